Source: an optimization exercise on an open RTL-to-GDS flow (aim: small area and a short achievable clock period). Production flows keep margins and buffers that such runs may drop. The RTL was checked by simulation tests, not by an equivalence proof against the original design. The runs stand in the order in which they began. Some may have run side by side, so a run need not build on the results above it, and the first need not be the original design. The series may have gaps, and a smaller design here may also do less where the tests do not look. Power and IR drop assume default switching activity.

**design/flow/design.v**
```verilog
`timescale 1ns / 1ps
module mux_2_to_1 #(
    DATA_WIDTH = 32
    )(
        input [DATA_WIDTH - 1 : 0] data0,
        input [DATA_WIDTH - 1 : 0] data1,
        input sel,
        output reg [DATA_WIDTH - 1 : 0] out
    );
    always @(*) begin
        case (sel)
            1'b0: out = data0;
            1'b1: out = data1;
        endcase
    end
endmodule
`timescale 1ns / 1ps
module mux_3_to_1 #(
    DATA_WIDTH = 32
    )(
        input [DATA_WIDTH - 1 : 0] data0,
        input [DATA_WIDTH - 1 : 0] data1,
        input [DATA_WIDTH - 1 : 0] data2,
        input [1:0]sel,
        output reg [DATA_WIDTH - 1 : 0] out
    );
    always @(*) begin
        case (sel)
            2'b00: out = data0;
            2'b01: out = data1;
            2'b10: out = data2;
            default: out = {DATA_WIDTH{1'b0}};
        endcase
    end
endmodule
`timescale 1ns / 1ps
module alu #(
    WORD_SIZE = 32
    )(
    input [3:0] alu_op,
    input [WORD_SIZE - 1 : 0] A,  
    input [WORD_SIZE - 1 : 0] B,  
    output reg [WORD_SIZE - 1 : 0] result,
    output zero
    );
    wire signed [WORD_SIZE - 1 : 0] signed_A = $signed(A);  
    wire signed [WORD_SIZE - 1 : 0] signed_B = $signed(B);
    always @(*) begin
        case (alu_op)
            4'b0000:    result = A + B;  
            4'b1000:    result = A - B;
            4'b0001:    result = A << B[4:0];
            4'b0010:    result = (signed_A < signed_B) ? {{(WORD_SIZE - 1){1'b0}}, 1'b1} : {WORD_SIZE{1'b0}};
            4'b0011:   result = (A < B) ? {{(WORD_SIZE - 1){1'b0}}, 1'b1} : {WORD_SIZE{1'b0}};
            4'b0100:    result = A ^ B;
            4'b0101:    result = A >> B[4:0];             
            4'b1101:    result = signed_A >>> B[4:0];     
            4'b0110:     result = A | B;
            4'b0111:    result = A & B;
            4'b1111:   result = B;
            default:        result = {WORD_SIZE{1'b0}};  
        endcase
    end
    assign zero = (result == {WORD_SIZE{1'b0}}) ? 1 : 0; 
endmodule
`timescale 1ns / 1ps
module ex_stage #(
    WORD_SIZE = 32,
    NUM_REGS = 32,
    NUM_WORDS = 1024,
    REG_SEL = $clog2(NUM_REGS),
    ADDR_SIZE = $clog2(NUM_WORDS)
    )(
    input [ADDR_SIZE - 1 : 0] pc,    
    input [WORD_SIZE - 1 : 0] data1,
    input [WORD_SIZE - 1 : 0] mem_forward1,
    input [WORD_SIZE - 1 : 0] wb_forward1,
    input [WORD_SIZE - 1 : 0] data2,
    input [WORD_SIZE - 1 : 0] mem_forward2,
    input [WORD_SIZE - 1 : 0] wb_forward2,
    input [WORD_SIZE - 1 : 0] immd,
    input [1 : 0] sel_forward1,
    input [1 : 0] sel_forward2,
    input [3:0] alu_op,
    input alu_src,
    input branch, 
    input jump,
    output zero,     
    output [ADDR_SIZE - 1 : 0] branch_target,    
    output [WORD_SIZE - 1 : 0] result,           
    output [WORD_SIZE - 1 : 0] write_data        
    );
    wire [WORD_SIZE - 1 : 0] alu1, alu2, alu_src2, alu_res;
    wire alu_zero;
    assign write_data = alu_src2;
    assign result = alu_res;
    assign branch_target = (branch || jump) ? (pc - 4) + immd : (pc - 4);
    assign zero = (alu_op == 4'b0010 || alu_op == 4'b0011) ? alu_res : alu_zero;
    mux_3_to_1 #(
        .DATA_WIDTH(WORD_SIZE)
    ) data1_mux (
        .data0(data1),
        .data1(mem_forward1),
        .data2(wb_forward1),
        .sel(sel_forward1),
        .out(alu1)
    );
    mux_3_to_1 #(
        .DATA_WIDTH(WORD_SIZE)
    ) data2_mux (
        .data0(data2),
        .data1(mem_forward2),
        .data2(wb_forward2),
        .sel(sel_forward2),
        .out(alu_src2)
    );
    mux_2_to_1 #(
        .DATA_WIDTH(WORD_SIZE)
    ) alu_src_mux (
        .data0(alu_src2),
        .data1(immd),
        .sel(alu_src),
        .out(alu2)
    );
    alu alu(
        .alu_op(alu_op),
        .A(alu1),
        .B(alu2),
        .result(alu_res),
        .zero(alu_zero)
    );
endmodule
`timescale 1ns / 1ps
module forwarding_unit #(
    NUM_REGS = 32,
    REG_SEL = $clog2(NUM_REGS)
    )(
    input [REG_SEL - 1 : 0] ex_rs1,
    input [REG_SEL - 1 : 0] ex_rs2,
    input [REG_SEL - 1 : 0] mem_rd,
    input [REG_SEL - 1 : 0] wb_rd,
    input mem_reg_write,
    input wb_reg_write,
    output reg [1 : 0] forward1,  
    output reg [1 : 0] forward2   
    );
    always @(*) begin
        forward1 = 2'b00;
        forward2 = 2'b00;
        if(mem_reg_write && (mem_rd != 0) && (mem_rd == ex_rs1)) forward1 = 2'b10;
        if(mem_reg_write && (mem_rd != 0) && (mem_rd == ex_rs2)) forward2 = 2'b10;
        if(wb_reg_write && (wb_rd != 0) && !(mem_reg_write && (mem_rd == ex_rs1)) && (wb_rd == ex_rs1)) forward1 = 2'b01;
        if(wb_reg_write && (wb_rd != 0) && !(mem_reg_write && (mem_rd == ex_rs2)) && (wb_rd == ex_rs2)) forward2 = 2'b01;
    end
endmodule
`timescale 1ns / 1ps
module id_ex_reg #(
    WORD_SIZE = 32,
    NUM_REGS = 32,
    NUM_WORDS = 1024,
    REG_SEL = $clog2(NUM_REGS),
    ADDR_SIZE = $clog2(NUM_WORDS)
    )(
    input clk,
    input rst,
    input flush,
    input stall,
    input [ADDR_SIZE - 1 : 0] pc,
    input [WORD_SIZE - 1 : 0] immd,
    input [WORD_SIZE - 1 : 0] data1,
    input [WORD_SIZE - 1 : 0] data2,
    input [3:0] alu_op,
    input [REG_SEL - 1 : 0] rd,  
    input [REG_SEL - 1 : 0] rs1, 
    input [REG_SEL - 1 : 0] rs2,  
    input mem_read,     
    input mem_write,    
    input mem_to_reg,   
    input reg_write,
    input alu_src,      
    input branch,       
    input jump,         
    input [1:0] data_size,
    input data_sign,
    output reg [WORD_SIZE - 1:0] pc_out,
    output reg [WORD_SIZE - 1:0] data1_out,
    output reg [WORD_SIZE - 1:0] data2_out,
    output reg [WORD_SIZE - 1:0] immd_out,
    output reg [3:0] alu_op_out,
    output reg [REG_SEL - 1:0] rs1_out,
    output reg [REG_SEL - 1:0] rs2_out,
    output reg [REG_SEL - 1:0] rd_out,
    output reg mem_read_out,
    output reg mem_write_out,
    output reg mem_to_reg_out,
    output reg reg_write_out,
    output reg alu_src_out,
    output reg branch_out,
    output reg jump_out,
    output reg [1:0] data_size_out,
    output reg data_sign_out
    );
    always @(posedge clk or posedge rst) begin
        if (rst) begin
            pc_out <= {WORD_SIZE{1'b0}};
            data1_out <= {WORD_SIZE{1'b0}};
            data2_out <= {WORD_SIZE{1'b0}};
            immd_out <= {WORD_SIZE{1'b0}};
            rd_out <= {REG_SEL{1'b0}};
            rs1_out <= {REG_SEL{1'b0}};
            rs2_out <= {REG_SEL{1'b0}};
            alu_op_out <= 4'b0000;  
            mem_read_out <= 1'b0;
            mem_write_out <= 1'b0;
            mem_to_reg_out <= 1'b0;
            reg_write_out <= 1'b0;
            alu_src_out <= 1'b1;  
            branch_out <= 1'b0;
            jump_out <= 1'b0;
            data_size_out <= 2'd0;
            data_sign_out <= 1'b0;
        end else if (flush) begin
            pc_out <= {WORD_SIZE{1'b0}};
            data1_out <= {WORD_SIZE{1'b0}};
            data2_out <= {WORD_SIZE{1'b0}};
            immd_out <= {WORD_SIZE{1'b0}};
            rd_out <= {REG_SEL{1'b0}};
            rs1_out <= {REG_SEL{1'b0}};
            rs2_out <= {REG_SEL{1'b0}};
            alu_op_out <= 4'b0000;  
            mem_read_out <= 1'b0;
            mem_write_out <= 1'b0;
            mem_to_reg_out <= 1'b0;
            reg_write_out <= 1'b0;
            alu_src_out <= 1'b1;  
            branch_out <= 1'b0;
            jump_out <= 1'b0;
            data_size_out <= 2'd0;
            data_sign_out <= 1'b0;
        end else if (!stall) begin
            pc_out <= pc;
            data1_out <= data1;
            data2_out <= data2;
            immd_out <= immd;
            rd_out <= rd;
            rs1_out <= rs1;
            rs2_out <= rs2;
            alu_op_out <= alu_op;
            mem_read_out <= mem_read;
            mem_write_out <= mem_write;
            mem_to_reg_out <= mem_to_reg;
            reg_write_out <= reg_write;
            alu_src_out <= alu_src;
            branch_out <= branch;
            jump_out <= jump;
            data_size_out <= data_size;
            data_sign_out <= data_sign;
        end
    end
endmodule
`timescale 1ns / 1ps
module ex_mem_reg #(
    WORD_SIZE = 32,
    NUM_REGS = 32,
    NUM_WORDS = 1024,
    REG_SEL = $clog2(NUM_REGS),
    ADDR_SIZE = $clog2(NUM_WORDS)
    )(
    input clk,
    input rst,
    input flush,
    input stall,
    input [ADDR_SIZE - 1 : 0] pc,
    input [ADDR_SIZE - 1 : 0] branch_target,     
    input [WORD_SIZE - 1 : 0] alu_result,        
    input [REG_SEL - 1 : 0] rd,                  
    input mem_read,              
    input mem_write,             
    input mem_to_reg,            
    input reg_write,             
    input alu_zero,              
    input branch,                
    input jump,                  
    input [WORD_SIZE - 1 : 0] write_data,    
    input [1:0] data_size,                   
    input data_sign,                         
    output reg [ADDR_SIZE - 1 : 0] pc_out,
    output reg [ADDR_SIZE - 1 : 0] branch_target_out,    
    output reg [WORD_SIZE - 1 : 0] alu_result_out,       
    output reg [REG_SEL - 1 : 0] rd_out,  
    output reg mem_read_out,             
    output reg mem_write_out,            
    output reg mem_to_reg_out,
    output reg reg_write_out,
    output reg alu_zero_out,             
    output reg branch_out,   
    output reg jump_out, 
    output reg [WORD_SIZE - 1 : 0] write_data_out,       
    output reg [1:0] data_size_out,
    output reg data_sign_out
    );
    always @(posedge clk or posedge rst) begin
        if (rst) begin
            pc_out <= {ADDR_SIZE{1'b0}};
            branch_target_out <= {ADDR_SIZE{1'b0}};
            alu_result_out <= {WORD_SIZE{1'b0}};
            write_data_out <= {WORD_SIZE{1'b0}};
            rd_out <= {REG_SEL{1'b0}};
            alu_zero_out <= 1'b0; 
            branch_out <= 1'b0;
            jump_out <= 1'b0;
            mem_read_out <= 1'b0;
            mem_to_reg_out <= 1'b0;
            mem_write_out <= 1'b0;
            reg_write_out <= 1'b0;
            data_sign_out <= 1'b0;
            data_size_out <= 2'b00;
        end else if (flush) begin
            pc_out <= {ADDR_SIZE{1'b0}};
            branch_target_out <= {ADDR_SIZE{1'b0}};
            alu_result_out <= {WORD_SIZE{1'b0}};
            write_data_out <= {WORD_SIZE{1'b0}};
            rd_out <= {REG_SEL{1'b0}};
            alu_zero_out <= 1'b0; 
            branch_out <= 1'b0;
            jump_out <= 1'b0;
            mem_read_out <= 1'b0;
            mem_to_reg_out <= 1'b0;
            mem_write_out <= 1'b0;
            reg_write_out <= 1'b0;
            data_sign_out <= 1'b0;
            data_size_out <= 2'b00;
        end else if(!stall) begin
            pc_out <= pc;
            branch_target_out <= branch_target;
            alu_result_out <= alu_result;
            write_data_out <= write_data;
            rd_out <= rd;
            alu_zero_out <= alu_zero; 
            branch_out <= branch;
            jump_out <= jump;
            mem_read_out <= mem_read;
            mem_to_reg_out <= mem_to_reg;
            mem_write_out <= mem_write;
            reg_write_out <= reg_write;
            data_sign_out <= data_sign;
            data_size_out <= data_size;
        end
    end
endmodule
`timescale 1ns / 1ps
module ex_unit #(
    WORD_SIZE = 32,
    NUM_REGS = 32,
    REG_SEL = $clog2(NUM_REGS),
    NUM_WORDS = 1024,
    ADDR_SIZE = $clog2(NUM_WORDS)
    )(
    input clk,
    input rst,
    input flush_idex,
    input stall_idex,
    input flush_exmem,
    input stall_exmem,
    input [ADDR_SIZE - 1 : 0] pc,
    input [WORD_SIZE - 1 : 0] immd,
    input [WORD_SIZE - 1 : 0] data1,
    input [WORD_SIZE - 1 : 0] data2,
    input [3:0] alu_op,
    input [REG_SEL - 1 : 0] rd,
    input [REG_SEL - 1 : 0] rs1,
    input [REG_SEL - 1 : 0] rs2,
    input mem_read,
    input mem_write,
    input mem_to_reg,
    input reg_write,
    input alu_src,
    input branch,
    input jump,
    input [1:0] data_size,
    input data_sign,
    input [WORD_SIZE - 1 : 0] wb_data,
    input [REG_SEL - 1 : 0] wb_rd,
    input wb_reg_write,
    output [ADDR_SIZE - 1 : 0] pc_mem,
    output [ADDR_SIZE - 1 : 0] branch_target_mem,
    output [WORD_SIZE - 1 : 0] alu_result_mem,
    output [REG_SEL - 1 : 0] rd_mem,
    output mem_read_mem,
    output mem_write_mem,
    output mem_to_reg_mem,
    output reg_write_mem,
    output alu_zero_mem,
    output branch_mem,
    output jump_mem,
    output [WORD_SIZE - 1 : 0] write_data_mem,
    output [1:0] data_size_mem,
    output data_sign_mem
    );
    wire [WORD_SIZE - 1 : 0] pc_ex;
    wire [WORD_SIZE - 1 : 0] immd_ex, data1_ex, data2_ex;
    wire [3:0] alu_op_ex;
    wire [REG_SEL - 1 : 0] rd_ex, rs1_ex, rs2_ex;
    wire mem_read_ex, mem_write_ex, mem_to_reg_ex, reg_write_ex;
    wire alu_src_ex, branch_ex, jump_ex;
    wire [1:0] data_size_ex;
    wire data_sign_ex;
    wire [1:0] forward_select1, forward_select2;
    wire alu_zero_ex;
    wire [ADDR_SIZE - 1 : 0] branch_target_ex;
    wire [WORD_SIZE - 1 : 0] alu_result_ex, write_data_ex;
    id_ex_reg #(
        .WORD_SIZE(WORD_SIZE),
        .NUM_REGS(NUM_REGS),
        .NUM_WORDS(NUM_WORDS),
        .REG_SEL(REG_SEL),
        .ADDR_SIZE(ADDR_SIZE)
    ) IDEX_register (
        .clk(clk),
        .rst(rst),
        .flush(flush_idex),
        .stall(stall_idex),
        .pc(pc),
        .immd(immd),
        .data1(data1),
        .data2(data2),
        .alu_op(alu_op),
        .rd(rd),
        .rs1(rs1),
        .rs2(rs2),
        .mem_read(mem_read),
        .mem_write(mem_write),
        .mem_to_reg(mem_to_reg),
        .reg_write(reg_write),
        .alu_src(alu_src),
        .branch(branch),
        .jump(jump),
        .data_size(data_size),
        .data_sign(data_sign),
        .pc_out(pc_ex),
        .immd_out(immd_ex),
        .data1_out(data1_ex),
        .data2_out(data2_ex),
        .alu_op_out(alu_op_ex),
        .rs1_out(rs1_ex),
        .rs2_out(rs2_ex),
        .rd_out(rd_ex),
        .mem_read_out(mem_read_ex),
        .mem_write_out(mem_write_ex),
        .mem_to_reg_out(mem_to_reg_ex),
        .reg_write_out(reg_write_ex),
        .alu_src_out(alu_src_ex),
        .branch_out(branch_ex),
        .jump_out(jump_ex),
        .data_size_out(data_size_ex),
        .data_sign_out(data_sign_ex)
    );
    forwarding_unit #(
        .NUM_REGS(NUM_REGS),
        .REG_SEL(REG_SEL)
    ) forwarding_unit (
        .ex_rs1(rs1_ex),
        .ex_rs2(rs2_ex),
        .mem_rd(rd_mem),
        .wb_rd(wb_rd),
        .mem_reg_write(reg_write_mem),
        .wb_reg_write(wb_reg_write),
        .forward1(forward_select1),
        .forward2(forward_select2)
    );
    ex_stage #(
        .WORD_SIZE(WORD_SIZE),
        .NUM_REGS(NUM_REGS),
        .NUM_WORDS(NUM_WORDS),
        .REG_SEL(REG_SEL),
        .ADDR_SIZE(ADDR_SIZE)
    ) execution (
        .pc(pc_ex[ADDR_SIZE - 1 : 0]),
        .data1(data1_ex),
        .mem_forward1(alu_result_mem),
        .wb_forward1(wb_data),
        .sel_forward1({forward_select1[0], forward_select1[1]}),
        .data2(data2_ex),
        .mem_forward2(alu_result_mem),
        .wb_forward2(wb_data),
        .sel_forward2({forward_select2[0], forward_select2[1]}),
        .alu_src(alu_src_ex),
        .immd(immd_ex),
        .alu_op(alu_op_ex),
        .zero(alu_zero_ex),
        .branch(branch_ex),
        .jump(jump_ex),
        .branch_target(branch_target_ex),
        .result(alu_result_ex),
        .write_data(write_data_ex)
    );
    ex_mem_reg #(
        .WORD_SIZE(WORD_SIZE),
        .NUM_REGS(NUM_REGS),
        .NUM_WORDS(NUM_WORDS),
        .REG_SEL(REG_SEL),
        .ADDR_SIZE(ADDR_SIZE)
    ) EXMEM_register (
        .clk(clk),
        .rst(rst),
        .flush(flush_exmem),
        .stall(stall_exmem),
        .pc(pc_ex[ADDR_SIZE - 1 : 0]),
        .branch_target(branch_target_ex),
        .alu_result(alu_result_ex),
        .rd(rd_ex),
        .mem_read(mem_read_ex),
        .mem_write(mem_write_ex),
        .mem_to_reg(mem_to_reg_ex),
        .reg_write(reg_write_ex),
        .alu_zero(alu_zero_ex),
        .branch(branch_ex),
        .jump(jump_ex),
        .write_data(write_data_ex),
        .data_size(data_size_ex),
        .data_sign(data_sign_ex),
        .pc_out(pc_mem),
        .branch_target_out(branch_target_mem),
        .alu_result_out(alu_result_mem),
        .rd_out(rd_mem),
        .mem_read_out(mem_read_mem),
        .mem_write_out(mem_write_mem),
        .mem_to_reg_out(mem_to_reg_mem),
        .reg_write_out(reg_write_mem),
        .alu_zero_out(alu_zero_mem),
        .branch_out(branch_mem),
        .jump_out(jump_mem),
        .write_data_out(write_data_mem),
        .data_size_out(data_size_mem),
        .data_sign_out(data_sign_mem)
    );
endmodule
```
**design/flow/run.sh**
```bash
#!/bin/bash
# synth_recipe.tcl (not shown) runs the flow's synth.tcl, then flattens the netlist and writes it again
# the make line also repeats each setting of config.mk as NAME=value (left out here)
make -C /OpenROAD-flow-scripts/flow DESIGN_CONFIG=/design/flow/config.mk WORK_HOME=/design/flow/orfs CLKGATE_MAP_FILE= SYNTH_SCRIPT=/design/flow/synth_recipe.tcl finish
```
**design/flow/config.mk**
```make
export PLATFORM = sky130hd
export DESIGN_NAME = ex_unit
export DESIGN_NICKNAME = ex_unit
export VERILOG_FILES = /design/flow/design.v
export SDC_FILE = /design/flow/constraint.sdc
export NUM_CORES = 4
export LEC_CHECK = 0
export CAP_MARGIN = 20
export CORE_MARGIN = 2
export CORE_UTILIZATION = 40
export SETUP_SLACK_MARGIN = 0.25
export SLEW_MARGIN = 20
```
**design/flow/constraint.sdc**
```tcl
create_clock -name core_clock -period 7.5 [get_ports {clk}]
set_input_delay 1.5000 -clock core_clock [delete_from_list [all_inputs] [get_ports {clk}]]
set_output_delay 1.5000 -clock core_clock [all_outputs]
set_load 0.01 [all_outputs]
```
==> qor.txt, run 1 <==
RUN STATUS
----------------------------------------------------------------------------------------------------
Run status                                                          no timing/DRC/antenna violations

DIE
----------------------------------------------------------------------------------------------------
Die area                                                                                  54600 um^2
Height of the die                                                                             234 um
Core Box Area                                                                             52300 um^2
Initial Util                                                                                   40.3%
Count of standard-cell rows                                                                       84
X dimension of the die                                                                        234 um
I/O Pins                                                                                         278

LOGIC SYNTHESIS
----------------------------------------------------------------------------------------------------
FF+latch count, synth                                                                            234
Number of distinct library cells after synthesis                                                  92
EDFF count, synth                                                                                  0
Async S/R FF share, synth                                                                       100%
Cells after Synth                                                                               2561
Post-synth top flop                                                                     sky130_fd_sc_hd__dfrtp_1
Post-synthesis instance area                                                              21100 um^2
Count of yosys warnings during synthesis                                                           6
Post-synthesis net count                                                                        2853
Average size of a mapped cell                                                              8.24 um^2
Share of the yosys chip area belonging to registers                                            27.7%

CRITICAL PATH
----------------------------------------------------------------------------------------------------
Startpoint of the worst register-to-register path                                       EXMEM_register.rd_out[1]
Critical path class                                                                     input pin to flip-flop
Worst R2R Setup Slack                                                                        0.91 ns
Critical Path Source Type                                                                  input pin
End of the worst register-to-register path                                              EXMEM_register.alu_zero_out
Critical path data arrival time                                                              7.64 ns
Setup crit end kind                                                                        flip-flop
Worst endpoint required time                                                                 7.97 ns
Largest fanout of any net on the critical path                                                     7
Depth of the most critical reg-to-reg path                                                        29

STA
----------------------------------------------------------------------------------------------------
Final cycle utilization of the critical path                                                   95.6%
RSZ-0062 raised after global routing                                                           false
Worst-case clock skew                                                                      0.0278 ns
Worst-Margin Slew                                                                            1.30 ns
Number of max-slew violations in the final report                                                  0
Fmax                                                                                         139 MHz
Number of hold-slack violations in the final timing report                                         0
Final setup violation count                                                                        0
Post-layout minimum cycle time                                                               7.17 ns
Max-Slew Margin vs Limit                                                                       13.3%

DRT
----------------------------------------------------------------------------------------------------
Count of nets left with antenna violations after detail routing                                    0
Per-cell routed wire length                                                                  29.4 um
DRC violations left                                                                                0
Drt first-iter violations                                                                       2673
Count of TritonRoute iterations in the first routing pass                                          7
Vias per inst                                                                                   6.28
Via count                                                                                      23.2k
Post-Route WL                                                                              108000 um

LAYOUT
----------------------------------------------------------------------------------------------------
Fin nets                                                                                        3279
Post-Layout Cell Count                                                                          3692
Area overhead of the layout relative to synthesis                                              30.7%
Share of cells above drive strength 1                                                          17.0%
Commonest non-fill, non-tap cells in the layout                                         sky130_fd_sc_hd__nor2_1 (392), sky130_fd_sc_hd__buf_4 (316), sky130_fd_sc_hd__mux2i_1 (315)
Post-layout util                                                                               52.7%
Most common cell after layout, fill and taps aside                                      sky130_fd_sc_hd__nor2_1

PWR
----------------------------------------------------------------------------------------------------
Worst IR drop on VDD                                                                        0.177 mV
Total net switching power                                                                    1920 uW
Total leakage power                                                                        0.0127 uW
Internal power                                                                               3000 uW
Share of total power consumed by net switching                                                 39.0%
Clock share of power                                                                           26.4%
Pwr Density                                                                              178 nW/um^2
Logic pwr share                                                                                44.7%
Sequential group share of total power                                                          28.9%

CTS
----------------------------------------------------------------------------------------------------
CTS tree                                                                                       built
Clk buf depth                                                                                      3
Num Clock Sinks                                                                                  234
Root Buffer Master                                                                      sky130_fd_sc_hd__clkbuf_16
Insertion delay of the later-clocked pin in the worst-skew pair                              0.55 ns
Inserted Clock Buffers                                                                            25
Clock-pin slew reported for the worst setup and hold paths after clock tree synthesis        0.08 ns
Number of H-tree levels                                                                            1
Number of hold buffers added after cts                                                             0

PLACED DESIGN
----------------------------------------------------------------------------------------------------
Gpl congestion                                                                                  1.04
Placed Cells incl. Taps                                                                         3633
Post-DP HPWL                                                                                83600 um
Number of buffers added on ports                                                                 277

GRT
----------------------------------------------------------------------------------------------------
Number of global-route vias before repair                                                      22.3k
All-Layer GR Usage                                                                             38.8%
Antenna violations before repair                                                                   6
Remaining global-route overflow                                                                    0
Maximum number of pins on one net before global-route repair                                     145
Wire length of the first global-routing pass                                               156000 um

MIN PATH
----------------------------------------------------------------------------------------------------
Beginning of the worst hold path                                                        IDEX_register.reg_write_out
End point of the most critical hold path                                                EXMEM_register.reg_write_out
Hold Path Depth                                                                                    2
HP Class                                                                                flip-flop to flip-flop

RUN
----------------------------------------------------------------------------------------------------
# Max-Cap Violations                                                                               0

[layout make-up]
cell class,count,area (um^2)
fill,5031,24800
sequential,234,5860
timing repair buffer,597,5260
clock buffer,32,692
inverter,106,412
clock inverter,11,136
tap,688,861
multi-input combinational,2023,14400
antenna,1,2.50
[layer usage]
metal  up-vias  part of all wire, %  global-route usage (%)
met2      1309                   45                    61.4
met1     11500                   40                    51.3
met5         -                0.045                       0
li1      10200                    -                       -
met4         8                  5.3                    17.1
met3       268                  9.4                    7.79
[critical path: stages]
cell	delay (ns)
sky130_fd_sc_hd__clkdlybuf4s50_1	0.42
sky130_fd_sc_hd__or4_4	0.57
sky130_fd_sc_hd__o211a_4	0.27
sky130_fd_sc_hd__o211a_4	0.21
sky130_fd_sc_hd__a221o_1	0.32
sky130_fd_sc_hd__o21a_2	0.24
sky130_fd_sc_hd__ha_2	0.21
sky130_fd_sc_hd__fa_1	0.45
sky130_fd_sc_hd__a211o_1	0.35
sky130_fd_sc_hd__a21oi_2	0.15
sky130_fd_sc_hd__buf_4	0.15
sky130_fd_sc_hd__o21bai_1	0.09
sky130_fd_sc_hd__a31oi_1	0.21
sky130_fd_sc_hd__buf_4	0.19
sky130_fd_sc_hd__nand2b_1	0.09
sky130_fd_sc_hd__xnor2_1	0.22
sky130_fd_sc_hd__nor2_1	0.10
sky130_fd_sc_hd__a2111oi_2	0.41
sky130_fd_sc_hd__o211ai_1	0.20
sky130_fd_sc_hd__nor4_1	0.22
sky130_fd_sc_hd__nand4_1	0.24
sky130_fd_sc_hd__nor4_2	0.31
sky130_fd_sc_hd__buf_4	0.15
sky130_fd_sc_hd__nand4_1	0.10
sky130_fd_sc_hd__o32ai_2	0.26
[cell usage after synthesis, types with 10 or more instances]
cell type	count	share of area (%)
sky130_fd_sc_hd__nor2_1	394	7.0
sky130_fd_sc_hd__mux2i_1	319	15
sky130_fd_sc_hd__dfrtp_1	233	28
sky130_fd_sc_hd__nand2_1	178	3.2
sky130_fd_sc_hd__a21oi_1	172	4.1
sky130_fd_sc_hd__clkbuf_1	127	2.3
sky130_fd_sc_hd__ha_1	110	6.5
sky130_fd_sc_hd__inv_1	100	1.8
sky130_fd_sc_hd__o21ai_0	100	2.4
sky130_fd_sc_hd__nor3_1	63	1.5
sky130_fd_sc_hd__a211oi_1	49	1.7
sky130_fd_sc_hd__nand2b_1	46	1.4
sky130_fd_sc_hd__o22ai_1	44	1.3
sky130_fd_sc_hd__xnor2_1	41	1.7
sky130_fd_sc_hd__nand3_1	36	0.85
sky130_fd_sc_hd__buf_1	35	0.62
sky130_fd_sc_hd__o211ai_1	33	1.2
sky130_fd_sc_hd__a22oi_1	31	1.1
sky130_fd_sc_hd__o221ai_1	24	1.0
sky130_fd_sc_hd__a221oi_1	20	0.83
sky130_fd_sc_hd__buf_2	19	0.45
sky130_fd_sc_hd__mux2_2	19	1.0
sky130_fd_sc_hd__a31oi_1	17	0.50
sky130_fd_sc_hd__o221a_2	17	0.91
sky130_fd_sc_hd__a21o_1	16	0.57
sky130_fd_sc_hd__nor4_1	16	0.47
sky130_fd_sc_hd__o21bai_1	14	0.50
sky130_fd_sc_hd__o21a_1	13	0.46
sky130_fd_sc_hd__o31ai_1	13	0.46
sky130_fd_sc_hd__xor2_1	13	0.54
sky130_fd_sc_hd__nand4_1	12	0.36
sky130_fd_sc_hd__nor2b_1	12	0.36
sky130_fd_sc_hd__or3_1	12	0.36
sky130_fd_sc_hd__a221o_1	10	0.47
sky130_fd_sc_hd__o211a_1	10	0.47
[flip-flops by register name (all words and copies together) (netlist names), 5 cells and up]
| name | cells |
|---|---|
| EXMEM_register.alu_result_out | 32 |
| EXMEM_register.branch_target_out | 10 |
| EXMEM_register.pc_out | 10 |
| EXMEM_register.rd_out | 5 |
| EXMEM_register.write_data_out | 32 |
| IDEX_register.data1_out | 32 |
| IDEX_register.data2_out | 32 |
| IDEX_register.immd_out | 32 |
| IDEX_register.pc_out | 10 |
| IDEX_register.rd_out | 5 |
| IDEX_register.rs1_out | 5 |
| IDEX_register.rs2_out | 5 |
[worst max path at each step]
stage / startpoint / end / slack (ns) / cells past startpoint
floorplan: wb_rd[1] / EXMEM_register.alu_zero_out / 0.40 / 26
global placement: wb_rd[1] / EXMEM_register.alu_zero_out / -0.51 / 25
detailed placement: wb_rd[1] / EXMEM_register.alu_zero_out / -0.46 / 25
CTS: wb_rd[1] / EXMEM_register.alu_zero_out / 0.22 / 28
global route: wb_rd[1] / EXMEM_register.alu_zero_out / 0.19 / 28
finish: wb_rd[1] / EXMEM_register.alu_zero_out / 0.33 / 25
[per-stage QoR]
step / TNS (ns) / instance area, um^2 / power (uW) / setup WS, ns / hold slack, ns
after floorplan: 0 / 21100 / 2520 / 0.401 / 0.480
after global placement: -1.99 / 26300 / 3480 / -0.506 / 0.496
after detailed placement: -1.95 / 26300 / 3490 / -0.456 / 0.507
after CTS: 0 / 27100 / 4790 / 0.215 / 0.525
after global routing: 0 / 27600 / 5100 / 0.188 / 0.550
final: 0 / 27600 / 4920 / 0.328 / 0.521
[timing repair]
action                                  CTS  global route
endpoints found under the hold margin     0             0
pin swaps                                 2            30
endpoints found under the setup margin    3             7
cloned                                    0             1
resized for setup                         9            67
setup buffers                             1            12
[power groups by stage]
stage	clock network, uW	registers, uW	logic, uW
after detailed placement	0	1440	2050
after global placement	0	1440	2040
after global routing	1360	1430	2310
after CTS	1300	1420	2070
final	1300	1420	2200
after floorplan	0	1420	1100
[kinds of logic after synthesis]
kind of cell               synth area share, %
buffers and inverters                     6.16
and+or+nand+nor                           17.0
muxes                                     17.3
xor gates and xnor gates                  2.24
AOI/OAI and AO/OA                         22.8
DFF                                       27.7
adders and majority gates                 6.80
==> run 2: changes to the inputs <==
==> design/flow/design.v (replaced) <==
`timescale 1ns / 1ps
module ex_unit #(
    parameter WORD_SIZE = 32,
    NUM_REGS = 32,
    REG_SEL = $clog2(NUM_REGS),
    NUM_WORDS = 1024,
    ADDR_SIZE = $clog2(NUM_WORDS)
    )(
    input clk,
    input rst,
    input flush_idex,
    input stall_idex,
    input flush_exmem,
    input stall_exmem,
    input [ADDR_SIZE - 1 : 0] pc,
    input [WORD_SIZE - 1 : 0] immd,
    input [WORD_SIZE - 1 : 0] data1,
    input [WORD_SIZE - 1 : 0] data2,
    input [3:0] alu_op,
    input [REG_SEL - 1 : 0] rd,
    input [REG_SEL - 1 : 0] rs1,
    input [REG_SEL - 1 : 0] rs2,
    input mem_read,
    input mem_write,
    input mem_to_reg,
    input reg_write,
    input alu_src,
    input branch,
    input jump,
    input [1:0] data_size,
    input data_sign,
    input [WORD_SIZE - 1 : 0] wb_data,
    input [REG_SEL - 1 : 0] wb_rd,
    input wb_reg_write,
    output reg [ADDR_SIZE - 1 : 0] pc_mem,
    output reg [ADDR_SIZE - 1 : 0] branch_target_mem,
    output reg [WORD_SIZE - 1 : 0] alu_result_mem,
    output reg [REG_SEL - 1 : 0] rd_mem,
    output reg mem_read_mem,
    output reg mem_write_mem,
    output reg mem_to_reg_mem,
    output reg reg_write_mem,
    output reg alu_zero_mem,
    output reg branch_mem,
    output reg jump_mem,
    output reg [WORD_SIZE - 1 : 0] write_data_mem,
    output reg [1:0] data_size_mem,
    output reg data_sign_mem
    );
    reg bubble_ex;
    always @(posedge clk or posedge rst) begin
        if (rst)              bubble_ex <= 1'b1;
        else if (flush_idex)  bubble_ex <= 1'b1;
        else if (!stall_idex) bubble_ex <= 1'b0;
    end
    reg [ADDR_SIZE - 1 : 0] pc_ex;
    reg [WORD_SIZE - 1 : 0] immd_ex, data1_ex, data2_ex;
    reg [3:0] alu_op_ex;
    reg [REG_SEL - 1 : 0] rd_ex, rs1_ex, rs2_ex;
    reg mem_read_ex, mem_write_ex, mem_to_reg_ex, reg_write_ex;
    reg alu_src_ex, branch_ex, jump_ex;
    reg [1:0] data_size_ex;
    reg data_sign_ex;
    always @(posedge clk) begin
        if (!stall_idex) begin
            pc_ex <= pc;
            immd_ex <= immd;
            data1_ex <= data1;
            data2_ex <= data2;
            alu_op_ex <= alu_op;
            rd_ex <= rd;
            rs1_ex <= rs1;
            rs2_ex <= rs2;
            mem_read_ex <= mem_read;
            mem_write_ex <= mem_write;
            mem_to_reg_ex <= mem_to_reg;
            reg_write_ex <= reg_write;
            alu_src_ex <= alu_src;
            branch_ex <= branch;
            jump_ex <= jump;
            data_size_ex <= data_size;
            data_sign_ex <= data_sign;
        end
    end
    wire mem_hit1 = reg_write_mem && (rd_mem != 0) && (rd_mem == rs1_ex);
    wire mem_hit2 = reg_write_mem && (rd_mem != 0) && (rd_mem == rs2_ex);
    wire wb_hit1 = wb_reg_write && (wb_rd != 0) && (wb_rd == rs1_ex) && !mem_hit1;
    wire wb_hit2 = wb_reg_write && (wb_rd != 0) && (wb_rd == rs2_ex) && !mem_hit2;
    wire [WORD_SIZE - 1 : 0] a_early = mem_hit1 ? alu_result_mem : data1_ex;
    wire [WORD_SIZE - 1 : 0] s2_early = mem_hit2 ? alu_result_mem : data2_ex;
    wire [WORD_SIZE - 1 : 0] op_a = wb_hit1 ? wb_data : a_early;
    wire [WORD_SIZE - 1 : 0] src2 = wb_hit2 ? wb_data : s2_early;
    wire [WORD_SIZE - 1 : 0] op_b = alu_src_ex ? immd_ex : src2;
    wire [3:0] op = alu_op_ex;
    wire is_add  = (op == 4'b0000);
    wire is_sub  = (op == 4'b1000);
    wire is_sll  = (op == 4'b0001);
    wire is_slt  = (op == 4'b0010);
    wire is_sltu = (op == 4'b0011);
    wire is_xor  = (op == 4'b0100);
    wire is_srl  = (op == 4'b0101);
    wire is_sra  = (op == 4'b1101);
    wire is_or   = (op == 4'b0110);
    wire is_and  = (op == 4'b0111);
    wire is_pass = (op == 4'b1111);
    wire subtract = is_sub | is_slt | is_sltu;
    wire [WORD_SIZE - 1 : 0] b_inv = op_b ^ {WORD_SIZE{subtract}};
    wire [WORD_SIZE : 0] sum = {1'b0, op_a} + {1'b0, b_inv} + {{WORD_SIZE{1'b0}}, subtract};
    wire ltu = ~sum[WORD_SIZE];
    wire lts = (op_a[WORD_SIZE - 1] ^ op_b[WORD_SIZE - 1]) ? op_a[WORD_SIZE - 1] : sum[WORD_SIZE - 1];
    function [WORD_SIZE - 1 : 0] reverse(input [WORD_SIZE - 1 : 0] v);
        integer i;
        for (i = 0; i < WORD_SIZE; i = i + 1) reverse[i] = v[WORD_SIZE - 1 - i];
    endfunction
    wire [WORD_SIZE - 1 : 0] sh_in = is_sll ? reverse(op_a) : op_a;
    wire sh_fill = is_sra & op_a[WORD_SIZE - 1];
    wire [2 * WORD_SIZE - 1 : 0] sh_wide = {{WORD_SIZE{sh_fill}}, sh_in} >> op_b[4:0];
    wire [WORD_SIZE - 1 : 0] sh_out = sh_wide[WORD_SIZE - 1 : 0];
    wire [WORD_SIZE - 1 : 0] alu_res =
          ({WORD_SIZE{is_add | is_sub}} & sum[WORD_SIZE - 1 : 0])
        | ({WORD_SIZE{is_srl | is_sra}} & sh_out)
        | ({WORD_SIZE{is_sll}} & reverse(sh_out))
        | ({WORD_SIZE{is_xor}} & (op_a ^ op_b))
        | ({WORD_SIZE{is_or}} & (op_a | op_b))
        | ({WORD_SIZE{is_and}} & (op_a & op_b))
        | ({WORD_SIZE{is_pass}} & op_b)
        | {{(WORD_SIZE - 1){1'b0}}, (is_slt & lts) | (is_sltu & ltu)};
    wire alu_zero = (is_slt | is_sltu) ? alu_res[0] : ~|alu_res;
    wire [ADDR_SIZE - 1 : 0] pc_m4 = pc_ex - 4;
    wire [ADDR_SIZE - 1 : 0] branch_target = (branch_ex | jump_ex) ? pc_m4 + immd_ex[ADDR_SIZE - 1 : 0] : pc_m4;
    wire live = !bubble_ex;
    always @(posedge clk or posedge rst) begin
        if (rst) begin
            pc_mem <= 0;
            branch_target_mem <= 0;
            alu_result_mem <= 0;
            write_data_mem <= 0;
            rd_mem <= 0;
            alu_zero_mem <= 1'b0;
            branch_mem <= 1'b0;
            jump_mem <= 1'b0;
            mem_read_mem <= 1'b0;
            mem_to_reg_mem <= 1'b0;
            mem_write_mem <= 1'b0;
            reg_write_mem <= 1'b0;
            data_sign_mem <= 1'b0;
            data_size_mem <= 2'b00;
        end else if (flush_exmem) begin
            pc_mem <= 0;
            branch_target_mem <= 0;
            alu_result_mem <= 0;
            write_data_mem <= 0;
            rd_mem <= 0;
            alu_zero_mem <= 1'b0;
            branch_mem <= 1'b0;
            jump_mem <= 1'b0;
            mem_read_mem <= 1'b0;
            mem_to_reg_mem <= 1'b0;
            mem_write_mem <= 1'b0;
            reg_write_mem <= 1'b0;
            data_sign_mem <= 1'b0;
            data_size_mem <= 2'b00;
        end else if (!stall_exmem) begin
            pc_mem <= live ? pc_ex : {ADDR_SIZE{1'b0}};
            branch_target_mem <= live ? branch_target : {{(ADDR_SIZE - 2){1'b1}}, 2'b00};
            alu_result_mem <= live ? alu_res : {WORD_SIZE{1'b0}};
            write_data_mem <= live ? src2 : {WORD_SIZE{1'b0}};
            rd_mem <= live ? rd_ex : {REG_SEL{1'b0}};
            alu_zero_mem <= live ? alu_zero : 1'b1;
            branch_mem <= live & branch_ex;
            jump_mem <= live & jump_ex;
            mem_read_mem <= live & mem_read_ex;
            mem_to_reg_mem <= live & mem_to_reg_ex;
            mem_write_mem <= live & mem_write_ex;
            reg_write_mem <= live & reg_write_ex;
            data_sign_mem <= live & data_sign_ex;
            data_size_mem <= live ? data_size_ex : 2'b00;
        end
    end
endmodule
==> run 2 against run 1 <==
Critical path depth is 1 higher. Sequential share of layout area is 4.8 points higher. Routed wire length is 11% lower. Critical endpoint is now alu_zero_mem.
==> qor.txt, run 2 <==
LAYOUT
----------------------------------------------------------------------------------------------------
Area overhead of the layout relative to synthesis                                              32.8%   was 30.7%
Post-Layout Cell Count                                                                          3206   was 3692
Commonest non-fill, non-tap cells in the layout                                         sky130_fd_sc_hd__clkdlybuf4s50_1 (275), sky130_fd_sc_hd__buf_4 (275), sky130_fd_sc_hd__nand2_1 (249)   was sky130_fd_sc_hd__nor2_1 (392), sky130_fd_sc_hd__buf_4 (316), sky130_fd_sc_hd__mux2i_1 (315)
Antenna fix cells                                                                                  0   was 1
Share of cells above drive strength 1                                                          15.4%   was 17.0%
Fin nets                                                                                        2869   was 3279

STA
----------------------------------------------------------------------------------------------------
Post-layout minimum cycle time                                                               7.02 ns   was 7.17 ns
Final setup violation count                                                                        0   unchanged
Worst-case clock skew                                                                      0.0399 ns   was 0.0278 ns
Final worst slack                                                                           0.480 ns   was 0.328 ns
Final cycle utilization of the critical path                                                   93.6%   was 95.6%
Post-Route Setup TNS                                                                            0 ns   unchanged
Number of hold-slack violations in the final timing report                                         0   unchanged
RSZ-0062 raised after global routing                                                           false   unchanged
Worst-Margin Slew                                                                            1.24 ns   was 1.30 ns
Max-Slew Margin vs Limit                                                                       16.3%   was 13.3%
Fmax                                                                                         142 MHz   was 139 MHz
Minimum hold slack                                                                          0.465 ns   was 0.521 ns
Number of max-slew violations in the final report                                                  0   unchanged

CRITICAL PATH
----------------------------------------------------------------------------------------------------
Setup crit end kind                                                                        flip-flop   unchanged
Critical Path Slowest Stage Cell                                                        sky130_fd_sc_hd__or4_4   unchanged
Depth of the most critical reg-to-reg path                                                        23   was 29
Bufs and invs on worst path                                                                        5   was 4
Crit path largest cell delay                                                                 0.55 ns   was 0.57 ns
Worst endpoint required time                                                                 8.00 ns   was 7.97 ns
Critical path data arrival time                                                              7.52 ns   was 7.64 ns
Largest fanout of any net on the critical path                                                     7   unchanged
Logic depth of the worst path, buffers included                                                   26   was 25
Critical Path Source Type                                                                  input pin   unchanged
Critical path class                                                                     input pin to flip-flop   unchanged
Dominant delay contributor by cell family on the critical path                          simple AND/OR/NAND/NOR gates   was compound AO/OA/AOI/OAI gates

LOGIC SYNTHESIS
----------------------------------------------------------------------------------------------------
Count of yosys warnings during synthesis                                                           1   was 6
Post-synth top flop                                                                     sky130_fd_sc_hd__edfxtp_1   was sky130_fd_sc_hd__dfrtp_1
Share of synthesized area spent on multiplexers                                                9.31%   was 17.3%
Most frequent cells after synthesis                                                     sky130_fd_sc_hd__nand2_1 (249), sky130_fd_sc_hd__o21ai_0 (176), sky130_fd_sc_hd__mux2i_1 (165), sky130_fd_sc_hd__edfxtp_1 (135), sky130_fd_sc_hd__nor2_1 (134)   was sky130_fd_sc_hd__nor2_1 (394), sky130_fd_sc_hd__mux2i_1 (319), sky130_fd_sc_hd__dfrtp_1 (233), sky130_fd_sc_hd__nand2_1 (178), sky130_fd_sc_hd__a21oi_1 (172)
Leading cell type by number of instances after synthesis                                sky130_fd_sc_hd__nand2_1   was sky130_fd_sc_hd__nor2_1
Post-synthesis net count                                                                        2446   was 2853
Cells after Synth                                                                               2155   was 2561
Compound-gate portion of the synthesized area                                                  24.3%   was 22.8%
Fraction of synthesized cell area in xor and xnor cells                                        4.02%   was 2.24%
Number of distinct library cells after synthesis                                                  90   was 92
Share of the yosys chip area belonging to registers                                            34.6%   was 27.7%
Cell taking the most area after synthesis                                               sky130_fd_sc_hd__edfxtp_1   was sky130_fd_sc_hd__dfrtp_1
Most area-consuming cells after synthesis                                               sky130_fd_sc_hd__edfxtp_1 (21%), sky130_fd_sc_hd__dfrtp_1 (13%), sky130_fd_sc_hd__mux2i_1 (8.7%), sky130_fd_sc_hd__ha_1 (7.3%), sky130_fd_sc_hd__nand2_1 (4.9%)   was sky130_fd_sc_hd__dfrtp_1 (28%), sky130_fd_sc_hd__mux2i_1 (15%), sky130_fd_sc_hd__nor2_1 (7.0%), sky130_fd_sc_hd__ha_1 (6.5%), sky130_fd_sc_hd__a21oi_1 (4.1%)
FF+latch count, synth                                                                            235   was 234
Average size of a mapped cell                                                              8.80 um^2   was 8.24 um^2
Portion of synthesized cell area occupied by the leading cell type                             21.4%   was 27.6%
Async S/R FF share, synth                                                                      42.6%   was 100%
Adder-Cell Fraction of Synth Area                                                              7.47%   was 6.80%
Post-synthesis instance area                                                              19000 um^2   was 21100 um^2
EDFF count, synth                                                                                135   was 0
Area share of and/or/nand/nor cells after synthesis                                            14.9%   was 17.0%
Dominant combinational cell family by area after synthesis                              compound AO/OA/AOI/OAI gates   unchanged

MIN PATH
----------------------------------------------------------------------------------------------------
Hold Path Depth                                                                                    1   was 2
HP Class                                                                                flip-flop to flip-flop   unchanged

GRT
----------------------------------------------------------------------------------------------------
Number of global-route vias before repair                                                      19.9k   was 22.3k
Antenna violations before repair                                                                   5   was 6
Remaining global-route overflow                                                                    0   unchanged
Wire length of the first global-routing pass                                               139000 um   was 156000 um
All-Layer GR Usage                                                                             38.1%   was 38.8%
Maximum number of pins on one net before global-route repair                                      89   was 145

DIE
----------------------------------------------------------------------------------------------------
Die area                                                                                  49100 um^2   was 54600 um^2
Count of standard-cell rows                                                                       79   was 84
Height of the die                                                                             222 um   was 234 um
Core Box Area                                                                             46700 um^2   was 52300 um^2
Initial Util                                                                                   40.6%   was 40.3%
X dimension of the die                                                                        222 um   was 234 um
I/O Pins                                                                                         278   unchanged

DRT
----------------------------------------------------------------------------------------------------
DRC violations left                                                                                0   unchanged
Post-Route WL                                                                               96600 um   was 108000 um
Vias per inst                                                                                   6.30   was 6.28
Via count                                                                                      20.2k   was 23.2k
Per-cell routed wire length                                                                  30.1 um   was 29.4 um
Drt first-iter violations                                                                       2294   was 2673
Count of nets left with antenna violations after detail routing                                    0   unchanged
Count of TritonRoute iterations in the first routing pass                                          8   was 7

CTS
----------------------------------------------------------------------------------------------------
Insertion delay of the later-clocked pin in the worst-skew pair                              0.60 ns   was 0.55 ns
Inserted Clock Buffers                                                                            27   was 25
Number of H-tree levels                                                                            1   unchanged
CTS tree                                                                                       built   unchanged
Num Clock Sinks                                                                                  235   was 234
Clk buf depth                                                                                      3   unchanged
Clock-pin slew reported for the worst setup and hold paths after clock tree synthesis        0.08 ns   about the same
Number of hold buffers added after cts                                                             0   unchanged
Root Buffer Master                                                                      sky130_fd_sc_hd__clkbuf_16   unchanged

RUN STATUS
----------------------------------------------------------------------------------------------------
Run status                                                          no timing/DRC/antenna violations   unchanged

PWR
----------------------------------------------------------------------------------------------------
Pwr Density                                                                              205 nW/um^2   was 178 nW/um^2
Total leakage power                                                                        0.0104 uW   was 0.0127 uW
Worst IR drop on VDD                                                                        0.210 mV   was 0.177 mV

PLACED DESIGN
----------------------------------------------------------------------------------------------------
Post-placement worst setup slack                                                           -0.425 ns   was -0.456 ns
Placed Cells incl. Taps                                                                         3148   was 3633
Post-DP HPWL                                                                                74000 um   was 83600 um
Number of buffers added on ports                                                                 277   unchanged
Gpl congestion                                                                                  1.02   was 1.04

RUN
----------------------------------------------------------------------------------------------------
# Max-Cap Violations                                                                               0   unchanged

## run 2: final timing paths
| check | start | end | slack (ns) |
|---|---|---|---|
| min in group asynchronous | rst | branch_mem | 1.31 |
| worst max-delay path | wb_rd[2] | alu_zero_mem | 0.48 |
| worst min-delay path | mem_write_ex | mem_write_mem | 0.47 |
| max in group asynchronous | rst | alu_result_mem[4] | 4.86 |
| worst max register to register | rd_mem[1] | alu_zero_mem | 1.04 |
| worst min register to register | mem_write_ex | mem_write_mem | 0.47 |
## run 2: layer usage
metal	GRT usage [%]	vias to the layer above	part of all wire, %
met1	48.7	9902	39
met2	60.8	1096	45
met3	7.50	261	9.3
li1	-	8942	-
met4	20.3	4	6.3
met5	0	-	0.029
## run 2: per-stage QoR
| step | util (%) | total power (uW) | cell area [um^2] |
|---|---|---|---|
| 2_1_floorplan | - | 2640 | 19000 |
| 3_3_place_gp | 51.5 | 3660 | 24000 |
| 3_5_place_dp | 51.5 | 3670 | 24000 |
| 4_1_cts | 53.5 | 5070 | 25000 |
| 5_1_grt | 54.0 | 5360 | 25200 |
| 6_report | 54.0 | 5160 | 25200 |
## run 2: what timing repair did
action | in CTS | in global routing
pin swaps | 0 | 17
gates resized for setup | 2 | 32
setup endpoints to repair | 1 | 1
cloned | 0 | 0
setup buffers | 0 | 8
## run 2: cell type report
| class | count | area, um^2 |
|---|---|---|
| fillers | 4343 | 21500 |
| multi-input cells | 1663 | 11600 |
| flip-flops and latches | 235 | 6560 |
| repair buffers | 558 | 4960 |
| well taps | 607 | 759 |
| clock buffers | 33 | 728 |
| inverters | 93 | 357 |
| clock inverters | 17 | 194 |
## run 2: where the power goes
group	switching, uW	leakage, uW	internal [uW]
Clock	595	0.000458	803
Combinational	1290	0.00726	917
Sequential	90.0	0.00269	1460
## run 2: cells by family (layout without fill, tap and decap cells)
kind of cell             count (synthesis)  count (layout)
XOR/XNOR                                87              87
AO/OA/AOI/OAI                          671             671
AND/OR/NAND/NOR                        618             618
flip-flops                             235             235
adder cells (fa/ha/maj)                112             112
multiplexers                           175             175
buffers and inverters                  257             701
==> run 3: changes to the inputs <==
--- a/design/flow/design.v
+++ b/design/flow/design.v
@@ -84,11 +84,15 @@
     end
-    wire mem_hit1 = reg_write_mem && (rd_mem != 0) && (rd_mem == rs1_ex);
-    wire mem_hit2 = reg_write_mem && (rd_mem != 0) && (rd_mem == rs2_ex);
-    wire wb_hit1 = wb_reg_write && (wb_rd != 0) && (wb_rd == rs1_ex) && !mem_hit1;
-    wire wb_hit2 = wb_reg_write && (wb_rd != 0) && (wb_rd == rs2_ex) && !mem_hit2;
+    wire mem_ok = reg_write_mem && (rd_mem != 0);
+    wire mem_hit1 = mem_ok && (rd_mem == rs1_ex);
+    wire mem_hit2 = mem_ok && (rd_mem == rs2_ex);
+    wire wb_may1 = (rs1_ex != 0) && !mem_hit1;
+    wire wb_may2 = (rs2_ex != 0) && !mem_hit2;
+    wire wb_hit1 = wb_reg_write && (wb_rd == rs1_ex) && wb_may1;
+    wire wb_hit2 = wb_reg_write && (wb_rd == rs2_ex) && wb_may2;
+    wire wb_hitb = wb_reg_write && (wb_rd == rs2_ex) && wb_may2 && !alu_src_ex;
     wire [WORD_SIZE - 1 : 0] a_early = mem_hit1 ? alu_result_mem : data1_ex;
     wire [WORD_SIZE - 1 : 0] s2_early = mem_hit2 ? alu_result_mem : data2_ex;
+    wire [WORD_SIZE - 1 : 0] b_early = alu_src_ex ? immd_ex : s2_early;
     wire [WORD_SIZE - 1 : 0] op_a = wb_hit1 ? wb_data : a_early;
     wire [WORD_SIZE - 1 : 0] src2 = wb_hit2 ? wb_data : s2_early;
-    wire [WORD_SIZE - 1 : 0] op_b = alu_src_ex ? immd_ex : src2;
     wire [3:0] op = alu_op_ex;
@@ -106,6 +110,11 @@
     wire subtract = is_sub | is_slt | is_sltu;
-    wire [WORD_SIZE - 1 : 0] b_inv = op_b ^ {WORD_SIZE{subtract}};
-    wire [WORD_SIZE : 0] sum = {1'b0, op_a} + {1'b0, b_inv} + {{WORD_SIZE{1'b0}}, subtract};
+    wire [WORD_SIZE - 1 : 0] b_inv = wb_hitb ? (wb_data ^ {WORD_SIZE{subtract}})
+                                             : (b_early ^ {WORD_SIZE{subtract}});
+    wire [WORD_SIZE - 1 : 0] op_b = b_inv;   
+    wire [WORD_SIZE - 1 : 0] prop = op_a ^ b_inv;
+    wire [WORD_SIZE - 1 : 0] gen = op_a & b_inv;
+    wire [WORD_SIZE + 1 : 0] sum_x = {1'b0, op_a, 1'b1} + {1'b0, b_inv, subtract};
+    wire [WORD_SIZE : 0] sum = sum_x[WORD_SIZE + 1 : 1];
     wire ltu = ~sum[WORD_SIZE];
-    wire lts = (op_a[WORD_SIZE - 1] ^ op_b[WORD_SIZE - 1]) ? op_a[WORD_SIZE - 1] : sum[WORD_SIZE - 1];
+    wire lts = (op_a[WORD_SIZE - 1] ^ ~b_inv[WORD_SIZE - 1]) ? op_a[WORD_SIZE - 1] : sum[WORD_SIZE - 1];
     function [WORD_SIZE - 1 : 0] reverse(input [WORD_SIZE - 1 : 0] v);
@@ -118,12 +127,18 @@
     wire [WORD_SIZE - 1 : 0] sh_out = sh_wide[WORD_SIZE - 1 : 0];
+    wire [WORD_SIZE - 1 : 0] res_other =
+          ({WORD_SIZE{is_srl | is_sra}} & sh_out)
+        | ({WORD_SIZE{is_sll}} & reverse(sh_out))
+        | ({WORD_SIZE{is_xor | is_or}} & prop)
+        | ({WORD_SIZE{is_and | is_or}} & gen)
+        | ({WORD_SIZE{is_pass}} & op_b);
+    wire is_cmp = is_slt | is_sltu;
+    wire cmp = (is_slt & lts) | (is_sltu & ltu);
+    wire is_addsub = is_add | is_sub;
     wire [WORD_SIZE - 1 : 0] alu_res =
-          ({WORD_SIZE{is_add | is_sub}} & sum[WORD_SIZE - 1 : 0])
-        | ({WORD_SIZE{is_srl | is_sra}} & sh_out)
-        | ({WORD_SIZE{is_sll}} & reverse(sh_out))
-        | ({WORD_SIZE{is_xor}} & (op_a ^ op_b))
-        | ({WORD_SIZE{is_or}} & (op_a | op_b))
-        | ({WORD_SIZE{is_and}} & (op_a & op_b))
-        | ({WORD_SIZE{is_pass}} & op_b)
-        | {{(WORD_SIZE - 1){1'b0}}, (is_slt & lts) | (is_sltu & ltu)};
-    wire alu_zero = (is_slt | is_sltu) ? alu_res[0] : ~|alu_res;
+          ({WORD_SIZE{is_addsub}} & sum[WORD_SIZE - 1 : 0])
+        | res_other
+        | {{(WORD_SIZE - 1){1'b0}}, cmp};
+    wire [WORD_SIZE - 1 : 0] zero_carry = {op_a[WORD_SIZE - 2 : 0] | b_inv[WORD_SIZE - 2 : 0], subtract};
+    wire [WORD_SIZE - 1 : 0] zero_bit = is_addsub ? ~(prop ^ zero_carry) : ~res_other;
+    wire alu_zero = is_cmp ? cmp : &zero_bit;
     wire [ADDR_SIZE - 1 : 0] pc_m4 = pc_ex - 4;
--- a/design/flow/config.mk
+++ b/design/flow/config.mk
@@ -7,2 +7,3 @@
 export LEC_CHECK = 0
+export ABC_AREA = 1
 export CAP_MARGIN = 20
@@ -10,3 +11,3 @@
 export CORE_UTILIZATION = 40
-export SETUP_SLACK_MARGIN = 0.25
+export SETUP_SLACK_MARGIN = 2.0
 export SLEW_MARGIN = 20
==> run 3 against run 2 <==
Combinational power up 3%. Design area down 5.9%. Critical path depth down 1. Fmax up 33%. Sequential cell count unchanged. Critical path type unchanged. Highest routed layer unchanged.
==> qor.txt, run 3 <==
STA
----------------------------------------------------------------------------------------------------
Final cycle utilization of the critical path                                                   70.3%   was 93.6%
Number of max-slew violations in the final report                                                  0   unchanged
Worst-case clock skew                                                                      0.0228 ns   was 0.0399 ns
Fmax                                                                                         190 MHz   was 142 MHz
Final worst slack                                                                            2.23 ns   was 0.480 ns
Max-Slew Margin vs Limit                                                                       28.4%   was 16.3%
Post-Route Setup TNS                                                                            0 ns   unchanged
RSZ-0062 raised after global routing                                                           false   unchanged
Post-layout minimum cycle time                                                               5.27 ns   was 7.02 ns
Final setup violation count                                                                        0   unchanged
Worst-Margin Slew                                                                            1.07 ns   was 1.24 ns
Number of hold-slack violations in the final timing report                                         0   unchanged

DIE
----------------------------------------------------------------------------------------------------
Core Box Area                                                                             44300 um^2   was 46700 um^2
Height of the die                                                                             216 um   was 222 um
Initial Util                                                                                   40.6%   about the same
Die area                                                                                  46700 um^2   was 49100 um^2
X dimension of the die                                                                        216 um   was 222 um
Count of standard-cell rows                                                                       77   was 79
I/O Pins                                                                                         278   unchanged

PLACED DESIGN
----------------------------------------------------------------------------------------------------
Post-placement worst setup slack                                                            0.713 ns   was -0.425 ns
Post-DP HPWL                                                                                67200 um   was 74000 um
Gpl congestion                                                                                 0.988   was 1.02
Number of buffers added on ports                                                                 277   unchanged
Placed Cells incl. Taps                                                                         3285   was 3148

LAYOUT
----------------------------------------------------------------------------------------------------
Fin nets                                                                                        3045   was 2869
Post-layout util                                                                               53.5%   was 54.0%
Area overhead of the layout relative to synthesis                                              31.6%   was 32.8%
Share of cells above drive strength 1                                                          12.6%   was 15.4%
Antenna fix cells                                                                                  0   unchanged
Post-Layout Cell Count                                                                          3407   was 3206
Most common cell after layout, fill and taps aside                                      sky130_fd_sc_hd__nand2_1
Commonest non-fill, non-tap cells in the layout                                         sky130_fd_sc_hd__nand2_1 (627), sky130_fd_sc_hd__nand3_1 (431), sky130_fd_sc_hd__clkdlybuf4s50_1 (272)   was sky130_fd_sc_hd__clkdlybuf4s50_1 (275), sky130_fd_sc_hd__buf_4 (275), sky130_fd_sc_hd__nand2_1 (249)

RUN STATUS
----------------------------------------------------------------------------------------------------
Run status                                                          no timing/DRC/antenna violations   unchanged

PWR
----------------------------------------------------------------------------------------------------
Total leakage power                                                                        0.0106 uW   was 0.0104 uW
Pwr Density                                                                              224 nW/um^2   was 205 nW/um^2
Worst IR drop on VDD                                                                        0.182 mV   was 0.210 mV

LOGIC SYNTHESIS
----------------------------------------------------------------------------------------------------
Count of yosys warnings during synthesis                                                           1   unchanged
Share of the yosys chip area belonging to registers                                            36.4%   was 34.6%
Most frequent cells after synthesis                                                     sky130_fd_sc_hd__nand2_1 (654), sky130_fd_sc_hd__nand3_1 (434), sky130_fd_sc_hd__inv_1 (274), sky130_fd_sc_hd__nor2_1 (179), sky130_fd_sc_hd__o21ai_0 (152)   was sky130_fd_sc_hd__nand2_1 (249), sky130_fd_sc_hd__o21ai_0 (176), sky130_fd_sc_hd__mux2i_1 (165), sky130_fd_sc_hd__edfxtp_1 (135), sky130_fd_sc_hd__nor2_1 (134)
FF+latch count, synth                                                                            235   unchanged
Cell taking the most area after synthesis                                               sky130_fd_sc_hd__edfxtp_1   unchanged
Most area-consuming cells after synthesis                                               sky130_fd_sc_hd__edfxtp_1 (23%), sky130_fd_sc_hd__dfrtp_1 (14%), sky130_fd_sc_hd__nand2_1 (14%), sky130_fd_sc_hd__nand3_1 (12%), sky130_fd_sc_hd__inv_1 (5.7%)   was sky130_fd_sc_hd__edfxtp_1 (21%), sky130_fd_sc_hd__dfrtp_1 (13%), sky130_fd_sc_hd__mux2i_1 (8.7%), sky130_fd_sc_hd__ha_1 (7.3%), sky130_fd_sc_hd__nand2_1 (4.9%)
EDFF count, synth                                                                                135   unchanged
Average size of a mapped cell                                                              7.16 um^2   was 8.80 um^2
Leading cell type by number of instances after synthesis                                sky130_fd_sc_hd__nand2_1   unchanged
Post-synth top flop                                                                     sky130_fd_sc_hd__edfxtp_1   unchanged
Post-synthesis net count                                                                        2769   was 2446
Number of distinct library cells after synthesis                                                  54   was 90
Post-synthesis instance area                                                              18000 um^2   was 19000 um^2
Cells after Synth                                                                               2516   was 2155
Portion of synthesized cell area occupied by the leading cell type                             22.5%   was 21.4%
Async S/R FF share, synth                                                                      42.6%   unchanged

RUN
----------------------------------------------------------------------------------------------------
# Max-Cap Violations                                                                               0   unchanged

CTS
----------------------------------------------------------------------------------------------------
Root Buffer Master                                                                      sky130_fd_sc_hd__clkbuf_16   unchanged
Number of H-tree levels                                                                            1   unchanged
CTS tree                                                                                       built   unchanged
Insertion delay of the later-clocked pin in the worst-skew pair                              0.58 ns   was 0.60 ns
Inserted Clock Buffers                                                                            29   was 27
Clk buf depth                                                                                      3   unchanged
Num Clock Sinks                                                                                  235   unchanged
Clock-pin slew reported for the worst setup and hold paths after clock tree synthesis        0.06 ns   was 0.08 ns

GRT
----------------------------------------------------------------------------------------------------
Number of global-route vias before repair                                                      18.6k   was 19.9k
Fraction of met3 tracks used by global routing                                                 7.17%   was 7.50%
Met1 usage                                                                                     50.3%   was 48.7%
Most used routing layer in global routing                                                       met2   unchanged
Antenna violations before repair                                                                   1   was 5
Wire length of the first global-routing pass                                               125000 um   was 139000 um
Remaining global-route overflow                                                                    0   unchanged
All-Layer GR Usage                                                                             35.9%   was 38.1%
Grt met2 use                                                                                   54.1%   was 60.8%
Maximum number of pins on one net before global-route repair                                      70   was 89

DRT
----------------------------------------------------------------------------------------------------
Count of TritonRoute iterations in the first routing pass                                          6   was 8
Drt first-iter violations                                                                       2517   was 2294
Post-Route WL                                                                               87200 um   was 96600 um
Via count                                                                                      19.8k   was 20.2k
Per-cell routed wire length                                                                  25.6 um   was 30.1 um
Vias per inst                                                                                   5.80   was 6.30
Count of nets left with antenna violations after detail routing                                    0   unchanged
DRC violations left                                                                                0   unchanged

CRITICAL PATH
----------------------------------------------------------------------------------------------------
Crit path largest cell delay                                                                 0.50 ns   was 0.55 ns
Critical path class                                                                     input pin to flip-flop   unchanged
Critical path data arrival time                                                              5.77 ns   was 7.52 ns
Critical Path Slowest Stage Cell                                                        sky130_fd_sc_hd__clkdlybuf4s50_1   was sky130_fd_sc_hd__or4_4
Largest fanout of any net on the critical path                                                     8   was 7
Cell seen most often among critical-path stages                                         sky130_fd_sc_hd__nand2_1
Worst endpoint required time                                                                 8.00 ns   about the same
Critical Path Source Type                                                                  input pin   unchanged
Setup crit end kind                                                                        flip-flop   unchanged

MIN PATH
----------------------------------------------------------------------------------------------------
HP Class                                                                                flip-flop to flip-flop   unchanged

## run 3: cell count changes in the layout (fill, tap and decap cells not counted), moves of 38 or more
| cell | delta |
|---|---|
| sky130_fd_sc_hd__a21oi_1 | -38 |
| sky130_fd_sc_hd__a31oi_1 | -46 |
| sky130_fd_sc_hd__buf_4 | -181 |
| sky130_fd_sc_hd__inv_1 | +181 |
| sky130_fd_sc_hd__a22o_1 | -38 |
| sky130_fd_sc_hd__o21ai_0 | -46 |
| sky130_fd_sc_hd__nand2_1 | +378 |
| sky130_fd_sc_hd__nor3_1 | -40 |
| sky130_fd_sc_hd__ha_1 | -66 |
| sky130_fd_sc_hd__nand3_1 | +375 |
| sky130_fd_sc_hd__mux2i_1 | -160 |
## run 3: kinds of logic after synthesis
group / count (synthesis) / share of synthesized area (%)
adder cells (fa/ha/maj): 74 / 5.22
flip-flops: 235 / 36.4
multiplexers: 5 / 0.278
buffers and inverters: 444 / 10.1
AO/OA/AOI/OAI: 339 / 11.7
XOR/XNOR: 82 / 4.03
AND/OR/NAND/NOR: 1337 / 32.3
## run 3: final timing paths
kind,from,end,slack [ns],cells after the start
hold / removal,rd_ex[4],rd_mem[4],0.46,2
min in group asynchronous,rst,data_sign_mem,1.47,2
setup reg to reg,rd_mem[1],alu_zero_mem,2.39,29
max in group asynchronous,rst,write_data_mem[0],4.77,3
setup / recovery,wb_reg_write,alu_result_mem[25],2.23,25
hold reg to reg,rd_ex[4],rd_mem[4],0.46,2
## run 3: worst max-delay path, delay by kind of cell
kind                       cells  cell delay, ns
buffers and inverters          5            0.96
xor gates and xnor gates       1            0.22
AOI/OAI and AO/OA              4            0.50
adders and majority gates      1            0.41
and+or+nand+nor               14            2.15
## run 3: stage by stage
stage / total power, uW / cell area [um^2] / hold slack, ns
floorplan: 2780 / 18000 / 0.430
global placement: 3490 / 21200 / 0.445
detailed placement: 3490 / 21200 / 0.445
CTS: 5080 / 22700 / 0.457
global route: 5550 / 23700 / 0.473
finish: 5300 / 23700 / 0.455
## run 3: area by class of cell
| cell class | count | area (um^2) |
|---|---|---|
| sequential | 235 | 6560 |
| fill | 4344 | 20600 |
| clock buffer | 38 | 840 |
| clock inverter | 16 | 184 |
| multi-input combinational | 1839 | 10500 |
| tap | 592 | 741 |
| inverter | 307 | 1170 |
| timing repair buffer | 380 | 3680 |
## run 3: per-layer routing
layer / vias to the layer above / part of all wire [%]
met2: 1246 / 43
li1: 8896 / -
met5: - / 0.017
met3: 208 / 11
met4: 2 / 5.2
met1: 9414 / 42
## run 3: power by group
part	leakage, uW	internal (uW)	switching [uW]
registers	0.00269	1460	56.2
clock network	0.000499	895	605
logic	0.00737	813	1470
## run 3: what timing repair did
action,in CTS,in global routing
resized for setup,78,133
endpoints found under the hold margin,0,0
setup buffers,8,55
gates cloned,2,3
hold buffers,0,0
setup endpoints to repair,11,13
pin swaps,3,38
==> run 4: changes to the inputs <==
==> design/flow/flow/run.sh (new file) <==
#!/bin/bash
# Standard layout, with plain buf_1 cells (not delay buffers) as the port buffers.
set -euo pipefail
export BUFFER_PORTS_ARGS="-buffer_cell sky130_fd_sc_hd__buf_1"
bash standard.sh > standard_flow.log 2>&1
==> design/flow/standard.sh (new file) <==
#!/bin/bash
# synth_recipe.tcl (not shown) runs the flow's synth.tcl, then flattens the netlist and writes it again
# the make line also repeats each setting of config.mk as NAME=value (left out here)
make -C /OpenROAD-flow-scripts/flow DESIGN_CONFIG=/design/flow/config.mk WORK_HOME=/design/flow/orfs CLKGATE_MAP_FILE= SYNTH_SCRIPT=/design/flow/synth_recipe.tcl "${@:-finish}"
removed: design/flow/run.sh
==> run 4 against run 3 <==
Cell count fell by 1.6%. Still clean. Highest routed layer unchanged. Global-route usage fell by 1.8 points. Via count fell by 3.4%. Routed wire length fell by 5.9%. Largest power group unchanged.
==> qor.txt, run 4 <==
RUN STATUS
----------------------------------------------------------------------------------------------------
Run status                                                          no timing/DRC/antenna violations   unchanged

CRITICAL PATH
----------------------------------------------------------------------------------------------------
Critical Path Slowest Stage Cell                                                        sky130_fd_sc_hd__fa_2   was sky130_fd_sc_hd__clkdlybuf4s50_1
Crit path largest cell delay                                                                 0.39 ns   was 0.50 ns
Bufs and invs on worst path                                                                        6   was 5
Worst endpoint required time                                                                 7.91 ns   was 8.00 ns
Depth of the most critical reg-to-reg path                                                        25   was 29
Worst R2R Setup Slack                                                                        2.28 ns   was 2.39 ns
Cell seen most often among critical-path stages                                         sky130_fd_sc_hd__nand2_1   unchanged
Critical path class                                                                     input pin to flip-flop   unchanged
Dominant delay contributor by cell family on the critical path                          simple AND/OR/NAND/NOR gates   unchanged
Critical path data arrival time                                                              5.69 ns   was 5.77 ns
Critical Path Source Type                                                                  input pin   unchanged
Startpoint of the worst register-to-register path                                       alu_op_ex[2]   was rd_mem[1]
End of the worst register-to-register path                                              alu_result_mem[0]   was alu_zero_mem
Largest fanout of any net on the critical path                                                     7   was 8
Setup crit end kind                                                                        flip-flop   unchanged

DRT
----------------------------------------------------------------------------------------------------
Drt first-iter violations                                                                       2518   was 2517
DRC violations left                                                                                0   unchanged
Per-cell routed wire length                                                                  24.5 um   was 25.6 um
Via count                                                                                      19.1k   was 19.8k
Count of nets left with antenna violations after detail routing                                    0   unchanged
Count of TritonRoute iterations in the first routing pass                                          6   unchanged
Post-Route WL                                                                               82000 um   was 87200 um
Vias per inst                                                                                   5.70   was 5.80

LOGIC SYNTHESIS
----------------------------------------------------------------------------------------------------
Share of the yosys chip area belonging to registers                                            36.4%   unchanged
Post-synth top flop                                                                     sky130_fd_sc_hd__edfxtp_1   unchanged
Async S/R FF share, synth                                                                      42.6%   unchanged
Count of yosys warnings during synthesis                                                           1   unchanged
Most area-consuming cells after synthesis                                               sky130_fd_sc_hd__edfxtp_1 (23%), sky130_fd_sc_hd__dfrtp_1 (14%), sky130_fd_sc_hd__nand2_1 (14%), sky130_fd_sc_hd__nand3_1 (12%), sky130_fd_sc_hd__inv_1 (5.7%)   unchanged
Cell taking the most area after synthesis                                               sky130_fd_sc_hd__edfxtp_1   unchanged
Leading cell type by number of instances after synthesis                                sky130_fd_sc_hd__nand2_1   unchanged
Number of distinct library cells after synthesis                                                  54   unchanged
Portion of synthesized cell area occupied by the leading cell type                             22.5%   unchanged
FF+latch count, synth                                                                            235   unchanged
Average size of a mapped cell                                                              7.16 um^2   unchanged
EDFF count, synth                                                                                135   unchanged
Most frequent cells after synthesis                                                     sky130_fd_sc_hd__nand2_1 (654), sky130_fd_sc_hd__nand3_1 (434), sky130_fd_sc_hd__inv_1 (274), sky130_fd_sc_hd__nor2_1 (179), sky130_fd_sc_hd__o21ai_0 (152)   unchanged
Post-synthesis instance area                                                              18000 um^2   unchanged
Cells after Synth                                                                               2516   unchanged
Post-synthesis net count                                                                        2769   unchanged

DIE
----------------------------------------------------------------------------------------------------
Core Box Area                                                                             44300 um^2   unchanged
Height of the die                                                                             216 um   unchanged
Count of standard-cell rows                                                                       77   unchanged
Initial Util                                                                                   40.6%   unchanged
I/O Pins                                                                                         278   unchanged
Die area                                                                                  46700 um^2   unchanged
X dimension of the die                                                                        216 um   unchanged

CTS
----------------------------------------------------------------------------------------------------
Num Clock Sinks                                                                                  235   unchanged
Inserted Clock Buffers                                                                            26   was 29
Clk buf depth                                                                                      3   unchanged
Clock-pin slew reported for the worst setup and hold paths after clock tree synthesis        0.06 ns   about the same
Number of H-tree levels                                                                            1   unchanged
Root Buffer Master                                                                      sky130_fd_sc_hd__clkbuf_16   unchanged
CTS tree                                                                                       built   unchanged
Insertion delay of the later-clocked pin in the worst-skew pair                              0.56 ns   was 0.58 ns
Number of hold buffers added after cts                                                             0   unchanged

LAYOUT
----------------------------------------------------------------------------------------------------
Antenna fix cells                                                                                  0   unchanged
Most common cell after layout, fill and taps aside                                      sky130_fd_sc_hd__nand2_1   unchanged
Share of cells above drive strength 1                                                          8.80%   was 12.6%
Commonest non-fill, non-tap cells in the layout                                         sky130_fd_sc_hd__nand2_1 (645), sky130_fd_sc_hd__nand3_1 (431), sky130_fd_sc_hd__buf_1 (273)   was sky130_fd_sc_hd__nand2_1 (627), sky130_fd_sc_hd__nand3_1 (431), sky130_fd_sc_hd__clkdlybuf4s50_1 (272)
Post-Layout Cell Count                                                                          3352   was 3407
Area overhead of the layout relative to synthesis                                              17.1%   was 31.6%
Fin nets                                                                                        2993   was 3045

PLACED DESIGN
----------------------------------------------------------------------------------------------------
Number of buffers added on ports                                                                 277   unchanged
Post-DP HPWL                                                                                64100 um   was 67200 um
Gpl congestion                                                                                  1.03   was 0.988
Placed Cells incl. Taps                                                                         3279   was 3285

GRT
----------------------------------------------------------------------------------------------------
Wire length of the first global-routing pass                                               119000 um   was 125000 um
Antenna violations before repair                                                                   1   unchanged
Remaining global-route overflow                                                                    0   unchanged
Maximum number of pins on one net before global-route repair                                      70   unchanged
All-Layer GR Usage                                                                             34.1%   was 35.9%
Number of global-route vias before repair                                                      18.3k   was 18.6k

MIN PATH
----------------------------------------------------------------------------------------------------
End point of the most critical hold path                                                   rd_mem[0]   was rd_mem[4]
Hold Path Depth                                                                                    2   unchanged
HP Class                                                                                flip-flop to flip-flop   unchanged
Beginning of the worst hold path                                                            rd_ex[0]   was rd_ex[4]

RUN
----------------------------------------------------------------------------------------------------
# Max-Cap Violations                                                                               0   unchanged

STA
----------------------------------------------------------------------------------------------------
Fmax                                                                                         189 MHz   was 190 MHz
Final cycle utilization of the critical path                                                   70.4%   was 70.3%
Number of max-slew violations in the final report                                                  0   unchanged
Max-Slew Margin vs Limit                                                                       23.1%   was 28.4%
Post-layout minimum cycle time                                                               5.28 ns   was 5.27 ns
Final setup violation count                                                                        0   unchanged
Worst-Margin Slew                                                                            1.15 ns   was 1.07 ns
RSZ-0062 raised after global routing                                                           false   unchanged
Post-Route Setup TNS                                                                            0 ns   unchanged
Worst-case clock skew                                                                      0.0158 ns   was 0.0228 ns
Number of hold-slack violations in the final timing report                                         0   unchanged

PWR
----------------------------------------------------------------------------------------------------
Worst IR drop on VDD                                                                        0.204 mV   was 0.182 mV
Pwr Density                                                                              228 nW/um^2   was 224 nW/um^2
Total leakage power                                                                       0.00943 uW   was 0.0106 uW

run 4: report_power, final:
part | total (uW) | internal, uW | leakage (uW) | switching (uW)
Clock | 1260 | 718 | 0.000401 | 547
Combinational | 2040 | 639 | 0.00634 | 1400
Sequential | 1520 | 1460 | 0.00269 | 52.9
run 4: stage by stage:
| step | worst slack (ns) | utilization, % | total power [uW] | cell area, um^2 | hold WS, ns |
|---|---|---|---|---|---|
| final | 2.22 | 47.6 | 4820 | 21100 | 0.465 |
| after global routing | 1.97 | 47.6 | 5070 | 21100 | 0.478 |
| after CTS | 2.01 | 45.8 | 4650 | 20300 | 0.466 |
| after detailed placement | 1.12 | 43.8 | 3370 | 19400 | 0.449 |
| after global placement | 1.21 | 43.8 | 3380 | 19400 | 0.446 |
| after floorplan | 2.06 | - | 2780 | 18000 | 0.430 |
run 4: timing repair:
item / 4_1_cts / 5_1_grt
cloned: 0 / 4
pin swaps: 1 / 19
gates resized for setup: 14 / 118
endpoints found under the setup margin: 3 / 12
setup buffers: 1 / 20
run 4: layer usage:
layer  global-route usage, %  vias to the layer above  part of all wire (%)
li1                        -                     8791                     -
met5                       0                        -                 0.013
met1                    46.6                     9132                    42
met3                    8.03                      163                   9.9
met2                    52.2                     1011                    44
met4                    13.3                        2                   4.5
run 4: how the worst max path moves through the flow:
| stage | startpoint | to | slack, ns | depth (start not counted) |
|---|---|---|---|---|
| after floorplan | wb_rd[0] | alu_result_mem[0] | 2.06 | 30 |
| after global routing | wb_rd[0] | alu_result_mem[0] | 1.97 | 29 |
| after detailed placement | wb_rd[0] | alu_result_mem[0] | 1.12 | 29 |
| final | wb_rd[0] | alu_result_mem[0] | 2.22 | 29 |
| after global placement | wb_rd[0] | alu_result_mem[0] | 1.21 | 29 |
| after CTS | wb_rd[0] | alu_result_mem[0] | 2.01 | 30 |
run 4: cell families (layout without fill, tap and decap cells):
family          count (synthesis)  after routing  share of synthesized area [%]
simple gates                 1337           1338                           32.3
flops                         235            235                           36.4
buf+inv                       444            687                           10.1
mux                             5              5                          0.278
xor+xnor                       82             82                           4.03
compound gates                339            339                           11.7
fa+ha+maj                      74             74                           5.22
run 4: final cells by class:
type / instances / area [um^2]
Fill cell: 4661 / 23200
Multi-Input combinational cell: 1838 / 10200
Sequential cell: 235 / 6560
Timing Repair Buffer: 332 / 1560
Inverter: 307 / 1170
Tap cell: 592 / 741
Clock buffer: 37 / 733
Clock inverter: 11 / 97.6
run 4: tightest hold or removal path, stage by stage (launching register included):
cell	delay [ns]
sky130_fd_sc_hd__edfxtp_1	0.32
sky130_fd_sc_hd__nand2_1	0.05
sky130_fd_sc_hd__o21ai_0	0.06
==> run 5: changes to the inputs <==
--- a/design/flow/design.v
+++ b/design/flow/design.v
@@ -115,6 +115,26 @@
     wire [WORD_SIZE - 1 : 0] gen = op_a & b_inv;
-    wire [WORD_SIZE + 1 : 0] sum_x = {1'b0, op_a, 1'b1} + {1'b0, b_inv, subtract};
-    wire [WORD_SIZE : 0] sum = sum_x[WORD_SIZE + 1 : 1];
+    localparam NPOS = WORD_SIZE + 1;
+    wire [NPOS - 1 : 0] pg_g [0 : 6];
+    wire [NPOS - 1 : 0] pg_p [0 : 6];
+    assign pg_g[0] = {gen, subtract};
+    assign pg_p[0] = {prop, 1'b0};
+    genvar lv, j;
+    generate
+        for (lv = 0; lv < 6; lv = lv + 1) begin : prefix
+            for (j = 0; j < NPOS; j = j + 1) begin : node
+                if ((j >> lv) & 1) begin : combine
+                    localparam integer K = ((j >> lv) << lv) - 1;
+                    assign pg_g[lv + 1][j] = pg_g[lv][j] | (pg_p[lv][j] & pg_g[lv][K]);
+                    assign pg_p[lv + 1][j] = pg_p[lv][j] & pg_p[lv][K];
+                end else begin : pass
+                    assign pg_g[lv + 1][j] = pg_g[lv][j];
+                    assign pg_p[lv + 1][j] = pg_p[lv][j];
+                end
+            end
+        end
+    endgenerate
+    wire [WORD_SIZE : 0] carry = pg_g[6];
+    wire [WORD_SIZE : 0] sum = {carry[WORD_SIZE], prop ^ carry[WORD_SIZE - 1 : 0]};
     wire ltu = ~sum[WORD_SIZE];
-    wire lts = (op_a[WORD_SIZE - 1] ^ ~b_inv[WORD_SIZE - 1]) ? op_a[WORD_SIZE - 1] : sum[WORD_SIZE - 1];
+    wire lts = sum[WORD_SIZE] ^ prop[WORD_SIZE - 1];
     function [WORD_SIZE - 1 : 0] reverse(input [WORD_SIZE - 1 : 0] v);
@@ -136,6 +156,2 @@
     wire is_addsub = is_add | is_sub;
-    wire [WORD_SIZE - 1 : 0] alu_res =
-          ({WORD_SIZE{is_addsub}} & sum[WORD_SIZE - 1 : 0])
-        | res_other
-        | {{(WORD_SIZE - 1){1'b0}}, cmp};
     wire [WORD_SIZE - 1 : 0] zero_carry = {op_a[WORD_SIZE - 2 : 0] | b_inv[WORD_SIZE - 2 : 0], subtract};
@@ -145,3 +161,19 @@
     wire [ADDR_SIZE - 1 : 0] branch_target = (branch_ex | jump_ex) ? pc_m4 + immd_ex[ADDR_SIZE - 1 : 0] : pc_m4;
-    wire live = !bubble_ex;
+    wire hold = !flush_exmem && stall_exmem;
+    wire load = !flush_exmem && !stall_exmem;
+    wire load_live = load && !bubble_ex;
+    wire load_bubble = load && bubble_ex;
+    wire load_sum = load_live && is_addsub;
+    wire [WORD_SIZE - 1 : 0] res_next_other =
+          ({WORD_SIZE{hold}} & alu_result_mem)
+        | ({WORD_SIZE{load_live}} & (res_other | {{(WORD_SIZE - 1){1'b0}}, cmp}));
+    wire [WORD_SIZE - 1 : 0] res_next_c0 = ({WORD_SIZE{load_sum}} & prop) | res_next_other;
+    wire [WORD_SIZE - 1 : 0] res_next_c1 = ({WORD_SIZE{load_sum}} & ~prop) | res_next_other;
+    wire [WORD_SIZE - 1 : 0] res_next;
+    generate
+        for (j = 0; j < WORD_SIZE; j = j + 1) begin : res_sel
+            assign res_next[j] = carry[j] ? res_next_c1[j] : res_next_c0[j];
+        end
+    endgenerate
+    wire [ADDR_SIZE - 1 : 0] bubble_target = {{(ADDR_SIZE - 2){1'b1}}, 2'b00};   
     always @(posedge clk or posedge rst) begin
@@ -162,32 +194,19 @@
             data_size_mem <= 2'b00;
-        end else if (flush_exmem) begin
-            pc_mem <= 0;
-            branch_target_mem <= 0;
-            alu_result_mem <= 0;
-            write_data_mem <= 0;
-            rd_mem <= 0;
-            alu_zero_mem <= 1'b0;
-            branch_mem <= 1'b0;
-            jump_mem <= 1'b0;
-            mem_read_mem <= 1'b0;
-            mem_to_reg_mem <= 1'b0;
-            mem_write_mem <= 1'b0;
-            reg_write_mem <= 1'b0;
-            data_sign_mem <= 1'b0;
-            data_size_mem <= 2'b00;
-        end else if (!stall_exmem) begin
-            pc_mem <= live ? pc_ex : {ADDR_SIZE{1'b0}};
-            branch_target_mem <= live ? branch_target : {{(ADDR_SIZE - 2){1'b1}}, 2'b00};
-            alu_result_mem <= live ? alu_res : {WORD_SIZE{1'b0}};
-            write_data_mem <= live ? src2 : {WORD_SIZE{1'b0}};
-            rd_mem <= live ? rd_ex : {REG_SEL{1'b0}};
-            alu_zero_mem <= live ? alu_zero : 1'b1;
-            branch_mem <= live & branch_ex;
-            jump_mem <= live & jump_ex;
-            mem_read_mem <= live & mem_read_ex;
-            mem_to_reg_mem <= live & mem_to_reg_ex;
-            mem_write_mem <= live & mem_write_ex;
-            reg_write_mem <= live & reg_write_ex;
-            data_sign_mem <= live & data_sign_ex;
-            data_size_mem <= live ? data_size_ex : 2'b00;
+        end else begin
+            pc_mem <= ({ADDR_SIZE{hold}} & pc_mem) | ({ADDR_SIZE{load_live}} & pc_ex);
+            branch_target_mem <= ({ADDR_SIZE{hold}} & branch_target_mem)
+                               | ({ADDR_SIZE{load_live}} & branch_target)
+                               | ({ADDR_SIZE{load_bubble}} & bubble_target);
+            alu_result_mem <= res_next;
+            write_data_mem <= ({WORD_SIZE{hold}} & write_data_mem) | ({WORD_SIZE{load_live}} & src2);
+            rd_mem <= ({REG_SEL{hold}} & rd_mem) | ({REG_SEL{load_live}} & rd_ex);
+            alu_zero_mem <= (hold & alu_zero_mem) | (load_live & alu_zero) | load_bubble;
+            branch_mem <= (hold & branch_mem) | (load_live & branch_ex);
+            jump_mem <= (hold & jump_mem) | (load_live & jump_ex);
+            mem_read_mem <= (hold & mem_read_mem) | (load_live & mem_read_ex);
+            mem_to_reg_mem <= (hold & mem_to_reg_mem) | (load_live & mem_to_reg_ex);
+            mem_write_mem <= (hold & mem_write_mem) | (load_live & mem_write_ex);
+            reg_write_mem <= (hold & reg_write_mem) | (load_live & reg_write_ex);
+            data_sign_mem <= (hold & data_sign_mem) | (load_live & data_sign_ex);
+            data_size_mem <= ({2{hold}} & data_size_mem) | ({2{load_live}} & data_size_ex);
         end
==> run 5 against run 4 <==
Register-to-register slack improved by 0.16 ns. Highest routed layer unchanged. Critical path type unchanged. Still clean on timing, DRC and antenna. Design area decreased by 4.0%. Fmax about the same. Via count decreased by 5.7%. Worst hold slack improved by 0.00086 ns. Sequential cell count unchanged. Non-clock buffer count decreased by 19.
==> qor.txt, run 5 <==
RUN STATUS
----------------------------------------------------------------------------------------------------
Run status                                                          no timing/DRC/antenna violations   unchanged

GRT
----------------------------------------------------------------------------------------------------
Wire length of the first global-routing pass                                               109000 um   was 119000 um
Met1 usage                                                                                     46.8%   was 46.6%
Maximum number of pins on one net before global-route repair                                      75   was 70
Fraction of met3 tracks used by global routing                                                 6.07%   was 8.03%
Remaining global-route overflow                                                                    0   unchanged
Number of global-route vias before repair                                                      16.9k   was 18.3k
Antenna violations before repair                                                                   2   was 1
All-Layer GR Usage                                                                             32.5%   was 34.1%
Grt met2 use                                                                                   48.6%   was 52.2%
Most used routing layer in global routing                                                       met2   unchanged

STA
----------------------------------------------------------------------------------------------------
Post-layout minimum cycle time                                                               5.28 ns   about the same
Fmax                                                                                         189 MHz   about the same
Worst-Margin Slew                                                                           0.995 ns   was 1.15 ns
Max-Slew Margin vs Limit                                                                       33.6%   was 23.1%
Worst-case clock skew                                                                      0.0437 ns   was 0.0158 ns
Final setup violation count                                                                        0   unchanged
Number of max-slew violations in the final report                                                  0   unchanged
Number of hold-slack violations in the final timing report                                         0   unchanged
Final cycle utilization of the critical path                                                   70.4%   about the same
RSZ-0062 raised after global routing                                                           false   unchanged
Post-Route Setup TNS                                                                            0 ns   unchanged

MIN PATH
----------------------------------------------------------------------------------------------------
HP Class                                                                                flip-flop to flip-flop   unchanged
Hold Path Depth                                                                                    1   was 2
End point of the most critical hold path                                                data_size_mem[0]   was rd_mem[0]
Beginning of the worst hold path                                                        data_size_ex[0]   was rd_ex[0]

LOGIC SYNTHESIS
----------------------------------------------------------------------------------------------------
Average size of a mapped cell                                                              7.36 um^2   was 7.16 um^2
EDFF count, synth                                                                                135   unchanged
Post-synthesis instance area                                                              17300 um^2   was 18000 um^2
Cells after Synth                                                                               2356   was 2516
Post-synth top flop                                                                     sky130_fd_sc_hd__edfxtp_1   unchanged
Most frequent cells after synthesis                                                     sky130_fd_sc_hd__nand2_1 (617), sky130_fd_sc_hd__nand3_1 (420), sky130_fd_sc_hd__inv_1 (288), sky130_fd_sc_hd__nor2_1 (140), sky130_fd_sc_hd__edfxtp_1 (135)   was sky130_fd_sc_hd__nand2_1 (654), sky130_fd_sc_hd__nand3_1 (434), sky130_fd_sc_hd__inv_1 (274), sky130_fd_sc_hd__nor2_1 (179), sky130_fd_sc_hd__o21ai_0 (152)
Portion of synthesized cell area occupied by the leading cell type                             23.4%   was 22.5%
Number of distinct library cells after synthesis                                                  56   was 54
Share of the yosys chip area belonging to registers                                            37.8%   was 36.4%
Most area-consuming cells after synthesis                                               sky130_fd_sc_hd__edfxtp_1 (23%), sky130_fd_sc_hd__dfrtp_1 (14%), sky130_fd_sc_hd__nand2_1 (13%), sky130_fd_sc_hd__nand3_1 (12%), sky130_fd_sc_hd__inv_1 (6.2%)   was sky130_fd_sc_hd__edfxtp_1 (23%), sky130_fd_sc_hd__dfrtp_1 (14%), sky130_fd_sc_hd__nand2_1 (14%), sky130_fd_sc_hd__nand3_1 (12%), sky130_fd_sc_hd__inv_1 (5.7%)
Post-synthesis net count                                                                        2607   was 2769
Leading cell type by number of instances after synthesis                                sky130_fd_sc_hd__nand2_1   unchanged
Async S/R FF share, synth                                                                      42.6%   unchanged
Count of yosys warnings during synthesis                                                           1   unchanged
Cell taking the most area after synthesis                                               sky130_fd_sc_hd__edfxtp_1   unchanged
FF+latch count, synth                                                                            235   unchanged

CTS
----------------------------------------------------------------------------------------------------
Clock-pin slew reported for the worst setup and hold paths after clock tree synthesis        0.07 ns   was 0.06 ns
Insertion delay of the later-clocked pin in the worst-skew pair                              0.59 ns   was 0.56 ns
CTS tree                                                                                       built   unchanged
Num Clock Sinks                                                                                  235   unchanged
Inserted Clock Buffers                                                                            27   was 26
Number of H-tree levels                                                                            1   unchanged
Clk buf depth                                                                                      3   unchanged
Root Buffer Master                                                                      sky130_fd_sc_hd__clkbuf_16   unchanged

DRT
----------------------------------------------------------------------------------------------------
Drt first-iter violations                                                                       2062   was 2518
DRC violations left                                                                                0   unchanged
Vias per inst                                                                                   5.65   was 5.70
Count of TritonRoute iterations in the first routing pass                                          7   was 6
Per-cell routed wire length                                                                  23.3 um   was 24.5 um
Count of nets left with antenna violations after detail routing                                    0   unchanged
Via count                                                                                      18.0k   was 19.1k
Post-Route WL                                                                               74400 um   was 82000 um

LAYOUT
----------------------------------------------------------------------------------------------------
Fin nets                                                                                        2835   was 2993
Fillcell total                                                                                  4452   was 4661
Most common cell after layout, fill and taps aside                                      sky130_fd_sc_hd__nand2_1   unchanged
Post-Layout Cell Count                                                                          3191   was 3352
Commonest non-fill, non-tap cells in the layout                                         sky130_fd_sc_hd__nand2_1 (613), sky130_fd_sc_hd__nand3_1 (417), sky130_fd_sc_hd__inv_1 (284)   was sky130_fd_sc_hd__nand2_1 (645), sky130_fd_sc_hd__nand3_1 (431), sky130_fd_sc_hd__buf_1 (273)
Share of cells above drive strength 1                                                          7.95%   was 8.80%
Area overhead of the layout relative to synthesis                                              16.8%   was 17.1%

PWR
----------------------------------------------------------------------------------------------------
Pwr Density                                                                              230 nW/um^2   was 228 nW/um^2
Worst IR drop on VDD                                                                        0.174 mV   was 0.204 mV
Total leakage power                                                                       0.00924 uW   was 0.00943 uW

CRITICAL PATH
----------------------------------------------------------------------------------------------------
Critical path data arrival time                                                              5.82 ns   was 5.69 ns
Setup crit end kind                                                                        flip-flop   unchanged
Startpoint of the worst register-to-register path                                          rs2_ex[0]   was alu_op_ex[2]
Worst R2R Setup Slack                                                                        2.44 ns   was 2.28 ns
Largest fanout of any net on the critical path                                                    16   was 7
Worst endpoint required time                                                                 8.03 ns   was 7.91 ns
End of the worst register-to-register path                                              alu_zero_mem   was alu_result_mem[0]
Critical path class                                                                     input pin to flip-flop   unchanged
Depth of the most critical reg-to-reg path                                                        27   was 25
Critical Path Source Type                                                                  input pin   unchanged

RUN
----------------------------------------------------------------------------------------------------
# Max-Cap Violations                                                                               0   unchanged

DIE
----------------------------------------------------------------------------------------------------
I/O Pins                                                                                         278   unchanged
Count of standard-cell rows                                                                       76   was 77
Height of the die                                                                             212 um   was 216 um
Initial Util                                                                                   40.4%   was 40.6%
Core Box Area                                                                             43000 um^2   was 44300 um^2
X dimension of the die                                                                        212 um   was 216 um
Die area                                                                                  45100 um^2   was 46700 um^2

PLACED DESIGN
----------------------------------------------------------------------------------------------------
Placed Cells incl. Taps                                                                         3127   was 3279
Gpl congestion                                                                                  1.00   was 1.03
Post-DP HPWL                                                                                56500 um   was 64100 um
Number of buffers added on ports                                                                 277   unchanged

run 5: cell types whose count changed after synthesis, moves of 9 or more:
| cell | before | now |
|---|---|---|
| sky130_fd_sc_hd__a21oi_1 | 60 | 35 |
| sky130_fd_sc_hd__a22o_1 | 22 | 10 |
| sky130_fd_sc_hd__a22oi_1 | 2 | 13 |
| sky130_fd_sc_hd__clkbuf_1 | 72 | 50 |
| sky130_fd_sc_hd__inv_1 | 274 | 288 |
| sky130_fd_sc_hd__nand2_1 | 654 | 617 |
| sky130_fd_sc_hd__nand3_1 | 434 | 420 |
| sky130_fd_sc_hd__nand3b_1 | 4 | 19 |
| sky130_fd_sc_hd__nand4_1 | 10 | 21 |
| sky130_fd_sc_hd__nor2_1 | 179 | 140 |
| sky130_fd_sc_hd__o21ai_0 | 152 | 100 |
| sky130_fd_sc_hd__o221ai_1 | 9 | 36 |
| sky130_fd_sc_hd__o31ai_1 | 2 | 11 |
| sky130_fd_sc_hd__xnor2_1 | 35 | 6 |
run 5: final cells by class:
class,count,area [um^2],area share (%)
Sequential cell,235,6560,32.4
Antenna cell,1,2.50,0.0124
Clock inverter,19,168,0.828
Tap cell,585,732,3.61
Multi-Input combinational cell,1692,9530,47.0
Inverter,314,1210,5.96
Timing Repair Buffer,313,1350,6.68
Timing Repair inverter,1,6.26,0.0309
Clock buffer,31,701,3.46
run 5: report_power, final:
part           leakage (uW)  switching [uW]  total [uW]  internal [uW]
clock              0.000412             598        1320            719
sequential          0.00269            53.1        1520           1460
combinational       0.00614            1280        1830            549
total               0.00924            1930        4660           2730
run 5: stage by stage:
| stage | utilization, % | setup WS [ns] | cell area [um^2] | power (uW) | hold slack (ns) |
|---|---|---|---|---|---|
| floorplan | - | 2.63 | 17300 | 2670 | 0.430 |
| global placement | 43.5 | 0.476 | 18700 | 3200 | 0.446 |
| detailed placement | 43.5 | 0.424 | 18700 | 3200 | 0.453 |
| CTS | 46.0 | 2.06 | 19800 | 4540 | 0.469 |
| global route | 47.1 | 1.96 | 20300 | 4890 | 0.480 |
| finish | 47.1 | 2.22 | 20300 | 4660 | 0.466 |
run 5: what timing repair did:
item / CTS / global route
gates resized for setup: 30 / 64
gates cloned: 2 / 1
buffers inserted: 2 / 8
setup endpoints to repair: 5 / 6
hold buffers: 0 / 0
pin swaps: 6 / 10
run 5: routing by layer:
layer,vias up,wire length (um)
met5,-,14
met4,2,2990
met3,144,7270
met2,981,32000
met1,8546,32100
li1,8341,-
run 5: worst max-delay path, stage by stage:
cell,delay (ns)
sky130_fd_sc_hd__buf_1,0.11
sky130_fd_sc_hd__inv_1,0.08
sky130_fd_sc_hd__nand2_1,0.06
sky130_fd_sc_hd__nand3_1,0.07
sky130_fd_sc_hd__nor2_1,0.13
sky130_fd_sc_hd__nand3_2,0.16
sky130_fd_sc_hd__clkinv_4,0.16
sky130_fd_sc_hd__clkbuf_16,0.21
sky130_fd_sc_hd__o21ai_0,0.08
sky130_fd_sc_hd__o21ai_0,0.16
sky130_fd_sc_hd__nand3_1,0.11
sky130_fd_sc_hd__nand2_1,0.10
sky130_fd_sc_hd__xor2_1,0.27
sky130_fd_sc_hd__inv_1,0.10
sky130_fd_sc_hd__ha_1,0.42
sky130_fd_sc_hd__a21oi_1,0.38
sky130_fd_sc_hd__o2111ai_2,0.22
sky130_fd_sc_hd__nor4b_4,0.42
sky130_fd_sc_hd__nand3_1,0.13
sky130_fd_sc_hd__a31oi_1,0.20
sky130_fd_sc_hd__o221ai_2,0.17
sky130_fd_sc_hd__a21oi_2,0.23
sky130_fd_sc_hd__nand3_1,0.13
sky130_fd_sc_hd__nand2_1,0.08
sky130_fd_sc_hd__nand2_1,0.05
sky130_fd_sc_hd__nand2_1,0.06
run 5: cell families after synthesis:
family                   share of synthesized area [%]
XOR/XNOR                                          3.17
AND/OR/NAND/NOR                                   31.9
AO/OA/AOI/OAI                                     11.5
adder cells (fa/ha/maj)                           5.24
flip-flops                                        37.8
buffers and inverters                             10.5
run 5: worst max-delay path by stage:
stage                     cells after the start                 end  startpoint  slack [ns]
final                                        26        alu_zero_mem    wb_rd[0]        2.22
after global routing                         26        alu_zero_mem    wb_rd[0]        1.96
after CTS                                    28        alu_zero_mem    wb_rd[1]        2.06
after detailed placement                     27        alu_zero_mem    wb_rd[1]        0.42
after global placement                       28        alu_zero_mem    wb_rd[1]        0.48
after floorplan                              26  alu_result_mem[28]    wb_rd[3]        2.63
==> run 6: changes to the inputs <==
--- a/design/flow/config.mk
+++ b/design/flow/config.mk
@@ -11,3 +11,3 @@
 export CORE_UTILIZATION = 40
-export SETUP_SLACK_MARGIN = 2.0
+export SETUP_SLACK_MARGIN = 3.0
 export SLEW_MARGIN = 20
==> run 6 against run 5 <==
Clock skew decreased by 0.028 ns. Still clean. Die area stayed put. Power is 5.2% higher. Largest power group unchanged.
==> qor.txt, run 6 <==
CTS
----------------------------------------------------------------------------------------------------
Insertion delay of the later-clocked pin in the worst-skew pair                              0.56 ns   was 0.59 ns
CTS tree                                                                                       built   unchanged
Num Clock Sinks                                                                                  235   unchanged
Number of H-tree levels                                                                            1   unchanged
Clk buf depth                                                                                      3   unchanged
Number of hold buffers added after cts                                                             0   unchanged
Clock-pin slew reported for the worst setup and hold paths after clock tree synthesis        0.07 ns   about the same
Root Buffer Master                                                                      sky130_fd_sc_hd__clkbuf_16   unchanged
Inserted Clock Buffers                                                                            26   was 27

STA
----------------------------------------------------------------------------------------------------
Worst-Margin Slew                                                                            1.06 ns   was 0.995 ns
Final worst slack                                                                            2.48 ns   was 2.22 ns
Number of max-slew violations in the final report                                                  0   unchanged
Final cycle utilization of the critical path                                                   66.9%   was 70.4%
Worst-case clock skew                                                                      0.0156 ns   was 0.0437 ns
Post-Route Setup TNS                                                                            0 ns   unchanged
Post-layout minimum cycle time                                                               5.02 ns   was 5.28 ns
Final setup violation count                                                                        0   unchanged
Fmax                                                                                         199 MHz   was 189 MHz
Number of hold-slack violations in the final timing report                                         0   unchanged
Max-Slew Margin vs Limit                                                                       28.6%   was 33.6%
RSZ-0062 raised after global routing                                                            true   was false

PWR
----------------------------------------------------------------------------------------------------
Total net switching power                                                                    2000 uW   was 1930 uW
Sequential group share of total power                                                          31.0%   was 32.5%
Worst IR drop on VDD                                                                        0.188 mV   was 0.174 mV
Share of total power consumed by net switching                                                 40.7%   was 41.4%
Total leakage power                                                                       0.00956 uW   was 0.00924 uW
Pwr Density                                                                              232 nW/um^2   was 230 nW/um^2
Internal power                                                                               2910 uW   was 2730 uW
Clock share of power                                                                           27.9%   was 28.2%
Logic pwr share                                                                                41.1%   was 39.2%
Overall power                                                                                4900 uW   was 4660 uW

LAYOUT
----------------------------------------------------------------------------------------------------
Most common cell after layout, fill and taps aside                                      sky130_fd_sc_hd__nand2_1   unchanged
Combined area of the multi-input logic cells                                              10000 um^2   was 9530 um^2
Area taken by flip-flops and latches                                                       6560 um^2   unchanged
Fin nets                                                                                        2868   was 2835
Share of cells above drive strength 1                                                          11.9%   was 7.95%
Area overhead of the layout relative to synthesis                                              22.0%   was 16.8%
Commonest non-fill, non-tap cells in the layout                                         sky130_fd_sc_hd__nand2_1 (598), sky130_fd_sc_hd__nand3_1 (403), sky130_fd_sc_hd__inv_1 (277)   was sky130_fd_sc_hd__nand2_1 (613), sky130_fd_sc_hd__nand3_1 (417), sky130_fd_sc_hd__inv_1 (284)
Fillcell total                                                                                  4384   was 4452

GRT
----------------------------------------------------------------------------------------------------
Fraction of met3 tracks used by global routing                                                 7.22%   was 6.07%
Grt met2 use                                                                                   50.9%   was 48.6%
Maximum number of pins on one net before global-route repair                                      75   unchanged
Remaining global-route overflow                                                                    0   unchanged
Antenna violations before repair                                                                   4   was 2
All-Layer GR Usage                                                                             34.2%   was 32.5%
Number of global-route vias before repair                                                      17.6k   was 16.9k
Most used routing layer in global routing                                                       met2   unchanged
Wire length of the first global-routing pass                                               114000 um   was 109000 um
Met1 usage                                                                                     48.1%   was 46.8%

LOGIC SYNTHESIS
----------------------------------------------------------------------------------------------------
Post-synthesis instance area                                                              17300 um^2   unchanged
Post-synth top flop                                                                     sky130_fd_sc_hd__edfxtp_1   unchanged
Count of yosys warnings during synthesis                                                           1   unchanged
FF+latch count, synth                                                                            235   unchanged
Average size of a mapped cell                                                              7.36 um^2   unchanged
Number of distinct library cells after synthesis                                                  56   unchanged
Portion of synthesized cell area occupied by the leading cell type                             23.4%   unchanged
Cell taking the most area after synthesis                                               sky130_fd_sc_hd__edfxtp_1   unchanged
Post-synthesis net count                                                                        2607   unchanged
Most area-consuming cells after synthesis                                               sky130_fd_sc_hd__edfxtp_1 (23%), sky130_fd_sc_hd__dfrtp_1 (14%), sky130_fd_sc_hd__nand2_1 (13%), sky130_fd_sc_hd__nand3_1 (12%), sky130_fd_sc_hd__inv_1 (6.2%)   unchanged
Leading cell type by number of instances after synthesis                                sky130_fd_sc_hd__nand2_1   unchanged
Share of the yosys chip area belonging to registers                                            37.8%   unchanged
Async S/R FF share, synth                                                                      42.6%   unchanged
EDFF count, synth                                                                                135   unchanged
Most frequent cells after synthesis                                                     sky130_fd_sc_hd__nand2_1 (617), sky130_fd_sc_hd__nand3_1 (420), sky130_fd_sc_hd__inv_1 (288), sky130_fd_sc_hd__nor2_1 (140), sky130_fd_sc_hd__edfxtp_1 (135)   unchanged
Cells after Synth                                                                               2356   unchanged

DIE
----------------------------------------------------------------------------------------------------
X dimension of the die                                                                        212 um   unchanged
Core Box Area                                                                             43000 um^2   unchanged
Die area                                                                                  45100 um^2   unchanged
I/O Pins                                                                                         278   unchanged
Count of standard-cell rows                                                                       76   unchanged
Initial Util                                                                                   40.4%   unchanged
Height of the die                                                                             212 um   unchanged

CRITICAL PATH
----------------------------------------------------------------------------------------------------
Largest fanout of any net on the critical path                                                     8   was 16
Worst R2R Setup Slack                                                                        2.53 ns   was 2.44 ns
Worst endpoint required time                                                                 8.00 ns   was 8.03 ns
Critical Path Source Type                                                                  input pin   unchanged
Critical path data arrival time                                                              5.52 ns   was 5.82 ns
Setup crit end kind                                                                        flip-flop   unchanged
Critical path class                                                                     input pin to flip-flop   unchanged

DRT
----------------------------------------------------------------------------------------------------
DRC violations left                                                                                0   unchanged
Drt first-iter violations                                                                       2273   was 2062
Per-cell routed wire length                                                                  24.0 um   was 23.3 um
Vias per inst                                                                                   5.77   was 5.65
Count of TritonRoute iterations in the first routing pass                                          7   unchanged
Count of nets left with antenna violations after detail routing                                    0   unchanged
Post-Route WL                                                                               77200 um   was 74400 um
Via count                                                                                      18.6k   was 18.0k

PLACED DESIGN
----------------------------------------------------------------------------------------------------
Gpl congestion                                                                                  1.03   was 1.00
Post-placement worst setup slack                                                             1.08 ns   was 0.424 ns
Number of buffers added on ports                                                                 277   unchanged
Post-DP HPWL                                                                                57200 um   was 56500 um

RUN STATUS
----------------------------------------------------------------------------------------------------
Run status                                                          no timing/DRC/antenna violations   unchanged

MIN PATH
----------------------------------------------------------------------------------------------------
HP Class                                                                                flip-flop to flip-flop   unchanged

RUN
----------------------------------------------------------------------------------------------------
# Max-Cap Violations                                                                               0   unchanged

-- run 6: cell count changes in the layout (fill, tap and decap cells not counted), sizes merged --
cell / before / now
clkdlybuf4s18: 0 / 1
buf: 311 / 342
inv: 317 / 313
clkinv: 10 / 12
nand2: 631 / 634
clkbuf: 33 / 29
diode: 1 / 3
bufinv: 1 / 4
-- run 6: worst paths after layout --
| kind | cells past startpoint | start | endpoint |
|---|---|---|---|
| setup / recovery | 28 | wb_rd[3] | alu_zero_mem |
| setup reg to reg | 23 | rd_mem[2] | alu_zero_mem |
| hold / removal | 2 | rd_ex[3] | rd_mem[3] |
| min in group asynchronous | 2 | rst | data_size_mem[0] |
| max in group asynchronous | 3 | rst | write_data_mem[23] |
| hold reg to reg | 2 | rd_ex[3] | rd_mem[3] |
-- run 6: cells by family after synthesis --
kind of cell	count (synthesis)	synth area share, %
AO/OA/AOI/OAI	298	11.5
adder cells (fa/ha/maj)	72	5.24
AND/OR/NAND/NOR	1260	31.9
flip-flops	235	37.8
XOR/XNOR	61	3.17
buffers and inverters	430	10.5
-- run 6: layer usage --
metal,vias to the layer above,wire length (um)
met5,-,13
met4,2,3680
met3,199,7950
met2,1092,33000
met1,8905,32600
li1,8426,-
-- run 6: stage by stage --
step	utilization [%]	cell area, um^2	hold slack [ns]	instances
4_1_cts	48.7	21000	0.463	3216
6_report	49.2	21200	0.461	3225
5_1_grt	49.2	21200	0.479	3222
3_3_place_gp	43.9	18900	0.445	3131
3_5_place_dp	44.0	18900	0.445	3132
2_1_floorplan	-	17500	0.430	2356
-- run 6: layout make-up --
cell class	count	share of cell area [%]
multi-input cells	1695	47.3
flip-flops and latches	235	31.0
repair buffers	343	8.14
inverters	314	5.80
well taps	585	3.46
clock buffers	29	3.23
clock inverters	19	0.993
repair inverters	2	0.0828
diodes	3	0.0355
-- run 6: timing repair --
action / CTS / global route
hold endpoints to repair: 0 / 0
gates cloned: 8 / 1
pin swaps: 19 / 10
setup buffers: 28 / 5
setup endpoints to repair: 33 / 31
resized for setup: 167 / 37
-- run 6: power groups by stage --
stage	combinational, uW	sequential (uW)	clock [uW]
6_report	2020	1520	1370
5_1_grt	2170	1520	1430
4_1_cts	1910	1520	1380
3_5_place_dp	1700	1540	0
3_3_place_gp	1700	1540	0
2_1_floorplan	1160	1530	0
-- run 6: critical path: stages --
cell,delay [ns]
sky130_fd_sc_hd__buf_8,0.08
sky130_fd_sc_hd__inv_4,0.03
sky130_fd_sc_hd__nand2_1,0.04
sky130_fd_sc_hd__o21ai_1,0.07
sky130_fd_sc_hd__nor2_1,0.14
sky130_fd_sc_hd__nand3_2,0.15
sky130_fd_sc_hd__clkinv_4,0.18
sky130_fd_sc_hd__buf_12,0.16
sky130_fd_sc_hd__o21ai_0,0.10
sky130_fd_sc_hd__o21ai_1,0.14
sky130_fd_sc_hd__nand3_1,0.10
sky130_fd_sc_hd__nand2_1,0.13
sky130_fd_sc_hd__xor2_2,0.18
sky130_fd_sc_hd__inv_2,0.08
sky130_fd_sc_hd__ha_4,0.32
sky130_fd_sc_hd__xor2_4,0.19
sky130_fd_sc_hd__o211ai_1,0.14
sky130_fd_sc_hd__a2111oi_2,0.27
sky130_fd_sc_hd__nand3_1,0.22
sky130_fd_sc_hd__nor4b_4,0.32
sky130_fd_sc_hd__nand3_1,0.09
sky130_fd_sc_hd__a31oi_1,0.15
sky130_fd_sc_hd__o221ai_1,0.16
sky130_fd_sc_hd__a21oi_1,0.21
sky130_fd_sc_hd__nand3_1,0.12
sky130_fd_sc_hd__nand2_1,0.08
sky130_fd_sc_hd__nand2_1,0.06
sky130_fd_sc_hd__nand2_1,0.09
==> run 7: changes to the inputs <==
--- a/design/flow/config.mk
+++ b/design/flow/config.mk
@@ -11,3 +11,3 @@
 export CORE_UTILIZATION = 40
-export SETUP_SLACK_MARGIN = 3.0
+export SETUP_SLACK_MARGIN = 4.0
 export SLEW_MARGIN = 20
==> run 7 against run 6 <==
Largest power group unchanged. Worst setup slack better by 0.26 ns. Critical path depth is 4 lower. Register-to-register slack gained 0.21 ns. Largest cell class unchanged. Still clean. Sequential cell count unchanged. Clock skew about the same.
==> qor.txt, run 7 <==
RUN STATUS
----------------------------------------------------------------------------------------------------
Run status                                                          no timing/DRC/antenna violations   unchanged

STA
----------------------------------------------------------------------------------------------------
Number of max-slew violations in the final report                                                  0   unchanged
Post-Route Setup TNS                                                                            0 ns   unchanged
Minimum hold slack                                                                          0.459 ns   was 0.461 ns
RSZ-0062 raised after global routing                                                            true   unchanged
Final setup violation count                                                                        0   unchanged
Post-layout minimum cycle time                                                               4.76 ns   was 5.02 ns
Fmax                                                                                         210 MHz   was 199 MHz
Worst-Margin Slew                                                                            1.16 ns   was 1.06 ns
Worst-case clock skew                                                                      0.0157 ns   was 0.0156 ns
Final cycle utilization of the critical path                                                   63.4%   was 66.9%
Max-Slew Margin vs Limit                                                                       22.8%   was 28.6%
Number of hold-slack violations in the final timing report                                         0   unchanged

CRITICAL PATH
----------------------------------------------------------------------------------------------------
Depth of the most critical reg-to-reg path                                                        24   was 23
End of the worst register-to-register path                                              alu_zero_mem   unchanged
Critical Path Slowest Stage Cell                                                        sky130_fd_sc_hd__dfrtp_1   was sky130_fd_sc_hd__ha_4
Crit path largest cell delay                                                                 0.47 ns   was 0.32 ns
Critical Path Source Type                                                                  flip-flop   was input pin
Dominant delay contributor by cell family on the critical path                          simple AND/OR/NAND/NOR gates   unchanged
Startpoint of the worst register-to-register path                                          rd_mem[2]   unchanged
Worst R2R Setup Slack                                                                        2.74 ns   was 2.53 ns
Worst endpoint required time                                                                 8.00 ns   about the same
Largest fanout of any net on the critical path                                                    10   was 8
Critical path class                                                                     flip-flop to flip-flop   was input pin to flip-flop
Critical path data arrival time                                                              5.26 ns   was 5.52 ns
Worst path cell trace                                                                   nor2_1 > nand3_1 > nand2_1 > clkinvlp_4 > nand3_2 > o21ai_0 > o21ai_0 > inv_1 > o31ai_4 > xor2_4 > inv_1 > ha_1 > xor2_4 > nand3_1 > nor4_2 > nor4b_4 > nand3_1 > a31oi_1 > o221ai_1 > a21oi_1 > nand3_1 > nand2_1 > nand2_1 > nand2_1
Bufs and invs on worst path                                                                        3   was 5
Setup crit end kind                                                                        flip-flop   unchanged

LOGIC SYNTHESIS
----------------------------------------------------------------------------------------------------
Cells after Synth                                                                               2356   unchanged
Average size of a mapped cell                                                              7.36 um^2   unchanged
FF+latch count, synth                                                                            235   unchanged
Leading cell type by number of instances after synthesis                                sky130_fd_sc_hd__nand2_1   unchanged
Share of the yosys chip area belonging to registers                                            37.8%   unchanged
Portion of synthesized cell area occupied by the leading cell type                             23.4%   unchanged
Post-synthesis net count                                                                        2607   unchanged
Most area-consuming cells after synthesis                                               sky130_fd_sc_hd__edfxtp_1 (23%), sky130_fd_sc_hd__dfrtp_1 (14%), sky130_fd_sc_hd__nand2_1 (13%), sky130_fd_sc_hd__nand3_1 (12%), sky130_fd_sc_hd__inv_1 (6.2%)   unchanged
Post-synthesis instance area                                                              17300 um^2   unchanged
Number of distinct library cells after synthesis                                                  56   unchanged
Async S/R FF share, synth                                                                      42.6%   unchanged
EDFF count, synth                                                                                135   unchanged
Cell taking the most area after synthesis                                               sky130_fd_sc_hd__edfxtp_1   unchanged
Post-synth top flop                                                                     sky130_fd_sc_hd__edfxtp_1   unchanged
Count of yosys warnings during synthesis                                                           1   unchanged
Most frequent cells after synthesis                                                     sky130_fd_sc_hd__nand2_1 (617), sky130_fd_sc_hd__nand3_1 (420), sky130_fd_sc_hd__inv_1 (288), sky130_fd_sc_hd__nor2_1 (140), sky130_fd_sc_hd__edfxtp_1 (135)   unchanged

LAYOUT
----------------------------------------------------------------------------------------------------
Commonest non-fill, non-tap cells in the layout                                         sky130_fd_sc_hd__nand2_1 (552), sky130_fd_sc_hd__nand3_1 (373), sky130_fd_sc_hd__buf_1 (272)   was sky130_fd_sc_hd__nand2_1 (598), sky130_fd_sc_hd__nand3_1 (403), sky130_fd_sc_hd__inv_1 (277)
Final standard cell area without fillers                                                  23200 um^2   was 21200 um^2
Fin nets                                                                                        2975   was 2868
Post-layout util                                                                               53.9%   was 49.2%
Area overhead of the layout relative to synthesis                                              33.5%   was 22.0%
Share of cells above drive strength 1                                                          20.2%   was 11.9%
Most common cell after layout, fill and taps aside                                      sky130_fd_sc_hd__nand2_1   unchanged

DRT
----------------------------------------------------------------------------------------------------
DRC violations left                                                                                0   unchanged
Count of TritonRoute iterations in the first routing pass                                          6   was 7
Via count                                                                                      19.4k   was 18.6k
Drt first-iter violations                                                                       2779   was 2273
Per-cell routed wire length                                                                  24.3 um   was 24.0 um
Count of nets left with antenna violations after detail routing                                    0   unchanged
Vias per inst                                                                                   5.81   was 5.77
Post-Route WL                                                                               80900 um   was 77200 um

CTS
----------------------------------------------------------------------------------------------------
CTS tree                                                                                       built   unchanged
Root Buffer Master                                                                      sky130_fd_sc_hd__clkbuf_16   unchanged
Inserted Clock Buffers                                                                            27   was 26
Num Clock Sinks                                                                                  235   unchanged
Number of hold buffers added after cts                                                             0   unchanged
Clk buf depth                                                                                      3   unchanged
Number of H-tree levels                                                                            1   unchanged
Insertion delay of the later-clocked pin in the worst-skew pair                              0.56 ns   about the same
Clock-pin slew reported for the worst setup and hold paths after clock tree synthesis        0.07 ns   about the same

PWR
----------------------------------------------------------------------------------------------------
Share of total power consumed by net switching                                                 41.1%   was 40.7%
Total net switching power                                                                    2130 uW   was 2000 uW
Pwr Density                                                                              224 nW/um^2   was 232 nW/um^2
Total leakage power                                                                        0.0103 uW   was 0.00956 uW
Worst IR drop on VDD                                                                        0.185 mV   was 0.188 mV
Clock share of power                                                                           25.7%   was 27.9%
Logic pwr share                                                                                45.1%   was 41.1%
Sequential group share of total power                                                          29.2%   was 31.0%
Internal power                                                                               3060 uW   was 2910 uW
Overall power                                                                                5200 uW   was 4900 uW

DIE
----------------------------------------------------------------------------------------------------
I/O Pins                                                                                         278   unchanged
X dimension of the die                                                                        212 um   unchanged
Height of the die                                                                             212 um   unchanged
Initial Util                                                                                   40.4%   unchanged
Core Box Area                                                                             43000 um^2   unchanged
Die area                                                                                  45100 um^2   unchanged
Count of standard-cell rows                                                                       76   unchanged

PLACED DESIGN
----------------------------------------------------------------------------------------------------
Area post-placement                                                                       19100 um^2   was 18900 um^2
Post-DP HPWL                                                                                56500 um   was 57200 um
Gpl congestion                                                                                  1.01   was 1.03
Number of buffers added on ports                                                                 277   unchanged

GRT
----------------------------------------------------------------------------------------------------
Antenna violations before repair                                                                   2   was 4
Remaining global-route overflow                                                                    0   unchanged
Number of global-route vias before repair                                                      17.8k   was 17.6k
Maximum number of pins on one net before global-route repair                                      70   was 75
All-Layer GR Usage                                                                             34.3%   was 34.2%
Wire length of the first global-routing pass                                               114000 um   about the same

RUN
----------------------------------------------------------------------------------------------------
# Max-Cap Violations                                                                               0   unchanged

MIN PATH
----------------------------------------------------------------------------------------------------
Hold Path Depth                                                                                    1   was 2
End point of the most critical hold path                                                reg_write_mem   was rd_mem[3]
Beginning of the worst hold path                                                        reg_write_ex   was rd_ex[3]
HP Class                                                                                flip-flop to flip-flop   unchanged

-- run 7: cell counts after synthesis --
Identical to the previous run, type by type.
-- run 7: worst register-to-register path, cell delays in order, from the launching register on --
cell and delay [ns]:
sky130_fd_sc_hd__dfrtp_1 0.47, sky130_fd_sc_hd__nor2_1 0.12, sky130_fd_sc_hd__nand3_1 0.08, sky130_fd_sc_hd__nand2_1 0.14, sky130_fd_sc_hd__clkinvlp_4 0.30, sky130_fd_sc_hd__nand3_2 0.46, sky130_fd_sc_hd__o21ai_0 0.21, sky130_fd_sc_hd__o21ai_0 0.16
sky130_fd_sc_hd__inv_1 0.13, sky130_fd_sc_hd__o31ai_4 0.30, sky130_fd_sc_hd__xor2_4 0.27, sky130_fd_sc_hd__inv_1 0.08, sky130_fd_sc_hd__ha_1 0.27, sky130_fd_sc_hd__xor2_4 0.22, sky130_fd_sc_hd__nand3_1 0.10, sky130_fd_sc_hd__nor4_2 0.28
sky130_fd_sc_hd__nor4b_4 0.25, sky130_fd_sc_hd__nand3_1 0.10, sky130_fd_sc_hd__a31oi_1 0.15, sky130_fd_sc_hd__o221ai_1 0.15, sky130_fd_sc_hd__a21oi_1 0.16, sky130_fd_sc_hd__nand3_1 0.10, sky130_fd_sc_hd__nand2_1 0.08, sky130_fd_sc_hd__nand2_1 0.06
sky130_fd_sc_hd__nand2_1 0.05
-- run 7: power groups by stage --
| stage | logic (uW) | registers, uW | clock network [uW] |
|---|---|---|---|
| 4_1_cts | 1990 | 1520 | 1350 |
| 5_1_grt | 2500 | 1520 | 1400 |
| 2_1_floorplan | 1230 | 1530 | 0 |
| 3_5_place_dp | 1750 | 1540 | 0 |
| 6_report | 2340 | 1520 | 1330 |
| 3_3_place_gp | 1740 | 1540 | 0 |
-- run 7: worst max-delay path by stage --
stage / start / to / depth (start not counted)
after floorplan: wb_rd[0] / alu_zero_mem / 27
after global placement: wb_rd[0] / alu_result_mem[0] / 36
after detailed placement: wb_rd[0] / alu_zero_mem / 36
after CTS: wb_rd[4] / alu_zero_mem / 26
after global routing: rd_mem[2] / alu_zero_mem / 24
final: rd_mem[2] / alu_zero_mem / 24
-- run 7: area by class of cell --
class | instances | area, um^2
Timing Repair inverter | 4 | 42.5
Tap cell | 585 | 732
Fill cell | 4119 | 19800
Sequential cell | 235 | 6560
Inverter | 314 | 1260
Antenna cell | 2 | 5.00
Multi-Input combinational cell | 1702 | 11000
Timing Repair Buffer | 440 | 2680
Clock buffer | 31 | 691
Clock inverter | 18 | 179
-- run 7: metrics by stage --
step           setup slack, ns  std cells
5_1_grt                   2.53       3329
3_5_place_dp             0.997       3131
2_1_floorplan             2.89       2356
6_report                  2.74       3331
4_1_cts                   2.75       3251
3_3_place_gp              1.06       3131
-- run 7: cell families after synthesis --
| kind of cell | Yosys count | synth area share [%] |
|---|---|---|
| flip-flops | 235 | 37.8 |
| XOR/XNOR | 61 | 3.17 |
| AO/OA/AOI/OAI | 298 | 11.5 |
| buffers and inverters | 430 | 10.5 |
| adder cells (fa/ha/maj) | 72 | 5.24 |
| AND/OR/NAND/NOR | 1260 | 31.9 |
-- run 7: per-layer routing --
metal	vias to the layer above	wire length (um)	share of wire, %	GRT usage (%)
met1	9123	32400	40	47.8
li1	8662	-	-	-
met4	4	4040	5.0	15.0
met5	-	24	0.030	0
met3	261	8960	11	7.08
met2	1313	35400	44	51.4
-- run 7: what timing repair did --
| action | in CTS | in global routing |
|---|---|---|
| setup buffers | 59 | 73 |
| pin swaps | 41 | 75 |
| setup endpoints to repair | 33 | 34 |
| gates resized for setup | 168 | 239 |
| cloned | 12 | 5 |
| hold endpoints to repair | 0 | 0 |
==> run 8: changes to the inputs <==
--- a/design/flow/design.v
+++ b/design/flow/design.v
@@ -91,8 +91,14 @@
     wire wb_hit2 = wb_reg_write && (wb_rd == rs2_ex) && wb_may2;
-    wire wb_hitb = wb_reg_write && (wb_rd == rs2_ex) && wb_may2 && !alu_src_ex;
-    wire [WORD_SIZE - 1 : 0] a_early = mem_hit1 ? alu_result_mem : data1_ex;
-    wire [WORD_SIZE - 1 : 0] s2_early = mem_hit2 ? alu_result_mem : data2_ex;
-    wire [WORD_SIZE - 1 : 0] b_early = alu_src_ex ? immd_ex : s2_early;
-    wire [WORD_SIZE - 1 : 0] op_a = wb_hit1 ? wb_data : a_early;
-    wire [WORD_SIZE - 1 : 0] src2 = wb_hit2 ? wb_data : s2_early;
+    wire sel1_mem = mem_hit1;
+    wire sel1_wb  = wb_hit1;
+    wire sel1_reg = !mem_hit1 && !wb_hit1;
+    wire sel2_mem = mem_hit2;
+    wire sel2_wb  = wb_hit2;
+    wire sel2_reg = !mem_hit2 && !wb_hit2;
+    wire [WORD_SIZE - 1 : 0] op_a = ({WORD_SIZE{sel1_mem}} & alu_result_mem)
+                                  | ({WORD_SIZE{sel1_wb}} & wb_data)
+                                  | ({WORD_SIZE{sel1_reg}} & data1_ex);
+    wire [WORD_SIZE - 1 : 0] src2 = ({WORD_SIZE{sel2_mem}} & alu_result_mem)
+                                  | ({WORD_SIZE{sel2_wb}} & wb_data)
+                                  | ({WORD_SIZE{sel2_reg}} & data2_ex);
     wire [3:0] op = alu_op_ex;
@@ -110,4 +116,4 @@
     wire subtract = is_sub | is_slt | is_sltu;
-    wire [WORD_SIZE - 1 : 0] b_inv = wb_hitb ? (wb_data ^ {WORD_SIZE{subtract}})
-                                             : (b_early ^ {WORD_SIZE{subtract}});
+    wire [WORD_SIZE - 1 : 0] b_inv = (({WORD_SIZE{alu_src_ex}} & immd_ex)
+                                    | ({WORD_SIZE{!alu_src_ex}} & src2)) ^ {WORD_SIZE{subtract}};
     wire [WORD_SIZE - 1 : 0] op_b = b_inv;   
@@ -157,4 +163,5 @@
     wire [WORD_SIZE - 1 : 0] zero_carry = {op_a[WORD_SIZE - 2 : 0] | b_inv[WORD_SIZE - 2 : 0], subtract};
-    wire [WORD_SIZE - 1 : 0] zero_bit = is_addsub ? ~(prop ^ zero_carry) : ~res_other;
-    wire alu_zero = is_cmp ? cmp : &zero_bit;
+    wire zero_sum = &(~(prop ^ zero_carry));
+    wire zero_other = ~|res_other;
+    wire alu_zero = is_cmp ? cmp : is_addsub ? zero_sum : zero_other;
     wire [ADDR_SIZE - 1 : 0] pc_m4 = pc_ex - 4;
--- a/design/flow/config.mk
+++ b/design/flow/config.mk
@@ -11,3 +11,3 @@
 export CORE_UTILIZATION = 40
-export SETUP_SLACK_MARGIN = 4.0
+export SETUP_SLACK_MARGIN = 1.0
 export SLEW_MARGIN = 20
==> run 8 against run 7 <==
Synthesized area decreased by 2.9%. Via count decreased by 11%. Register-to-register slack got worse by 0.91 ns. Fmax decreased by 16%. Sequential power about the same. Clock power increased by 12%. Non-clock buffer count decreased by 139. Design area decreased by 17%. Global-route usage decreased by 3.5 points. Largest cell class unchanged. Highest routed layer unchanged.
==> qor.txt, run 8 <==
PWR
----------------------------------------------------------------------------------------------------
Logic pwr share                                                                                34.2%   was 45.1%
Pwr Density                                                                              239 nW/um^2   was 224 nW/um^2
Clock share of power                                                                           32.5%   was 25.7%
Share of total power consumed by net switching                                                 38.2%   was 41.1%
Sequential group share of total power                                                          33.3%   was 29.2%
Internal power                                                                               2830 uW   was 3060 uW
Worst IR drop on VDD                                                                        0.170 mV   was 0.185 mV
Overall power                                                                                4580 uW   was 5200 uW
Total net switching power                                                                    1750 uW   was 2130 uW
Total leakage power                                                                       0.00849 uW   was 0.0103 uW

CRITICAL PATH
----------------------------------------------------------------------------------------------------
Critical Path Slowest Stage Cell                                                        sky130_fd_sc_hd__ha_1   was sky130_fd_sc_hd__dfrtp_1
Critical path class                                                                     flip-flop to flip-flop   unchanged
Critical path data arrival time                                                              6.10 ns   was 5.26 ns
Setup crit end kind                                                                        flip-flop   unchanged
Largest fanout of any net on the critical path                                                    32   was 10
Critical Path Source Type                                                                  flip-flop   unchanged
Cell seen most often among critical-path stages                                         sky130_fd_sc_hd__nand2_1
Worst endpoint required time                                                                 7.94 ns   was 8.00 ns
Crit path largest cell delay                                                                 0.60 ns   was 0.47 ns

LAYOUT
----------------------------------------------------------------------------------------------------
Commonest non-fill, non-tap cells in the layout                                         sky130_fd_sc_hd__nand2_1 (570), sky130_fd_sc_hd__nand3_1 (520), sky130_fd_sc_hd__buf_1 (277)   was sky130_fd_sc_hd__nand2_1 (552), sky130_fd_sc_hd__nand3_1 (373), sky130_fd_sc_hd__buf_1 (272)
Fin nets                                                                                        2680   was 2975
Area overhead of the layout relative to synthesis                                              13.8%   was 33.5%
Share of cells above drive strength 1                                                          5.23%   was 20.2%
Combined area of the multi-input logic cells                                               8940 um^2   was 11000 um^2
Fillcell total                                                                                  4232   was 4119
Area taken by flip-flops and latches                                                       6560 um^2   unchanged
Most common cell after layout, fill and taps aside                                      sky130_fd_sc_hd__nand2_1   unchanged
Antenna fix cells                                                                                  0   was 2

LOGIC SYNTHESIS
----------------------------------------------------------------------------------------------------
FF+latch count, synth                                                                            235   unchanged
Leading cell type by number of instances after synthesis                                sky130_fd_sc_hd__nand2_1   unchanged
Average size of a mapped cell                                                              7.61 um^2   was 7.36 um^2
Cells after Synth                                                                               2215   was 2356
Post-synth top flop                                                                     sky130_fd_sc_hd__edfxtp_1   unchanged
Cell taking the most area after synthesis                                               sky130_fd_sc_hd__edfxtp_1   unchanged
Most frequent cells after synthesis                                                     sky130_fd_sc_hd__nand2_1 (570), sky130_fd_sc_hd__nand3_1 (520), sky130_fd_sc_hd__inv_1 (190), sky130_fd_sc_hd__edfxtp_1 (135), sky130_fd_sc_hd__dfrtp_1 (99)   was sky130_fd_sc_hd__nand2_1 (617), sky130_fd_sc_hd__nand3_1 (420), sky130_fd_sc_hd__inv_1 (288), sky130_fd_sc_hd__nor2_1 (140), sky130_fd_sc_hd__edfxtp_1 (135)
Share of the yosys chip area belonging to registers                                            38.9%   was 37.8%
Most area-consuming cells after synthesis                                               sky130_fd_sc_hd__edfxtp_1 (24%), sky130_fd_sc_hd__nand3_1 (15%), sky130_fd_sc_hd__dfrtp_1 (15%), sky130_fd_sc_hd__nand2_1 (13%), sky130_fd_sc_hd__ha_1 (5.4%)   was sky130_fd_sc_hd__edfxtp_1 (23%), sky130_fd_sc_hd__dfrtp_1 (14%), sky130_fd_sc_hd__nand2_1 (13%), sky130_fd_sc_hd__nand3_1 (12%), sky130_fd_sc_hd__inv_1 (6.2%)
Post-synthesis instance area                                                              16900 um^2   was 17300 um^2
Count of yosys warnings during synthesis                                                           1   unchanged
Post-synthesis net count                                                                        2468   was 2607
Portion of synthesized cell area occupied by the leading cell type                             24.1%   was 23.4%
Number of distinct library cells after synthesis                                                  50   was 56
EDFF count, synth                                                                                135   unchanged
Async S/R FF share, synth                                                                      42.6%   unchanged

STA
----------------------------------------------------------------------------------------------------
Post-layout minimum cycle time                                                               5.66 ns   was 4.76 ns
Final setup violation count                                                                        0   unchanged
RSZ-0062 raised after global routing                                                           false   was true
Number of max-slew violations in the final report                                                  0   unchanged
Final worst slack                                                                            1.84 ns   was 2.74 ns
Worst-Margin Slew                                                                            1.12 ns   was 1.16 ns
Number of hold-slack violations in the final timing report                                         0   unchanged
Max-Slew Margin vs Limit                                                                       25.3%   was 22.8%
Worst-case clock skew                                                                      0.0205 ns   was 0.0157 ns
Final cycle utilization of the critical path                                                   75.5%   was 63.4%
Post-Route Setup TNS                                                                            0 ns   unchanged
Fmax                                                                                         177 MHz   was 210 MHz
Minimum hold slack                                                                          0.465 ns   was 0.459 ns

DIE
----------------------------------------------------------------------------------------------------
Height of the die                                                                             209 um   was 212 um
Count of standard-cell rows                                                                       75   was 76
Initial Util                                                                                   40.4%   about the same
Core Box Area                                                                             41800 um^2   was 43000 um^2
X dimension of the die                                                                        209 um   was 212 um
I/O Pins                                                                                         278   unchanged
Die area                                                                                  43800 um^2   was 45100 um^2

CTS
----------------------------------------------------------------------------------------------------
Num Clock Sinks                                                                                  235   unchanged
Number of H-tree levels                                                                            1   unchanged
Clk buf depth                                                                                      3   unchanged
Number of hold buffers added after cts                                                             0   unchanged
Root Buffer Master                                                                      sky130_fd_sc_hd__clkbuf_16   unchanged
Clock-pin slew reported for the worst setup and hold paths after clock tree synthesis        0.06 ns   was 0.07 ns
Cells resized by post-CTS repair                                                                   0   was 168
CTS tree                                                                                       built   unchanged
Insertion delay of the later-clocked pin in the worst-skew pair                              0.57 ns   was 0.56 ns
Number of setup buffers added after CTS                                                            0   was 59
Inserted Clock Buffers                                                                            28   was 27

MIN PATH
----------------------------------------------------------------------------------------------------
HP Class                                                                                flip-flop to flip-flop   unchanged

DRT
----------------------------------------------------------------------------------------------------
Post-Route WL                                                                               69100 um   was 80900 um
Drt first-iter violations                                                                       1982   was 2779
DRC violations left                                                                                0   unchanged
Via count                                                                                      17.2k   was 19.4k
Count of nets left with antenna violations after detail routing                                    0   unchanged
Count of TritonRoute iterations in the first routing pass                                          6   unchanged
Per-cell routed wire length                                                                  23.1 um   was 24.3 um
Vias per inst                                                                                   5.75   was 5.81

GRT
----------------------------------------------------------------------------------------------------
Antenna violations before repair                                                                   1   was 2
All-Layer GR Usage                                                                             30.8%   was 34.3%
Wire length of the first global-routing pass                                               102000 um   was 114000 um
Remaining global-route overflow                                                                    0   unchanged
Number of global-route vias before repair                                                      16.2k   was 17.8k
Maximum number of pins on one net before global-route repair                                      81   was 70

PLACED DESIGN
----------------------------------------------------------------------------------------------------
Post-DP HPWL                                                                                52500 um   was 56500 um
Number of buffers added on ports                                                                 277   unchanged
Gpl congestion                                                                                 0.982   was 1.01
Post-placement worst setup slack                                                             1.60 ns   was 0.997 ns

RUN STATUS
----------------------------------------------------------------------------------------------------
Run status                                                          no timing/DRC/antenna violations   unchanged

RUN
----------------------------------------------------------------------------------------------------
# Max-Cap Violations                                                                               0   unchanged

## run 8: area by class of cell
type	count	area share [%]
tap	539	3.52
timing repair buffer	301	6.38
sequential	235	34.2
multi-input combinational	1654	46.6
clock buffer	35	3.95
clock inverter	17	1.23
inverter	207	4.10
## run 8: power groups by stage
stage	clock network, uW	registers (uW)	logic [uW]
5_1_grt	1550	1530	1720
6_report	1490	1520	1570
3_5_place_dp	0	1550	1540
2_1_floorplan	0	1540	1070
3_3_place_gp	0	1550	1540
4_1_cts	1500	1520	1540
## run 8: layer usage
layer | up-vias | share of wire (%) | track usage, %
met1 | 8279 | 45 | 45.1
li1 | 7974 | - | -
met4 | 2 | 2.3 | 7.34
met2 | 830 | 44 | 46.7
met3 | 95 | 9.1 | 6.02
met5 | - | 0.019 | 0
## run 8: stage by stage
stage	area, um^2	utilization (%)	instances
2_1_floorplan	16900	-	2215
3_3_place_gp	18200	43.5	2935
3_5_place_dp	18200	43.5	2935
4_1_cts	19200	45.9	2987
5_1_grt	19200	45.9	2988
6_report	19200	45.9	2988
## run 8: cell families (layout without fill, tap and decap cells)
group,Yosys count,after routing,synth area share [%]
DFF,235,235,38.9
buffers and inverters,326,560,8.26
AOI/OAI and AO/OA,221,221,8.67
muxes,6,6,0.356
and+or+nand+nor,1276,1276,34.2
xor gates and xnor gates,77,77,4.05
adders and majority gates,74,74,5.54
## run 8: worst paths after layout
kind,start,to,slack (ns),depth (start not counted)
setup / recovery,rd_mem[0],alu_result_mem[21],1.84,28
hold / removal,rd_ex[0],rd_mem[0],0.46,1
setup reg to reg,rd_mem[0],alu_result_mem[21],1.84,28
hold reg to reg,rd_ex[0],rd_mem[0],0.46,1
max in group asynchronous,rst,rd_mem[4],5.18,3
min in group asynchronous,rst,data_sign_mem,1.13,2
## run 8: worst max-delay path: cells and delay by family (launching register included)
kind	cells	cell delay [ns]
buffers and inverters	4	1.19
and+or+nand+nor	20	2.64
DFF	1	0.50
AOI/OAI and AO/OA	3	0.54
adders and majority gates	1	0.60
==> run 9: changes to the inputs <==
--- a/design/flow/config.mk
+++ b/design/flow/config.mk
@@ -11,3 +11,3 @@
 export CORE_UTILIZATION = 40
-export SETUP_SLACK_MARGIN = 1.0
+export SETUP_SLACK_MARGIN = 2.0
 export SLEW_MARGIN = 20
==> run 9 against run 8 <==
Largest power group unchanged. Worst hold slack improved by 0.0011 ns. Critical endpoint is now alu_zero_mem. Die area unchanged. Synthesized area unchanged. Still clean. Combinational power about the same. Non-clock buffer count unchanged.
==> qor.txt, run 9 <==
CRITICAL PATH
----------------------------------------------------------------------------------------------------
Cell seen most often among critical-path stages                                         sky130_fd_sc_hd__nand3_1   was sky130_fd_sc_hd__nand2_1
Critical path data arrival time                                                              5.68 ns   was 6.10 ns
End of the worst register-to-register path                                              alu_zero_mem   was alu_result_mem[21]
Setup crit end kind                                                                        flip-flop   unchanged
Crit. Startpoint                                                                            wb_rd[3]   was rd_mem[0]
Critical Path Slowest Stage Cell                                                        sky130_fd_sc_hd__nand2_4   was sky130_fd_sc_hd__ha_1
Depth of the most critical reg-to-reg path                                                        31   was 28
Critical path class                                                                     input pin to flip-flop   was flip-flop to flip-flop
Critical Path Source Type                                                                  input pin   was flip-flop
Largest fanout of any net on the critical path                                                    35   was 32
Worst endpoint required time                                                                 8.02 ns   was 7.94 ns
Worst setup path endpoint                                                               alu_zero_mem   was alu_result_mem[21]
Worst R2R Setup Slack                                                                        2.42 ns   was 1.84 ns
Startpoint of the worst register-to-register path                                          rd_mem[0]   unchanged
Crit path largest cell delay                                                                 0.66 ns   was 0.60 ns

PWR
----------------------------------------------------------------------------------------------------
Sequential group share of total power                                                          33.2%   was 33.3%
Logic pwr share                                                                                34.3%   was 34.2%
Clock share of power                                                                           32.4%   was 32.5%
Internal power                                                                               2830 uW   about the same
Worst IR drop on VDD                                                                        0.169 mV   was 0.170 mV
Total leakage power                                                                       0.00850 uW   was 0.00849 uW
Share of total power consumed by net switching                                                 38.2%   about the same
Total net switching power                                                                    1750 uW   about the same
Pwr Density                                                                              239 nW/um^2   about the same

DIE
----------------------------------------------------------------------------------------------------
X dimension of the die                                                                        209 um   unchanged
Initial Util                                                                                   40.4%   unchanged
I/O Pins                                                                                         278   unchanged
Height of the die                                                                             209 um   unchanged
Die area                                                                                  43800 um^2   unchanged
Count of standard-cell rows                                                                       75   unchanged
Core Box Area                                                                             41800 um^2   unchanged

DRT
----------------------------------------------------------------------------------------------------
Count of TritonRoute iterations in the first routing pass                                          6   unchanged
Count of nets left with antenna violations after detail routing                                    0   unchanged
DRC violations left                                                                                0   unchanged
Per-cell routed wire length                                                                  23.2 um   was 23.1 um
Via count                                                                                      17.1k   was 17.2k
Drt first-iter violations                                                                       1935   was 1982
Post-Route WL                                                                               69200 um   was 69100 um
Vias per inst                                                                                   5.74   was 5.75

STA
----------------------------------------------------------------------------------------------------
Post-layout minimum cycle time                                                               5.16 ns   was 5.66 ns
Number of hold-slack violations in the final timing report                                         0   unchanged
Max-Slew Margin vs Limit                                                                       24.5%   was 25.3%
Final worst slack                                                                            2.34 ns   was 1.84 ns
Worst-case clock skew                                                                      0.0269 ns   was 0.0205 ns
Post-Route Setup TNS                                                                            0 ns   unchanged
RSZ-0062 raised after global routing                                                            true   was false
Worst-Margin Slew                                                                            1.13 ns   was 1.12 ns
Number of max-slew violations in the final report                                                  0   unchanged
Final setup violation count                                                                        0   unchanged
Fmax                                                                                         194 MHz   was 177 MHz
Minimum hold slack                                                                          0.466 ns   was 0.465 ns
Final cycle utilization of the critical path                                                   68.8%   was 75.5%

LOGIC SYNTHESIS
----------------------------------------------------------------------------------------------------
Most area-consuming cells after synthesis                                               sky130_fd_sc_hd__edfxtp_1 (24%), sky130_fd_sc_hd__nand3_1 (15%), sky130_fd_sc_hd__dfrtp_1 (15%), sky130_fd_sc_hd__nand2_1 (13%), sky130_fd_sc_hd__ha_1 (5.4%)   unchanged
Portion of synthesized cell area occupied by the leading cell type                             24.1%   unchanged
Post-synthesis instance area                                                              16900 um^2   unchanged
Async S/R FF share, synth                                                                      42.6%   unchanged
Share of the yosys chip area belonging to registers                                            38.9%   unchanged
Leading cell type by number of instances after synthesis                                sky130_fd_sc_hd__nand2_1   unchanged
Post-synth top flop                                                                     sky130_fd_sc_hd__edfxtp_1   unchanged
Cell taking the most area after synthesis                                               sky130_fd_sc_hd__edfxtp_1   unchanged
EDFF count, synth                                                                                135   unchanged
Number of distinct library cells after synthesis                                                  50   unchanged
Post-synthesis net count                                                                        2468   unchanged
Average size of a mapped cell                                                              7.61 um^2   unchanged
Most frequent cells after synthesis                                                     sky130_fd_sc_hd__nand2_1 (570), sky130_fd_sc_hd__nand3_1 (520), sky130_fd_sc_hd__inv_1 (190), sky130_fd_sc_hd__edfxtp_1 (135), sky130_fd_sc_hd__dfrtp_1 (99)   unchanged
Count of yosys warnings during synthesis                                                           1   unchanged
FF+latch count, synth                                                                            235   unchanged
Cells after Synth                                                                               2215   unchanged

CTS
----------------------------------------------------------------------------------------------------
Root Buffer Master                                                                      sky130_fd_sc_hd__clkbuf_16   unchanged
Number of hold buffers added after cts                                                             0   unchanged
CTS tree                                                                                       built   unchanged
Num Clock Sinks                                                                                  235   unchanged
Clk buf depth                                                                                      3   unchanged
Insertion delay of the later-clocked pin in the worst-skew pair                              0.58 ns   was 0.57 ns
Clock-pin slew reported for the worst setup and hold paths after clock tree synthesis        0.07 ns   was 0.06 ns
Inserted Clock Buffers                                                                            28   unchanged
Number of H-tree levels                                                                            1   unchanged

PLACED DESIGN
----------------------------------------------------------------------------------------------------
Post-placement worst setup slack                                                             1.60 ns   unchanged
Number of buffers added on ports                                                                 277   unchanged
Gpl congestion                                                                                 0.982   unchanged
Placed Cells incl. Taps                                                                         2935   unchanged
Post-DP HPWL                                                                                52500 um   unchanged

RUN
----------------------------------------------------------------------------------------------------
# Max-Cap Violations                                                                               0   unchanged

RUN STATUS
----------------------------------------------------------------------------------------------------
Run status                                                          no timing/DRC/antenna violations   unchanged

LAYOUT
----------------------------------------------------------------------------------------------------
Combined area of the multi-input logic cells                                               8960 um^2   was 8940 um^2
Area taken by flip-flops and latches                                                       6560 um^2   unchanged
Post-Layout Cell Count                                                                          2988   unchanged
Area overhead of the layout relative to synthesis                                              14.0%   was 13.8%
Fillcell total                                                                                  4232   unchanged
Most common cell after layout, fill and taps aside                                      sky130_fd_sc_hd__nand2_1   unchanged
Commonest non-fill, non-tap cells in the layout                                         sky130_fd_sc_hd__nand2_1 (570), sky130_fd_sc_hd__nand3_1 (520), sky130_fd_sc_hd__buf_1 (277)   unchanged
Antenna fix cells                                                                                  0   unchanged
Fin nets                                                                                        2680   unchanged
Share of cells above drive strength 1                                                          5.35%   was 5.23%

GRT
----------------------------------------------------------------------------------------------------
Remaining global-route overflow                                                                    0   unchanged
Most used routing layer in global routing                                                       met2   unchanged
Antenna violations before repair                                                                   1   unchanged
Wire length of the first global-routing pass                                               102000 um   about the same
Maximum number of pins on one net before global-route repair                                      81   unchanged
Grt met2 use                                                                                   46.7%   about the same
Met1 usage                                                                                     45.1%   about the same
Number of global-route vias before repair                                                      16.2k   about the same
All-Layer GR Usage                                                                             30.8%   about the same
Fraction of met3 tracks used by global routing                                                 6.03%   was 6.02%

MIN PATH
----------------------------------------------------------------------------------------------------
HP Class                                                                                flip-flop to flip-flop   unchanged

## run 9: cell counts after synthesis
Identical to the previous run, type by type.
## run 9: layout make-up
cell class                 count  share of cell area (%)
multi-input combinational   1654                    46.6
sequential                   235                    34.1
timing repair buffer         301                    6.43
inverter                     207                    4.12
clock buffer                  35                    3.94
tap                          539                    3.51
clock inverter                17                    1.23
## run 9: stage by stage
stage / total power (uW) / util (%) / instance area (um^2)
after floorplan: 2610 / - / 16900
after global placement: 3080 / 43.5 / 18200
after detailed placement: 3080 / 43.5 / 18200
after CTS: 4570 / 45.9 / 19200
after global routing: 4810 / 46.0 / 19200
final: 4580 / 46.0 / 19200
## run 9: how the worst min path moves through the flow
stage	end	slack [ns]	depth (start not counted)	startpoint
2_1_floorplan	rd_mem[1]	0.43	2	rd_ex[1]
3_3_place_gp	rd_mem[0]	0.45	1	rd_ex[0]
3_5_place_dp	rd_mem[0]	0.45	1	rd_ex[0]
4_1_cts	rd_mem[0]	0.47	1	rd_ex[0]
5_1_grt	rd_mem[0]	0.48	1	rd_ex[0]
6_report	rd_mem[0]	0.47	1	rd_ex[0]
## run 9: routing by layer
metal / share of wire (%) / vias to the layer above
met5: 0.019 / -
met4: 2.2 / 2
met3: 8.8 / 98
met2: 44 / 825
met1: 45 / 8251
li1: - / 7964
## run 9: repair_timing
item | in CTS | in global routing
setup endpoints to repair | 4 | 24
gates resized for setup | 1 | 11
gates cloned | 0 | 0
setup buffers | 0 | 0
## run 9: power by group through the flow
stage	Combinational (uW)	Clock, uW	Sequential (uW)
after global placement	1540	0	1550
after global routing	1730	1550	1530
after CTS	1540	1500	1520
after floorplan	1070	0	1540
final	1570	1490	1520
after detailed placement	1540	0	1550
## run 9: worst max-delay path, delay by kind of cell
family	cells	cell delay, ns
AND/OR/NAND/NOR	23	3.97
buffers and inverters	2	0.19
## run 9: cell families (layout without fill, tap and decap cells)
logic type	after synthesis	in the layout	synth area share, %
fa+ha+maj	74	74	5.54
xor+xnor	77	77	4.05
buf+inv	326	560	8.26
compound gates	221	221	8.67
flops	235	235	38.9
mux	6	6	0.356
simple gates	1276	1276	34.2
==> run 10: changes to the inputs <==
--- a/design/flow/config.mk
+++ b/design/flow/config.mk
@@ -11,2 +11,4 @@
 export CORE_UTILIZATION = 40
+export CTS_CLUSTER_DIAMETER = 120
+export CTS_CLUSTER_SIZE = 20
 export SETUP_SLACK_MARGIN = 2.0
==> run 10 against run 9 <==
Routed wire length down 0.48%. Synthesized cell count unchanged. Clock-buffer cell count shrank 10. Largest power group unchanged. Highest routed layer unchanged.
==> qor.txt, run 10 <==
RUN STATUS
----------------------------------------------------------------------------------------------------
Run status                                                          no timing/DRC/antenna violations   unchanged

MIN PATH
----------------------------------------------------------------------------------------------------
HP Class                                                                                flip-flop to flip-flop   unchanged
End point of the most critical hold path                                                data_size_mem[0]   was rd_mem[0]
Beginning of the worst hold path                                                        data_size_ex[0]   was rd_ex[0]
Hold Path Depth                                                                                    1   unchanged

LOGIC SYNTHESIS
----------------------------------------------------------------------------------------------------
Average size of a mapped cell                                                              7.61 um^2   unchanged
Count of yosys warnings during synthesis                                                           1   unchanged
Cells after Synth                                                                               2215   unchanged
Leading cell type by number of instances after synthesis                                sky130_fd_sc_hd__nand2_1   unchanged
Number of distinct library cells after synthesis                                                  50   unchanged
Most frequent cells after synthesis                                                     sky130_fd_sc_hd__nand2_1 (570), sky130_fd_sc_hd__nand3_1 (520), sky130_fd_sc_hd__inv_1 (190), sky130_fd_sc_hd__edfxtp_1 (135), sky130_fd_sc_hd__dfrtp_1 (99)   unchanged
Compound-gate portion of the synthesized area                                                  8.67%   unchanged
Fraction of synthesized cell area in xor and xnor cells                                        4.05%   unchanged
Most area-consuming cells after synthesis                                               sky130_fd_sc_hd__edfxtp_1 (24%), sky130_fd_sc_hd__nand3_1 (15%), sky130_fd_sc_hd__dfrtp_1 (15%), sky130_fd_sc_hd__nand2_1 (13%), sky130_fd_sc_hd__ha_1 (5.4%)   unchanged
Post-synth top flop                                                                     sky130_fd_sc_hd__edfxtp_1   unchanged
FF+latch count, synth                                                                            235   unchanged
Adder-Cell Fraction of Synth Area                                                              5.54%   unchanged
Cell taking the most area after synthesis                                               sky130_fd_sc_hd__edfxtp_1   unchanged
EDFF count, synth                                                                                135   unchanged
Async S/R FF share, synth                                                                      42.6%   unchanged
Share of the yosys chip area belonging to registers                                            38.9%   unchanged
Portion of synthesized cell area occupied by the leading cell type                             24.1%   unchanged
Area share of and/or/nand/nor cells after synthesis                                            34.2%   unchanged
Share of synthesized area spent on multiplexers                                               0.356%   unchanged
Dominant combinational cell family by area after synthesis                              simple AND/OR/NAND/NOR gates   unchanged
Post-synthesis instance area                                                              16900 um^2   unchanged
Post-synthesis net count                                                                        2468   unchanged

CRITICAL PATH
----------------------------------------------------------------------------------------------------
Crit path largest cell delay                                                                 0.43 ns   was 0.66 ns
Depth of the most critical reg-to-reg path                                                        31   unchanged
Critical Path Slowest Stage Cell                                                        sky130_fd_sc_hd__xor2_1   was sky130_fd_sc_hd__nand2_4
Bufs and invs on worst path                                                                        8   was 2
Critical path data arrival time                                                              5.58 ns   was 5.68 ns
Worst R2R Setup Slack                                                                        2.36 ns   was 2.42 ns
Cell seen most often among critical-path stages                                         sky130_fd_sc_hd__nand2_1   was sky130_fd_sc_hd__nand3_1
Startpoint of the worst register-to-register path                                          rd_mem[0]   unchanged
End of the worst register-to-register path                                              alu_zero_mem   unchanged
Critical path class                                                                     input pin to flip-flop   unchanged
Largest fanout of any net on the critical path                                                    30   was 35
Worst endpoint required time                                                                 7.92 ns   was 8.02 ns
Setup crit end kind                                                                        flip-flop   unchanged
Dominant delay contributor by cell family on the critical path                          simple AND/OR/NAND/NOR gates   unchanged
Critical Path Source Type                                                                  input pin   unchanged

DRT
----------------------------------------------------------------------------------------------------
Count of nets left with antenna violations after detail routing                                    0   unchanged
Via count                                                                                      17.1k   about the same
DRC violations left                                                                                0   unchanged
Per-cell routed wire length                                                                  23.2 um   about the same
Vias per inst                                                                                   5.75   was 5.74
Count of TritonRoute iterations in the first routing pass                                          6   unchanged
Post-Route WL                                                                               68900 um   was 69200 um
Drt first-iter violations                                                                       1895   was 1935

CTS
----------------------------------------------------------------------------------------------------
Inserted Clock Buffers                                                                            16   was 28
CTS tree                                                                                       built   unchanged
Clock-pin slew reported for the worst setup and hold paths after clock tree synthesis        0.08 ns   was 0.07 ns
Clk buf depth                                                                                      3   unchanged
Number of H-tree levels                                                                            1   unchanged
Insertion delay of the later-clocked pin in the worst-skew pair                              0.55 ns   was 0.58 ns
Root Buffer Master                                                                      sky130_fd_sc_hd__clkbuf_16   unchanged
Num Clock Sinks                                                                                  235   unchanged
Number of setup buffers added after CTS                                                            0   unchanged

STA
----------------------------------------------------------------------------------------------------
Fmax                                                                                         194 MHz   about the same
Max-Slew Margin vs Limit                                                                       28.7%   was 24.5%
Worst-case clock skew                                                                      0.0454 ns   was 0.0269 ns
Post-layout minimum cycle time                                                               5.16 ns   about the same
Post-Route Setup TNS                                                                            0 ns   unchanged
Number of max-slew violations in the final report                                                  0   unchanged
Final cycle utilization of the critical path                                                   68.9%   was 68.8%
Worst-Margin Slew                                                                            1.07 ns   was 1.13 ns
Final setup violation count                                                                        0   unchanged
Number of hold-slack violations in the final timing report                                         0   unchanged
RSZ-0062 raised after global routing                                                            true   unchanged
Minimum hold slack                                                                          0.471 ns   was 0.466 ns

DIE
----------------------------------------------------------------------------------------------------
Die area                                                                                  43800 um^2   unchanged
I/O Pins                                                                                         278   unchanged
Height of the die                                                                             209 um   unchanged
Count of standard-cell rows                                                                       75   unchanged
Core Box Area                                                                             41800 um^2   unchanged
X dimension of the die                                                                        209 um   unchanged
Initial Util                                                                                   40.4%   unchanged

PWR
----------------------------------------------------------------------------------------------------
Logic pwr share                                                                                39.2%   was 34.3%
Total net switching power                                                                    1670 uW   was 1750 uW
Overall power                                                                                4030 uW   was 4580 uW
Internal power                                                                               2370 uW   was 2830 uW
Share of total power consumed by net switching                                                 41.3%   was 38.2%
Worst IR drop on VDD                                                                        0.168 mV   was 0.169 mV
Total leakage power                                                                       0.00828 uW   was 0.00850 uW
Clock share of power                                                                           23.1%   was 32.4%
Sequential group share of total power                                                          37.7%   was 33.2%
Pwr Density                                                                              215 nW/um^2   was 239 nW/um^2

GRT
----------------------------------------------------------------------------------------------------
Wire length of the first global-routing pass                                               102000 um   about the same
All-Layer GR Usage                                                                             30.6%   was 30.8%
Number of global-route vias before repair                                                      16.0k   was 16.2k
Antenna violations before repair                                                                   1   unchanged
Maximum number of pins on one net before global-route repair                                      81   unchanged
Remaining global-route overflow                                                                    0   unchanged

RUN
----------------------------------------------------------------------------------------------------
# Max-Cap Violations                                                                               0   unchanged

LAYOUT
----------------------------------------------------------------------------------------------------
Fillcell total                                                                                  4270   was 4232
Share of cells above drive strength 1                                                          4.49%   was 5.35%
Final standard cell area without fillers                                                  18800 um^2   was 19200 um^2
Most common cell after layout, fill and taps aside                                      sky130_fd_sc_hd__nand2_1   unchanged
Area overhead of the layout relative to synthesis                                              11.3%   was 14.0%
Commonest non-fill, non-tap cells in the layout                                         sky130_fd_sc_hd__nand2_1 (570), sky130_fd_sc_hd__nand3_1 (520), sky130_fd_sc_hd__buf_1 (277)   unchanged
Antenna fix cells                                                                                  0   unchanged
Fin nets                                                                                        2669   was 2680

PLACED DESIGN
----------------------------------------------------------------------------------------------------
Gpl congestion                                                                                 0.982   unchanged
Area post-placement                                                                       18200 um^2   unchanged
Number of buffers added on ports                                                                 277   unchanged
Post-DP HPWL                                                                                52500 um   unchanged

[run 10: worst max path at each step]
stage          cells past startpoint      start            endpoint  slack (ns)
2_1_floorplan                     29   wb_rd[0]  alu_result_mem[28]        2.63
3_3_place_gp                      27   wb_rd[0]  alu_result_mem[21]        1.69
3_5_place_dp                      31   wb_rd[3]        alu_zero_mem        1.60
4_1_cts                           18  rs1_ex[2]  alu_result_mem[21]        2.02
5_1_grt                           31   wb_rd[3]        alu_zero_mem        1.96
6_report                          30   wb_rd[3]        alu_zero_mem        2.34
[run 10: per-layer routing]
layer	vias up	share of wire [%]	GRT usage, %	wire length (um)
li1	7935	-	-	-
met1	8213	45	45.7	31200
met2	828	44	46.7	30300
met3	84	8.6	4.74	5920
met4	2	2.2	6.92	1500
met5	-	0.019	0	13
[run 10: repair_timing]
| action | in CTS | in global routing |
|---|---|---|
| endpoints found under the setup margin | 4 | 24 |
| hold buffers | 0 | 0 |
| resized for setup | 1 | 14 |
[run 10: power by group through the flow]
stage | registers (uW) | clock network (uW) | logic (uW)
2_1_floorplan | 1540 | 0 | 1070
3_3_place_gp | 1550 | 0 | 1540
3_5_place_dp | 1550 | 0 | 1540
4_1_cts | 1520 | 936 | 1540
5_1_grt | 1530 | 980 | 1730
6_report | 1520 | 930 | 1580
[run 10: cells by family (layout without fill, tap and decap cells)]
kind of cell,count (synthesis),after routing
XOR/XNOR,77,77
adder cells (fa/ha/maj),74,74
multiplexers,6,6
flip-flops,235,235
AND/OR/NAND/NOR,1276,1276
buffers and inverters,326,537
AO/OA/AOI/OAI,221,221
[run 10: metrics by stage]
stage / std cells / util (%) / worst slack (ns)
floorplan: 2215 / - / 2.63
global placement: 2935 / 43.5 / 1.69
detailed placement: 2935 / 43.5 / 1.60
CTS: 2963 / 44.7 / 2.02
global route: 2965 / 44.9 / 1.96
finish: 2965 / 44.9 / 2.34
[run 10: area by class of cell]
cell class                 instances  area (um^2)  area share, %
sequential                       235         6560           35.0
multi-input combinational       1654         8980           47.9
tap                              539          674           3.60
timing repair buffer             302         1250           6.69
clock buffer                      25          444           2.37
inverter                         207          792           4.22
clock inverter                     3         45.0          0.240
==> run 11: changes to the inputs <==
--- a/design/flow/config.mk
+++ b/design/flow/config.mk
@@ -13,3 +13,4 @@
 export CTS_CLUSTER_SIZE = 20
-export SETUP_SLACK_MARGIN = 2.0
+export SETUP_SLACK_MARGIN = 3.0
 export SLEW_MARGIN = 20
+export TNS_END_PERCENT = 0
==> run 11 against run 10 <==
Still clean on timing, DRC and antenna. Routed wire length grew 6.6%. Register-to-register slack better by 0.60 ns. Non-clock buffer count increased by 105. Largest power group unchanged.
==> qor.txt, run 11 <==
GRT
----------------------------------------------------------------------------------------------------
Maximum number of pins on one net before global-route repair                                      81   unchanged
Remaining global-route overflow                                                                    0   unchanged
Antenna violations before repair                                                                   1   unchanged
Number of global-route vias before repair                                                      16.9k   was 16.0k
Wire length of the first global-routing pass                                               106000 um   was 102000 um
All-Layer GR Usage                                                                             32.0%   was 30.6%

CRITICAL PATH
----------------------------------------------------------------------------------------------------
Critical Path Source Type                                                                  input pin   unchanged
Critical path data arrival time                                                              5.01 ns   was 5.58 ns
Crit path largest cell delay                                                                 0.17 ns   was 0.43 ns
Cell seen most often among critical-path stages                                         sky130_fd_sc_hd__buf_4   was sky130_fd_sc_hd__nand2_1
Worst R2R Setup Slack                                                                        2.96 ns   was 2.36 ns
Critical Path Slowest Stage Cell                                                        sky130_fd_sc_hd__buf_4   was sky130_fd_sc_hd__xor2_1
Worst endpoint required time                                                                 7.91 ns   was 7.92 ns
Setup crit end kind                                                                        flip-flop   unchanged
Critical path class                                                                     input pin to flip-flop   unchanged
Largest fanout of any net on the critical path                                                    11   was 30

STA
----------------------------------------------------------------------------------------------------
Worst-Margin Slew                                                                            1.07 ns   about the same
Number of hold-slack violations in the final timing report                                         0   unchanged
Final setup violation count                                                                        0   unchanged
Fmax                                                                                         218 MHz   was 194 MHz
Worst-case clock skew                                                                      0.0430 ns   was 0.0454 ns
Final cycle utilization of the critical path                                                   61.3%   was 68.9%
Number of max-slew violations in the final report                                                  0   unchanged
Max-Slew Margin vs Limit                                                                       28.3%   was 28.7%
Post-Route Setup TNS                                                                            0 ns   unchanged
Post-layout minimum cycle time                                                               4.60 ns   was 5.16 ns
RSZ-0062 raised after global routing                                                            true   unchanged

LOGIC SYNTHESIS
----------------------------------------------------------------------------------------------------
Cell taking the most area after synthesis                                               sky130_fd_sc_hd__edfxtp_1   unchanged
Most frequent cells after synthesis                                                     sky130_fd_sc_hd__nand2_1 (570), sky130_fd_sc_hd__nand3_1 (520), sky130_fd_sc_hd__inv_1 (190), sky130_fd_sc_hd__edfxtp_1 (135), sky130_fd_sc_hd__dfrtp_1 (99)   unchanged
Post-synth top flop                                                                     sky130_fd_sc_hd__edfxtp_1   unchanged
Async S/R FF share, synth                                                                      42.6%   unchanged
Compound-gate portion of the synthesized area                                                  8.67%   unchanged
Count of yosys warnings during synthesis                                                           1   unchanged
Share of synthesized area spent on multiplexers                                               0.356%   unchanged
Leading cell type by number of instances after synthesis                                sky130_fd_sc_hd__nand2_1   unchanged
EDFF count, synth                                                                                135   unchanged
Average size of a mapped cell                                                              7.61 um^2   unchanged
Adder-Cell Fraction of Synth Area                                                              5.54%   unchanged
Share of the yosys chip area belonging to registers                                            38.9%   unchanged
Post-synthesis net count                                                                        2468   unchanged
Area share of and/or/nand/nor cells after synthesis                                            34.2%   unchanged
FF+latch count, synth                                                                            235   unchanged
Cells after Synth                                                                               2215   unchanged
Number of distinct library cells after synthesis                                                  50   unchanged
Post-synthesis instance area                                                              16900 um^2   unchanged
Dominant combinational cell family by area after synthesis                              simple AND/OR/NAND/NOR gates   unchanged
Fraction of synthesized cell area in xor and xnor cells                                        4.05%   unchanged
Portion of synthesized cell area occupied by the leading cell type                             24.1%   unchanged
Most area-consuming cells after synthesis                                               sky130_fd_sc_hd__edfxtp_1 (24%), sky130_fd_sc_hd__nand3_1 (15%), sky130_fd_sc_hd__dfrtp_1 (15%), sky130_fd_sc_hd__nand2_1 (13%), sky130_fd_sc_hd__ha_1 (5.4%)   unchanged

RUN
----------------------------------------------------------------------------------------------------
# Max-Cap Violations                                                                               0   unchanged

CTS
----------------------------------------------------------------------------------------------------
CTS tree                                                                                       built   unchanged
Num Clock Sinks                                                                                  235   unchanged
Insertion delay of the later-clocked pin in the worst-skew pair                              0.55 ns   about the same
Root Buffer Master                                                                      sky130_fd_sc_hd__clkbuf_16   unchanged
Number of hold buffers added after cts                                                             0   unchanged
Number of H-tree levels                                                                            1   unchanged
Clk buf depth                                                                                      3   unchanged
Inserted Clock Buffers                                                                            16   unchanged
Clock-pin slew reported for the worst setup and hold paths after clock tree synthesis        0.09 ns   was 0.08 ns

DIE
----------------------------------------------------------------------------------------------------
Core Box Area                                                                             41800 um^2   unchanged
Height of the die                                                                             209 um   unchanged
I/O Pins                                                                                         278   unchanged
Die area                                                                                  43800 um^2   unchanged
Count of standard-cell rows                                                                       75   unchanged
Initial Util                                                                                   40.4%   unchanged
X dimension of the die                                                                        209 um   unchanged

DRT
----------------------------------------------------------------------------------------------------
Per-cell routed wire length                                                                  23.9 um   was 23.2 um
Via count                                                                                      18.1k   was 17.1k
Count of nets left with antenna violations after detail routing                                    0   unchanged
Count of TritonRoute iterations in the first routing pass                                          6   unchanged
Uppermost layer routed                                                                          met5   unchanged
Routed wl met2                                                                              32300 um   was 30300 um
Post-Route M1 WL                                                                            31300 um   was 31200 um
Vias per inst                                                                                   5.87   was 5.75
DRC violations left                                                                                0   unchanged
Drt first-iter violations                                                                       2217   was 1895
Total length of routed met3 wires                                                            7310 um   was 5920 um
Post-Route WL                                                                               73400 um   was 68900 um

LAYOUT
----------------------------------------------------------------------------------------------------
Fin nets                                                                                        2783   was 2669
Final standard cell area without fillers                                                  20600 um^2   was 18800 um^2
Most common cell after layout, fill and taps aside                                      sky130_fd_sc_hd__nand2_1   unchanged
Commonest non-fill, non-tap cells in the layout                                         sky130_fd_sc_hd__nand2_1 (540), sky130_fd_sc_hd__nand3_1 (514), sky130_fd_sc_hd__buf_1 (272)   was sky130_fd_sc_hd__nand2_1 (570), sky130_fd_sc_hd__nand3_1 (520), sky130_fd_sc_hd__buf_1 (277)
Combined area of the multi-input logic cells                                               9850 um^2   was 8980 um^2
Fillcell total                                                                                  4119   was 4270
Area taken by flip-flops and latches                                                       6560 um^2   about the same
Antenna fix cells                                                                                  0   unchanged
Share of cells above drive strength 1                                                          13.8%   was 4.49%
Area overhead of the layout relative to synthesis                                              22.5%   was 11.3%

PWR
----------------------------------------------------------------------------------------------------
Pwr Density                                                                              211 nW/um^2   was 215 nW/um^2
Total leakage power                                                                       0.00898 uW   was 0.00828 uW
Worst IR drop on VDD                                                                        0.170 mV   was 0.168 mV

PLACED DESIGN
----------------------------------------------------------------------------------------------------
Post-DP HPWL                                                                                51600 um   was 52500 um
Number of buffers added on ports                                                                 277   unchanged
Area post-placement                                                                       18200 um^2   about the same
Gpl congestion                                                                                 0.987   was 0.982

RUN STATUS
----------------------------------------------------------------------------------------------------
Run status                                                          no timing/DRC/antenna violations   unchanged

MIN PATH
----------------------------------------------------------------------------------------------------
HP Class                                                                                flip-flop to flip-flop   unchanged

## run 11: cell counts after synthesis
Identical to the previous run, type by type.
## run 11: repair_timing
item | CTS | global route
setup buffers | 81 | 21
endpoints found under the setup margin | 33 | 26
resized for setup | 151 | 72
gates cloned | 6 | 7
pin swaps | 52 | 47
hold endpoints to repair | 0 | 0
## run 11: path summary, 6_finish.rpt
kind / from / depth (start not counted) / end
setup / recovery: wb_rd[4] / 29 / write_data_mem[20]
min in group asynchronous: rst / 2 / data_sign_mem
max in group asynchronous: rst / 3 / rd_mem[4]
hold / removal: data_sign_ex / 1 / data_sign_mem
setup reg to reg: rs2_ex[1] / 32 / write_data_mem[13]
hold reg to reg: data_sign_ex / 1 / data_sign_mem
## run 11: cell families after synthesis
family,after synthesis
multiplexers,6
XOR/XNOR,77
buffers and inverters,326
adder cells (fa/ha/maj),74
AO/OA/AOI/OAI,221
AND/OR/NAND/NOR,1276
flip-flops,235
## run 11: layer usage
layer | global-route usage [%] | vias up
met5 | 0 | -
met4 | 9.09 | 2
met3 | 5.61 | 167
met2 | 49.0 | 1061
met1 | 46.3 | 8633
li1 | - | 8187
## run 11: per-stage QoR
step / hold slack, ns / utilization, % / std cells / power [uW] / setup WS, ns
6_report: 0.443 / 49.4 / 3077 / 4350 / 2.90
5_1_grt: 0.449 / 49.4 / 3077 / 4570 / 2.69
4_1_cts: 0.447 / 48.1 / 3049 / 4220 / 2.99
3_5_place_dp: 0.445 / 43.6 / 2936 / 3080 / 1.76
3_3_place_gp: 0.440 / 43.6 / 2936 / 3080 / 1.82
2_1_floorplan: 0.430 / - / 2215 / 2620 / 2.73
## run 11: cell type report
cell class	instances	area share (%)
clock buffers	23	2.07
clock inverters	3	0.218
inverters	207	4.01
multi-input cells	1661	47.7
flip-flops and latches	235	31.8
well taps	539	3.27
repair buffers	407	10.8
repair inverters	2	0.0970
## run 11: worst max-delay path: cells and delay by family
| kind | cells | cell delay [ns] |
|---|---|---|
| compound gates | 2 | 0.31 |
| buf+inv | 21 | 2.59 |
| simple gates | 6 | 0.58 |
## run 11: report_power, final
| group | internal, uW | switching (uW) | total [uW] |
|---|---|---|---|
| Sequential | 1460 | 63.1 | 1520 |
| Combinational | 685 | 1240 | 1920 |
| Clock | 411 | 498 | 909 |
==> run 12: changes to the inputs <==
--- a/design/flow/design.v
+++ b/design/flow/design.v
@@ -91,5 +91,6 @@
     wire wb_hit2 = wb_reg_write && (wb_rd == rs2_ex) && wb_may2;
-    wire sel1_mem = mem_hit1;
-    wire sel1_wb  = wb_hit1;
-    wire sel1_reg = !mem_hit1 && !wb_hit1;
+    wire pass_op = (alu_op_ex == 4'b1111);
+    wire sel1_mem = mem_hit1 && !pass_op;
+    wire sel1_wb  = wb_hit1 && !pass_op;
+    wire sel1_reg = !mem_hit1 && !wb_hit1 && !pass_op;
     wire sel2_mem = mem_hit2;
@@ -157,7 +158,6 @@
         | ({WORD_SIZE{is_xor | is_or}} & prop)
-        | ({WORD_SIZE{is_and | is_or}} & gen)
-        | ({WORD_SIZE{is_pass}} & op_b);
+        | ({WORD_SIZE{is_and | is_or}} & gen);
     wire is_cmp = is_slt | is_sltu;
     wire cmp = (is_slt & lts) | (is_sltu & ltu);
-    wire is_addsub = is_add | is_sub;
+    wire is_addsub = is_add | is_sub | is_pass;
     wire [WORD_SIZE - 1 : 0] zero_carry = {op_a[WORD_SIZE - 2 : 0] | b_inv[WORD_SIZE - 2 : 0], subtract};
==> run 12 against run 11 <==
Cell count down 2.3%. Sequential share of layout area up 0.43 points. Synthesized area down 1.7%. Critical path depth down 2. First-iteration DRC count down 22%. Sequential cell count unchanged. Worst setup slack better by 0.045 ns. Design area down 1.4%. Global-route usage down 1.6 points. Critical endpoint is now alu_result_mem[30]. Highest routed layer is now met4.
==> qor.txt, run 12 <==
PWR
----------------------------------------------------------------------------------------------------
Internal power                                                                               2580 uW   was 2560 uW
Share of total power consumed by net switching                                                 41.1%   was 41.3%
Total net switching power                                                                    1800 uW   about the same
Logic pwr share                                                                                44.5%   was 44.1%
Worst IR drop on VDD                                                                        0.166 mV   was 0.170 mV
Total leakage power                                                                       0.00885 uW   was 0.00898 uW
Pwr Density                                                                              215 nW/um^2   was 211 nW/um^2
Sequential group share of total power                                                          34.8%   was 35.0%
Clock share of power                                                                           20.7%   was 20.9%
Overall power                                                                                4380 uW   was 4350 uW

DIE
----------------------------------------------------------------------------------------------------
X dimension of the die                                                                        208 um   was 209 um
Initial Util                                                                                   40.6%   was 40.4%
Die area                                                                                  43100 um^2   was 43800 um^2
Count of standard-cell rows                                                                       74   was 75
Height of the die                                                                             208 um   was 209 um
Core Box Area                                                                             40800 um^2   was 41800 um^2
I/O Pins                                                                                         278   unchanged

LAYOUT
----------------------------------------------------------------------------------------------------
Combined area of the multi-input logic cells                                               9750 um^2   was 9850 um^2
Post-Layout Cell Count                                                                          3006   was 3077
Area taken by flip-flops and latches                                                       6560 um^2   about the same
Share of cells above drive strength 1                                                          13.6%   was 13.8%
Fin nets                                                                                        2715   was 2783
Commonest non-fill, non-tap cells in the layout                                         sky130_fd_sc_hd__nand2_1 (499), sky130_fd_sc_hd__nand3_1 (403), sky130_fd_sc_hd__buf_1 (273)   was sky130_fd_sc_hd__nand2_1 (540), sky130_fd_sc_hd__nand3_1 (514), sky130_fd_sc_hd__buf_1 (272)
Most common cell after layout, fill and taps aside                                      sky130_fd_sc_hd__nand2_1   unchanged
Area overhead of the layout relative to synthesis                                              22.8%   was 22.5%
Post-layout util                                                                               49.8%   was 49.4%
Fillcell total                                                                                  4052   was 4119

LOGIC SYNTHESIS
----------------------------------------------------------------------------------------------------
Fraction of synthesized cell area in xor and xnor cells                                        4.40%   was 4.05%
Number of distinct library cells after synthesis                                                  54   was 50
Post-synthesis instance area                                                              16600 um^2   was 16900 um^2
EDFF count, synth                                                                                135   unchanged
Cells after Synth                                                                               2164   was 2215
Cell taking the most area after synthesis                                               sky130_fd_sc_hd__edfxtp_1   unchanged
Post-synth top flop                                                                     sky130_fd_sc_hd__edfxtp_1   unchanged
Compound-gate portion of the synthesized area                                                  9.71%   was 8.67%
Portion of synthesized cell area occupied by the leading cell type                             24.5%   was 24.1%
Adder-Cell Fraction of Synth Area                                                              5.63%   was 5.54%
Share of synthesized area spent on multiplexers                                               0.242%   was 0.356%
Most area-consuming cells after synthesis                                               sky130_fd_sc_hd__edfxtp_1 (24%), sky130_fd_sc_hd__dfrtp_1 (15%), sky130_fd_sc_hd__nand3_1 (13%), sky130_fd_sc_hd__nand2_1 (12%), sky130_fd_sc_hd__ha_1 (5.5%)   was sky130_fd_sc_hd__edfxtp_1 (24%), sky130_fd_sc_hd__nand3_1 (15%), sky130_fd_sc_hd__dfrtp_1 (15%), sky130_fd_sc_hd__nand2_1 (13%), sky130_fd_sc_hd__ha_1 (5.4%)
Async S/R FF share, synth                                                                      42.6%   unchanged
Average size of a mapped cell                                                              7.65 um^2   was 7.61 um^2
Leading cell type by number of instances after synthesis                                sky130_fd_sc_hd__nand2_1   unchanged
Post-synthesis net count                                                                        2417   was 2468
Most frequent cells after synthesis                                                     sky130_fd_sc_hd__nand2_1 (524), sky130_fd_sc_hd__nand3_1 (417), sky130_fd_sc_hd__inv_1 (178), sky130_fd_sc_hd__edfxtp_1 (135), sky130_fd_sc_hd__nor2_1 (125)   was sky130_fd_sc_hd__nand2_1 (570), sky130_fd_sc_hd__nand3_1 (520), sky130_fd_sc_hd__inv_1 (190), sky130_fd_sc_hd__edfxtp_1 (135), sky130_fd_sc_hd__dfrtp_1 (99)
Dominant combinational cell family by area after synthesis                              simple AND/OR/NAND/NOR gates   unchanged
Count of yosys warnings during synthesis                                                           1   unchanged
Area share of and/or/nand/nor cells after synthesis                                            32.8%   was 34.2%
FF+latch count, synth                                                                            235   unchanged
Share of the yosys chip area belonging to registers                                            39.6%   was 38.9%

GRT
----------------------------------------------------------------------------------------------------
All-Layer GR Usage                                                                             30.4%   was 32.0%
Maximum number of pins on one net before global-route repair                                     137   was 81
Number of global-route vias before repair                                                      16.3k   was 16.9k
Antenna violations before repair                                                                   1   unchanged
Remaining global-route overflow                                                                    0   unchanged
Wire length of the first global-routing pass                                               100000 um   was 106000 um

RUN STATUS
----------------------------------------------------------------------------------------------------
Run status                                                          no timing/DRC/antenna violations   unchanged

CTS
----------------------------------------------------------------------------------------------------
Root Buffer Master                                                                      sky130_fd_sc_hd__clkbuf_16   unchanged
Number of H-tree levels                                                                            1   unchanged
Number of hold buffers added after cts                                                             0   unchanged
CTS tree                                                                                       built   unchanged
Inserted Clock Buffers                                                                            16   unchanged
Clk buf depth                                                                                      3   unchanged
Insertion delay of the later-clocked pin in the worst-skew pair                              0.52 ns   was 0.55 ns
Num Clock Sinks                                                                                  235   unchanged
Clock-pin slew reported for the worst setup and hold paths after clock tree synthesis        0.10 ns   was 0.09 ns

STA
----------------------------------------------------------------------------------------------------
Post-layout minimum cycle time                                                               4.55 ns   was 4.60 ns
Max-Slew Margin vs Limit                                                                       26.5%   was 28.3%
Final cycle utilization of the critical path                                                   60.7%   was 61.3%
Final worst slack                                                                            2.95 ns   was 2.90 ns
Final setup violation count                                                                        0   unchanged
Number of hold-slack violations in the final timing report                                         0   unchanged
RSZ-0062 raised after global routing                                                            true   unchanged
Number of max-slew violations in the final report                                                  0   unchanged
Worst-Margin Slew                                                                            1.10 ns   was 1.07 ns
Fmax                                                                                         220 MHz   was 218 MHz
Post-Route Setup TNS                                                                            0 ns   unchanged
Worst-case clock skew                                                                      0.0253 ns   was 0.0430 ns

DRT
----------------------------------------------------------------------------------------------------
Vias per inst                                                                                   5.79   was 5.87
Per-cell routed wire length                                                                  23.0 um   was 23.9 um
Post-Route WL                                                                               69200 um   was 73400 um
Count of TritonRoute iterations in the first routing pass                                          6   unchanged
Count of nets left with antenna violations after detail routing                                    0   unchanged
DRC violations left                                                                                0   unchanged
Via count                                                                                      17.4k   was 18.1k
Drt first-iter violations                                                                       1724   was 2217

CRITICAL PATH
----------------------------------------------------------------------------------------------------
Largest fanout of any net on the critical path                                                     8   was 11
Critical path data arrival time                                                              4.99 ns   was 5.01 ns
Worst R2R Setup Slack                                                                        3.09 ns   was 2.96 ns
Critical Path Source Type                                                                  input pin   unchanged
Critical path class                                                                     input pin to flip-flop   unchanged
Setup crit end kind                                                                        flip-flop   unchanged
Worst endpoint required time                                                                 7.94 ns   was 7.91 ns

PLACED DESIGN
----------------------------------------------------------------------------------------------------
Gpl congestion                                                                                 0.974   was 0.987
Post-DP HPWL                                                                                49300 um   was 51600 um
Placed Cells incl. Taps                                                                         2884   was 2936
Number of buffers added on ports                                                                 277   unchanged
Post-placement worst setup slack                                                             1.24 ns   was 1.76 ns

MIN PATH
----------------------------------------------------------------------------------------------------
HP Class                                                                                flip-flop to flip-flop   unchanged

RUN
----------------------------------------------------------------------------------------------------
# Max-Cap Violations                                                                               0   unchanged

[run 12: routing by layer]
| metal | routed length (um) | GRT usage (%) | vias up | part of all wire [%] |
|---|---|---|---|---|
| li1 | - | - | 8034 | - |
| met1 | 29100 | 42.8 | 8316 | 42 |
| met5 | 0 | 0 | - | 0 |
| met2 | 30300 | 45.4 | 921 | 44 |
| met3 | 7650 | 8.38 | 131 | 11 |
| met4 | 2160 | 9.26 | 0 | 3.1 |
[run 12: metrics by stage]
step | instance area, um^2 | hold WS [ns]
after floorplan | 16600 | 0.430
after global placement | 18000 | 0.446
after detailed placement | 18000 | 0.451
after CTS | 19300 | 0.467
after global routing | 20300 | 0.499
final | 20300 | 0.467
[run 12: layout make-up]
type	instances	area share (%)
timing repair inverter	1	0.0430
antenna	2	0.0246
sequential	235	32.2
clock buffer	25	2.24
inverter	202	3.97
timing repair buffer	382	10.2
clock inverter	3	0.148
tap	532	3.27
multi-input combinational	1624	47.9
[run 12: path summary, 6_finish.rpt]
kind,start,to,cells after the start
min in group asynchronous,rst,write_data_mem[14],2
setup reg to reg,rs2_ex[0],alu_result_mem[0],27
hold / removal,rd_ex[4],rd_mem[4],2
setup / recovery,wb_rd[0],alu_result_mem[30],27
hold reg to reg,rd_ex[4],rd_mem[4],2
max in group asynchronous,rst,data_size_mem[0],3
[run 12: critical path, stage by stage]
cell and delay [ns]:
sky130_fd_sc_hd__buf_2 0.11, sky130_fd_sc_hd__inv_2 0.04, sky130_fd_sc_hd__nand2_2 0.07, sky130_fd_sc_hd__nand3_2 0.10, sky130_fd_sc_hd__nor2_4 0.14, sky130_fd_sc_hd__nand3_4 0.13, sky130_fd_sc_hd__nor2_4 0.15, sky130_fd_sc_hd__buf_12 0.15
sky130_fd_sc_hd__buf_12 0.16, sky130_fd_sc_hd__a21oi_2 0.07, sky130_fd_sc_hd__o21ai_1 0.20, sky130_fd_sc_hd__xor2_1 0.25, sky130_fd_sc_hd__inv_1 0.12, sky130_fd_sc_hd__ha_4 0.25, sky130_fd_sc_hd__nand2_2 0.09, sky130_fd_sc_hd__nand2_2 0.07
sky130_fd_sc_hd__a21oi_1 0.12, sky130_fd_sc_hd__inv_1 0.09, sky130_fd_sc_hd__a21oi_4 0.17, sky130_fd_sc_hd__o21ai_2 0.09, sky130_fd_sc_hd__a21oi_2 0.18, sky130_fd_sc_hd__buf_4 0.13, sky130_fd_sc_hd__buf_4 0.09, sky130_fd_sc_hd__o21a_1 0.10
sky130_fd_sc_hd__nand2_1 0.07, sky130_fd_sc_hd__xor2_1 0.14, sky130_fd_sc_hd__o21ai_0 0.17
[run 12: cells by family (layout without fill, tap and decap cells)]
logic type	after synthesis	in the layout
compound gates	262	262
xor+xnor	81	81
fa+ha+maj	74	74
buf+inv	312	613
flops	235	235
mux	4	4
other cells	0	2
simple gates	1196	1203
[run 12: power groups by stage]
stage	Sequential [uW]	Clock [uW]	Combinational, uW
final	1530	909	1950
after global routing	1530	970	2110
after CTS	1520	927	1700
after detailed placement	1550	0	1550
after global placement	1550	0	1550
after floorplan	1540	0	1100
[run 12: what timing repair did]
item	4_1_cts	5_1_grt
gates resized for setup	104	144
gates cloned	7	4
buffers inserted	38	43
endpoints found under the hold margin	0	0
pin swaps	21	50
endpoints found under the setup margin	33	24
==> run 13: changes to the inputs <==
--- a/design/flow/design.v
+++ b/design/flow/design.v
@@ -165,3 +165,5 @@
     wire zero_other = ~|res_other;
-    wire alu_zero = is_cmp ? cmp : is_addsub ? zero_sum : zero_other;
+    wire zero_nocmp = is_addsub ? zero_sum : zero_other;
+    wire cmp_if_c1 = is_slt & ~prop[WORD_SIZE - 1];
+    wire cmp_if_c0 = (is_slt & prop[WORD_SIZE - 1]) | is_sltu;
     wire [ADDR_SIZE - 1 : 0] pc_m4 = pc_ex - 4;
@@ -175,3 +177,3 @@
           ({WORD_SIZE{hold}} & alu_result_mem)
-        | ({WORD_SIZE{load_live}} & (res_other | {{(WORD_SIZE - 1){1'b0}}, cmp}));
+        | ({WORD_SIZE{load_live}} & res_other);
     wire [WORD_SIZE - 1 : 0] res_next_c0 = ({WORD_SIZE{load_sum}} & prop) | res_next_other;
@@ -180,3 +182,3 @@
     generate
-        for (j = 0; j < WORD_SIZE; j = j + 1) begin : res_sel
+        for (j = 1; j < WORD_SIZE; j = j + 1) begin : res_sel
             assign res_next[j] = carry[j] ? res_next_c1[j] : res_next_c0[j];
@@ -184,2 +186,10 @@
     endgenerate
+    wire res0_base = carry[0] ? res_next_c1[0] : res_next_c0[0];
+    wire res0_if_c1 = res0_base | (load_live & cmp_if_c1);
+    wire res0_if_c0 = res0_base | (load_live & cmp_if_c0);
+    assign res_next[0] = carry[WORD_SIZE] ? res0_if_c1 : res0_if_c0;
+    wire zero_base = (hold & alu_zero_mem) | load_bubble | (load_live & !is_cmp & zero_nocmp);
+    wire zero_if_c1 = zero_base | (load_live & cmp_if_c1);
+    wire zero_if_c0 = zero_base | (load_live & cmp_if_c0);
+    wire zero_next = carry[WORD_SIZE] ? zero_if_c1 : zero_if_c0;
     wire [ADDR_SIZE - 1 : 0] bubble_target = {{(ADDR_SIZE - 2){1'b1}}, 2'b00};   
@@ -209,3 +219,3 @@
             rd_mem <= ({REG_SEL{hold}} & rd_mem) | ({REG_SEL{load_live}} & rd_ex);
-            alu_zero_mem <= (hold & alu_zero_mem) | (load_live & alu_zero) | load_bubble;
+            alu_zero_mem <= zero_next;
             branch_mem <= (hold & branch_mem) | (load_live & branch_ex);
==> run 13 against run 12 <==
Fmax up 0.73%. Worst setup slack gained 0.033 ns. Clock-buffer cell count is 2 lower. Critical endpoint is now alu_result_mem[28]. Largest cell class unchanged.
==> qor.txt, run 13 <==
CTS
----------------------------------------------------------------------------------------------------
Root Buffer Master                                                                      sky130_fd_sc_hd__clkbuf_16   unchanged
Clock-pin slew reported for the worst setup and hold paths after clock tree synthesis        0.10 ns   about the same
Clk buf depth                                                                                      3   unchanged
Num Clock Sinks                                                                                  235   unchanged
CTS tree                                                                                       built   unchanged
Insertion delay of the later-clocked pin in the worst-skew pair                              0.55 ns   was 0.52 ns
Inserted Clock Buffers                                                                            16   unchanged
Number of H-tree levels                                                                            1   unchanged

CRITICAL PATH
----------------------------------------------------------------------------------------------------
Critical path data arrival time                                                              4.92 ns   was 4.99 ns
Critical Path Slowest Stage Cell                                                        sky130_fd_sc_hd__a311oi_2   was sky130_fd_sc_hd__xor2_1
Worst R2R Setup Slack                                                                        3.18 ns   was 3.09 ns
Depth of the most critical reg-to-reg path                                                        28   was 27
Startpoint of the worst register-to-register path                                          rs2_ex[1]   was rs2_ex[0]
Worst endpoint required time                                                                 7.90 ns   was 7.94 ns
Cell seen most often among critical-path stages                                         sky130_fd_sc_hd__a21oi_2   was sky130_fd_sc_hd__nand2_2
Setup crit end kind                                                                        flip-flop   unchanged
Worst path cell trace                                                                   buf_12 > nand2_4 > nand3_4 > nor2_4 > nand3_4 > nor2_4 > buf_12 > clkbuf_16 > a21oi_2 > o21ai_2 > xor2_2 > inv_2 > ha_4 > a21oi_2 > inv_1 > a21oi_2 > nand2_1 > a21oi_2 > inv_2 > a311oi_2 > nand2_1 > or2_4 > nand3_2 > o211ai_1
End of the worst register-to-register path                                              alu_result_mem[10]   was alu_result_mem[0]
Critical Path Source Type                                                                  input pin   unchanged
Crit path largest cell delay                                                                 0.29 ns   was 0.25 ns
Critical path class                                                                     input pin to flip-flop   unchanged
Largest fanout of any net on the critical path                                                     8   unchanged

PLACED DESIGN
----------------------------------------------------------------------------------------------------
Placed Cells incl. Taps                                                                         2895   was 2884
Number of buffers added on ports                                                                 277   unchanged
Post-DP HPWL                                                                                50800 um   was 49300 um
Gpl congestion                                                                                 0.975   was 0.974

PWR
----------------------------------------------------------------------------------------------------
Clock share of power                                                                           21.6%   was 20.7%
Internal power                                                                               2650 uW   was 2580 uW
Pwr Density                                                                              223 nW/um^2   was 215 nW/um^2
Sequential group share of total power                                                          33.7%   was 34.8%
Total net switching power                                                                    1880 uW   was 1800 uW
Worst IR drop on VDD                                                                        0.166 mV   about the same
Logic pwr share                                                                                44.7%   was 44.5%
Share of total power consumed by net switching                                                 41.4%   was 41.1%
Total leakage power                                                                       0.00887 uW   was 0.00885 uW

LOGIC SYNTHESIS
----------------------------------------------------------------------------------------------------
FF+latch count, synth                                                                            235   unchanged
Post-synthesis net count                                                                        2427   was 2417
Average size of a mapped cell                                                              7.67 um^2   was 7.65 um^2
Number of distinct library cells after synthesis                                                  49   was 54
Post-synthesis instance area                                                              16700 um^2   was 16600 um^2
Share of the yosys chip area belonging to registers                                            39.3%   was 39.6%
Portion of synthesized cell area occupied by the leading cell type                             24.3%   was 24.5%
Cells after Synth                                                                               2174   was 2164
Most frequent cells after synthesis                                                     sky130_fd_sc_hd__nand2_1 (559), sky130_fd_sc_hd__nand3_1 (336), sky130_fd_sc_hd__nor2_1 (159), sky130_fd_sc_hd__inv_1 (151), sky130_fd_sc_hd__edfxtp_1 (135)   was sky130_fd_sc_hd__nand2_1 (524), sky130_fd_sc_hd__nand3_1 (417), sky130_fd_sc_hd__inv_1 (178), sky130_fd_sc_hd__edfxtp_1 (135), sky130_fd_sc_hd__nor2_1 (125)
Count of yosys warnings during synthesis                                                           1   unchanged
Post-synth top flop                                                                     sky130_fd_sc_hd__edfxtp_1   unchanged
Most area-consuming cells after synthesis                                               sky130_fd_sc_hd__edfxtp_1 (24%), sky130_fd_sc_hd__dfrtp_1 (15%), sky130_fd_sc_hd__nand2_1 (13%), sky130_fd_sc_hd__nand3_1 (10%), sky130_fd_sc_hd__ha_1 (5.5%)   was sky130_fd_sc_hd__edfxtp_1 (24%), sky130_fd_sc_hd__dfrtp_1 (15%), sky130_fd_sc_hd__nand3_1 (13%), sky130_fd_sc_hd__nand2_1 (12%), sky130_fd_sc_hd__ha_1 (5.5%)
Leading cell type by number of instances after synthesis                                sky130_fd_sc_hd__nand2_1   unchanged
Cell taking the most area after synthesis                                               sky130_fd_sc_hd__edfxtp_1   unchanged
Async S/R FF share, synth                                                                      42.6%   unchanged
EDFF count, synth                                                                                135   unchanged

GRT
----------------------------------------------------------------------------------------------------
Fraction of met3 tracks used by global routing                                                 4.92%   was 8.38%
All-Layer GR Usage                                                                             30.0%   was 30.4%
Most used routing layer in global routing                                                       met1   was met2
Antenna violations before repair                                                                   0   was 1
Remaining global-route overflow                                                                    0   unchanged
Met1 usage                                                                                     45.5%   was 42.8%
Maximum number of pins on one net before global-route repair                                      73   was 137
Number of global-route vias before repair                                                      16.0k   was 16.3k
Grt met2 use                                                                                   45.0%   was 45.4%
Wire length of the first global-routing pass                                                99500 um   was 100000 um

STA
----------------------------------------------------------------------------------------------------
Worst-Margin Slew                                                                           0.917 ns   was 1.10 ns
Number of hold-slack violations in the final timing report                                         0   unchanged
Post-Route Setup TNS                                                                            0 ns   unchanged
Fmax                                                                                         221 MHz   was 220 MHz
Final setup violation count                                                                        0   unchanged
Post-layout minimum cycle time                                                               4.52 ns   was 4.55 ns
Max-Slew Margin vs Limit                                                                       38.5%   was 26.5%
Worst-case clock skew                                                                      0.0450 ns   was 0.0253 ns
RSZ-0062 raised after global routing                                                            true   unchanged
Number of max-slew violations in the final report                                                  0   unchanged
Final cycle utilization of the critical path                                                   60.2%   was 60.7%

RUN STATUS
----------------------------------------------------------------------------------------------------
Run status                                                          no timing/DRC/antenna violations   unchanged

LAYOUT
----------------------------------------------------------------------------------------------------
Post-layout util                                                                               49.5%   was 49.8%
Fin nets                                                                                        2703   was 2715
Combined area of the multi-input logic cells                                               9850 um^2   was 9750 um^2
Post-Layout Cell Count                                                                          2992   was 3006
Fillcell total                                                                                  4101   was 4052
Share of cells above drive strength 1                                                          14.1%   was 13.6%
Commonest non-fill, non-tap cells in the layout                                         sky130_fd_sc_hd__nand2_1 (536), sky130_fd_sc_hd__nand3_1 (325), sky130_fd_sc_hd__buf_1 (272)   was sky130_fd_sc_hd__nand2_1 (499), sky130_fd_sc_hd__nand3_1 (403), sky130_fd_sc_hd__buf_1 (273)
Most common cell after layout, fill and taps aside                                      sky130_fd_sc_hd__nand2_1   unchanged
Area taken by flip-flops and latches                                                       6560 um^2   unchanged
Area overhead of the layout relative to synthesis                                              21.8%   was 22.8%

MIN PATH
----------------------------------------------------------------------------------------------------
Hold Path Depth                                                                                    1   was 2
HP Class                                                                                flip-flop to flip-flop   unchanged
Beginning of the worst hold path                                                            rd_ex[0]   was rd_ex[4]
End point of the most critical hold path                                                   rd_mem[0]   was rd_mem[4]

DRT
----------------------------------------------------------------------------------------------------
Count of nets left with antenna violations after detail routing                                    0   unchanged
Post-Route WL                                                                               69100 um   was 69200 um
Drt first-iter violations                                                                       1992   was 1724
Per-cell routed wire length                                                                  23.1 um   was 23.0 um
DRC violations left                                                                                0   unchanged
Count of TritonRoute iterations in the first routing pass                                          6   unchanged
Vias per inst                                                                                   5.85   was 5.79
Via count                                                                                      17.5k   was 17.4k

DIE
----------------------------------------------------------------------------------------------------
X dimension of the die                                                                        208 um   about the same
I/O Pins                                                                                         278   unchanged
Count of standard-cell rows                                                                       74   unchanged
Initial Util                                                                                   40.7%   was 40.6%
Die area                                                                                  43300 um^2   was 43100 um^2
Height of the die                                                                             208 um   about the same
Core Box Area                                                                             41000 um^2   was 40800 um^2

RUN
----------------------------------------------------------------------------------------------------
# Max-Cap Violations                                                                               0   unchanged

-- run 13: cell types whose count changed after synthesis, sizes merged, moves of 14 or more --
| cell | delta |
|---|---|
| nor2 | +32 |
| a22oi | -14 |
| nand4 | +22 |
| nand2 | +34 |
| a22o | +22 |
| a21oi | +26 |
| inv | -27 |
| a31oi | -22 |
| nand3 | -82 |
| a32oi | +19 |
-- run 13: logic make-up after synthesis --
family,Yosys count,share of synthesized area [%]
compound gates,288,11.0
simple gates,1206,32.3
mux,1,0.0600
fa+ha+maj,74,5.60
buf+inv,293,7.47
flops,235,39.3
xor+xnor,77,4.27
-- run 13: critical path: cells and delay by family --
kind                     cells  cell delay, ns
AO/OA/AOI/OAI                7            1.18
buffers and inverters        6            0.63
adder cells (fa/ha/maj)      1            0.26
XOR/XNOR                     1            0.22
AND/OR/NAND/NOR              9            1.10
-- run 13: worst max-delay path by stage --
stage	from	to	slack [ns]	cells after the start
global placement	wb_rd[1]	alu_result_mem[30]	1.43	26
detailed placement	wb_rd[1]	alu_result_mem[30]	1.34	26
finish	wb_rd[1]	alu_result_mem[28]	2.98	24
floorplan	wb_rd[1]	alu_result_mem[28]	2.74	27
global route	wb_rd[1]	alu_result_mem[28]	2.83	24
CTS	wb_rd[1]	alu_zero_mem	3.00	31
-- run 13: per-layer routing --
metal,up-vias,share of wire [%]
li1,8053,-
met1,8456,44
met2,900,44
met3,100,9.6
met4,0,2.1
met5,-,0
-- run 13: area by class of cell --
type | count | area share, %
Timing Repair Buffer | 370 | 9.51
Inverter | 176 | 3.65
Clock buffer | 23 | 2.10
Multi-Input combinational cell | 1647 | 48.5
Clock inverter | 4 | 0.474
Antenna cell | 1 | 0.0123
Sequential cell | 235 | 32.3
Timing Repair inverter | 4 | 0.185
Tap cell | 532 | 3.28
-- run 13: power by group through the flow --
stage	sequential, uW	clock, uW	combinational, uW
after floorplan	1540	0	1150
final	1520	979	2020
after CTS	1520	990	1740
after global placement	1550	0	1630
after detailed placement	1550	0	1640
after global routing	1530	1030	2190
-- run 13: repair_timing --
action	4_1_cts	5_1_grt
buffers inserted	19	42
pin swaps	13	55
setup endpoints to repair	33	25
hold buffers	0	0
cloned	1	7
resized for setup	83	192
-- run 13: metrics by stage --
stage	worst slack [ns]	hold WS, ns	area (um^2)	power, uW
finish	2.98	0.461	20300	4530
floorplan	2.74	0.430	16800	2690
CTS	3.00	0.467	19100	4250
detailed placement	1.34	0.444	18100	3180
global placement	1.43	0.440	18100	3180
global route	2.83	0.479	20300	4750
==> run 14: changes to the inputs <==
--- a/design/flow/config.mk
+++ b/design/flow/config.mk
@@ -13,3 +13,3 @@
 export CTS_CLUSTER_SIZE = 20
-export SETUP_SLACK_MARGIN = 3.0
+export SETUP_SLACK_MARGIN = 2.8
 export SLEW_MARGIN = 20
==> run 14 against run 13 <==
Core utilization fell by 2.3 points. Sequential power barely moved. Cell count fell by 1.0%. Fmax fell by 1.1%. Global-route usage fell by 0.083 points. Die area did not move. Largest cell class unchanged. Combinational power fell by 9%. Worst setup slack got worse by 0.051 ns. First-iteration DRC count fell by 2.0%. Critical path type unchanged. Sequential share of layout area rose by 1.6 points. Via count fell by 2.2%.
==> qor.txt, run 14 <==
RUN STATUS
----------------------------------------------------------------------------------------------------
Run status                                                          no timing/DRC/antenna violations   unchanged

PWR
----------------------------------------------------------------------------------------------------
Share of total power consumed by net switching                                                 41.2%   was 41.4%
Pwr Density                                                                              224 nW/um^2   was 223 nW/um^2
Internal power                                                                               2550 uW   was 2650 uW
Total net switching power                                                                    1790 uW   was 1880 uW
Sequential group share of total power                                                          35.1%   was 33.7%
Total leakage power                                                                       0.00857 uW   was 0.00887 uW
Clock share of power                                                                           22.5%   was 21.6%
Worst IR drop on VDD                                                                        0.167 mV   was 0.166 mV
Logic pwr share                                                                                42.3%   was 44.7%

PLACED DESIGN
----------------------------------------------------------------------------------------------------
Area post-placement                                                                       18100 um^2   unchanged
Post-placement worst setup slack                                                             1.34 ns   unchanged
Gpl congestion                                                                                 0.975   unchanged
Placed Cells incl. Taps                                                                         2895   unchanged
Post-DP HPWL                                                                                50800 um   unchanged
Number of buffers added on ports                                                                 277   unchanged

DRT
----------------------------------------------------------------------------------------------------
Total length of routed met3 wires                                                            5980 um   was 6660 um
Vias per inst                                                                                   5.78   was 5.85
Uppermost layer routed                                                                          met4   unchanged
Routed wl met2                                                                              28900 um   was 30300 um
Count of TritonRoute iterations in the first routing pass                                          5   was 6
Drt first-iter violations                                                                       1953   was 1992
DRC violations left                                                                                0   unchanged
Count of nets left with antenna violations after detail routing                                    0   unchanged
Per-cell routed wire length                                                                  22.5 um   was 23.1 um
Post-Route WL                                                                               66700 um   was 69100 um
Via count                                                                                      17.1k   was 17.5k
Post-Route M1 WL                                                                            30600 um   was 30700 um

LOGIC SYNTHESIS
----------------------------------------------------------------------------------------------------
Most area-consuming cells after synthesis                                               sky130_fd_sc_hd__edfxtp_1 (24%), sky130_fd_sc_hd__dfrtp_1 (15%), sky130_fd_sc_hd__nand2_1 (13%), sky130_fd_sc_hd__nand3_1 (10%), sky130_fd_sc_hd__ha_1 (5.5%)   unchanged
EDFF count, synth                                                                                135   unchanged
Post-synth top flop                                                                     sky130_fd_sc_hd__edfxtp_1   unchanged
Average size of a mapped cell                                                              7.67 um^2   unchanged
Share of the yosys chip area belonging to registers                                            39.3%   unchanged
Cell taking the most area after synthesis                                               sky130_fd_sc_hd__edfxtp_1   unchanged
Cells after Synth                                                                               2174   unchanged
Async S/R FF share, synth                                                                      42.6%   unchanged
FF+latch count, synth                                                                            235   unchanged
Number of distinct library cells after synthesis                                                  49   unchanged
Count of yosys warnings during synthesis                                                           1   unchanged
Share of synthesized area spent on multiplexers                                              0.0600%   unchanged
Portion of synthesized cell area occupied by the leading cell type                             24.3%   unchanged
Area share of and/or/nand/nor cells after synthesis                                            32.3%   unchanged
Compound-gate portion of the synthesized area                                                  11.0%   unchanged
Leading cell type by number of instances after synthesis                                sky130_fd_sc_hd__nand2_1   unchanged
Adder-Cell Fraction of Synth Area                                                              5.60%   unchanged
Post-synthesis net count                                                                        2427   unchanged
Fraction of synthesized cell area in xor and xnor cells                                        4.27%   unchanged
Dominant combinational cell family by area after synthesis                              simple AND/OR/NAND/NOR gates   unchanged
Post-synthesis instance area                                                              16700 um^2   unchanged
Most frequent cells after synthesis                                                     sky130_fd_sc_hd__nand2_1 (559), sky130_fd_sc_hd__nand3_1 (336), sky130_fd_sc_hd__nor2_1 (159), sky130_fd_sc_hd__inv_1 (151), sky130_fd_sc_hd__edfxtp_1 (135)   unchanged

STA
----------------------------------------------------------------------------------------------------
Final worst slack                                                                            2.93 ns   was 2.98 ns
Worst-case clock skew                                                                      0.0404 ns   was 0.0450 ns
Final cycle utilization of the critical path                                                   60.9%   was 60.2%
RSZ-0062 raised after global routing                                                            true   unchanged
Number of hold-slack violations in the final timing report                                         0   unchanged
Post-layout minimum cycle time                                                               4.57 ns   was 4.52 ns
Number of max-slew violations in the final report                                                  0   unchanged
Final setup violation count                                                                        0   unchanged
Worst-Margin Slew                                                                           0.866 ns   was 0.917 ns
Max-Slew Margin vs Limit                                                                       41.9%   was 38.5%
Fmax                                                                                         219 MHz   was 221 MHz
Post-Route Setup TNS                                                                            0 ns   unchanged

LAYOUT
----------------------------------------------------------------------------------------------------
Share of cells above drive strength 1                                                          9.97%   was 14.1%
Post-layout util                                                                               47.2%   was 49.5%
Most common cell after layout, fill and taps aside                                      sky130_fd_sc_hd__nand2_1   unchanged
Fin nets                                                                                        2672   was 2703
Commonest non-fill, non-tap cells in the layout                                         sky130_fd_sc_hd__nand2_1 (548), sky130_fd_sc_hd__nand3_1 (331), sky130_fd_sc_hd__buf_1 (272)   was sky130_fd_sc_hd__nand2_1 (536), sky130_fd_sc_hd__nand3_1 (325), sky130_fd_sc_hd__buf_1 (272)
Fillcell total                                                                                  4207   was 4101
Final standard cell area without fillers                                                  19400 um^2   was 20300 um^2
Area overhead of the layout relative to synthesis                                              16.1%   was 21.8%
Post-Layout Cell Count                                                                          2961   was 2992

CTS
----------------------------------------------------------------------------------------------------
Num Clock Sinks                                                                                  235   unchanged
Insertion delay of the later-clocked pin in the worst-skew pair                              0.55 ns   about the same
Inserted Clock Buffers                                                                            16   unchanged
Number of hold buffers added after cts                                                             0   unchanged
Root Buffer Master                                                                      sky130_fd_sc_hd__clkbuf_16   unchanged
CTS tree                                                                                       built   unchanged
Clock-pin slew reported for the worst setup and hold paths after clock tree synthesis        0.09 ns   was 0.10 ns
Clk buf depth                                                                                      3   unchanged
Number of H-tree levels                                                                            1   unchanged

CRITICAL PATH
----------------------------------------------------------------------------------------------------
Worst setup path endpoint                                                               alu_result_mem[10]   was alu_result_mem[28]
Setup crit end kind                                                                        flip-flop   unchanged
Worst R2R Setup Slack                                                                        3.07 ns   was 3.18 ns
Crit. Startpoint                                                                            wb_rd[3]   was wb_rd[1]
Critical path data arrival time                                                              4.95 ns   was 4.92 ns
Largest fanout of any net on the critical path                                                     5   was 8
Startpoint of the worst register-to-register path                                       alu_op_ex[1]   was rs2_ex[1]
End of the worst register-to-register path                                              alu_zero_mem   was alu_result_mem[10]
Depth of the most critical reg-to-reg path                                                        21   was 28
Worst endpoint required time                                                                 7.88 ns   was 7.90 ns
Critical path class                                                                     input pin to flip-flop   unchanged
Critical Path Source Type                                                                  input pin   unchanged

GRT
----------------------------------------------------------------------------------------------------
Maximum number of pins on one net before global-route repair                                      73   unchanged
Wire length of the first global-routing pass                                                99100 um   was 99500 um
Number of global-route vias before repair                                                      15.9k   was 16.0k
All-Layer GR Usage                                                                             29.9%   was 30.0%
Remaining global-route overflow                                                                    0   unchanged
Antenna violations before repair                                                                   0   unchanged

DIE
----------------------------------------------------------------------------------------------------
Height of the die                                                                             208 um   unchanged
Initial Util                                                                                   40.7%   unchanged
Count of standard-cell rows                                                                       74   unchanged
Core Box Area                                                                             41000 um^2   unchanged
Die area                                                                                  43300 um^2   unchanged
I/O Pins                                                                                         278   unchanged
X dimension of the die                                                                        208 um   unchanged

MIN PATH
----------------------------------------------------------------------------------------------------
HP Class                                                                                flip-flop to flip-flop   unchanged

RUN
----------------------------------------------------------------------------------------------------
# Max-Cap Violations                                                                               0   unchanged

-- run 14: cell counts after synthesis --
No cell type changed its count.
-- run 14: cells by family (layout without fill, tap and decap cells) --
group | count (synthesis) | after routing
AOI/OAI and AO/OA | 288 | 288
xor gates and xnor gates | 77 | 77
adders and majority gates | 74 | 74
buffers and inverters | 293 | 546
DFF | 235 | 235
muxes | 1 | 1
other | 0 | 1
and+or+nand+nor | 1206 | 1207
-- run 14: routing by layer --
metal,vias to the layer above,track usage (%)
met4,0,5.95
met5,-,0
met3,82,4.74
met1,8236,45.6
li1,7991,-
met2,812,44.5
-- run 14: per-stage QoR --
step	total power, uW	hold slack, ns
global route	4570	0.479
finish	4340	0.463
CTS	4190	0.467
global placement	3180	0.440
floorplan	2690	0.430
detailed placement	3180	0.444
-- run 14: repair_timing --
action / in CTS / in global routing
setup buffers: 13 / 23
endpoints found under the hold margin: 0 / 0
resized for setup: 29 / 104
endpoints found under the setup margin: 29 / 26
pin swaps: 5 / 13
gates cloned: 1 / 1
-- run 14: worst min path at each step --
stage	startpoint	endpoint	slack, ns	cells past startpoint
floorplan	rd_ex[1]	rd_mem[1]	0.43	2
global placement	rd_ex[4]	rd_mem[4]	0.44	2
detailed placement	rd_ex[4]	rd_mem[4]	0.44	2
CTS	rd_ex[0]	rd_mem[0]	0.47	1
global route	rd_ex[0]	rd_mem[0]	0.48	1
finish	rd_ex[0]	rd_mem[0]	0.46	1
-- run 14: area by class of cell --
type,instances,area [um^2],share of cell area (%)
flip-flops and latches,235,6560,33.9
inverters,176,721,3.72
repair inverters,1,8.76,0.0452
diodes,1,2.50,0.0129
clock buffers,23,427,2.20
repair buffers,342,1570,8.12
clock inverters,4,96.3,0.497
well taps,532,666,3.44
multi-input cells,1647,9320,48.1
-- run 14: power by group through the flow --
stage	Clock, uW	Sequential [uW]	Combinational [uW]
final	977	1520	1840
after floorplan	0	1540	1150
after detailed placement	0	1550	1640
after global placement	0	1550	1630
after CTS	990	1520	1680
after global routing	1030	1530	2000
-- run 14: worst max-delay path, stage by stage --
cell                       delay [ns]
sky130_fd_sc_hd__clkbuf_2        0.11
sky130_fd_sc_hd__inv_1           0.05
sky130_fd_sc_hd__nand2_1         0.05
sky130_fd_sc_hd__nand2_1         0.08
sky130_fd_sc_hd__nor2_4          0.15
sky130_fd_sc_hd__nand3_4         0.14
sky130_fd_sc_hd__nor2_4          0.21
sky130_fd_sc_hd__buf_6           0.15
sky130_fd_sc_hd__nand2_1         0.06
sky130_fd_sc_hd__nand3_1         0.08
sky130_fd_sc_hd__inv_2           0.06
sky130_fd_sc_hd__o21ai_4         0.20
sky130_fd_sc_hd__xor2_4          0.32
sky130_fd_sc_hd__clkinv_8        0.10
sky130_fd_sc_hd__ha_2            0.33
sky130_fd_sc_hd__nand2_1         0.11
sky130_fd_sc_hd__nand2_1         0.06
sky130_fd_sc_hd__a21oi_1         0.15
sky130_fd_sc_hd__nand2_2         0.16
sky130_fd_sc_hd__inv_1           0.12
sky130_fd_sc_hd__nor2_1          0.07
sky130_fd_sc_hd__a21oi_1         0.24
sky130_fd_sc_hd__nor2_2          0.09
sky130_fd_sc_hd__nor2_1          0.12
sky130_fd_sc_hd__nand2_1         0.06
sky130_fd_sc_hd__nand3_1         0.08
sky130_fd_sc_hd__o211ai_1        0.09
==> run 15: changes to the inputs <==
--- a/design/flow/config.mk
+++ b/design/flow/config.mk
@@ -10,3 +10,3 @@
 export CORE_MARGIN = 2
-export CORE_UTILIZATION = 40
+export CORE_UTILIZATION = 60
 export CTS_CLUSTER_DIAMETER = 120
==> run 15 against run 14 <==
Die area fell by 33%. Clock power fell by 14%. Routed wire length fell by 3.7%. First-iteration DRC count rose by 40%. Register-to-register slack got worse by 0.11 ns. Largest cell class unchanged. Still clean. Design area fell by 0.42%.
==> qor.txt, run 15 <==
DRT
----------------------------------------------------------------------------------------------------
Drt first-iter violations                                                                       2731   was 1953
Vias per inst                                                                                   6.47   was 5.78
DRC violations left                                                                                0   unchanged
Count of TritonRoute iterations in the first routing pass                                          8   was 5
Via count                                                                                      18.1k   was 17.1k
Per-cell routed wire length                                                                  22.9 um   was 22.5 um
Count of nets left with antenna violations after detail routing                                    0   unchanged
Post-Route WL                                                                               64200 um   was 66700 um

GRT
----------------------------------------------------------------------------------------------------
Antenna violations before repair                                                                   1   was 0
Wire length of the first global-routing pass                                                91500 um   was 99100 um
Remaining global-route overflow                                                                    0   unchanged
All-Layer GR Usage                                                                             41.1%   was 29.9%
Number of global-route vias before repair                                                      16.1k   was 15.9k
Maximum number of pins on one net before global-route repair                                      82   was 73

STA
----------------------------------------------------------------------------------------------------
Final setup violation count                                                                        0   unchanged
Final worst slack                                                                            2.88 ns   was 2.93 ns
Max-Slew Margin vs Limit                                                                       29.1%   was 41.9%
Post-Route Setup TNS                                                                            0 ns   unchanged
Minimum hold slack                                                                          0.471 ns   was 0.463 ns
Final cycle utilization of the critical path                                                   61.6%   was 60.9%
Worst-Margin Slew                                                                            1.06 ns   was 0.866 ns
Fmax                                                                                         217 MHz   was 219 MHz
Worst-case clock skew                                                                      0.0399 ns   was 0.0404 ns
RSZ-0062 raised after global routing                                                            true   unchanged
Number of hold-slack violations in the final timing report                                         0   unchanged
Number of max-slew violations in the final report                                                  0   unchanged
Post-layout minimum cycle time                                                               4.62 ns   was 4.57 ns

CRITICAL PATH
----------------------------------------------------------------------------------------------------
Critical path class                                                                     input pin to flip-flop   unchanged
Critical Path Slowest Stage Cell                                                        sky130_fd_sc_hd__ha_1   was sky130_fd_sc_hd__ha_2
Critical Path Source Type                                                                  input pin   unchanged
Dominant delay contributor by cell family on the critical path                          simple AND/OR/NAND/NOR gates   unchanged
Bufs and invs on worst path                                                                        5   was 6
Crit path largest cell delay                                                                 0.38 ns   was 0.33 ns
Setup crit end kind                                                                        flip-flop   unchanged
Largest fanout of any net on the critical path                                                    12   was 5
Critical path data arrival time                                                              5.00 ns   was 4.95 ns
Cell seen most often among critical-path stages                                         sky130_fd_sc_hd__nand2_1   unchanged
Worst endpoint required time                                                                 7.88 ns   about the same

CTS
----------------------------------------------------------------------------------------------------
Inserted Clock Buffers                                                                            15   was 16
Number of hold buffers added after cts                                                             0   unchanged
Number of H-tree levels                                                                            1   unchanged
Num Clock Sinks                                                                                  235   unchanged
Root Buffer Master                                                                      sky130_fd_sc_hd__clkbuf_16   unchanged
CTS tree                                                                                       built   unchanged
Insertion delay of the later-clocked pin in the worst-skew pair                              0.52 ns   was 0.55 ns
Clk buf depth                                                                                      3   unchanged
Clock-pin slew reported for the worst setup and hold paths after clock tree synthesis        0.08 ns   was 0.09 ns

DIE
----------------------------------------------------------------------------------------------------
Count of standard-cell rows                                                                       61   was 74
Height of the die                                                                             171 um   was 208 um
Initial Util                                                                                   60.5%   was 40.7%
Core Box Area                                                                             27600 um^2   was 41000 um^2
X dimension of the die                                                                        171 um   was 208 um
I/O Pins                                                                                         278   unchanged
Die area                                                                                  29100 um^2   was 43300 um^2

LOGIC SYNTHESIS
----------------------------------------------------------------------------------------------------
Post-synthesis instance area                                                              16700 um^2   unchanged
Cells after Synth                                                                               2174   unchanged
Share of the yosys chip area belonging to registers                                            39.3%   unchanged
Most area-consuming cells after synthesis                                               sky130_fd_sc_hd__edfxtp_1 (24%), sky130_fd_sc_hd__dfrtp_1 (15%), sky130_fd_sc_hd__nand2_1 (13%), sky130_fd_sc_hd__nand3_1 (10%), sky130_fd_sc_hd__ha_1 (5.5%)   unchanged
FF+latch count, synth                                                                            235   unchanged
Most frequent cells after synthesis                                                     sky130_fd_sc_hd__nand2_1 (559), sky130_fd_sc_hd__nand3_1 (336), sky130_fd_sc_hd__nor2_1 (159), sky130_fd_sc_hd__inv_1 (151), sky130_fd_sc_hd__edfxtp_1 (135)   unchanged
Portion of synthesized cell area occupied by the leading cell type                             24.3%   unchanged
EDFF count, synth                                                                                135   unchanged
Count of yosys warnings during synthesis                                                           1   unchanged
Post-synthesis net count                                                                        2427   unchanged
Async S/R FF share, synth                                                                      42.6%   unchanged
Leading cell type by number of instances after synthesis                                sky130_fd_sc_hd__nand2_1   unchanged
Average size of a mapped cell                                                              7.67 um^2   unchanged
Cell taking the most area after synthesis                                               sky130_fd_sc_hd__edfxtp_1   unchanged
Post-synth top flop                                                                     sky130_fd_sc_hd__edfxtp_1   unchanged
Number of distinct library cells after synthesis                                                  49   unchanged

LAYOUT
----------------------------------------------------------------------------------------------------
Final standard cell area without fillers                                                  19300 um^2   was 19400 um^2
Area overhead of the layout relative to synthesis                                              15.7%   was 16.1%
Share of cells above drive strength 1                                                          10.2%   was 9.97%
Fin nets                                                                                        2664   was 2672
Commonest non-fill, non-tap cells in the layout                                         sky130_fd_sc_hd__nand2_1 (545), sky130_fd_sc_hd__nand3_1 (329), sky130_fd_sc_hd__buf_1 (272)   was sky130_fd_sc_hd__nand2_1 (548), sky130_fd_sc_hd__nand3_1 (331), sky130_fd_sc_hd__buf_1 (272)
Most common cell after layout, fill and taps aside                                      sky130_fd_sc_hd__nand2_1   unchanged

PLACED DESIGN
----------------------------------------------------------------------------------------------------
Post-DP HPWL                                                                                45600 um   was 50800 um
Post-placement worst setup slack                                                             1.48 ns   was 1.34 ns
Area post-placement                                                                       17900 um^2   was 18100 um^2
Gpl congestion                                                                                  1.01   was 0.975
Number of buffers added on ports                                                                 277   unchanged

PWR
----------------------------------------------------------------------------------------------------
Overall power                                                                                4240 uW   was 4340 uW
Worst IR drop on VDD                                                                        0.212 mV   was 0.167 mV
Pwr Density                                                                              220 nW/um^2   was 224 nW/um^2
Total leakage power                                                                       0.00854 uW   was 0.00857 uW

RUN
----------------------------------------------------------------------------------------------------
# Max-Cap Violations                                                                               0   unchanged

RUN STATUS
----------------------------------------------------------------------------------------------------
Run status                                                          no timing/DRC/antenna violations   unchanged

MIN PATH
----------------------------------------------------------------------------------------------------
HP Class                                                                                flip-flop to flip-flop   unchanged

[run 15: worst paths after layout]
kind                           start                 end  cells after the start  slack (ns)
max reg2reg                rd_mem[0]        alu_zero_mem                     24        2.96
max                         wb_rd[2]  alu_result_mem[22]                     25        2.88
min reg2reg                 rd_ex[1]           rd_mem[1]                      2        0.47
min                         rd_ex[1]           rd_mem[1]                      2        0.47
min in group asynchronous        rst  write_data_mem[30]                      2        1.06
max in group asynchronous        rst   alu_result_mem[5]                      3        5.21
[run 15: worst register-to-register path, cell delays in order (launching register included)]
cell	delay [ns]
sky130_fd_sc_hd__dfrtp_1	0.47
sky130_fd_sc_hd__xor2_1	0.20
sky130_fd_sc_hd__nor2_1	0.21
sky130_fd_sc_hd__nand3_4	0.34
sky130_fd_sc_hd__buf_4	0.38
sky130_fd_sc_hd__nand2_1	0.14
sky130_fd_sc_hd__nor2_4	0.10
sky130_fd_sc_hd__buf_4	0.22
sky130_fd_sc_hd__nand2_1	0.12
sky130_fd_sc_hd__nand3_2	0.28
sky130_fd_sc_hd__o21ai_2	0.36
sky130_fd_sc_hd__nand2_1	0.13
sky130_fd_sc_hd__nand3_1	0.14
sky130_fd_sc_hd__nand3_1	0.12
sky130_fd_sc_hd__nand3_1	0.14
sky130_fd_sc_hd__nand3_1	0.08
sky130_fd_sc_hd__nand2_1	0.16
sky130_fd_sc_hd__nor2_1	0.07
sky130_fd_sc_hd__nor2_1	0.28
sky130_fd_sc_hd__nand2_1	0.09
sky130_fd_sc_hd__nor2_1	0.14
sky130_fd_sc_hd__nand2_1	0.07
sky130_fd_sc_hd__nor2_1	0.10
sky130_fd_sc_hd__nand3_1	0.09
sky130_fd_sc_hd__nand2_1	0.06
[run 15: final cells by class]
| class | count | area (um^2) |
|---|---|---|
| timing repair buffer | 330 | 1510 |
| fill | 2196 | 8270 |
| tap | 378 | 473 |
| sequential | 235 | 6560 |
| inverter | 176 | 713 |
| antenna | 1 | 2.50 |
| clock inverter | 2 | 13.8 |
| clock buffer | 24 | 419 |
| timing repair inverter | 2 | 17.5 |
| multi-input combinational | 1651 | 9580 |
[run 15: cell families (layout without fill, tap and decap cells)]
group           count (synthesis)  count (layout)  share of synthesized area [%]
simple gates                 1206            1211                           32.3
other cells                     0               1                              0
xor+xnor                       77              77                           4.27
compound gates                288             288                           11.0
buf+inv                       293             534                           7.47
flops                         235             235                           39.3
mux                             1               1                         0.0600
fa+ha+maj                      74              74                           5.60
[run 15: per-layer routing]
layer	part of all wire (%)	vias up	GRT usage (%)	wire length, um
met5	0	-	0	0
met4	5.1	0	14.2	3280
met3	13	251	8.98	8560
met2	44	1464	63.4	28200
met1	38	8424	57.4	24200
li1	-	7971	-	-
[run 15: through the flow]
step / util (%) / std cells
after floorplan: - / 2174
after global placement: 64.8 / 2732
after detailed placement: 64.8 / 2732
after CTS: 67.0 / 2767
after global routing: 70.0 / 2798
final: 70.0 / 2799
[run 15: repair_timing]
action                     4_1_cts  5_1_grt
gates cloned                     0        8
pin swaps                        4       24
gates resized for setup         26      137
setup endpoints to repair       33       31
setup buffers                    9       23
[run 15: power breakdown]
part / internal (uW) / leakage, uW / switching (uW)
Clock: 390 / 0.000210 / 452
Combinational: 623 / 0.00564 / 1250
Sequential: 1460 / 0.00269 / 62.7

[afterwards: timing with drivers on the ports]
No port has a modelled driver above. Below, the same layouts with a new extraction and two added sets of constraints.
Step 1: set_driving_cell puts a clkbuf_16 on clk and a buf_2 on each other input, an assumption about the parent block.
Step 2 times the ports against the registers' clock, not the clock port: input delays grow and output delays shrink by t, the midpoint of the rising clock arrivals with the driver on.
a / b / c = ideal ports / drivers / drivers and shift; a / b = the first two.
| run | t (ns) | setup slack, ns | worst setup path at the end | latest minus earliest clock arrival (ns) | cell pins on the clock port's net |
|---|---|---|---|---|---|
| run 1 | 0.593 | 0.328 / 0.358 / -0.234 | input to register | 0.028 / 0.027 | 1 |
| run 2 | 0.636 | 0.480 / 0.503 / -0.133 | input to register | 0.040 / 0.040 | 1 |
| run 3 | 0.627 | 2.226 / 2.259 / 1.631 | input to register | 0.023 / 0.023 | 1 |
| run 4 | 0.601 | 2.222 / 2.252 / 1.651 | input to register | 0.020 / 0.019 | 1 |
| run 5 | 0.625 | 2.219 / 2.250 / 1.625 | input to register | 0.044 / 0.044 | 1 |
| run 6 | 0.607 | 2.484 / 2.487 / 1.881 | input to register | 0.015 / 0.015 | 1 |
| run 7 | 0.608 | 2.743 / 2.743 / 2.170 | input to register | 0.016 / 0.016 | 1 |
| run 8 | 0.617 | 1.835 / 1.835 / 1.496 | input to register | 0.020 / 0.021 | 1 |
| run 9 | 0.623 | 2.338 / 2.374 / 1.751 | input to register | 0.026 / 0.027 | 1 |
| run 10 | 0.585 | 2.335 / 2.360 / 1.784 | input to register | 0.045 / 0.045 | 1 |
| run 11 | 0.589 | 2.903 / 2.899 / 2.310 | input to register | 0.044 / 0.044 | 1 |
| run 12 | 0.567 | 2.948 / 2.967 / 2.401 | input to register | 0.025 / 0.025 | 1 |
| run 13 | 0.583 | 2.981 / 2.983 / 2.400 | input to register | 0.048 / 0.048 | 1 |
| run 14 | 0.582 | 2.930 / 2.955 / 2.374 | input to register | 0.042 / 0.043 | 1 |
| run 15 | 0.556 | 2.881 / 2.906 / 2.349 | input to register | 0.042 / 0.043 | 1 |
Met with ideal ports but missed after step 2: setup timing in run 1 and run 2. The setup slack of run 2, which loses most, moves by +0.023 ns with the drivers and by -0.613 ns with both steps.
